From an optimization exercise on the open Yosys and OpenROAD flow, aimed at small area; shortcuts taken in it are not production practice.
Where RTL was checked, it was by simulation tests only, not by an equivalence proof against the original.
Runs are listed by start time; runs that overlapped did not see each other's results, and the first one shown may already differ from the original design.
The series may have gaps, and a smaller design here may also do less where the tests do not look.
No functional check of the RTL was part of runs 2 to 7 and 18.
Power is estimated from default activity; no workload was simulated.

$ cat flow/run.sh
#!/bin/bash
# synth_recipe.tcl (not shown) runs the flow's synth.tcl, then flattens the netlist and writes it again
# the make line also repeats each setting of config.mk as NAME=value (left out here)
make -C /OpenROAD-flow-scripts/flow DESIGN_CONFIG=/design/flow/config.mk WORK_HOME=/design/flow/orfs CLKGATE_MAP_FILE= SYNTH_SCRIPT=/design/flow/synth_recipe.tcl finish
$ cat flow/config.mk
export PLATFORM = sky130hd
export DESIGN_NAME = pe
export DESIGN_NICKNAME = pe
export VERILOG_FILES = /design/flow/design.v
export SDC_FILE = /design/flow/constraint.sdc
export NUM_CORES = 4
export LEC_CHECK = 0
export CAP_MARGIN = 20
export CORE_MARGIN = 2
export CORE_UTILIZATION = 40
export SLEW_MARGIN = 20
$ cat flow/constraint.sdc
create_clock -name core_clock -period 7.5 [get_ports {clk}]
set_input_delay 1.5000 -clock core_clock [delete_from_list [all_inputs] [get_ports {clk}]]
set_output_delay 1.5000 -clock core_clock [all_outputs]
set_load 0.01 [all_outputs]
$ cat flow/design.v
module pe(
    input clk,
    input rst,
    input [15:0] matchpoint,
    input [15:0] gap_e,
    input [15:0] gap_o,
    input [2:0] Q,
    input [2:0] R,
    input en,
    input signed [32:0] H_up,
    input signed [32:0] D_up,
    output reg signed [32:0] curr_H,
    output reg signed [32:0] curr_I,
    output reg signed [32:0] curr_D,
    output [3:0] ptr
);
    reg signed [32:0] H_diag;
    wire signed [32:0] D_out;
    wire signed [32:0] H_out;
    wire signed [32:0] I_out;
    wire [15:0] matchin;
    assign matchin = (Q==R) ? matchpoint :16'd0;
    always @(posedge clk or posedge rst) begin
        if(rst) begin
            H_diag <= 33'd0;
        end else begin
            H_diag <= H_up;
        end
    end
    ALU pe_alu(
        .clk(clk), 
        .rst(rst), 
        .H_up(H_up),
        .D_up(D_up),
        .H_diag(H_diag),
        .H_left(curr_H),
        .I_left(curr_I),
        .gap_o(gap_o),
        .gap_e(gap_e),
        .matchpoint(matchin),
        .H_out(H_out),
        .D_out(D_out),
        .I_out(I_out),
        .ptr(ptr)
    );
    always @(posedge clk or posedge rst) begin
        if (rst) begin
            curr_H <= 33'd0;
            curr_D <= 33'd0;
            curr_I <= 33'd0;
        end else begin
            curr_H <= H_out;
            curr_D <= D_out;
            curr_I <= I_out;
        end
    end
endmodule
module ALU(
    input clk,
    input rst,
    input signed [32:0] H_up,
    input signed [32:0] D_up,
    input signed [32:0] H_diag,
    input signed [32:0] H_left,
    input signed [32:0] I_left,
    input [15:0] gap_o,
    input [15:0] gap_e,
    input [15:0] matchpoint,
    output signed [32:0] H_out,
    output signed [32:0] D_out,
    output signed [32:0] I_out,
    output reg [3:0] ptr  
);
    reg signed [32:0] H_out_reg;
    reg signed [32:0] D_out_reg;
    reg signed [32:0] I_out_reg;
    wire signed [32:0] I1;
    wire signed [32:0] I2;
    wire signed [32:0] D1;
    wire signed [32:0] D2;
    wire signed [32:0] H1;
    wire signed [32:0] H2;
    wire signed [32:0] H3;
    wire signed [32:0] H4;
    assign I1 = H_left - gap_o;
    assign I2 = I_left - gap_e;
    assign D1 = H_up - gap_o;
    assign D2 = D_up - gap_e;
    assign H1 = 33'd0;
    assign H2 = I_out_reg;
    assign H3 = D_out_reg;
    assign H4 = H_diag + matchpoint;
    assign I_out = I_out_reg; 
    assign D_out = D_out_reg;
    assign H_out = H_out_reg;
    always @(posedge clk or posedge rst) begin
        if (rst) begin
            I_out_reg <= 33'd0; 
            D_out_reg <= 33'd0; 
            H_out_reg <= 33'd0; 
            ptr <= 4'd0; 
        end else begin
            if (I1 >= I2) begin
                I_out_reg <= I1;
                ptr[3] <= 1'b0;
            end else begin
                I_out_reg <= I2;
                ptr[3] <= 1'b1;
            end
            if (D1 >= D2) begin
                D_out_reg <= D1;
                ptr[2] <= 1'b0;
            end else begin
                D_out_reg <= D2;
                ptr[2] <= 1'b1;
            end
            if (H1 >= H2 && H1 >= H3 && H1 >= H4) begin 
                H_out_reg <= H1;
                ptr[1:0] <= 2'd0;
            end else if (H2 >= H3 && H2 >= H4) begin
                H_out_reg <= H2;
                ptr[1:0] <= 2'd1;
            end else if (H3 >= H4) begin 
                H_out_reg <= H3;
                ptr[1:0] <= 2'd2;
            end else begin
                H_out_reg <= H4;
                ptr[1:0] <= 2'd3;
            end
        end
    end
endmodule
==> run summary, run 1 <==
Status: timing/DRC/antenna clean
Layout-stage area growth over the synthesis result: 25.0%
CTS buffer count: 26
Wire length after detailed routing: 58.6 mm
Internal power: 4.76 mW
Number of hold buffers added after CTS: 0
Placement Setup Slack: -29.8 ps
Antenna Violating Nets Remaining: 0
Relative slew slack: 0.371
Final count of pins violating max slew: 0
WS Path Type: primary input to flip-flop
Number of register bits inferred by synthesis: 235
Leak Pwr: 10.2 nW
Placed insts: 2722
Top FF cell, synth: sky130_fd_sc_hd__dfrtp_1
Remaining routing DRC violations: 0
Total GRT Usage: 0.258
Clock period minus worst slack: 6990 ps
CTS tree: done
Reported net switching power: 3.55 mW
Detail Placement HPWL: 48.4 mm
Final worst-path cycle share: 0.932
Proportion of synthesized chip area in sequential cells: 0.334
Vias: 15300
Maximum fanout along the worst path: 20
Worst hold slack: 347 ps
H-Tree Depth: 1
Wire length of the first global-routing pass: 88.9 mm
Total of max-cap violations: 0
Ys Warns: 2
Total cell area at the placement stage: 21100 um2
Critical path arrival: 7400 ps
Seq. cell area: 5880 um2
Site Rows: 76
Clk sinks: 235
Top achievable clock speed: 0.143 GHz
Via count of the first global-routing pass: 15600
Most common library cell in the layout ignoring fill and taps: sky130_fd_sc_hd__ha_1
Count of non-filler cells in the finished layout: 2770
Unrepaired setup endpoints after global routing: false
Synth Cell Area: 17600 um2
Setup Buffers After CTS: 0
Clock Pin Slew Worst Setup and Hold Paths: 60 ps
Critical path capture point type: flip-flop
Placer Congestion: 0.914
Overall power: 8.31 mW
Master cell of the clock root buffer: sky130_fd_sc_hd__clkbuf_16
CTS resizes: 0
DIE AREA: 45700 um2
Initial antenna violation count: 0
Count of buffers inserted at the top-level ports: 224
Initial Utilization: 0.407
Count of filler cells inserted in the layout: 4069
Required time of the critical path: 7910 ps
Clock insertion delay at the later pin of the skew report: 560 ps
Number of nets in the synthesized netlist: 2252
Combined area of the multi-input logic cells: 10900 um2
Core outline area: 43300 um2
Setup slack after layout: 511 ps
Clk_skew: 14.5 ps
Ratio of total power to cell area: 378 nW/um2
Share of power burned in registers: 0.277
Number of distinct library cells after synthesis: 82
Mapped Cells: 1880
Logic pwr share: 0.559
Number of hold violations in the final report: 0
Endpoints failing setup: 0
Iter 0 DRT Violations: 901
Die extent in x: 214 um
Max clock buf depth: 3
IR Drop Worst-Case VDD: 0.209 mV
Top cell type by total area after synthesis: sky130_fd_sc_hd__dfrtp_1
Routed vias/inst: 5.53
Largest cells by area after synthesis: sky130_fd_sc_hd__dfrtp_1 (33%), sky130_fd_sc_hd__ha_1 (17%), sky130_fd_sc_hd__xnor2_1 (4.0%)
Nature of the critical path startpoint: primary input
Proportion of layout cells with a drive suffix above 1: 0.0778
Number of synthesized flops with an enable pin: 0
Commonest non-fill, non-tap cells in the layout: sky130_fd_sc_hd__ha_1 (244), sky130_fd_sc_hd__dfrtp_1 (235), sky130_fd_sc_hd__clkdlybuf4s50_1 (224)
Final instance area: 22000 um2
Post-Syn Area per Cell: 9.37 um2
Transition time at the pin with the least slew margin: 944 ps
Portion of total power attributed to the clock network: 0.164
Type of the most critical hold path: flip-flop to flip-flop
Initial DRT Pass Iterations: 5
Synth top area share: 0.334
Average detailed-routed wire length per instance: 21.2 um
Die extent in y: 214 um
I/O Pins: 226
Pin count of the biggest net entering global routing: 150
Sw frac: 0.427
Net count of the finished layout: 2537
Total congestion overflow after global routing: 0
Async set or reset register ratio after synthesis: 1.00
## power by group through the flow
stage | Clock (mW) | Sequential (mW) | Combinational [mW]
floorplan | 0 | 2.18 | 2.90
CTS | 1.39 | 2.31 | 4.63
global route | 1.44 | 2.36 | 5.16
detailed placement | 0 | 2.33 | 4.59
finish | 1.36 | 2.31 | 4.64
global placement | 0 | 2.32 | 4.47
## cells by family (layout without fill, tap and decap cells)
group / after synthesis / count (layout) / share of synthesized area
AO/OA/AOI/OAI: 440 / 440 / 0.171
XOR/XNOR: 149 / 149 / 0.0741
adder cells (fa/ha/maj): 251 / 251 / 0.180
buffers and inverters: 202 / 506 / 0.0459
flip-flops: 235 / 235 / 0.334
multiplexers: 54 / 54 / 0.0325
other: 0 / 1 / 0
AND/OR/NAND/NOR: 549 / 549 / 0.162
## final timing paths
path,slack (ps),cells past startpoint,start,end
hold / removal,350,0,pe_alu.H_out_reg[16],curr_H[16]
max in group asynchronous,4880,3,rst,H_diag[14]
setup reg to reg,1930,26,curr_H[0],pe_alu.I_out_reg[2]
setup / recovery,510,27,Q[0],pe_alu.H_out_reg[13]
hold reg to reg,350,0,pe_alu.H_out_reg[16],curr_H[16]
min in group asynchronous,1320,2,rst,curr_I[2]
## synth_stat cells (all sizes together) (5+ instances only)
| library cell | n |
|---|---|
| a31oi | 11 |
| or2 | 8 |
| nand3 | 46 |
| nand2b | 22 |
| buf | 22 |
| mux2i | 43 |
| a311oi | 6 |
| nor2 | 115 |
| a21o | 54 |
| o21ai | 64 |
| a21oi | 132 |
| ha | 244 |
| nor3 | 57 |
| and2 | 25 |
| or4 | 7 |
| and3 | 17 |
| mux2 | 11 |
| a211oi | 22 |
| o21bai | 13 |
| o211ai | 18 |
| a221oi | 10 |
| o2111ai | 5 |
| a211o | 19 |
| o21a | 25 |
| nand4 | 39 |
| xnor2 | 81 |
| and4 | 7 |
| inv | 155 |
| xor2 | 68 |
| nor4 | 37 |
| a21boi | 5 |
| a2111oi | 8 |
| dfrtp | 235 |
| nor2b | 30 |
| or3 | 16 |
| nor3b | 6 |
| fa | 5 |
| clkbuf | 24 |
| nand2 | 104 |
| o31ai | 13 |
## worst max-delay path, stage by stage
cell and delay [ps]:
sky130_fd_sc_hd__clkdlybuf4s50_1 470, sky130_fd_sc_hd__xor2_1 150, sky130_fd_sc_hd__nor3_1 70, sky130_fd_sc_hd__buf_4 180
sky130_fd_sc_hd__and2_1 170, sky130_fd_sc_hd__ha_1 220, sky130_fd_sc_hd__fa_1 390, sky130_fd_sc_hd__a211oi_1 330
sky130_fd_sc_hd__o21bai_1 190, sky130_fd_sc_hd__a41o_1 340, sky130_fd_sc_hd__a21o_1 190, sky130_fd_sc_hd__and2_1 200
sky130_fd_sc_hd__nand4_1 140, sky130_fd_sc_hd__xor2_1 260, sky130_fd_sc_hd__ha_1 300, sky130_fd_sc_hd__a21o_1 180
sky130_fd_sc_hd__a21oi_1 150, sky130_fd_sc_hd__nor2b_1 70, sky130_fd_sc_hd__o21ai_0 150, sky130_fd_sc_hd__a21oi_1 140
sky130_fd_sc_hd__a2111oi_2 380, sky130_fd_sc_hd__o21ai_1 160, sky130_fd_sc_hd__o211ai_2 220, sky130_fd_sc_hd__nand2_1 110
sky130_fd_sc_hd__buf_12 170, sky130_fd_sc_hd__a221oi_1 450, sky130_fd_sc_hd__nor3_1 100
## layout make-up
class / instances / share of cell area
well taps: 585 / 0.0333
flip-flops and latches: 235 / 0.267
multi-input cells: 1443 / 0.497
diodes: 1 / 0.000114
clock buffers: 36 / 0.0345
inverters: 156 / 0.0268
repair buffers: 303 / 0.135
clock inverters: 11 / 0.00671
## metrics by stage
step           setup TNS, ps  utilization
2_1_floorplan              0            -
3_5_place_dp           -29.8        0.488
3_3_place_gp               0        0.488
4_1_cts                    0        0.509
5_1_grt                    0        0.509
6_report                   0        0.509
## metal layers
metal | part of all wire | routed length [um] | track usage
met2 | 0.46 | 27000 | 0.427
met5 | 0 | 0 | 0
met4 | 0.029 | 1710 | 0.0800
met1 | 0.46 | 27100 | 0.354
met3 | 0.048 | 2810 | 0.0277
==> inputs of run 2 (changes only) <==
==> flow/design.v (replaced) <==
module pe(
    input clk,
    input rst,
    input [15:0] matchpoint,
    input [15:0] gap_e,
    input [15:0] gap_o,
    input [2:0] Q,
    input [2:0] R,
    input en,
    input signed [32:0] H_up,
    input signed [32:0] D_up,
    output signed [32:0] curr_H,
    output reg signed [32:0] curr_I,
    output reg signed [32:0] curr_D,
    output [3:0] ptr
);
    reg signed [32:0] Hd, Ir, Dr;
    reg [31:0] Hr, cH;
    reg [3:0] p;
    assign curr_H = {1'b0, cH};
    assign ptr = p;
    function [32:0] sub16;
        input [32:0] a;
        input [15:0] b;
        integer i;
        reg c, bb;
        begin
            c = 1'b1;
            for (i = 0; i < 33; i = i + 1) begin
                bb = (i < 16) ? ~b[i] : 1'b1;
                sub16[i] = a[i] ^ bb ^ c;
                c = (a[i] & bb) | (c & (a[i] ^ bb));
            end
        end
    endfunction
    function [32:0] add16;
        input [32:0] a;
        input [15:0] b;
        integer i;
        reg c, bb;
        begin
            c = 1'b0;
            for (i = 0; i < 33; i = i + 1) begin
                bb = (i < 16) ? b[i] : 1'b0;
                add16[i] = a[i] ^ bb ^ c;
                c = (a[i] & bb) | (c & (a[i] ^ bb));
            end
        end
    endfunction
    function ge;
        input [32:0] x;
        input [32:0] y;
        integer i;
        reg c, xa, yb;
        begin
            c = 1'b1;
            for (i = 0; i < 33; i = i + 1) begin
                xa = (i == 32) ? ~x[i] : x[i];
                yb = (i == 32) ? y[i] : ~y[i];
                c = (xa & yb) | (c & (xa | yb));
            end
            ge = c;
        end
    endfunction
    wire [15:0] m = (Q == R) ? matchpoint : 16'd0;
    wire [32:0] I1 = sub16({1'b0, cH}, gap_o);
    wire [32:0] I2 = sub16(curr_I, gap_e);
    wire [32:0] D1 = sub16(H_up, gap_o);
    wire [32:0] D2 = sub16(D_up, gap_e);
    wire [32:0] H4 = add16(Hd, m);
    wire selI = ~ge(I1, I2);
    wire selD = ~ge(D1, D2);
    wire [32:0] In = selI ? I2 : I1;
    wire [32:0] Dn = selD ? D2 : D1;
    wire gDH = ge(Dr, H4);
    wire [32:0] b = gDH ? Dr : H4;
    wire [1:0] bi = gDH ? 2'd2 : 2'd3;
    wire gIb = ge(Ir, b);
    wire [32:0] c = gIb ? Ir : b;
    wire [1:0] ci = gIb ? 2'd1 : bi;
    wire pos = ~c[32] & (|c[31:0]);
    wire [31:0] Hn = pos ? c[31:0] : 32'd0;
    wire [1:0] hi = pos ? ci : 2'd0;
    always @(posedge clk or posedge rst) begin
        if (rst) begin
            Hd <= 33'd0;
            Ir <= 33'd0;
            Dr <= 33'd0;
            Hr <= 32'd0;
            cH <= 32'd0;
            curr_I <= 33'd0;
            curr_D <= 33'd0;
            p <= 4'd0;
        end else begin
            Hd <= H_up;
            Ir <= In;
            Dr <= Dn;
            Hr <= Hn;
            cH <= Hr;
            curr_I <= Ir;
            curr_D <= Dr;
            p <= {selI, selD, hi};
        end
    end
endmodule
--- a/flow/config.mk
+++ b/flow/config.mk
@@ -7,2 +7,3 @@
 export LEC_CHECK = 0
+export ABC_AREA = 1
 export CAP_MARGIN = 20
==> run summary, run 2 <==
Share of power burned in registers: 0.243 (was 0.277)
Placed insts: 2233 (was 2722)
Worst hold slack: 346 ps (was 347 ps)
Final worst-path cycle share: 1.91 (was 0.932)
Type of the most critical hold path: flip-flop to flip-flop (unchanged)
Top cell type by total area after synthesis: sky130_fd_sc_hd__dfrtp_1 (unchanged)
Clk sinks: 233 (was 235)
Category of cells accounting for the largest share of critical-path delay: adder cells (was compound AO/OA/AOI/OAI gates)
Leak Pwr: 9.94 nW (was 10.2 nW)
Synth top area share: 0.441 (was 0.334)
Antenna Violating Nets Remaining: 0 (unchanged)
Total congestion overflow after global routing: 0 (unchanged)
Largest cells by area after synthesis: sky130_fd_sc_hd__dfrtp_1 (44%), sky130_fd_sc_hd__fa_1 (11%), sky130_fd_sc_hd__nand2_1 (8.9%) (was sky130_fd_sc_hd__dfrtp_1 (33%), sky130_fd_sc_hd__ha_1 (17%), sky130_fd_sc_hd__xnor2_1 (4.0%))
Die extent in y: 186 um (was 214 um)
Unrepaired setup endpoints after global routing: true (was false)
Top achievable clock speed: 0.0697 GHz (was 0.143 GHz)
Total cell area at the placement stage: 18700 um2 (was 21100 um2)
Average detailed-routed wire length per instance: 17.4 um (was 21.2 um)
Relative slew slack: 0.432 (was 0.371)
Die extent in x: 186 um (was 214 um)
Top Layer Used: met5 (was met4)
Met2 WL: 20.2 mm (was 27.0 mm)
Count of buffers inserted at the top-level ports: 223 (was 224)
Nature of the critical path startpoint: primary input (unchanged)
Critical path capture point type: flip-flop (unchanged)
Violated Checks: negative setup slack
Most repeated cell in the gate-level netlist after synthesis: sky130_fd_sc_hd__nand2_1 (was sky130_fd_sc_hd__ha_1)
Number of register bits inferred by synthesis: 233 (was 235)
Max clock buf depth: 3 (unchanged)
Remaining routing DRC violations: 0 (unchanged)
Detail Placement HPWL: 27.3 mm (was 48.4 mm)
Setup slack after layout: -6840 ps (was 511 ps)
Status: finished with violations (was timing/DRC/antenna clean)
I/O Pins: 226 (unchanged)
Wire length after detailed routing: 40.6 mm (was 58.6 mm)
CTS tree: done (unchanged)
H-Tree Depth: 1 (unchanged)
Initial Utilization: 0.407 (about the same)
Pin count of the biggest net entering global routing: 77 (was 150)
Transition time at the pin with the least slew margin: 853 ps (was 944 ps)
Master cell of the clock root buffer: sky130_fd_sc_hd__clkbuf_16 (unchanged)
Critical path arrival: 14790 ps (was 7400 ps)
Site Rows: 66 (was 76)
Ratio of total power to cell area: 404 nW/um2 (was 378 nW/um2)
Clock period minus worst slack: 14340 ps (was 6990 ps)
Number of distinct library cells after synthesis: 40 (was 82)
Wire length of the first global-routing pass: 62.8 mm (was 88.9 mm)
Number of hold violations in the final report: 0 (unchanged)
Portion of total power attributed to the clock network: 0.155 (was 0.164)
Total of max-cap violations: 0 (unchanged)
Layout-stage area growth over the synthesis result: 60.8% (was 25.0%)
Reported net switching power: 3.42 mW (was 3.55 mW)
CP max stage delay: 380 ps (was 470 ps)
Endpoints failing setup: 102 (was 0)
Net count of the finished layout: 2150 (was 2537)
Ys Warns: 1 (was 2)
Number of nets in the synthesized netlist: 1675 (was 2252)
Proportion of synthesized chip area in sequential cells: 0.441 (was 0.334)
Sw frac: 0.399 (was 0.427)
Most common library cell in the layout ignoring fill and taps: sky130_fd_sc_hd__nand2_1 (was sky130_fd_sc_hd__ha_1)
Initial antenna violation count: 2 (was 0)
Wire length on met3: 1.67 mm (was 2.81 mm)
Clock Pin Slew Worst Setup and Hold Paths: 60 ps (about the same)
Detailed-route wire length on metal 1: 17.7 mm (was 27.1 mm)
Top FF cell, synth: sky130_fd_sc_hd__dfrtp_1 (unchanged)
Logic pwr share: 0.601 (was 0.559)
Final count of pins violating max slew: 0 (unchanged)
Routed vias/inst: 4.74 (was 5.53)
Via count of the first global-routing pass: 11800 (was 15600)
Clock insertion delay at the later pin of the skew report: 550 ps (was 560 ps)
Required time of the critical path: 7950 ps (was 7910 ps)
Post-synth top cells: sky130_fd_sc_hd__nand2_1 (312), sky130_fd_sc_hd__inv_1 (264), sky130_fd_sc_hd__dfrtp_1 (233) (was sky130_fd_sc_hd__ha_1 (244), sky130_fd_sc_hd__dfrtp_1 (235), sky130_fd_sc_hd__inv_1 (155))
Maximum fanout along the worst path: 6 (was 20)
Commonest non-fill, non-tap cells in the layout: sky130_fd_sc_hd__nand2_1 (243), sky130_fd_sc_hd__inv_1 (235), sky130_fd_sc_hd__dfrtp_1 (233) (was sky130_fd_sc_hd__ha_1 (244), sky130_fd_sc_hd__dfrtp_1 (235), sky130_fd_sc_hd__clkdlybuf4s50_1 (224))
Placer Congestion: 0.863 (was 0.914)
Total GRT Usage: 0.239 (was 0.258)
Mapped Cells: 1392 (was 1880)
Core outline area: 32500 um2 (was 43300 um2)
IR Drop Worst-Case VDD: 0.293 mV (was 0.209 mV)
CTS buffer count: 27 (was 26)
Count of non-filler cells in the finished layout: 2330 (was 2770)
Post-Syn Area per Cell: 9.50 um2 (was 9.37 um2)
Cell at the slowest stage of the critical path: sky130_fd_sc_hd__fa_2 (was sky130_fd_sc_hd__clkdlybuf4s50_1)
Internal power: 5.17 mW (was 4.76 mW)
CP dominant cell by count: sky130_fd_sc_hd__nand3_2
Proportion of layout cells with a drive suffix above 1: 0.404 (was 0.0778)
WS Path Type: primary input to flip-flop (unchanged)
Async set or reset register ratio after synthesis: 1.00 (unchanged)
Number of synthesized flops with an enable pin: 0 (unchanged)
Initial DRT Pass Iterations: 5 (unchanged)
Final instance area: 21300 um2 (was 22000 um2)
Clk_skew: 15.6 ps (was 14.5 ps)
Iter 0 DRT Violations: 410 (was 901)
Number of buffer and inverter stages on the critical path: 12 (was 3)
Vias: 11000 (was 15300)
Synth Cell Area: 13200 um2 (was 17600 um2)
DIE AREA: 34500 um2 (was 45700 um2)
-- run 2: cell types whose count changed in the layout (fill, tap and decap cells not counted), sizes merged, moves of 54 or more --
| cell | before | now |
|---|---|---|
| nor3 | 57 | 0 |
| ha | 244 | 85 |
| buf | 79 | 264 |
| a21oi | 132 | 10 |
| xnor2 | 81 | 5 |
| inv | 155 | 269 |
| xor2 | 68 | 1 |
| a21o | 54 | 0 |
| nand2 | 104 | 331 |
| fa | 5 | 75 |
-- run 2: final timing paths --
kind / from / slack [ps] / endpoint / cells past startpoint
max in group asynchronous: rst / 4690 / Hd[20] / 4
setup / recovery: Q[2] / -6840 / Hr[12] / 95
min in group asynchronous: rst / 1500 / cH[31] / 3
hold / removal: Hr[8] / 350 / cH[8] / 0
hold reg to reg: Hr[8] / 350 / cH[8] / 0
setup reg to reg: Hd[0] / -5860 / Hr[12] / 89
-- run 2: what timing repair did --
action,in CTS,in global routing
cloned,20,3
buffers inserted,27,9
endpoints found under the setup margin,102,102
hold buffers,0,0
pin swaps,44,31
resized for setup,237,110
-- run 2: area by class of cell --
| class | instances | area (um2) |
|---|---|---|
| antenna | 1 | 2.50 |
| clock buffer | 41 | 818 |
| clock inverter | 8 | 80.1 |
| fill | 2636 | 11300 |
| inverter | 270 | 1040 |
| multi-input combinational | 859 | 8220 |
| sequential | 233 | 5830 |
| tap | 442 | 553 |
| timing repair buffer | 476 | 4720 |
-- run 2: cells by family (layout without fill, tap and decap cells) --
group / after synthesis / count (layout) / synth area share
flops: 233 / 233 / 0.441
fa+ha+maj: 160 / 160 / 0.194
simple gates: 503 / 507 / 0.180
buf+inv: 304 / 795 / 0.0971
xor+xnor: 6 / 6 / 0.00397
compound gates: 185 / 185 / 0.0835
other cells: 1 / 2 / 0.000283
-- run 2: power groups by stage --
| stage | Sequential [mW] | Combinational (mW) | Clock (mW) |
|---|---|---|---|
| floorplan | 2.06 | 2.25 | 0 |
| global placement | 2.11 | 3.79 | 0 |
| detailed placement | 2.11 | 3.87 | 0 |
| CTS | 2.10 | 4.89 | 1.36 |
| global route | 2.15 | 5.61 | 1.41 |
| finish | 2.09 | 5.17 | 1.33 |
-- run 2: per-stage QoR --
step	total power [mW]	TNS, ps	setup slack, ps	utilization
after floorplan	4.30	-344800	-6380	-
after global placement	5.91	-459410	-7660	0.576
after detailed placement	5.98	-471440	-7870	0.576
after CTS	8.35	-369550	-6820	0.643
after global routing	9.17	-407470	-7440	0.654
final	8.59	-370520	-6840	0.654
-- run 2: per-layer routing --
| layer | track usage | up-vias |
|---|---|---|
| li1 | - | 5321 |
| met1 | 0.316 | 5401 |
| met2 | 0.404 | 253 |
| met3 | 0.0387 | 58 |
| met4 | 0.0715 | 2 |
| met5 | 0 | - |
==> inputs of run 3 (changes only) <==
--- a/flow/design.v
+++ b/flow/design.v
@@ -74,11 +74,11 @@
     wire [32:0] Dn = selD ? D2 : D1;
+    wire gID = ge(Ir, Dr);
+    wire gIH = ge(Ir, H4);
     wire gDH = ge(Dr, H4);
-    wire [32:0] b = gDH ? Dr : H4;
-    wire [1:0] bi = gDH ? 2'd2 : 2'd3;
-    wire gIb = ge(Ir, b);
-    wire [32:0] c = gIb ? Ir : b;
-    wire [1:0] ci = gIb ? 2'd1 : bi;
-    wire pos = ~c[32] & (|c[31:0]);
-    wire [31:0] Hn = pos ? c[31:0] : 32'd0;
-    wire [1:0] hi = pos ? ci : 2'd0;
+    wire wI = gID & gIH & ~Ir[32];
+    wire wD = ~gID & gDH & ~Dr[32];
+    wire wH = ~gIH & ~gDH & ~H4[32];
+    wire [31:0] Hn = ({32{wI}} & Ir[31:0]) | ({32{wD}} & Dr[31:0]) | ({32{wH}} & H4[31:0]);
+    wire nz = |Hn;
+    wire [1:0] hi = nz ? {wD | wH, wI | wH} : 2'd0;
     always @(posedge clk or posedge rst) begin
==> flow/flow/run.sh (new file) <==
#!/bin/bash
# Own layout flow: the standard ORFS flow, with two changes:
#  - synthesis maps with an area-oriented ABC script (flow/abc_area.script),
#  - ports are buffered with sky130_fd_sc_hd__buf_1 instead of the default cell.
# Every tool's output goes to a log file in this folder.
set -uo pipefail
here=$(pwd)
rm -rf "$here/scripts_copy"
cp -r "$FLOW_HOME/scripts" "$here/scripts_copy"
cp "$here/flow/abc_area.script" "$here/scripts_copy/abc_area.script"
knobs=(SCRIPTS_DIR="$here/scripts_copy" ABC_AREA=1)
[ -f "$here/flow/knobs.txt" ] && while read -r l; do [ -n "$l" ] && knobs+=("$l"); done < "$here/flow/knobs.txt"
bash standard.sh "${knobs[@]}" finish > "$here/flow_make.log" 2>&1
rc=$?
cp -r "$here/orfs/logs" "$here/orfs_logs" 2>/dev/null
exit $rc
==> flow/flow/abc_area.script (new file) <==
strash; dch -f; amap; topo; stime -c
==> flow/flow/knobs.txt (new file) <==
BUFFER_PORTS_ARGS=-buffer_cell sky130_fd_sc_hd__buf_1
ADDER_MAP_FILE=
==> flow/standard.sh (new file) <==
#!/bin/bash
# synth_recipe.tcl (not shown) runs the flow's synth.tcl, then flattens the netlist and writes it again
# the make line also repeats each setting of config.mk as NAME=value (left out here)
make -C /OpenROAD-flow-scripts/flow DESIGN_CONFIG=/design/flow/config.mk WORK_HOME=/design/flow/orfs CLKGATE_MAP_FILE= SYNTH_SCRIPT=/design/flow/synth_recipe.tcl "${@:-finish}"
--- a/flow/config.mk
+++ b/flow/config.mk
@@ -7,3 +7,2 @@
 export LEC_CHECK = 0
-export ABC_AREA = 1
 export CAP_MARGIN = 20
removed: flow/run.sh
==> run summary, run 3 <==
Final instance area: 22500 um2 (was 21300 um2)
CTS buffer count: 25 (was 27)
CTS tree: done (unchanged)
Type of the most critical hold path: flip-flop to flip-flop (unchanged)
Leak Pwr: 9.39 nW (was 9.94 nW)
Number of register bits inferred by synthesis: 233 (unchanged)
Placer Congestion: 0.875 (was 0.863)
I/O Pins: 226 (unchanged)
Die extent in y: 181 um (was 186 um)
Ys Warns: 1 (unchanged)
Top cell type by total area after synthesis: sky130_fd_sc_hd__dfrtp_1 (unchanged)
Via count of the first global-routing pass: 14400 (was 11800)
Clock Pin Slew Worst Setup and Hold Paths: 60 ps (about the same)
Clk sinks: 233 (unchanged)
Required time of the critical path: 7910 ps (was 7950 ps)
WS Path Type: primary input to flip-flop (unchanged)
CP dominant cell by count: sky130_fd_sc_hd__o21ai_1 (was sky130_fd_sc_hd__nand3_2)
Most common library cell in the layout ignoring fill and taps: sky130_fd_sc_hd__buf_4 (was sky130_fd_sc_hd__nand2_1)
Detail Placement HPWL: 28.8 mm (was 27.3 mm)
Seq. cell area: 5830 um2 (unchanged)
Initial antenna violation count: 3 (was 2)
Initial Utilization: 0.408 (was 0.407)
IR Drop Worst-Case VDD: 0.243 mV (was 0.293 mV)
Endpoints failing setup: 100 (was 102)
Clock period minus worst slack: 10510 ps (was 14340 ps)
Average detailed-routed wire length per instance: 16.9 um (was 17.4 um)
Critical path arrival: 10920 ps (was 14790 ps)
Remaining routing DRC violations: 0 (unchanged)
Initial DRT Pass Iterations: 5 (unchanged)
Commonest non-fill, non-tap cells in the layout: sky130_fd_sc_hd__buf_4 (429), sky130_fd_sc_hd__clkinv_1 (268), sky130_fd_sc_hd__dfrtp_1 (233) (was sky130_fd_sc_hd__nand2_1 (243), sky130_fd_sc_hd__inv_1 (235), sky130_fd_sc_hd__dfrtp_1 (233))
Top Layer Used: met4 (was met5)
DIE AREA: 32700 um2 (was 34500 um2)
Total of max-cap violations: 0 (unchanged)
Status: finished with violations (unchanged)
Transition time at the pin with the least slew margin: 973 ps (was 853 ps)
Count of filler cells inserted in the layout: 2182 (was 2636)
Number of synthesized flops with an enable pin: 0 (unchanged)
Placed insts: 2536 (was 2233)
Site Rows: 64 (was 66)
Proportion of synthesized chip area in sequential cells: 0.466 (was 0.441)
Fin Setup TNS: -142040 ps (was -370520 ps)
Cell at the slowest stage of the critical path: sky130_fd_sc_hd__or3_4 (was sky130_fd_sc_hd__fa_2)
Core outline area: 30700 um2 (was 32500 um2)
Vias: 14700 (was 11000)
Most repeated cell in the gate-level netlist after synthesis: sky130_fd_sc_hd__clkinv_1 (was sky130_fd_sc_hd__nand2_1)
CP max stage delay: 450 ps (was 380 ps)
Clk_skew: 14.0 ps (was 15.6 ps)
Wire length after detailed routing: 47.4 mm (was 40.6 mm)
Max clock buf depth: 3 (unchanged)
Count of non-filler cells in the finished layout: 2801 (was 2330)
Met2 WL: 24.3 mm (was 20.2 mm)
Net count of the finished layout: 2507 (was 2150)
Wire length of the first global-routing pass: 71.0 mm (was 62.8 mm)
Combined area of the multi-input logic cells: 8350 um2 (was 8220 um2)
Layout-stage area growth over the synthesis result: 80.0% (was 60.8%)
Post-synth top cells: sky130_fd_sc_hd__clkinv_1 (378), sky130_fd_sc_hd__o21ai_0 (363), sky130_fd_sc_hd__dfrtp_1 (233) (was sky130_fd_sc_hd__nand2_1 (312), sky130_fd_sc_hd__inv_1 (264), sky130_fd_sc_hd__dfrtp_1 (233))
Master cell of the clock root buffer: sky130_fd_sc_hd__clkbuf_16 (unchanged)
Nature of the critical path startpoint: primary input (unchanged)
Setup slack after layout: -3010 ps (was -6840 ps)
Detailed-route wire length on metal 1: 18.7 mm (was 17.7 mm)
Synth Cell Area: 12500 um2 (was 13200 um2)
Synth top area share: 0.466 (was 0.441)
Count of buffers inserted at the top-level ports: 223 (unchanged)
Number of hold violations in the final report: 0 (unchanged)
H-Tree Depth: 1 (unchanged)
Total congestion overflow after global routing: 0 (unchanged)
Total GRT Usage: 0.271 (was 0.239)
Number of hold buffers added after CTS: 0 (unchanged)
Relative slew slack: 0.351 (was 0.432)
Placement Setup Slack: -3560 ps (was -7870 ps)
Unrepaired setup endpoints after global routing: true (unchanged)
Overall power: 8.89 mW (was 8.59 mW)
Top achievable clock speed: 0.0951 GHz (was 0.0697 GHz)
Ratio of total power to cell area: 395 nW/um2 (was 404 nW/um2)
Final worst-path cycle share: 1.40 (was 1.91)
Async set or reset register ratio after synthesis: 1.00 (unchanged)
Critical path capture point type: flip-flop (unchanged)
Iter 0 DRT Violations: 675 (was 410)
Top FF cell, synth: sky130_fd_sc_hd__dfrtp_1 (unchanged)
Final count of pins violating max slew: 0 (unchanged)
Antenna Violating Nets Remaining: 0 (unchanged)
Violated Checks: negative setup slack (unchanged)
Routed vias/inst: 5.25 (was 4.74)
Die extent in x: 181 um (was 186 um)
Number of distinct library cells after synthesis: 23 (was 40)
Maximum fanout along the worst path: 8 (was 6)
Proportion of layout cells with a drive suffix above 1: 0.496 (was 0.404)
Mapped Cells: 1616 (was 1392)
Clock insertion delay at the later pin of the skew report: 530 ps (was 550 ps)
Pin count of the biggest net entering global routing: 136 (was 77)
Number of nets in the synthesized netlist: 1739 (was 1675)
Wire length on met3: 2.37 mm (was 1.67 mm)
Post-Syn Area per Cell: 7.73 um2 (was 9.50 um2)
Total cell area at the placement stage: 16900 um2 (was 18700 um2)
Largest cells by area after synthesis: sky130_fd_sc_hd__dfrtp_1 (47%), sky130_fd_sc_hd__o21ai_0 (15%), sky130_fd_sc_hd__clkinv_1 (11%) (was sky130_fd_sc_hd__dfrtp_1 (44%), sky130_fd_sc_hd__fa_1 (11%), sky130_fd_sc_hd__nand2_1 (8.9%))
## run 3: through the flow
| step | hold WS, ps | utilization |
|---|---|---|
| after floorplan | 331 | - |
| after global placement | 331 | 0.551 |
| after detailed placement | 335 | 0.551 |
| after CTS | 345 | 0.696 |
| after global routing | 350 | 0.734 |
| final | 335 | 0.734 |
## run 3: cell type report
| type | instances | share of cell area |
|---|---|---|
| tap | 396 | 0.0220 |
| clock buffer | 36 | 0.0314 |
| inverter | 378 | 0.0736 |
| clock inverter | 8 | 0.00512 |
| sequential | 233 | 0.259 |
| multi-input combinational | 1010 | 0.371 |
| timing repair buffer | 736 | 0.237 |
| antenna | 4 | 0.000445 |
## run 3: per-layer routing
metal	global-route usage	up-vias
met2	0.493	442
met5	0	-
met3	0.0296	138
met1	0.331	7023
li1	-	7108
met4	0.0952	0
## run 3: cells by family after synthesis
group,after synthesis,share of synthesized area
buffers and inverters,379,0.114
flip-flops,233,0.466
AO/OA/AOI/OAI,729,0.330
other,1,0.000300
AND/OR/NAND/NOR,274,0.0892
## run 3: final timing paths
kind                            start         end  slack [ps]  cells past startpoint
worst min-delay path            Hr[6]       cH[6]         330                      0
worst min register to register  Hr[6]       cH[6]         330                      0
min in group asynchronous         rst  curr_D[14]        1130                      2
worst max register to register  Hd[1]        p[1]       -1640                     79
worst max-delay path             R[2]        p[1]       -3010                     84
max in group asynchronous         rst       Hr[6]        5110                      3
## run 3: timing repair
| action | CTS | global route |
|---|---|---|
| cloned | 16 | 1 |
| pin swaps | 101 | 124 |
| endpoints found under the setup margin | 102 | 102 |
| resized for setup | 677 | 278 |
| buffers inserted | 160 | 58 |
## run 3: critical path, delay by kind of cell
family	cells	cell delay, ps
buffers and inverters	8	890
AND/OR/NAND/NOR	16	2530
AO/OA/AOI/OAI	60	5940
## run 3: where the power goes
part	total (mW)	internal [mW]	leakage (nW)	switching, mW
registers	2.09	1.64	2.86	0.446
clock network	1.27	0.754	0.407	0.511
logic	5.53	2.72	6.12	2.81
==> inputs of run 4 (changes only) <==
--- a/flow/design.v
+++ b/flow/design.v
@@ -25,9 +25,14 @@
         integer i;
-        reg c, bb;
+        reg c, bb, z;
         begin
             c = 1'b1;
-            for (i = 0; i < 33; i = i + 1) begin
-                bb = (i < 16) ? ~b[i] : 1'b1;
+            for (i = 0; i < 16; i = i + 1) begin
+                bb = ~b[i];
                 sub16[i] = a[i] ^ bb ^ c;
                 c = (a[i] & bb) | (c & (a[i] ^ bb));
+            end
+            z = 1'b1;
+            for (i = 16; i < 33; i = i + 1) begin
+                sub16[i] = a[i] ^ (~c & z);
+                z = z & ~a[i];
             end
@@ -39,9 +44,13 @@
         integer i;
-        reg c, bb;
+        reg c, p;
         begin
             c = 1'b0;
-            for (i = 0; i < 33; i = i + 1) begin
-                bb = (i < 16) ? b[i] : 1'b0;
-                add16[i] = a[i] ^ bb ^ c;
-                c = (a[i] & bb) | (c & (a[i] ^ bb));
+            for (i = 0; i < 16; i = i + 1) begin
+                add16[i] = a[i] ^ b[i] ^ c;
+                c = (a[i] & b[i]) | (c & (a[i] ^ b[i]));
+            end
+            p = 1'b1;
+            for (i = 16; i < 33; i = i + 1) begin
+                add16[i] = a[i] ^ (c & p);
+                p = p & a[i];
             end
==> flow/flow/abc_area.script (replaced) <==
strash; dch -f; map -D 6000; topo; buffer -c; upsize -D 6000; dnsize -D 6000; stime -c
==> run summary, run 4 <==
Combined area of the multi-input logic cells: 7820 um2 (was 8350 um2)
WS Path Type: primary input to flip-flop (unchanged)
Largest cells by area after synthesis: sky130_fd_sc_hd__dfrtp_1 (43%), sky130_fd_sc_hd__nand2_1 (9.3%), sky130_fd_sc_hd__inv_1 (7.1%) (was sky130_fd_sc_hd__dfrtp_1 (47%), sky130_fd_sc_hd__o21ai_0 (15%), sky130_fd_sc_hd__clkinv_1 (11%))
Number of buffer and inverter stages on the critical path: 6 (was 8)
Proportion of layout cells with a drive suffix above 1: 0.322 (was 0.496)
Antenna Violating Nets Remaining: 0 (unchanged)
Endpoints failing setup: 94 (was 100)
Layout-stage area growth over the synthesis result: 47.7% (was 80.0%)
Post-synth top cells: sky130_fd_sc_hd__nand2_1 (337), sky130_fd_sc_hd__inv_1 (257), sky130_fd_sc_hd__dfrtp_1 (233) (was sky130_fd_sc_hd__clkinv_1 (378), sky130_fd_sc_hd__o21ai_0 (363), sky130_fd_sc_hd__dfrtp_1 (233))
Most common library cell in the layout ignoring fill and taps: sky130_fd_sc_hd__buf_4 (unchanged)
Synth top area share: 0.427 (was 0.466)
Top achievable clock speed: 0.125 GHz (was 0.0951 GHz)
Ratio of total power to cell area: 406 nW/um2 (was 395 nW/um2)
DIE AREA: 35700 um2 (was 32700 um2)
Maximum fanout along the worst path: 7 (was 8)
Total of max-cap violations: 0 (unchanged)
Via count of the first global-routing pass: 13000 (was 14400)
Wire length after detailed routing: 44.0 mm (was 47.4 mm)
Number of hold violations in the final report: 0 (unchanged)
Master cell of the clock root buffer: sky130_fd_sc_hd__clkbuf_16 (unchanged)
Most repeated cell in the gate-level netlist after synthesis: sky130_fd_sc_hd__nand2_1 (was sky130_fd_sc_hd__clkinv_1)
Routing usage on met1: 0.336 (was 0.331)
Proportion of synthesized chip area in sequential cells: 0.427 (was 0.466)
Critical path arrival: 8450 ps (was 10920 ps)
CTS buffer count: 25 (unchanged)
Core outline area: 33600 um2 (was 30700 um2)
Number of hold buffers added after CTS: 0 (unchanged)
CP max stage delay: 320 ps (was 450 ps)
Net count of the finished layout: 2398 (was 2507)
Commonest non-fill, non-tap cells in the layout: sky130_fd_sc_hd__buf_4 (300), sky130_fd_sc_hd__nand2_1 (275), sky130_fd_sc_hd__inv_1 (252) (was sky130_fd_sc_hd__buf_4 (429), sky130_fd_sc_hd__clkinv_1 (268), sky130_fd_sc_hd__dfrtp_1 (233))
Initial DRT Pass Iterations: 5 (unchanged)
Total congestion overflow after global routing: 0 (unchanged)
Type of the most critical hold path: flip-flop to flip-flop (unchanged)
Number of nets in the synthesized netlist: 1829 (was 1739)
Internal power: 4.71 mW (was 5.12 mW)
Clock Pin Slew Worst Setup and Hold Paths: 60 ps (about the same)
Count of filler cells inserted in the layout: 2890 (was 2182)
Clock period minus worst slack: 7990 ps (was 10510 ps)
GRT Max-Usage Layer: met2 (unchanged)
CP dominant cell by count: sky130_fd_sc_hd__maj3_2 (was sky130_fd_sc_hd__o21ai_1)
Final worst-path cycle share: 1.07 (was 1.40)
Routed vias/inst: 4.89 (was 5.25)
Sw frac: 0.425 (was 0.424)
Top FF cell, synth: sky130_fd_sc_hd__dfrtp_1 (unchanged)
Number of distinct library cells after synthesis: 56 (was 23)
Met2 Resource Use GR: 0.387 (was 0.493)
CTS tree: done (unchanged)
Average detailed-routed wire length per instance: 16.0 um (was 16.9 um)
Vias: 13400 (was 14700)
Violated Checks: negative setup slack (unchanged)
Status: finished with violations (unchanged)
Post-Syn Area per Cell: 8.01 um2 (was 7.73 um2)
Max clock buf depth: 3 (unchanged)
Wire length of the first global-routing pass: 68.0 mm (was 71.0 mm)
Async set or reset register ratio after synthesis: 1.00 (unchanged)
Required time of the critical path: 7950 ps (was 7910 ps)
Category of cells accounting for the largest share of critical-path delay: adder cells (was compound AO/OA/AOI/OAI gates)
Leak Pwr: 9.59 nW (was 9.39 nW)
Share of power burned in registers: 0.255 (was 0.235)
Reported net switching power: 3.48 mW (was 3.77 mW)
Die extent in y: 189 um (was 181 um)
Number of register bits inferred by synthesis: 233 (unchanged)
Setup slack after layout: -493 ps (was -3010 ps)
Clock insertion delay at the later pin of the skew report: 530 ps (about the same)
Clk sinks: 233 (unchanged)
Final count of pins violating max slew: 0 (unchanged)
Seq. cell area: 5830 um2 (unchanged)
Cell at the slowest stage of the critical path: sky130_fd_sc_hd__maj3_2 (was sky130_fd_sc_hd__or3_4)
Iter 0 DRT Violations: 850 (was 675)
Nature of the critical path startpoint: primary input (unchanged)
Initial antenna violation count: 2 (was 3)
Fraction of met3 tracks used by global routing: 0.0441 (was 0.0296)
Detail Placement HPWL: 29.7 mm (was 28.8 mm)
H-Tree Depth: 1 (unchanged)
Die extent in x: 189 um (was 181 um)
Pin count of the biggest net entering global routing: 166 (was 136)
Transition time at the pin with the least slew margin: 965 ps (was 973 ps)
Mapped Cells: 1706 (was 1616)
Synth Cell Area: 13700 um2 (was 12500 um2)
Portion of total power attributed to the clock network: 0.161 (was 0.142)
Unrepaired setup endpoints after global routing: true (unchanged)
Count of non-filler cells in the finished layout: 2743 (was 2801)
Initial Utilization: 0.407 (was 0.408)
Ys Warns: 1 (unchanged)
Placement Setup Slack: -1220 ps (was -3560 ps)
I/O Pins: 226 (unchanged)
Top cell type by total area after synthesis: sky130_fd_sc_hd__dfrtp_1 (unchanged)
Remaining routing DRC violations: 0 (unchanged)
Site Rows: 67 (was 64)
Clk_skew: 15.5 ps (was 14.0 ps)
Critical path capture point type: flip-flop (unchanged)
Placed insts: 2621 (was 2536)
Placer Congestion: 0.863 (was 0.875)
Total GRT Usage: 0.242 (was 0.271)
Logic pwr share: 0.585 (was 0.623)
Count of buffers inserted at the top-level ports: 223 (unchanged)
Relative slew slack: 0.357 (was 0.351)
IR Drop Worst-Case VDD: 0.246 mV (was 0.243 mV)
Number of synthesized flops with an enable pin: 0 (unchanged)
-- run 4: metrics by stage --
stage          cell area [um2]  hold slack [ps]  total power [mW]  TNS (ps)  utilization
6_report                 20200              347              8.20    -29970        0.601
5_1_grt                  20200              353              8.69    -73460        0.601
4_1_cts                  19500              347              7.91    -25570        0.579
3_5_place_dp             17100              335              5.47    -84190        0.508
3_3_place_gp             17100              333              5.39    -71580        0.508
2_1_floorplan            13800              331              4.25     -16.1            -
-- run 4: cell families after synthesis --
| kind of cell | count (synthesis) | synth area share |
|---|---|---|
| AND/OR/NAND/NOR | 681 | 0.207 |
| AO/OA/AOI/OAI | 320 | 0.156 |
| buffers and inverters | 297 | 0.0934 |
| flip-flops | 233 | 0.427 |
| XOR/XNOR | 142 | 0.0915 |
| adder cells (fa/ha/maj) | 32 | 0.0251 |
| other | 1 | 0.000274 |
-- run 4: metal layers --
metal | part of all wire | vias to the layer above | wire length [um]
li1 | - | 6690 | -
met1 | 0.45 | 6306 | 20000
met2 | 0.45 | 356 | 19900
met3 | 0.062 | 69 | 2740
met4 | 0.030 | 0 | 1300
met5 | 0 | - | 0
-- run 4: power by group through the flow --
stage	Sequential [mW]	Combinational, mW	Clock, mW
finish	2.09	4.79	1.32
CTS	2.08	4.51	1.33
global route	2.13	5.17	1.39
floorplan	2.04	2.21	0
global placement	2.08	3.31	0
detailed placement	2.08	3.39	0
-- run 4: worst paths after layout --
kind | start | to | slack, ps | depth (start not counted)
max in group asynchronous | rst | curr_D[32] | 5070 | 3
worst max register to register | curr_I[1] | Ir[30] | 240 | 46
worst min-delay path | Hr[29] | cH[29] | 350 | 0
worst max-delay path | R[0] | p[1] | -490 | 50
min in group asynchronous | rst | curr_D[14] | 1070 | 2
worst min register to register | Hr[29] | cH[29] | 350 | 0
-- run 4: cell type report --
cell class | instances | area share
Tap cell | 448 | 0.0278
Antenna cell | 2 | 0.000248
Inverter | 269 | 0.0506
Multi-Input combinational cell | 1176 | 0.387
Timing Repair Buffer | 570 | 0.202
Clock buffer | 33 | 0.0345
Clock inverter | 12 | 0.00867
Sequential cell | 233 | 0.289
-- run 4: worst reg2reg max path, delay by kind of cell (launching register included) --
| kind | cells | cell delay, ps |
|---|---|---|
| AO/OA/AOI/OAI | 25 | 3240 |
| adder cells (fa/ha/maj) | 6 | 1980 |
| buffers and inverters | 5 | 680 |
| AND/OR/NAND/NOR | 9 | 640 |
| flip-flops | 1 | 400 |
| XOR/XNOR | 1 | 160 |
-- run 4: what timing repair did --
| item | CTS | global route |
|---|---|---|
| gates cloned | 18 | 2 |
| gates resized for setup | 192 | 162 |
| buffers inserted | 48 | 18 |
| pin swaps | 49 | 97 |
| setup endpoints to repair | 100 | 100 |
==> inputs of run 5 (changes only) <==
==> flow/flow/abc_area.script (replaced) <==
strash; dch -f; map -D 5500; topo; buffer -c; upsize -D 5500; dnsize -D 5500; stime -c
==> run summary, run 5 <==
Status: finished with violations (unchanged)
Violated Checks: negative setup slack (unchanged)
Number of nets in the synthesized netlist: 1944 (was 1829)
Remaining routing DRC violations: 0 (unchanged)
Count of filler cells inserted in the layout: 3035 (was 2890)
CP dominant cell by count: sky130_fd_sc_hd__nand2_2 (was sky130_fd_sc_hd__maj3_2)
Number of register bits inferred by synthesis: 233 (unchanged)
Logic pwr share: 0.570 (was 0.585)
Clock Pin Slew Worst Setup and Hold Paths: 60 ps (about the same)
Area fraction in and, or, nand and nor cells after synthesis: 0.250 (was 0.207)
Mapped Cells: 1821 (was 1706)
Worst-case reg-to-reg path depth: 46 (unchanged)
Top achievable clock speed: 0.132 GHz (was 0.125 GHz)
Startpoint of the worst-slack reg-to-reg timing path: curr_I[0] (was curr_I[1])
WS Path Type: primary input to flip-flop (unchanged)
Clock period minus worst slack: 7570 ps (was 7990 ps)
Commonest non-fill, non-tap cells in the layout: sky130_fd_sc_hd__nand2_1 (319), sky130_fd_sc_hd__inv_1 (273), sky130_fd_sc_hd__buf_4 (240) (was sky130_fd_sc_hd__buf_4 (300), sky130_fd_sc_hd__nand2_1 (275), sky130_fd_sc_hd__inv_1 (252))
Number of hold violations in the final report: 0 (unchanged)
Startpoint of the worst hold path: Hr[18] (was Hr[29])
Required time of the critical path: 7960 ps (was 7950 ps)
H-Tree Depth: 1 (unchanged)
Clk_skew: 20.4 ps (was 15.5 ps)
Site Rows: 67 (unchanged)
Initial antenna violation count: 2 (unchanged)
Wire length of the first global-routing pass: 63.8 mm (was 68.0 mm)
Master cell of the clock root buffer: sky130_fd_sc_hd__clkbuf_16 (unchanged)
Critical path capture point type: flip-flop (unchanged)
Relative slew slack: 0.375 (was 0.357)
Initial DRT Pass Iterations: 5 (unchanged)
Portion of total power attributed to the clock network: 0.165 (was 0.161)
Vias: 14000 (was 13400)
Leak Pwr: 9.53 nW (was 9.59 nW)
Clock insertion delay at the later pin of the skew report: 540 ps (was 530 ps)
Setup slack after layout: -65.9 ps (was -493 ps)
CP max stage delay: 380 ps (was 320 ps)
Post-synth top cells: sky130_fd_sc_hd__nand2_1 (369), sky130_fd_sc_hd__inv_1 (286), sky130_fd_sc_hd__dfrtp_1 (233) (was sky130_fd_sc_hd__nand2_1 (337), sky130_fd_sc_hd__inv_1 (257), sky130_fd_sc_hd__dfrtp_1 (233))
Reg-to-reg setup timing slack: 850 ps (was 240 ps)
Routed vias/inst: 4.99 (was 4.89)
IR Drop Worst-Case VDD: 0.232 mV (was 0.246 mV)
Post-synthesis adder-cell area fraction: 0.0102 (was 0.0251)
Core outline area: 33700 um2 (was 33600 um2)
CTS tree: done (unchanged)
Top FF cell, synth: sky130_fd_sc_hd__dfrtp_1 (unchanged)
Type of the most critical hold path: flip-flop to flip-flop (unchanged)
Die extent in x: 190 um (was 189 um)
Internal power: 4.44 mW (was 4.71 mW)
Top cell type by total area after synthesis: sky130_fd_sc_hd__dfrtp_1 (unchanged)
Transition time at the pin with the least slew margin: 937 ps (was 965 ps)
Detail Placement HPWL: 31.4 mm (was 29.7 mm)
Count of buffers inserted at the top-level ports: 223 (unchanged)
Net count of the finished layout: 2454 (was 2398)
Share of power burned in registers: 0.265 (was 0.255)
Number of synthesized flops with an enable pin: 0 (unchanged)
Final worst-path cycle share: 1.01 (was 1.07)
Via count of the first global-routing pass: 12900 (was 13000)
Area fraction in compound gates after synthesis: 0.142 (was 0.156)
Number of distinct library cells after synthesis: 49 (was 56)
Proportion of layout cells with a drive suffix above 1: 0.255 (was 0.322)
Average detailed-routed wire length per instance: 16.2 um (was 16.0 um)
Total cell area at the placement stage: 16800 um2 (was 17100 um2)
Layout-stage area growth over the synthesis result: 42.3% (was 47.7%)
Post-Syn Area per Cell: 7.57 um2 (was 8.01 um2)
Async set or reset register ratio after synthesis: 1.00 (unchanged)
Dominant combinational cell family by area after synthesis: simple AND/OR/NAND/NOR gates (unchanged)
Pin count of the biggest net entering global routing: 74 (was 166)
I/O Pins: 226 (unchanged)
Maximum fanout along the worst path: 6 (was 7)
Wire length after detailed routing: 45.3 mm (was 44.0 mm)
Unrepaired setup endpoints after global routing: true (unchanged)
Terminating pin of the worst hold path: cH[18] (was cH[29])
Synth Cell Area: 13800 um2 (was 13700 um2)
Most repeated cell in the gate-level netlist after synthesis: sky130_fd_sc_hd__nand2_1 (unchanged)
Max clock buf depth: 3 (unchanged)
Die extent in y: 190 um (was 189 um)
Initial Utilization: 0.409 (was 0.407)
Cells on Worst Hold Path: 0 (unchanged)
DIE AREA: 36000 um2 (was 35700 um2)
Cell at the slowest stage of the critical path: sky130_fd_sc_hd__a31oi_4 (was sky130_fd_sc_hd__maj3_2)
Iter 0 DRT Violations: 806 (was 850)
Placer Congestion: 0.854 (was 0.863)
CTS buffer count: 28 (was 25)
Ratio of total power to cell area: 403 nW/um2 (was 406 nW/um2)
Synth top area share: 0.423 (was 0.427)
Mux contribution to synthesized area: 0 (unchanged)
Proportion of synthesized chip area in sequential cells: 0.423 (was 0.427)
Largest cells by area after synthesis: sky130_fd_sc_hd__dfrtp_1 (42%), sky130_fd_sc_hd__nand2_1 (10%), sky130_fd_sc_hd__inv_1 (7.8%) (was sky130_fd_sc_hd__dfrtp_1 (43%), sky130_fd_sc_hd__nand2_1 (9.3%), sky130_fd_sc_hd__inv_1 (7.1%))
Final count of pins violating max slew: 0 (unchanged)
Area share of xor/xnor cells in the synthesized design: 0.0832 (was 0.0915)
Sw frac: 0.439 (was 0.425)
Total of max-cap violations: 0 (unchanged)
Antenna Violating Nets Remaining: 0 (unchanged)
Critical path arrival: 8030 ps (was 8450 ps)
Placement Setup Slack: -522 ps (was -1220 ps)
Most common library cell in the layout ignoring fill and taps: sky130_fd_sc_hd__nand2_1 (was sky130_fd_sc_hd__buf_4)
Ys Warns: 1 (unchanged)
Nature of the critical path startpoint: primary input (unchanged)
Endpoints failing setup: 6 (was 94)
Reported net switching power: 3.47 mW (was 3.48 mW)
Final instance area: 19600 um2 (was 20200 um2)
Total congestion overflow after global routing: 0 (unchanged)
Clk sinks: 233 (unchanged)
End of the worst register-to-register path: Ir[26] (was Ir[30])
Worst hold slack: 341 ps (was 347 ps)
Total GRT Usage: 0.221 (was 0.242)
run 5: worst max path at each step:
stage	from	to
6_report	R[0]	p[1]
5_1_grt	R[0]	p[1]
4_1_cts	gap_o[0]	Dr[1]
3_5_place_dp	R[1]	p[1]
3_3_place_gp	R[1]	p[1]
2_1_floorplan	R[0]	p[0]
run 5: power groups by stage:
stage,sequential (mW),combinational [mW],clock (mW)
floorplan,2.05,1.90,0
global placement,2.08,3.20,0
detailed placement,2.09,3.27,0
CTS,2.08,3.29,1.33
global route,2.15,4.87,1.38
finish,2.09,4.50,1.31
run 5: worst max-delay path, delay by kind of cell:
kind / cells / cell delay (ps)
XOR/XNOR: 1 / 180
AO/OA/AOI/OAI: 12 / 1730
AND/OR/NAND/NOR: 33 / 3620
buffers and inverters: 8 / 970
run 5: stage by stage:
step                      total power [mW]  setup TNS [ps]   util  cells
after floorplan                       3.95               0      -   1821
after global placement                5.29          -21980  0.500   2690
after detailed placement              5.37          -30240  0.500   2690
after CTS                             6.69               0  0.527   2740
after global routing                  8.39          -18330  0.582   2799
final                                 7.90            -128  0.582   2801
run 5: logic make-up after synthesis:
family,after synthesis
AO/OA/AOI/OAI,307
AND/OR/NAND/NOR,817
flip-flops,233
buffers and inverters,318
other,1
XOR/XNOR,131
adder cells (fa/ha/maj),14
run 5: area by class of cell:
type                    count  area, um2  area share
diodes                      2       5.00    0.000255
repair buffers            508       3490       0.178
multi-input cells        1271       7750       0.395
flip-flops and latches    233       5830       0.297
well taps                 448        561      0.0286
inverters                 289       1090      0.0556
clock buffers              37        786      0.0401
clock inverters            13        103     0.00523
run 5: what timing repair did:
item / 4_1_cts / 5_1_grt
setup buffers: 0 / 43
hold buffers: 0 / 0
pin swaps: 0 / 135
gates cloned: 0 / 16
gates resized for setup: 2 / 359
endpoints found under the setup margin: 2 / 100
run 5: routing by layer:
layer	vias up	part of all wire	routed length [um]	GRT usage
li1	6929	-	-	-
met5	-	0.0027	120	0
met4	2	0.023	1060	0.0531
met3	82	0.058	2640	0.0330
met2	420	0.46	20700	0.357
met1	6533	0.46	20700	0.314
==> inputs of run 6 (changes only) <==
--- a/flow/design.v
+++ b/flow/design.v
@@ -16,7 +16,6 @@
 );
-    reg signed [32:0] Hd, Ir, Dr;
-    reg [31:0] Hr, cH;
-    reg [3:0] p;
+    reg signed [32:0] Hd, Ir, Dr, H4r;
+    reg [31:0] cH;
+    reg [1:0] pID;
     assign curr_H = {1'b0, cH};
-    assign ptr = p;
     function [32:0] sub16;
@@ -83,11 +82,11 @@
     wire [32:0] Dn = selD ? D2 : D1;
-    wire gID = ge(Ir, Dr);
-    wire gIH = ge(Ir, H4);
-    wire gDH = ge(Dr, H4);
-    wire wI = gID & gIH & ~Ir[32];
-    wire wD = ~gID & gDH & ~Dr[32];
-    wire wH = ~gIH & ~gDH & ~H4[32];
-    wire [31:0] Hn = ({32{wI}} & Ir[31:0]) | ({32{wD}} & Dr[31:0]) | ({32{wH}} & H4[31:0]);
-    wire nz = |Hn;
-    wire [1:0] hi = nz ? {wD | wH, wI | wH} : 2'd0;
+    wire gID = ge(curr_I, curr_D);
+    wire gIH = ge(curr_I, H4r);
+    wire gDH = ge(curr_D, H4r);
+    wire wI = gID & gIH & ~curr_I[32];
+    wire wD = ~gID & gDH & ~curr_D[32];
+    wire wH = ~gIH & ~gDH & ~H4r[32];
+    wire [31:0] Hr = ({32{wI}} & curr_I[31:0]) | ({32{wD}} & curr_D[31:0]) | ({32{wH}} & H4r[31:0]);
+    wire nz = |Hr;
+    assign ptr = {pID, nz & (wD | wH), nz & (wI | wH)};
     always @(posedge clk or posedge rst) begin
@@ -97,3 +96,3 @@
             Dr <= 33'd0;
-            Hr <= 32'd0;
+            H4r <= 33'd0;
             cH <= 32'd0;
@@ -101,3 +100,3 @@
             curr_D <= 33'd0;
-            p <= 4'd0;
+            pID <= 2'd0;
         end else begin
@@ -106,3 +105,3 @@
             Dr <= Dn;
-            Hr <= Hn;
+            H4r <= H4;
             cH <= Hr;
@@ -110,3 +109,3 @@
             curr_D <= Dr;
-            p <= {selI, selD, hi};
+            pID <= {selI, selD};
         end
==> flow/flow/abc_area.script (replaced) <==
strash; dch -f; map -D 5000; topo; buffer -c; upsize -D 5000; dnsize -D 5000; stime -c
--- a/flow/config.mk
+++ b/flow/config.mk
@@ -10,2 +10,3 @@
 export CORE_UTILIZATION = 40
+export GPL_TIMING_DRIVEN = 0
 export SLEW_MARGIN = 20
==> run summary, run 6 <==
Die extent in x: 186 um (was 190 um)
Vias: 12400 (was 14000)
Top FF cell, synth: sky130_fd_sc_hd__dfrtp_1 (unchanged)
Layout-stage area growth over the synthesis result: 29.4% (was 42.3%)
Via count of the first global-routing pass: 11700 (was 12900)
Number of hold buffers added after CTS: 0 (unchanged)
Clock Pin Slew Worst Setup and Hold Paths: 60 ps (about the same)
Mapped Cells: 1679 (was 1821)
Total congestion overflow after global routing: 0 (unchanged)
Initial antenna violation count: 0 (was 2)
Max clock buf depth: 3 (unchanged)
Total of max-cap violations: 0 (unchanged)
Initial Utilization: 0.407 (was 0.409)
Synth Cell Area: 13200 um2 (was 13800 um2)
Most repeated cell in the gate-level netlist after synthesis: sky130_fd_sc_hd__nand2_1 (unchanged)
Antenna Violating Nets Remaining: 0 (unchanged)
Maximum fanout along the worst path: 10 (was 6)
Net count of the finished layout: 2101 (was 2454)
Master cell of the clock root buffer: sky130_fd_sc_hd__clkbuf_16 (unchanged)
Die extent in y: 186 um (was 190 um)
Ys Warns: 1 (unchanged)
Clk sinks: 232 (was 233)
Fin Setup TNS: -1200 ps (was -128 ps)
Total cell area at the placement stage: 14800 um2 (was 16800 um2)
Pin count of the biggest net entering global routing: 36 (was 74)
Total GRT Usage: 0.228 (was 0.221)
Final instance area: 17100 um2 (was 19600 um2)
I/O Pins: 226 (unchanged)
Placer Congestion: 0.926 (was 0.854)
Seq. cell area: 5810 um2 (was 5830 um2)
WS Path Type: flip-flop to primary output (was primary input to flip-flop)
Violated Checks: negative setup slack (unchanged)
Proportion of layout cells with a drive suffix above 1: 0.155 (was 0.255)
Required time of the critical path: 6000 ps (was 7960 ps)
CP max stage delay: 390 ps (was 380 ps)
Remaining routing DRC violations: 0 (unchanged)
Status: finished with violations (unchanged)
Relative slew slack: 0.501 (was 0.375)
Post-Syn Area per Cell: 7.89 um2 (was 7.57 um2)
Ratio of total power to cell area: 439 nW/um2 (was 403 nW/um2)
Top achievable clock speed: 0.124 GHz (was 0.132 GHz)
IR Drop Worst-Case VDD: 0.252 mV (was 0.232 mV)
Transition time at the pin with the least slew margin: 748 ps (was 937 ps)
Nature of the critical path startpoint: flip-flop (was primary input)
Final count of pins violating max slew: 0 (unchanged)
Type of the most critical hold path: flip-flop to flip-flop (unchanged)
Cell at the slowest stage of the critical path: sky130_fd_sc_hd__dfrtp_1 (was sky130_fd_sc_hd__a31oi_4)
Leak Pwr: 8.14 nW (was 9.53 nW)
CTS buffer count: 27 (was 28)
Count of buffers inserted at the top-level ports: 223 (unchanged)
Critical path capture point type: primary output (was flip-flop)
Synth top area share: 0.438 (was 0.423)
Wire length after detailed routing: 41.2 mm (was 45.3 mm)
Async set or reset register ratio after synthesis: 1.00 (unchanged)
Clk_skew: 40.3 ps (was 20.4 ps)
Number of register bits inferred by synthesis: 232 (was 233)
DIE AREA: 34600 um2 (was 36000 um2)
Post-synth top cells: sky130_fd_sc_hd__nand2_1 (297), sky130_fd_sc_hd__inv_1 (286), sky130_fd_sc_hd__dfrtp_1 (232) (was sky130_fd_sc_hd__nand2_1 (369), sky130_fd_sc_hd__inv_1 (286), sky130_fd_sc_hd__dfrtp_1 (233))
Top cell type by total area after synthesis: sky130_fd_sc_hd__dfrtp_1 (unchanged)
Core outline area: 32500 um2 (was 33700 um2)
H-Tree Depth: 1 (unchanged)
Number of distinct library cells after synthesis: 47 (was 49)
Critical path arrival: 6560 ps (was 8030 ps)
Routed vias/inst: 5.08 (was 4.99)
CP dominant cell by count: sky130_fd_sc_hd__o22ai_1 (was sky130_fd_sc_hd__nand2_2)
CTS tree: done (unchanged)
Clock insertion delay at the later pin of the skew report: 550 ps (was 540 ps)
Wire length of the first global-routing pass: 61.1 mm (was 63.8 mm)
Count of filler cells inserted in the layout: 3129 (was 3035)
Largest cells by area after synthesis: sky130_fd_sc_hd__dfrtp_1 (44%), sky130_fd_sc_hd__nand2_1 (8.4%), sky130_fd_sc_hd__inv_1 (8.1%) (was sky130_fd_sc_hd__dfrtp_1 (42%), sky130_fd_sc_hd__nand2_1 (10%), sky130_fd_sc_hd__inv_1 (7.8%))
Iter 0 DRT Violations: 969 (was 806)
Average detailed-routed wire length per instance: 16.9 um (was 16.2 um)
Detail Placement HPWL: 31.4 mm (about the same)
Combined area of the multi-input logic cells: 7010 um2 (was 7750 um2)
Commonest non-fill, non-tap cells in the layout: sky130_fd_sc_hd__inv_1 (283), sky130_fd_sc_hd__nand2_1 (261), sky130_fd_sc_hd__dfrtp_1 (227) (was sky130_fd_sc_hd__nand2_1 (319), sky130_fd_sc_hd__inv_1 (273), sky130_fd_sc_hd__buf_4 (240))
Number of nets in the synthesized netlist: 1802 (was 1944)
Unrepaired setup endpoints after global routing: true (unchanged)
Initial DRT Pass Iterations: 5 (unchanged)
Proportion of synthesized chip area in sequential cells: 0.438 (was 0.423)
Clock period minus worst slack: 8060 ps (was 7570 ps)
Most common library cell in the layout ignoring fill and taps: sky130_fd_sc_hd__inv_1 (was sky130_fd_sc_hd__nand2_1)
Post-Route Utilization: 0.527 (was 0.582)
Number of synthesized flops with an enable pin: 0 (unchanged)
Site Rows: 66 (was 67)
Setup slack after layout: -560 ps (was -65.9 ps)
Endpoints failing setup: 14 (was 6)
Number of hold violations in the final report: 0 (unchanged)
Final worst-path cycle share: 1.07 (was 1.01)
[run 6: cell types whose count changed after synthesis, moves of 7 or more]
cell                       delta
sky130_fd_sc_hd__a21oi_1      +9
sky130_fd_sc_hd__nand3_1    -118
sky130_fd_sc_hd__nand2_1     -72
sky130_fd_sc_hd__o21ai_2     +12
sky130_fd_sc_hd__a22oi_1     +14
sky130_fd_sc_hd__o22ai_1      +8
sky130_fd_sc_hd__o21a_1      -18
sky130_fd_sc_hd__nor4_1       +7
sky130_fd_sc_hd__o211ai_1    -10
sky130_fd_sc_hd__maj3_1      -10
sky130_fd_sc_hd__a21boi_1     -7
sky130_fd_sc_hd__o21ai_0     +24
sky130_fd_sc_hd__o221ai_1    +30
sky130_fd_sc_hd__nand2_2      +7
[run 6: through the flow]
step / hold WS [ps] / total power [mW] / worst slack [ps] / std cells
5_1_grt: 340 / 8.01 / -1050 / 2436
6_report: 331 / 7.53 / -560 / 2437
3_5_place_dp: 335 / 4.97 / -1460 / 2351
3_3_place_gp: 331 / 4.92 / -1460 / 2344
2_1_floorplan: 331 / 4.01 / 498 / 1679
4_1_cts: 328 / 6.43 / -649 / 2404
[run 6: worst paths after layout]
| path | cells past startpoint | start | slack [ps] | endpoint |
|---|---|---|---|---|
| setup / recovery | 42 | H4r[1] | -560 | ptr[0] |
| hold / removal | 0 | Dr[20] | 330 | curr_D[20] |
| setup reg to reg | 45 | cH[1] | 650 | Ir[24] |
| hold reg to reg | 0 | Dr[20] | 330 | curr_D[20] |
| max in group asynchronous | 6 | rst | 5250 | curr_D[26] |
| min in group asynchronous | 2 | rst | 970 | cH[3] |
[run 6: repair_timing]
action | 4_1_cts | 5_1_grt
pin swaps | 25 | 72
cloned | 2 | 7
endpoints found under the setup margin | 66 | 70
gates resized for setup | 90 | 190
setup buffers | 6 | 26
[run 6: critical path, delay by kind of cell, from the launching register on]
kind            cells  cell delay (ps)
compound gates     28             3670
simple gates        9             1110
buf+inv             4              520
flops               1              390
fa+ha+maj           1              300
[run 6: layer usage]
metal | part of all wire | up-vias | track usage | wire length (um)
met5 | 0 | - | 0 | 0
met4 | 0.033 | 0 | 0.0806 | 1380
met3 | 0.061 | 78 | 0.0409 | 2520
met2 | 0.46 | 348 | 0.373 | 18900
met1 | 0.45 | 5870 | 0.305 | 18400
li1 | - | 6094 | - | -
[run 6: cell type report]
cell class                      instances  share of cell area
Multi-Input combinational cell       1133               0.409
Sequential cell                       232               0.339
Timing Repair Buffer                  271              0.0863
Inverter                              289              0.0645
Clock buffer                           37              0.0439
Tap cell                              442              0.0323
Buffer                                 24              0.0190
Clock inverter                          8             0.00584
Antenna cell                            1            0.000146
[run 6: cells by family after synthesis]
family                   after synthesis  share of synthesized area
AND/OR/NAND/NOR                      616                      0.191
AO/OA/AOI/OAI                        374                      0.182
buffers and inverters                314                     0.0934
flip-flops                           232                      0.438
XOR/XNOR                             133                     0.0879
adder cells (fa/ha/maj)                9                    0.00727
other                                  1                   0.000283
[run 6: where the power goes]
group          total [mW]  switching (mW)  internal, mW
clock network        1.28           0.518         0.765
logic                4.30            2.43          1.87
registers            1.94           0.349          1.60
==> inputs of run 7 (changes only) <==
==> flow/flow/abc_area.script (replaced) <==
strash; dch -f; map -D 5500; topo; buffer -c; upsize -D 5500; dnsize -D 5500; stime -c
==> run summary, run 7 <==
Combined area of the multi-input logic cells: 7540 um2 (was 7010 um2)
Detail Placement HPWL: 30.8 mm (was 31.4 mm)
Type of the most critical hold path: flip-flop to flip-flop (unchanged)
Initial Utilization: 0.405 (was 0.407)
Critical path arrival: 7040 ps (was 6560 ps)
Fin Setup TNS: -14650 ps (was -1200 ps)
Largest cells by area after synthesis: sky130_fd_sc_hd__dfrtp_1 (44%), sky130_fd_sc_hd__nand2_1 (8.7%), sky130_fd_sc_hd__inv_1 (8.2%) (was sky130_fd_sc_hd__dfrtp_1 (44%), sky130_fd_sc_hd__nand2_1 (8.4%), sky130_fd_sc_hd__inv_1 (8.1%))
Top FF cell, synth: sky130_fd_sc_hd__dfrtp_1 (unchanged)
Number of synthesized flops with an enable pin: 0 (unchanged)
Ratio of total power to cell area: 431 nW/um2 (was 439 nW/um2)
WS Path Type: flip-flop to primary output (unchanged)
Clock period minus worst slack: 8540 ps (was 8060 ps)
Top achievable clock speed: 0.117 GHz (was 0.124 GHz)
H-Tree Depth: 1 (unchanged)
Synth Cell Area: 13100 um2 (was 13200 um2)
Cell at the slowest stage of the critical path: sky130_fd_sc_hd__dfrtp_1 (unchanged)
Average detailed-routed wire length per instance: 17.6 um (was 16.9 um)
Async set or reset register ratio after synthesis: 1.00 (unchanged)
Worst hold slack: 344 ps (was 331 ps)
Antenna Violating Nets Remaining: 0 (unchanged)
Site Rows: 66 (unchanged)
Pin count of the biggest net entering global routing: 36 (unchanged)
IR Drop Worst-Case VDD: 0.268 mV (was 0.252 mV)
Wire length of the first global-routing pass: 64.8 mm (was 61.1 mm)
Count of buffers inserted at the top-level ports: 223 (unchanged)
Clock insertion delay at the later pin of the skew report: 550 ps (about the same)
Ys Warns: 1 (unchanged)
Transition time at the pin with the least slew margin: 759 ps (was 748 ps)
Die extent in y: 185 um (was 186 um)
Endpoints failing setup: 35 (was 14)
Violated Checks: negative setup slack (unchanged)
Net count of the finished layout: 2161 (was 2101)
Required time of the critical path: 6000 ps (about the same)
Number of hold violations in the final report: 0 (unchanged)
Mapped Cells: 1657 (was 1679)
Leak Pwr: 8.72 nW (was 8.14 nW)
Routed vias/inst: 5.10 (was 5.08)
DIE AREA: 34200 um2 (was 34600 um2)
CP dominant cell by count: sky130_fd_sc_hd__a21oi_1 (was sky130_fd_sc_hd__o22ai_1)
Remaining routing DRC violations: 0 (unchanged)
Post-Route Utilization: 0.574 (was 0.527)
Core outline area: 32400 um2 (was 32500 um2)
Clock Pin Slew Worst Setup and Hold Paths: 60 ps (about the same)
Final count of pins violating max slew: 0 (unchanged)
Antenna fix cells: 0 (was 1)
Most repeated cell in the gate-level netlist after synthesis: sky130_fd_sc_hd__nand2_1 (unchanged)
CTS buffer count: 27 (unchanged)
Max clock buf depth: 3 (unchanged)
Via count of the first global-routing pass: 12400 (was 11700)
CTS tree: done (unchanged)
Wire length after detailed routing: 44.1 mm (was 41.2 mm)
Status: finished with violations (unchanged)
Total congestion overflow after global routing: 0 (unchanged)
Unrepaired setup endpoints after global routing: true (unchanged)
Number of distinct library cells after synthesis: 41 (was 47)
Seq. cell area: 5810 um2 (about the same)
Iter 0 DRT Violations: 823 (was 969)
Die extent in x: 185 um (was 186 um)
Setup slack after layout: -1040 ps (was -560 ps)
Post-Syn Area per Cell: 7.91 um2 (was 7.89 um2)
Initial antenna violation count: 0 (unchanged)
Synth top area share: 0.443 (was 0.438)
Post-synth top cells: sky130_fd_sc_hd__nand2_1 (303), sky130_fd_sc_hd__inv_1 (285), sky130_fd_sc_hd__dfrtp_1 (232) (was sky130_fd_sc_hd__nand2_1 (297), sky130_fd_sc_hd__inv_1 (286), sky130_fd_sc_hd__dfrtp_1 (232))
Vias: 12700 (was 12400)
Clk_skew: 20.6 ps (was 40.3 ps)
I/O Pins: 226 (unchanged)
Commonest non-fill, non-tap cells in the layout: sky130_fd_sc_hd__inv_1 (272), sky130_fd_sc_hd__nand2_1 (237), sky130_fd_sc_hd__dfrtp_1 (228) (was sky130_fd_sc_hd__inv_1 (283), sky130_fd_sc_hd__nand2_1 (261), sky130_fd_sc_hd__dfrtp_1 (227))
Proportion of synthesized chip area in sequential cells: 0.443 (was 0.438)
Initial DRT Pass Iterations: 5 (unchanged)
Total GRT Usage: 0.245 (was 0.228)
Number of nets in the synthesized netlist: 1780 (was 1802)
Nature of the critical path startpoint: flip-flop (unchanged)
Maximum fanout along the worst path: 4 (was 10)
Number of hold buffers added after CTS: 0 (unchanged)
Relative slew slack: 0.489 (was 0.501)
Most common library cell in the layout ignoring fill and taps: sky130_fd_sc_hd__inv_1 (unchanged)
Placer Congestion: 0.976 (was 0.926)
Proportion of layout cells with a drive suffix above 1: 0.236 (was 0.155)
Total of max-cap violations: 0 (unchanged)
Top cell type by total area after synthesis: sky130_fd_sc_hd__dfrtp_1 (unchanged)
Layout-stage area growth over the synthesis result: 41.7% (was 29.4%)
Master cell of the clock root buffer: sky130_fd_sc_hd__clkbuf_16 (unchanged)
CP max stage delay: 400 ps (was 390 ps)
Cells on Worst Hold Path: 0 (unchanged)
Number of register bits inferred by synthesis: 232 (unchanged)
Count of filler cells inserted in the layout: 2890 (was 3129)
Clk sinks: 232 (unchanged)
Worst-case reg-to-reg path depth: 48 (was 45)
Final worst-path cycle share: 1.14 (was 1.07)
Critical path capture point type: primary output (unchanged)
[run 7: cell types whose count changed after synthesis, moves of 6 or more]
cell and delta:
sky130_fd_sc_hd__a22oi_1 -23, sky130_fd_sc_hd__nand2_1 +6, sky130_fd_sc_hd__xnor2_1 -6, sky130_fd_sc_hd__xor2_1 +6, sky130_fd_sc_hd__clkbuf_1 +9, sky130_fd_sc_hd__maj3_1 +7
sky130_fd_sc_hd__o221ai_1 +12, sky130_fd_sc_hd__o21a_1 -7, sky130_fd_sc_hd__o21ai_2 -14, sky130_fd_sc_hd__o21ai_1 +27, sky130_fd_sc_hd__nor2_1 -21
[run 7: stage by stage]
step                      power, mW  setup WS [ps]  cell area [um2]  cells
after global routing           8.45          -1440            18600   2499
after CTS                      7.33          -1110            17300   2455
final                          8.01          -1040            18600   2499
after floorplan                3.82            125            13100   1657
after global placement         4.73          -1720            14500   2322
after detailed placement       4.77          -1720            14600   2329
[run 7: final timing paths]
check | slack, ps | start | to
worst max-delay path | -1040 | curr_I[1] | ptr[0]
worst min-delay path | 340 | Ir[18] | curr_I[18]
worst max register to register | 180 | cH[1] | Ir[18]
worst min register to register | 340 | Ir[18] | curr_I[18]
max in group asynchronous | 5390 | rst | curr_D[31]
min in group asynchronous | 1030 | rst | curr_I[18]
[run 7: cells by family after synthesis]
logic type                 count (synthesis)  share of synthesized area
and+or+nand+nor                          592                      0.183
buffers and inverters                    313                     0.0934
AOI/OAI and AO/OA                        366                      0.175
other                                      1                   0.000286
adders and majority gates                 20                     0.0161
DFF                                      232                      0.443
xor gates and xnor gates                 133                     0.0889
[run 7: cell type report]
type,count,area share
inverter,285,0.0583
timing repair buffer,352,0.120
clock buffer,35,0.0396
clock inverter,13,0.00829
sequential,232,0.313
tap,442,0.0298
multi-input combinational,1112,0.406
buffer,28,0.0254
[run 7: routing by layer]
metal  track usage  vias up  part of all wire
met4        0.0781        0             0.033
li1              -     6225                 -
met3        0.0372       83             0.058
met1         0.318     6071              0.42
met5             0        -                 0
met2         0.422      364              0.48
[run 7: report_power, final]
part / switching [mW] / total, mW / internal [mW] / leakage, nW
registers: 0.343 / 1.93 / 1.59 / 2.81
clock network: 0.532 / 1.32 / 0.793 / 0.439
logic: 2.64 / 4.75 / 2.11 / 5.47
[run 7: critical path: cells and delay by family, from the launching register on]
family | cells | cell delay, ps
simple gates | 5 | 450
flops | 1 | 400
compound gates | 36 | 4350
fa+ha+maj | 1 | 340
buf+inv | 7 | 970
[run 7: timing repair]
| item | 4_1_cts | 5_1_grt |
|---|---|---|
| gates cloned | 10 | 4 |
| pin swaps | 41 | 76 |
| buffers inserted | 68 | 41 |
| endpoints found under the setup margin | 68 | 74 |
| resized for setup | 270 | 226 |
==> inputs of run 8 (changes only) <==
--- a/flow/design.v
+++ b/flow/design.v
@@ -89,4 +89,6 @@
     wire [31:0] Hr = ({32{wI}} & curr_I[31:0]) | ({32{wD}} & curr_D[31:0]) | ({32{wH}} & H4r[31:0]);
-    wire nz = |Hr;
-    assign ptr = {pID, nz & (wD | wH), nz & (wI | wH)};
+    wire xI = wI & (|curr_I[31:0]);
+    wire xD = wD & (|curr_D[31:0]);
+    wire xH = wH & (|H4r[31:0]);
+    assign ptr = {pID, xD | xH, xI | xH};
     always @(posedge clk or posedge rst) begin
==> flow/flow/abc_area.script (replaced) <==
strash; dc2; dc2; dch -f; map -D 5500; topo; buffer -c; upsize -D 5500; dnsize -D 5500; stime -c
==> run summary, run 8 <==
Initial antenna violation count: 0 (unchanged)
Number of register bits inferred by synthesis: 232 (unchanged)
Share of power burned in registers: 0.310 (was 0.242)
Logic pwr share: 0.481 (was 0.593)
CP dominant cell by count: sky130_fd_sc_hd__maj3_2 (was sky130_fd_sc_hd__a21oi_1)
Post-synth top cells: sky130_fd_sc_hd__inv_1 (259), sky130_fd_sc_hd__nand2_1 (248), sky130_fd_sc_hd__dfrtp_1 (232) (was sky130_fd_sc_hd__nand2_1 (303), sky130_fd_sc_hd__inv_1 (285), sky130_fd_sc_hd__dfrtp_1 (232))
Proportion of synthesized chip area in sequential cells: 0.444 (was 0.443)
Critical path arrival: 8780 ps (was 7040 ps)
Internal power: 3.54 mW (was 4.50 mW)
Average detailed-routed wire length per instance: 17.4 um (was 17.6 um)
Total congestion overflow after global routing: 0 (unchanged)
Max clock buf depth: 3 (unchanged)
Die extent in x: 185 um (about the same)
Violated Checks: negative setup slack (unchanged)
Maximum fanout along the worst path: 7 (was 4)
Worst-case reg-to-reg path depth: 50 (was 48)
Antenna fix cells: 0 (unchanged)
Total GRT Usage: 0.235 (was 0.245)
Setup slack after layout: -876 ps (was -1040 ps)
Unrepaired setup endpoints after global routing: true (unchanged)
Clk sinks: 232 (unchanged)
Fin Setup TNS: -27090 ps (was -14650 ps)
DIE AREA: 34200 um2 (about the same)
Pin count of the biggest net entering global routing: 36 (unchanged)
CP max stage delay: 380 ps (was 400 ps)
Number of distinct library cells after synthesis: 49 (was 41)
Ys Warns: 1 (unchanged)
Commonest non-fill, non-tap cells in the layout: sky130_fd_sc_hd__inv_1 (255), sky130_fd_sc_hd__dfrtp_1 (229), sky130_fd_sc_hd__nand2_1 (224) (was sky130_fd_sc_hd__inv_1 (272), sky130_fd_sc_hd__nand2_1 (237), sky130_fd_sc_hd__dfrtp_1 (228))
Mapped Cells: 1586 (was 1657)
Wire length of the first global-routing pass: 61.8 mm (was 64.8 mm)
Critical path capture point type: flip-flop (was primary output)
Top FF cell, synth: sky130_fd_sc_hd__dfrtp_1 (unchanged)
Count of buffers inserted at the top-level ports: 223 (unchanged)
Largest cells by area after synthesis: sky130_fd_sc_hd__dfrtp_1 (44%), sky130_fd_sc_hd__inv_1 (7.4%), sky130_fd_sc_hd__nand2_1 (7.1%) (was sky130_fd_sc_hd__dfrtp_1 (44%), sky130_fd_sc_hd__nand2_1 (8.7%), sky130_fd_sc_hd__inv_1 (8.2%))
Detail Placement HPWL: 30.6 mm (was 30.8 mm)
Worst hold slack: 344 ps (about the same)
Endpoints failing setup: 34 (was 35)
Top achievable clock speed: 0.119 GHz (was 0.117 GHz)
Relative slew slack: 0.491 (was 0.489)
Required time of the critical path: 7910 ps (was 6000 ps)
Synth top area share: 0.444 (was 0.443)
Transition time at the pin with the least slew margin: 756 ps (was 759 ps)
Number of hold violations in the final report: 0 (unchanged)
Sw frac: 0.435 (was 0.439)
Top cell type by total area after synthesis: sky130_fd_sc_hd__dfrtp_1 (unchanged)
Cell at the slowest stage of the critical path: sky130_fd_sc_hd__or3_4 (was sky130_fd_sc_hd__dfrtp_1)
Placer Congestion: 0.886 (was 0.976)
Nature of the critical path startpoint: primary input (was flip-flop)
Core outline area: 32400 um2 (unchanged)
Portion of total power attributed to the clock network: 0.209 (was 0.165)
Cells on Worst Hold Path: 0 (unchanged)
Master cell of the clock root buffer: sky130_fd_sc_hd__clkbuf_16 (unchanged)
Wire length after detailed routing: 40.8 mm (was 44.1 mm)
Type of the most critical hold path: flip-flop to flip-flop (unchanged)
Leak Pwr: 7.56 nW (was 8.72 nW)
IR Drop Worst-Case VDD: 0.212 mV (was 0.268 mV)
Clk_skew: 6.79 ps (was 20.6 ps)
Number of hold buffers added after CTS: 0 (unchanged)
Reported net switching power: 2.72 mW (was 3.51 mW)
Initial Utilization: 0.404 (was 0.405)
Async set or reset register ratio after synthesis: 1.00 (unchanged)
Site Rows: 66 (unchanged)
Combined area of the multi-input logic cells: 6590 um2 (was 7540 um2)
Count of filler cells inserted in the layout: 3097 (was 2890)
Remaining routing DRC violations: 0 (unchanged)
Post-Syn Area per Cell: 8.24 um2 (was 7.91 um2)
Total of max-cap violations: 0 (unchanged)
Iter 0 DRT Violations: 844 (was 823)
Placement Setup Slack: -2180 ps (was -1720 ps)
Ratio of total power to cell area: 377 nW/um2 (was 431 nW/um2)
WS Path Type: primary input to flip-flop (was flip-flop to primary output)
Most repeated cell in the gate-level netlist after synthesis: sky130_fd_sc_hd__inv_1 (was sky130_fd_sc_hd__nand2_1)
Routed vias/inst: 5.08 (was 5.10)
Status: finished with violations (unchanged)
CTS tree: done (unchanged)
Via count of the first global-routing pass: 11300 (was 12400)
Seq. cell area: 5810 um2 (about the same)
Post-Route Utilization: 0.513 (was 0.574)
I/O Pins: 226 (unchanged)
Number of nets in the synthesized netlist: 1709 (was 1780)
Layout-stage area growth over the synthesis result: 27.0% (was 41.7%)
Proportion of layout cells with a drive suffix above 1: 0.143 (was 0.236)
Die extent in y: 185 um (about the same)
Number of synthesized flops with an enable pin: 0 (unchanged)
Vias: 11900 (was 12700)
Most common library cell in the layout ignoring fill and taps: sky130_fd_sc_hd__inv_1 (unchanged)
Antenna Violating Nets Remaining: 0 (unchanged)
Synth Cell Area: 13100 um2 (about the same)
Overall power: 6.26 mW (was 8.01 mW)
Initial DRT Pass Iterations: 6 (was 5)
H-Tree Depth: 1 (unchanged)
Clock insertion delay at the later pin of the skew report: 530 ps (was 550 ps)
Final worst-path cycle share: 1.12 (was 1.14)
Final count of pins violating max slew: 0 (unchanged)
CTS buffer count: 26 (was 27)
Net count of the finished layout: 2011 (was 2161)
Clock Pin Slew Worst Setup and Hold Paths: 60 ps (about the same)
Clock period minus worst slack: 8380 ps (was 8540 ps)
run 8: area by class of cell:
class | count | share of cell area
clock buffer | 39 | 0.0476
multi-input combinational | 1060 | 0.397
sequential | 232 | 0.350
clock inverter | 7 | 0.00527
inverter | 260 | 0.0596
timing repair buffer | 275 | 0.0893
tap | 442 | 0.0333
buffer | 33 | 0.0185
run 8: worst max-delay path, delay by kind of cell:
kind | cells | cell delay (ps)
adders and majority gates | 10 | 3290
and+or+nand+nor | 18 | 2480
AOI/OAI and AO/OA | 8 | 810
buffers and inverters | 6 | 700
run 8: repair_timing:
action | 4_1_cts | 5_1_grt
pin swaps | 13 | 11
gates cloned | 3 | 2
gates resized for setup | 123 | 85
setup buffers | 28 | 16
setup endpoints to repair | 75 | 80
hold endpoints to repair | 0 | 0
run 8: through the flow:
stage / area, um2 / cells
detailed placement: 14700 / 2258
CTS: 16300 / 2335
global route: 16600 / 2348
finish: 16600 / 2348
floorplan: 13100 / 1586
global placement: 14500 / 2251
run 8: final timing paths:
path / start / slack (ps) / to
max: gap_e[0] / -880 / Dr[28]
min: Ir[12] / 340 / curr_I[12]
max reg2reg: curr_I[1] / 560 / Ir[16]
min reg2reg: Ir[12] / 340 / curr_I[12]
max in group asynchronous: rst / 5520 / curr_D[17]
min in group asynchronous: rst / 990 / Hd[3]
run 8: per-layer routing:
| layer | global-route usage | vias up | part of all wire |
|---|---|---|---|
| li1 | - | 5836 | - |
| met1 | 0.328 | 5609 | 0.44 |
| met2 | 0.366 | 407 | 0.45 |
| met3 | 0.0411 | 86 | 0.066 |
| met4 | 0.0876 | 0 | 0.038 |
| met5 | 0 | - | 0 |
run 8: cell families (layout without fill, tap and decap cells):
kind of cell / count (synthesis) / in the layout / synth area share
AOI/OAI and AO/OA: 349 / 349 / 0.176
xor gates and xnor gates: 155 / 155 / 0.104
adders and majority gates: 20 / 20 / 0.0163
buffers and inverters: 294 / 614 / 0.0888
DFF: 232 / 232 / 0.444
other: 1 / 1 / 0.000287
and+or+nand+nor: 535 / 535 / 0.171
run 8: power by group through the flow:
stage                     clock network, mW  logic (mW)  registers [mW]
after floorplan                           0        1.78            1.94
after global placement                    0        2.66            1.94
after detailed placement                  0        2.70            1.95
after CTS                              1.33        2.93            1.94
after global routing                   1.38        3.32            1.99
final                                  1.31        3.01            1.94
==> inputs of run 9 (changes only) <==
==> flow/flow/abc_area.script (replaced) <==
strash; dc2; dc2; dch -f; map -D 5000; topo; buffer -c; upsize -D 5000; dnsize -D 5000; stime -c
--- a/flow/config.mk
+++ b/flow/config.mk
@@ -9,4 +9,8 @@
 export CORE_MARGIN = 2
-export CORE_UTILIZATION = 40
+export CORE_UTILIZATION = 60
+export CTS_BUF_LIST = sky130_fd_sc_hd__clkbuf_8
+export CTS_CLUSTER_DIAMETER = 60
+export CTS_CLUSTER_SIZE = 16
 export GPL_TIMING_DRIVEN = 0
+export SETUP_SLACK_MARGIN = 0.05
 export SLEW_MARGIN = 20
==> run summary, run 9 <==
Status: timing/DRC/antenna clean (was finished with violations)
CTS buffer count: 21 (was 26)
Proportion of synthesized chip area in sequential cells: 0.435 (was 0.444)
Number of distinct library cells after synthesis: 56 (was 49)
CP max stage delay: 390 ps (was 380 ps)
Number of synthesized flops with an enable pin: 0 (unchanged)
Post-Syn Area per Cell: 8.23 um2 (was 8.24 um2)
Startpoint of the worst hold path: Dr[11] (was Ir[12])
Antenna Violating Nets Remaining: 0 (unchanged)
Routed vias/inst: 5.82 (was 5.08)
Total congestion overflow after global routing: 0 (unchanged)
Mapped Cells: 1620 (was 1586)
Site Rows: 54 (was 66)
Type of the most critical hold path: flip-flop to flip-flop (unchanged)
Async set or reset register ratio after synthesis: 1.00 (unchanged)
Number of hold buffers added after CTS: 0 (unchanged)
CP dominant cell by count: sky130_fd_sc_hd__nand2_2 (was sky130_fd_sc_hd__maj3_2)
Number of register bits inferred by synthesis: 232 (unchanged)
Final worst-path cycle share: 0.973 (was 1.12)
Top FF cell, synth: sky130_fd_sc_hd__dfrtp_1 (unchanged)
Largest cells by area after synthesis: sky130_fd_sc_hd__dfrtp_1 (44%), sky130_fd_sc_hd__inv_1 (7.6%), sky130_fd_sc_hd__nand2_1 (6.6%) (was sky130_fd_sc_hd__dfrtp_1 (44%), sky130_fd_sc_hd__inv_1 (7.4%), sky130_fd_sc_hd__nand2_1 (7.1%))
Ys Warns: 1 (unchanged)
Max clock buf depth: 3 (unchanged)
Master cell of the clock root buffer: sky130_fd_sc_hd__clkbuf_8 (was sky130_fd_sc_hd__clkbuf_16)
Unrepaired setup endpoints after global routing: true (unchanged)
Commonest non-fill, non-tap cells in the layout: sky130_fd_sc_hd__inv_1 (267), sky130_fd_sc_hd__dfrtp_1 (225), sky130_fd_sc_hd__nand2_1 (220) (was sky130_fd_sc_hd__inv_1 (255), sky130_fd_sc_hd__dfrtp_1 (229), sky130_fd_sc_hd__nand2_1 (224))
Clk sinks: 232 (unchanged)
Leak Pwr: 7.55 nW (was 7.56 nW)
Origin of the worst setup path: gap_e[1] (was gap_e[0])
Die extent in x: 153 um (was 185 um)
Total GRT Usage: 0.330 (was 0.235)
Clock period minus worst slack: 7300 ps (was 8380 ps)
Detail Placement HPWL: 30.4 mm (was 30.6 mm)
H-Tree Depth: 1 (unchanged)
Critical path capture point type: flip-flop (unchanged)
Post-synth top cells: sky130_fd_sc_hd__inv_1 (271), sky130_fd_sc_hd__nand2_1 (234), sky130_fd_sc_hd__dfrtp_1 (232) (was sky130_fd_sc_hd__inv_1 (259), sky130_fd_sc_hd__nand2_1 (248), sky130_fd_sc_hd__dfrtp_1 (232))
Placer Congestion: 0.945 (was 0.886)
Number of hold violations in the final report: 0 (unchanged)
Top cell type by total area after synthesis: sky130_fd_sc_hd__dfrtp_1 (unchanged)
Initial DRT Pass Iterations: 5 (was 6)
Count of filler cells inserted in the layout: 1647 (was 3097)
Clock insertion delay at the later pin of the skew report: 540 ps (was 530 ps)
Clock Pin Slew Worst Setup and Hold Paths: 100 ps (was 60 ps)
Final count of pins violating max slew: 0 (unchanged)
Proportion of layout cells with a drive suffix above 1: 0.163 (was 0.143)
DIE AREA: 23400 um2 (was 34200 um2)
Layout-stage area growth over the synthesis result: 22.6% (was 27.0%)
Initial Utilization: 0.611 (was 0.404)
Startpoint of the worst-slack reg-to-reg timing path: curr_I[1] (unchanged)
Worst hold slack: 342 ps (was 344 ps)
Average detailed-routed wire length per instance: 18.5 um (was 17.4 um)
Via count of the first global-routing pass: 11900 (was 11300)
Endpoints failing setup: 0 (was 34)
Most repeated cell in the gate-level netlist after synthesis: sky130_fd_sc_hd__inv_1 (unchanged)
Wire length after detailed routing: 41.2 mm (was 40.8 mm)
Wire length of the first global-routing pass: 61.2 mm (was 61.8 mm)
Most common library cell in the layout ignoring fill and taps: sky130_fd_sc_hd__inv_1 (unchanged)
Synth top area share: 0.435 (was 0.444)
Antenna fix cells: 0 (unchanged)
Critical path arrival: 7710 ps (was 8780 ps)
Ratio of total power to cell area: 373 nW/um2 (was 377 nW/um2)
Core outline area: 21800 um2 (was 32400 um2)
Nature of the critical path startpoint: primary input (unchanged)
Count of buffers inserted at the top-level ports: 223 (unchanged)
Vias: 12900 (was 11900)
Remaining routing DRC violations: 0 (unchanged)
Top achievable clock speed: 0.137 GHz (was 0.119 GHz)
Die extent in y: 153 um (was 185 um)
Initial antenna violation count: 1 (was 0)
Pin count of the biggest net entering global routing: 37 (was 36)
WS Path Type: primary input to flip-flop (unchanged)
Total cell area at the placement stage: 14700 um2 (about the same)
I/O Pins: 226 (unchanged)
Overall power: 6.09 mW (was 6.26 mW)
Iter 0 DRT Violations: 1120 (was 844)
Required time of the critical path: 7910 ps (about the same)
IR Drop Worst-Case VDD: 0.208 mV (was 0.212 mV)
Final instance area: 16400 um2 (was 16600 um2)
Number of nets in the synthesized netlist: 1743 (was 1709)
CTS tree: done (unchanged)
Clk_skew: 24.9 ps (was 6.79 ps)
Synth Cell Area: 13300 um2 (was 13100 um2)
Maximum fanout along the worst path: 10 (was 7)
Cell at the slowest stage of the critical path: sky130_fd_sc_hd__or3_4 (unchanged)
Total of max-cap violations: 0 (unchanged)
Net count of the finished layout: 2054 (was 2011)
Relative slew slack: 0.445 (was 0.491)
Transition time at the pin with the least slew margin: 833 ps (was 756 ps)
[run 9: cell types whose count changed in the layout (fill, tap and decap cells not counted), moves of 16 or more]
cell	previous run	this run
sky130_fd_sc_hd__buf_4	34	55
sky130_fd_sc_hd__o21ai_0	54	36
sky130_fd_sc_hd__clkbuf_16	30	4
sky130_fd_sc_hd__nor2_1	177	160
sky130_fd_sc_hd__o21ai_1	30	46
sky130_fd_sc_hd__o211ai_1	1	19
[run 9: path summary, 6_finish.rpt]
kind | to | slack [ps] | depth (start not counted)
setup / recovery | Dr[4] | 200 | 44
hold / removal | curr_D[11] | 340 | 0
setup reg to reg | Ir[28] | 1020 | 45
hold reg to reg | curr_D[11] | 340 | 0
max in group asynchronous | Dr[29] | 5290 | 6
min in group asynchronous | Hd[5] | 990 | 2
[run 9: area by class of cell]
class	count	area (um2)	share of cell area
clock buffer	22	303	0.0185
timing repair buffer	288	1550	0.0948
tap	280	350	0.0214
clock inverter	12	130	0.00796
sequential	232	5810	0.356
buffer	36	284	0.0174
multi-input combinational	1079	6890	0.421
inverter	273	1030	0.0632
[run 9: cells by family (layout without fill, tap and decap cells)]
kind of cell             count (synthesis)  in the layout  synth area share
flip-flops                             232            232             0.435
other                                    1              1          0.000281
XOR/XNOR                               155            155             0.102
AO/OA/AOI/OAI                          389            389             0.195
buffers and inverters                  309            631            0.0911
AND/OR/NAND/NOR                        525            525             0.169
adder cells (fa/ha/maj)                  9              9           0.00732
[run 9: layer usage]
metal  track usage  wire (um)  up-vias
li1              -          -     6030
met1         0.465      17100     6167
met2         0.519      19000      624
met3        0.0493       3350      115
met4         0.126       1740        2
met5             0          8        -
[run 9: repair_timing]
item,CTS,global route
resized for setup,60,173
cloned,0,4
pin swaps,7,36
buffers inserted,7,47
endpoints found under the setup margin,74,81
[run 9: metrics by stage]
step / std cells / utilization / setup slack, ps / setup TNS [ps]
after global routing: 2222 / 0.749 / -111 / -1240
final: 2222 / 0.749 / 199 / 0
after floorplan: 1620 / - / 395 / 0
after global placement: 2123 / 0.666 / -1360 / -61200
after CTS: 2171 / 0.704 / 82.9 / 0
after detailed placement: 2130 / 0.673 / -1340 / -69100
[run 9: critical path: cells and delay by family]
kind | cells | cell delay, ps
AOI/OAI and AO/OA | 8 | 860
buffers and inverters | 4 | 550
and+or+nand+nor | 26 | 2810
adders and majority gates | 6 | 1990
[run 9: report_power, final]
group	switching, mW	internal (mW)	total (mW)
Sequential	0.348	1.60	1.95
Clock	0.445	0.352	0.797
Combinational	2.04	1.30	3.35
==> inputs of run 10 (changes only) <==
==> flow/flow/abc_area.script (replaced) <==
strash; dc2; dc2; dch -f; map -D 5000; topo; upsize -D 5000; dnsize -D 5000; stime -c
==> flow/flow/knobs.txt (replaced) <==
BUFFER_PORTS_ARGS=-buffer_cell sky130_fd_sc_hd__buf_1
ADDER_MAP_FILE=
CTS_ARGS=-sink_clustering_enable -repair_clock_nets -buf_list sky130_fd_sc_hd__clkbuf_4 -sink_clustering_size 8 -sink_clustering_max_diameter 40 -dont_use_dummy_load
--- a/flow/config.mk
+++ b/flow/config.mk
@@ -10,5 +10,2 @@
 export CORE_UTILIZATION = 60
-export CTS_BUF_LIST = sky130_fd_sc_hd__clkbuf_8
-export CTS_CLUSTER_DIAMETER = 60
-export CTS_CLUSTER_SIZE = 16
 export GPL_TIMING_DRIVEN = 0
==> run summary, run 10 <==
Status: finished with violations (was timing/DRC/antenna clean)
Violated Checks: negative setup slack
WS Path Type: flip-flop to primary output (was primary input to flip-flop)
Number of hold buffers added after CTS: 0 (unchanged)
Top cell type by total area after synthesis: sky130_fd_sc_hd__dfrtp_1 (unchanged)
Wire length of the first global-routing pass: 60.6 mm (was 61.2 mm)
Die extent in x: 151 um (was 153 um)
H-Tree Depth: 2 (was 1)
CP dominant cell by count: sky130_fd_sc_hd__o221ai_1 (was sky130_fd_sc_hd__nand2_2)
Core outline area: 21200 um2 (was 21800 um2)
Final worst-path cycle share: 1.03 (was 0.973)
Initial Utilization: 0.615 (was 0.611)
Layout-stage area growth over the synthesis result: 25.1% (was 22.6%)
Critical path capture point type: primary output (was flip-flop)
Die extent in y: 151 um (was 153 um)
Synth Cell Area: 13000 um2 (was 13300 um2)
Master cell of the clock root buffer: sky130_fd_sc_hd__clkbuf_4 (was sky130_fd_sc_hd__clkbuf_8)
Largest cells by area after synthesis: sky130_fd_sc_hd__dfrtp_1 (45%), sky130_fd_sc_hd__clkinv_1 (7.8%), sky130_fd_sc_hd__nand2_1 (7.1%) (was sky130_fd_sc_hd__dfrtp_1 (44%), sky130_fd_sc_hd__inv_1 (7.6%), sky130_fd_sc_hd__nand2_1 (6.6%))
Most common library cell in the layout ignoring fill and taps: sky130_fd_sc_hd__clkinv_1 (was sky130_fd_sc_hd__inv_1)
Initial antenna violation count: 1 (unchanged)
Count of non-filler cells in the finished layout: 2207 (was 2222)
CTS tree: done (unchanged)
Setup slack after layout: -249 ps (was 199 ps)
Clock Pin Slew Worst Setup and Hold Paths: 70 ps (was 100 ps)
Clk_skew: 79.9 ps (was 24.9 ps)
Clock period minus worst slack: 7750 ps (was 7300 ps)
Ys Warns: 1 (unchanged)
CTS buffer count: 41 (was 21)
Antenna Violating Nets Remaining: 0 (unchanged)
Total GRT Usage: 0.346 (was 0.330)
Final count of pins violating max slew: 0 (unchanged)
Placement Setup Slack: -1680 ps (was -1340 ps)
Net count of the finished layout: 2056 (was 2054)
Proportion of synthesized chip area in sequential cells: 0.446 (was 0.435)
Category of cells accounting for the largest share of critical-path delay: compound AO/OA/AOI/OAI gates (was simple AND/OR/NAND/NOR gates)
Max clock buf depth: 3 (unchanged)
Detail Placement HPWL: 26.4 mm (was 30.4 mm)
Vias: 13100 (was 12900)
Remaining routing DRC violations: 0 (unchanged)
Number of nets in the synthesized netlist: 1708 (was 1743)
Fin Setup TNS: -328 ps (was 0 ps)
Most repeated cell in the gate-level netlist after synthesis: sky130_fd_sc_hd__clkinv_1 (was sky130_fd_sc_hd__inv_1)
Clock insertion delay at the later pin of the skew report: 670 ps (was 540 ps)
I/O Pins: 226 (unchanged)
Nature of the critical path startpoint: flip-flop (was primary input)
IR Drop Worst-Case VDD: 0.245 mV (was 0.208 mV)
Post-Syn Area per Cell: 8.21 um2 (was 8.23 um2)
Proportion of layout cells with a drive suffix above 1: 0.175 (was 0.163)
Routed vias/inst: 5.93 (was 5.82)
Number of hold violations in the final report: 0 (unchanged)
Via count of the first global-routing pass: 11700 (was 11900)
Top FF cell, synth: sky130_fd_sc_hd__dfrtp_1 (unchanged)
Initial DRT Pass Iterations: 8 (was 5)
DIE AREA: 22900 um2 (was 23400 um2)
Placer Congestion: 0.898 (was 0.945)
Total congestion overflow after global routing: 0 (unchanged)
Site Rows: 53 (was 54)
Relative slew slack: 0.367 (was 0.445)
Required time of the critical path: 6000 ps (was 7910 ps)
Count of filler cells inserted in the layout: 1574 (was 1647)
Average detailed-routed wire length per instance: 19.0 um (was 18.5 um)
Type of the most critical hold path: flip-flop to flip-flop (unchanged)
Transition time at the pin with the least slew margin: 941 ps (was 833 ps)
Count of buffers inserted at the top-level ports: 223 (unchanged)
Clk sinks: 232 (unchanged)
Commonest non-fill, non-tap cells in the layout: sky130_fd_sc_hd__clkinv_1 (255), sky130_fd_sc_hd__dfrtp_1 (227), sky130_fd_sc_hd__buf_1 (215) (was sky130_fd_sc_hd__inv_1 (267), sky130_fd_sc_hd__dfrtp_1 (225), sky130_fd_sc_hd__nand2_1 (220))
Total of max-cap violations: 0 (unchanged)
Number of distinct library cells after synthesis: 50 (was 56)
Leak Pwr: 6.57 nW (was 7.55 nW)
Synth top area share: 0.446 (was 0.435)
Ratio of total power to cell area: 365 nW/um2 (was 373 nW/um2)
Unrepaired setup endpoints after global routing: true (unchanged)
Critical path arrival: 6250 ps (was 7710 ps)
Iter 0 DRT Violations: 1059 (was 1120)
Wire length after detailed routing: 41.9 mm (was 41.2 mm)
Async set or reset register ratio after synthesis: 1.00 (unchanged)
Cell at the slowest stage of the critical path: sky130_fd_sc_hd__dfrtp_1 (was sky130_fd_sc_hd__or3_4)
Mapped Cells: 1585 (was 1620)
Pin count of the biggest net entering global routing: 83 (was 37)
Post-synth top cells: sky130_fd_sc_hd__clkinv_1 (271), sky130_fd_sc_hd__nand2_1 (245), sky130_fd_sc_hd__dfrtp_1 (232) (was sky130_fd_sc_hd__inv_1 (271), sky130_fd_sc_hd__nand2_1 (234), sky130_fd_sc_hd__dfrtp_1 (232))
CP max stage delay: 470 ps (was 390 ps)
Maximum fanout along the worst path: 20 (was 10)
Placed insts: 2087 (was 2130)
Top achievable clock speed: 0.129 GHz (was 0.137 GHz)
Endpoints failing setup: 2 (was 0)
Number of synthesized flops with an enable pin: 0 (unchanged)
Number of buffer and inverter stages on the critical path: 3 (was 4)
Number of register bits inferred by synthesis: 232 (unchanged)
==> run 10: layer usage <==
layer	vias to the layer above	global-route usage	wire length, um	share of wire
li1	6094	-	-	-
met1	6261	0.450	16700	0.40
met2	621	0.550	19700	0.47
met3	114	0.104	4000	0.095
met4	0	0.122	1470	0.035
met5	-	0	0	0
==> run 10: path summary, 6_finish.rpt <==
check | start | cells past startpoint | end | slack, ps
worst max-delay path | curr_I[1] | 36 | ptr[0] | -250
worst min-delay path | Dr[5] | 0 | curr_D[5] | 340
worst max register to register | curr_I[1] | 45 | Ir[23] | 770
worst min register to register | Dr[5] | 0 | curr_D[5] | 340
max in group asynchronous | rst | 3 | Hd[11] | 5670
min in group asynchronous | rst | 2 | Dr[31] | 940
==> run 10: through the flow <==
stage                util  cell area (um2)  total power [mW]  hold WS (ps)
floorplan               -            13000              3.79           331
global placement    0.671            14200              4.54           331
detailed placement  0.677            14300              4.64           335
CTS                 0.726            15400              5.55           329
global route        0.770            16300              6.31           339
finish              0.770            16300              5.94           339
==> run 10: what timing repair did <==
action / CTS / global route
pin swaps: 21 / 67
cloned: 10 / 2
resized for setup: 78 / 214
buffers inserted: 32 / 34
endpoints found under the setup margin: 76 / 78
==> run 10: where the power goes <==
| group | total, mW | internal [mW] | leakage (nW) | switching, mW |
|---|---|---|---|---|
| sequential | 2.01 | 1.60 | 2.79 | 0.414 |
| combinational | 3.24 | 1.25 | 3.59 | 1.99 |
| clock | 0.689 | 0.251 | 0.189 | 0.439 |
==> run 10: logic make-up after synthesis <==
family	after synthesis	synth area share
AOI/OAI and AO/OA	389	0.195
xor gates and xnor gates	155	0.104
adders and majority gates	9	0.00750
buffers and inverters	274	0.0793
DFF	232	0.446
other	1	0.000288
and+or+nand+nor	525	0.168
==> run 10: cell type report <==
type | instances | area [um2] | area share
antenna | 1 | 2.50 | 0.000154
tap | 275 | 344 | 0.0211
multi-input combinational | 1090 | 7190 | 0.441
clock buffer | 41 | 308 | 0.0189
inverter | 273 | 1050 | 0.0648
buffer | 1 | 7.51 | 0.000461
sequential | 232 | 5810 | 0.357
timing repair buffer | 294 | 1570 | 0.0963
==> inputs of run 11 (changes only) <==
==> flow/flow/abc_area.script (replaced) <==
strash; dc2; dc2; dch -f; map -D 5000; topo; buffer -c; upsize -D 5000; dnsize -D 5000; stime -c
--- a/flow/config.mk
+++ b/flow/config.mk
@@ -7,3 +7,3 @@
 export LEC_CHECK = 0
-export CAP_MARGIN = 20
+export CAP_MARGIN = 5
 export CORE_MARGIN = 2
@@ -12,2 +12,2 @@
 export SETUP_SLACK_MARGIN = 0.05
-export SLEW_MARGIN = 20
+export SLEW_MARGIN = 5
==> run summary, run 11 <==
Status: timing/DRC/antenna clean (was finished with violations)
Clock insertion delay at the later pin of the skew report: 680 ps (was 670 ps)
Top Layer Used: met4 (unchanged)
Final worst-path cycle share: 0.975 (was 1.03)
WS Path Type: primary input to flip-flop (was flip-flop to primary output)
CTS tree: done (unchanged)
Top FF cell, synth: sky130_fd_sc_hd__dfrtp_1 (unchanged)
Master cell of the clock root buffer: sky130_fd_sc_hd__clkbuf_4 (unchanged)
Relative slew slack: 0.399 (was 0.367)
Net count of the finished layout: 2065 (was 2056)
Worst hold slack: 312 ps (was 339 ps)
Async set or reset register ratio after synthesis: 1.00 (unchanged)
Via count of the first global-routing pass: 12000 (was 11700)
Number of distinct library cells after synthesis: 56 (was 50)
Clk sinks: 232 (unchanged)
Post-Route Utilization: 0.736 (was 0.770)
Post-Syn Area per Cell: 8.23 um2 (was 8.21 um2)
Cell at the slowest stage of the critical path: sky130_fd_sc_hd__or3_4 (was sky130_fd_sc_hd__dfrtp_1)
Die extent in x: 153 um (was 151 um)
Total congestion overflow after global routing: 0 (unchanged)
Total of max-cap violations: 0 (unchanged)
Number of hold violations in the final report: 0 (unchanged)
Unrepaired setup endpoints after global routing: true (unchanged)
Initial antenna violation count: 1 (unchanged)
Leak Pwr: 7.43 nW (was 6.57 nW)
Initial Utilization: 0.611 (was 0.615)
Nature of the critical path startpoint: primary input (was flip-flop)
Total GRT Usage: 0.330 (was 0.346)
Ys Warns: 1 (unchanged)
Post-synth top cells: sky130_fd_sc_hd__inv_1 (271), sky130_fd_sc_hd__nand2_1 (234), sky130_fd_sc_hd__dfrtp_1 (232) (was sky130_fd_sc_hd__clkinv_1 (271), sky130_fd_sc_hd__nand2_1 (245), sky130_fd_sc_hd__dfrtp_1 (232))
Setup slack after layout: 185 ps (was -249 ps)
Top cell type by total area after synthesis: sky130_fd_sc_hd__dfrtp_1 (unchanged)
Iter 0 DRT Violations: 922 (was 1059)
Initial DRT Pass Iterations: 5 (was 8)
H-Tree Depth: 2 (unchanged)
CP max stage delay: 380 ps (was 470 ps)
Count of non-filler cells in the finished layout: 2222 (was 2207)
CP dominant cell by count: sky130_fd_sc_hd__nand2_2 (was sky130_fd_sc_hd__o221ai_1)
Placer Congestion: 0.945 (was 0.898)
Ratio of total power to cell area: 363 nW/um2 (was 365 nW/um2)
Placed insts: 2129 (was 2087)
Wire length after detailed routing: 40.8 mm (was 41.9 mm)
Count of buffers inserted at the top-level ports: 223 (unchanged)
Final count of pins violating max slew: 0 (unchanged)
Clock Pin Slew Worst Setup and Hold Paths: 90 ps (was 70 ps)
Antenna Violating Nets Remaining: 0 (unchanged)
Number of synthesized flops with an enable pin: 0 (unchanged)
Largest cells by area after synthesis: sky130_fd_sc_hd__dfrtp_1 (44%), sky130_fd_sc_hd__inv_1 (7.6%), sky130_fd_sc_hd__nand2_1 (6.6%) (was sky130_fd_sc_hd__dfrtp_1 (45%), sky130_fd_sc_hd__clkinv_1 (7.8%), sky130_fd_sc_hd__nand2_1 (7.1%))
Most repeated cell in the gate-level netlist after synthesis: sky130_fd_sc_hd__inv_1 (was sky130_fd_sc_hd__clkinv_1)
Wire length of the first global-routing pass: 60.8 mm (was 60.6 mm)
Pin count of the biggest net entering global routing: 43 (was 83)
Transition time at the pin with the least slew margin: 902 ps (was 941 ps)
Wire length on met3: 3.59 mm (was 4.00 mm)
Number of register bits inferred by synthesis: 232 (unchanged)
Endpoints failing setup: 0 (was 2)
Remaining routing DRC violations: 0 (unchanged)
Top achievable clock speed: 0.137 GHz (was 0.129 GHz)
Critical path arrival: 7900 ps (was 6250 ps)
Required time of the critical path: 8080 ps (was 6000 ps)
Site Rows: 54 (was 53)
Vias: 12800 (was 13100)
Commonest non-fill, non-tap cells in the layout: sky130_fd_sc_hd__inv_1 (269), sky130_fd_sc_hd__dfrtp_1 (225), sky130_fd_sc_hd__nand2_1 (223) (was sky130_fd_sc_hd__clkinv_1 (255), sky130_fd_sc_hd__dfrtp_1 (227), sky130_fd_sc_hd__buf_1 (215))
Placement Setup Slack: -1370 ps (was -1680 ps)
Die extent in y: 153 um (was 151 um)
IR Drop Worst-Case VDD: 0.160 mV (was 0.245 mV)
DIE AREA: 23400 um2 (was 22900 um2)
Critical path capture point type: flip-flop (was primary output)
Average detailed-routed wire length per instance: 18.3 um (was 19.0 um)
Maximum fanout along the worst path: 5 (was 20)
Met2 WL: 18.8 mm (was 19.7 mm)
Detailed-route wire length on metal 1: 16.7 mm (about the same)
Max clock buf depth: 3 (unchanged)
Detail Placement HPWL: 30.2 mm (was 26.4 mm)
CTS buffer count: 43 (was 41)
Proportion of layout cells with a drive suffix above 1: 0.155 (was 0.175)
Mapped Cells: 1620 (was 1585)
Clk_skew: 85.6 ps (was 79.9 ps)
Number of nets in the synthesized netlist: 1743 (was 1708)
Proportion of synthesized chip area in sequential cells: 0.435 (was 0.446)
Layout-stage area growth over the synthesis result: 20.5% (was 25.1%)
Most common library cell in the layout ignoring fill and taps: sky130_fd_sc_hd__inv_1 (was sky130_fd_sc_hd__clkinv_1)
Core outline area: 21800 um2 (was 21200 um2)
Synth Cell Area: 13300 um2 (was 13000 um2)
Synth top area share: 0.435 (was 0.446)
Routed vias/inst: 5.78 (was 5.93)
Type of the most critical hold path: flip-flop to flip-flop (unchanged)
Clock period minus worst slack: 7310 ps (was 7750 ps)
I/O Pins: 226 (unchanged)
run 11: cell count changes in the layout (fill, tap and decap cells not counted), moves of 9 or more:
cell                       before  now
sky130_fd_sc_hd__buf_4         60   47
sky130_fd_sc_hd__inv_1          0  269
sky130_fd_sc_hd__clkbuf_1       0   16
sky130_fd_sc_hd__nor2_4        24   15
sky130_fd_sc_hd__nand2_2       34   20
sky130_fd_sc_hd__clkinv_1     255    0
sky130_fd_sc_hd__nand2_1      205  223
run 11: cell families after synthesis:
group | count (synthesis) | synth area share
other | 1 | 0.000281
and+or+nand+nor | 525 | 0.169
adders and majority gates | 9 | 0.00732
buffers and inverters | 309 | 0.0911
xor gates and xnor gates | 155 | 0.102
DFF | 232 | 0.435
AOI/OAI and AO/OA | 389 | 0.195
run 11: layout make-up:
cell class / instances / area, um2
Multi-Input combinational cell: 1079 / 6860
Sequential cell: 232 / 5810
Fill cell: 1768 / 5750
Timing Repair Buffer: 278 / 1420
Inverter: 273 / 1030
Tap cell: 280 / 350
Clock buffer: 43 / 323
Buffer: 35 / 265
Antenna cell: 2 / 5.00
run 11: layer usage:
metal  global-route usage  vias up
li1                     -     6034
met1                0.456     6057
met2                0.521      627
met3               0.0584      120
met4                0.131        0
met5                    0        -
run 11: worst max-delay path, delay by kind of cell:
kind,cells,cell delay [ps]
buf+inv,6,670
simple gates,27,3000
compound gates,7,730
fa+ha+maj,6,1990
run 11: final timing paths:
path,from,cells past startpoint,slack [ps],to
worst max-delay path,gap_e[1],46,190,Dr[1]
worst min-delay path,Dr[17],0,310,curr_D[17]
worst max register to register,curr_I[0],44,960,Ir[20]
worst min register to register,Dr[17],0,310,curr_D[17]
max in group asynchronous,rst,6,5330,Dr[27]
min in group asynchronous,rst,2,830,cH[9]
run 11: report_power, final:
group / total [mW] / internal [mW] / leakage [nW] / switching (mW)
combinational: 3.20 / 1.22 / 4.45 / 1.98
clock: 0.691 / 0.262 / 0.198 / 0.429
sequential: 1.95 / 1.60 / 2.79 / 0.346
run 11: per-stage QoR:
stage | setup TNS, ps | power, mW | instance area (um2)
6_report | 0 | 5.84 | 16100
5_1_grt | -671 | 6.21 | 16100
4_1_cts | 0 | 5.53 | 15200
3_5_place_dp | -68380 | 4.71 | 14700
3_3_place_gp | -61200 | 4.64 | 14500
2_1_floorplan | 0 | 3.82 | 13300
run 11: what timing repair did:
| action | in CTS | in global routing |
|---|---|---|
| buffers inserted | 6 | 40 |
| cloned | 0 | 3 |
| gates resized for setup | 45 | 165 |
| setup endpoints to repair | 71 | 80 |
| pin swaps | 4 | 25 |
| hold buffers | 0 | 0 |
==> inputs of run 12 (changes only) <==
--- a/flow/design.v
+++ b/flow/design.v
@@ -72,2 +72,28 @@
     endfunction
+    function gef;
+        input [32:0] x;
+        input [32:0] y;
+        integer i, k;
+        reg [32:0] gt, eq;
+        reg [8:0] gg, ee;
+        reg c;
+        begin
+            for (i = 0; i < 33; i = i + 1) begin
+                gt[i] = (i == 32) ? (~x[i] & y[i]) : (x[i] & ~y[i]);
+                eq[i] = ~(x[i] ^ y[i]);
+            end
+            for (k = 0; k < 9; k = k + 1) begin
+                gg[k] = 1'b0;
+                ee[k] = 1'b1;
+                for (i = 4 * k; i < 4 * k + 4 && i < 33; i = i + 1) begin
+                    gg[k] = gt[i] | (eq[i] & gg[k]);
+                    ee[k] = ee[k] & eq[i];
+                end
+            end
+            c = 1'b1;
+            for (k = 0; k < 9; k = k + 1)
+                c = gg[k] | (ee[k] & c);
+            gef = c;
+        end
+    endfunction
     wire [15:0] m = (Q == R) ? matchpoint : 16'd0;
@@ -78,9 +104,9 @@
     wire [32:0] H4 = add16(Hd, m);
-    wire selI = ~ge(I1, I2);
-    wire selD = ~ge(D1, D2);
+    wire selI = ~gef(I1, I2);
+    wire selD = ~gef(D1, D2);
     wire [32:0] In = selI ? I2 : I1;
     wire [32:0] Dn = selD ? D2 : D1;
-    wire gID = ge(curr_I, curr_D);
-    wire gIH = ge(curr_I, H4r);
-    wire gDH = ge(curr_D, H4r);
+    wire gID = gef(curr_I, curr_D);
+    wire gIH = gef(curr_I, H4r);
+    wire gDH = gef(curr_D, H4r);
     wire wI = gID & gIH & ~curr_I[32];
==> flow/flow/abc_area.script (replaced) <==
strash; dc2; dc2; dch -f; map -D 5800; topo; buffer -c; upsize -D 5800; dnsize -D 5800; stime -c
==> run summary, run 12 <==
Sw frac: 0.474 (was 0.472)
Unrepaired setup endpoints after global routing: true (unchanged)
Layout-stage area growth over the synthesis result: 21.2% (was 20.5%)
Cells on Worst Hold Path: 0 (unchanged)
Detail Placement HPWL: 29.3 mm (was 30.2 mm)
Violated Checks: negative setup slack
Leak Pwr: 7.36 nW (was 7.43 nW)
CP max stage delay: 330 ps (was 380 ps)
Core outline area: 21200 um2 (was 21800 um2)
Endpoints failing setup: 27 (was 0)
Clock Pin Slew Worst Setup and Hold Paths: 90 ps (about the same)
Final worst-path cycle share: 1.01 (was 0.975)
Max clock buf depth: 3 (unchanged)
Top achievable clock speed: 0.132 GHz (was 0.137 GHz)
Top cell type by total area after synthesis: sky130_fd_sc_hd__dfrtp_1 (unchanged)
Total of max-cap violations: 0 (unchanged)
Number of hold buffers added after CTS: 0 (unchanged)
IR Drop Worst-Case VDD: 0.263 mV (was 0.160 mV)
Number of register bits inferred by synthesis: 232 (unchanged)
Share of power burned in registers: 0.319 (was 0.334)
CP dominant cell by count: sky130_fd_sc_hd__maj3_2 (was sky130_fd_sc_hd__nand2_2)
Terminating pin of the worst hold path: curr_D[15] (was curr_D[17])
Master cell of the clock root buffer: sky130_fd_sc_hd__clkbuf_4 (unchanged)
Overall power: 6.23 mW (was 5.84 mW)
Ys Warns: 1 (unchanged)
Routed vias/inst: 5.72 (was 5.78)
Relative slew slack: 0.457 (was 0.399)
Initial DRT Pass Iterations: 8 (was 5)
Number of synthesized flops with an enable pin: 0 (unchanged)
Required time of the critical path: 8060 ps (was 8080 ps)
Ratio of total power to cell area: 393 nW/um2 (was 363 nW/um2)
Commonest non-fill, non-tap cells in the layout: sky130_fd_sc_hd__nand2_1 (279), sky130_fd_sc_hd__inv_1 (254), sky130_fd_sc_hd__dfrtp_1 (232) (was sky130_fd_sc_hd__inv_1 (269), sky130_fd_sc_hd__dfrtp_1 (225), sky130_fd_sc_hd__nand2_1 (223))
Maximum fanout along the worst path: 10 (was 5)
Synth top area share: 0.444 (was 0.435)
Type of the most critical hold path: flip-flop to flip-flop (unchanged)
Setup slack after layout: -90.8 ps (was 185 ps)
Most common library cell in the layout ignoring fill and taps: sky130_fd_sc_hd__nand2_1 (was sky130_fd_sc_hd__inv_1)
Initial antenna violation count: 1 (unchanged)
Final count of pins violating max slew: 0 (unchanged)
Async set or reset register ratio after synthesis: 1.00 (unchanged)
Cell at the slowest stage of the critical path: sky130_fd_sc_hd__maj3_2 (was sky130_fd_sc_hd__or3_4)
Average detailed-routed wire length per instance: 17.9 um (was 18.3 um)
Proportion of layout cells with a drive suffix above 1: 0.137 (was 0.155)
Logic pwr share: 0.576 (was 0.548)
CTS buffer count: 37 (was 43)
Post-Syn Area per Cell: 7.89 um2 (was 8.23 um2)
Placer Congestion: 0.912 (was 0.945)
Largest cells by area after synthesis: sky130_fd_sc_hd__dfrtp_1 (44%), sky130_fd_sc_hd__nand2_1 (8.3%), sky130_fd_sc_hd__inv_1 (7.4%) (was sky130_fd_sc_hd__dfrtp_1 (44%), sky130_fd_sc_hd__inv_1 (7.6%), sky130_fd_sc_hd__nand2_1 (6.6%))
Initial Utilization: 0.616 (was 0.611)
Synth Cell Area: 13100 um2 (was 13300 um2)
H-Tree Depth: 2 (unchanged)
Antenna Violating Nets Remaining: 0 (unchanged)
Total GRT Usage: 0.342 (was 0.330)
Critical path capture point type: flip-flop (unchanged)
I/O Pins: 226 (unchanged)
Wire length of the first global-routing pass: 60.5 mm (was 60.8 mm)
Category of cells accounting for the largest share of critical-path delay: compound AO/OA/AOI/OAI gates (was simple AND/OR/NAND/NOR gates)
Critical path arrival: 8150 ps (was 7900 ps)
Die extent in y: 152 um (was 153 um)
Clk_skew: 86.5 ps (was 85.6 ps)
WS Path Type: primary input to flip-flop (unchanged)
Number of hold violations in the final report: 0 (unchanged)
Transition time at the pin with the least slew margin: 814 ps (was 902 ps)
Site Rows: 53 (was 54)
Startpoint of the worst hold path: Dr[15] (was Dr[17])
Wire length after detailed routing: 40.3 mm (was 40.8 mm)
Vias: 12900 (was 12800)
Status: finished with violations (was timing/DRC/antenna clean)
Startpoint of the worst-slack reg-to-reg timing path: cH[1] (was curr_I[0])
Reported net switching power: 2.95 mW (was 2.76 mW)
Worst-case reg-to-reg path depth: 41 (was 44)
Internal power: 3.27 mW (was 3.08 mW)
Nature of the critical path startpoint: primary input (unchanged)
Reg-to-reg setup timing slack: 350 ps (was 960 ps)
Proportion of synthesized chip area in sequential cells: 0.444 (was 0.435)
Pin count of the biggest net entering global routing: 43 (unchanged)
Clock period minus worst slack: 7590 ps (was 7310 ps)
Clock insertion delay at the later pin of the skew report: 660 ps (was 680 ps)
Number of nets in the synthesized netlist: 1780 (was 1743)
Via count of the first global-routing pass: 11900 (was 12000)
Portion of total power attributed to the clock network: 0.105 (was 0.118)
Remaining routing DRC violations: 0 (unchanged)
Total congestion overflow after global routing: 0 (unchanged)
Number of distinct library cells after synthesis: 50 (was 56)
Iter 0 DRT Violations: 974 (was 922)
Mapped Cells: 1657 (was 1620)
CTS tree: done (unchanged)
Clk sinks: 232 (unchanged)
Number of buffer and inverter stages on the critical path: 5 (was 6)
Post-synth top cells: sky130_fd_sc_hd__nand2_1 (289), sky130_fd_sc_hd__inv_1 (259), sky130_fd_sc_hd__nor2_1 (236) (was sky130_fd_sc_hd__inv_1 (271), sky130_fd_sc_hd__nand2_1 (234), sky130_fd_sc_hd__dfrtp_1 (232))
Top FF cell, synth: sky130_fd_sc_hd__dfrtp_1 (unchanged)
DIE AREA: 23000 um2 (was 23400 um2)
End of the worst register-to-register path: Ir[19] (was Ir[20])
Count of non-filler cells in the finished layout: 2251 (was 2222)
Most repeated cell in the gate-level netlist after synthesis: sky130_fd_sc_hd__nand2_1 (was sky130_fd_sc_hd__inv_1)
Placed insts: 2161 (was 2129)
Count of buffers inserted at the top-level ports: 223 (unchanged)
Die extent in x: 152 um (was 153 um)
Net count of the finished layout: 2100 (was 2065)
-- run 12: cell types whose count changed after synthesis, sizes merged, moves of 4 or more --
cell,before,now
a211oi,0,4
a21oi,55,79
a22oi,32,22
and3,6,10
clkbuf,27,16
inv,272,264
nand2,247,289
nand3,19,14
nor2,201,236
o211ai,19,10
o221ai,67,39
o22ai,52,61
o31ai,14,1
-- run 12: power by group through the flow --
stage	clock network, mW	registers (mW)	logic [mW]
floorplan	0	1.97	1.86
global placement	0	1.98	2.66
detailed placement	0	1.99	2.73
CTS	0.664	1.97	3.27
global route	0.714	2.03	3.90
finish	0.656	1.98	3.58
-- run 12: worst max path at each step --
stage               startpoint  endpoint  cells after the start
floorplan             gap_o[0]     Ir[3]                     37
global placement       H_up[0]    Dr[30]                     61
detailed placement    gap_e[0]    Dr[30]                     58
CTS                   gap_o[0]    Ir[13]                     40
global route          gap_e[0]    Ir[21]                     56
finish                gap_o[0]    Ir[19]                     41
-- run 12: logic make-up (layout without fill, tap and decap cells) --
family	count (synthesis)	count (layout)	share of synthesized area
fa+ha+maj	9	9	0.00737
compound gates	373	373	0.177
buf+inv	291	609	0.0853
simple gates	600	600	0.184
flops	232	232	0.444
other cells	1	2	0.000287
xor+xnor	151	151	0.101
-- run 12: layout make-up --
cell class,instances,area (um2)
Fill cell,1653,5380
Clock buffer,37,278
Timing Repair Buffer,282,1430
Antenna cell,1,2.50
Sequential cell,232,5810
Inverter,265,998
Multi-Input combinational cell,1134,6730
Tap cell,275,344
Buffer,25,256
-- run 12: through the flow --
step	hold slack (ps)	area, um2	setup TNS (ps)	util	setup WS (ps)
detailed placement	335	14400	-83880	0.677	-1390
finish	314	15800	-1020	0.747	-90.8
CTS	281	15300	-5.41	0.722	-5.41
global route	324	15800	-32540	0.747	-589
floorplan	331	13100	0	-	242
global placement	331	14300	-65050	0.672	-1140
-- run 12: what timing repair did --
action / 4_1_cts / 5_1_grt
pin swaps: 19 / 35
buffers inserted: 24 / 26
endpoints found under the setup margin: 68 / 73
gates cloned: 3 / 1
gates resized for setup: 129 / 104
-- run 12: routing by layer --
metal | vias to the layer above | part of all wire | routed length (um) | global-route usage
met2 | 645 | 0.47 | 18800 | 0.551
met1 | 6023 | 0.41 | 16400 | 0.459
met3 | 113 | 0.093 | 3740 | 0.0749
li1 | 6103 | - | - | -
met5 | - | 0 | 0 | 0
met4 | 0 | 0.033 | 1340 | 0.121
==> inputs of run 13 (changes only) <==
==> flow/flow/abc_area.script (replaced) <==
strash; dc2; dc2; dch -f; map -D 5300; topo; buffer -c; upsize -D 5300; dnsize -D 5300; stime -c
==> run summary, run 13 <==
Average detailed-routed wire length per instance: 17.8 um (was 17.9 um)
Clock period minus worst slack: 7290 ps (was 7590 ps)
Total cell area at the placement stage: 14600 um2 (was 14400 um2)
Core outline area: 21800 um2 (was 21200 um2)
Detail Placement HPWL: 28.3 mm (was 29.3 mm)
Top cell type by total area after synthesis: sky130_fd_sc_hd__dfrtp_1 (unchanged)
Worst hold slack: 326 ps (was 314 ps)
Total of max-cap violations: 0 (unchanged)
Critical path capture point type: flip-flop (unchanged)
Leak Pwr: 7.42 nW (was 7.36 nW)
Wire length after detailed routing: 39.8 mm (was 40.3 mm)
Number of synthesized flops with an enable pin: 0 (unchanged)
IR Drop Worst-Case VDD: 0.210 mV (was 0.263 mV)
Routed vias/inst: 5.69 (was 5.72)
Initial antenna violation count: 1 (unchanged)
Async set or reset register ratio after synthesis: 1.00 (unchanged)
Number of register bits inferred by synthesis: 232 (unchanged)
Final instance area: 16100 um2 (was 15800 um2)
Portion of total power attributed to the clock network: 0.107 (was 0.105)
Clk_skew: 83.7 ps (was 86.5 ps)
Setup slack after layout: 211 ps (was -90.8 ps)
Internal power: 3.32 mW (was 3.27 mW)
Die extent in x: 153 um (was 152 um)
Sw frac: 0.470 (was 0.474)
Maximum fanout along the worst path: 6 (was 10)
Synth top area share: 0.437 (was 0.444)
Commonest non-fill, non-tap cells in the layout: sky130_fd_sc_hd__nand2_1 (255), sky130_fd_sc_hd__inv_1 (249), sky130_fd_sc_hd__dfrtp_1 (232) (was sky130_fd_sc_hd__nand2_1 (279), sky130_fd_sc_hd__inv_1 (254), sky130_fd_sc_hd__dfrtp_1 (232))
Total GRT Usage: 0.316 (was 0.342)
Status: timing/DRC/antenna clean (was finished with violations)
Placer Congestion: 0.929 (was 0.912)
Max clock buf depth: 3 (unchanged)
Count of buffers inserted at the top-level ports: 223 (unchanged)
Most common library cell in the layout ignoring fill and taps: sky130_fd_sc_hd__nand2_1 (unchanged)
Top achievable clock speed: 0.137 GHz (was 0.132 GHz)
Critical path arrival: 7810 ps (was 8150 ps)
Share of power burned in registers: 0.315 (was 0.319)
Count of filler cells inserted in the layout: 1725 (was 1653)
Reg-to-reg setup timing slack: 700 ps (was 350 ps)
Number of hold violations in the final report: 0 (unchanged)
Post-Syn Area per Cell: 8.07 um2 (was 7.89 um2)
Clock insertion delay at the later pin of the skew report: 660 ps (about the same)
CP max stage delay: 340 ps (was 330 ps)
Reported net switching power: 2.95 mW (about the same)
Initial Utilization: 0.611 (was 0.616)
Largest cells by area after synthesis: sky130_fd_sc_hd__dfrtp_1 (44%), sky130_fd_sc_hd__nand2_1 (7.5%), sky130_fd_sc_hd__inv_1 (7.2%) (was sky130_fd_sc_hd__dfrtp_1 (44%), sky130_fd_sc_hd__nand2_1 (8.3%), sky130_fd_sc_hd__inv_1 (7.4%))
Clock Pin Slew Worst Setup and Hold Paths: 90 ps (about the same)
I/O Pins: 226 (unchanged)
CTS buffer count: 39 (was 37)
Proportion of layout cells with a drive suffix above 1: 0.156 (was 0.137)
Ratio of total power to cell area: 389 nW/um2 (was 393 nW/um2)
Iter 0 DRT Violations: 1033 (was 974)
Layout-stage area growth over the synthesis result: 21.4% (was 21.2%)
Remaining routing DRC violations: 0 (unchanged)
Initial DRT Pass Iterations: 8 (unchanged)
Type of the most critical hold path: flip-flop to flip-flop (unchanged)
Die extent in y: 153 um (was 152 um)
Most repeated cell in the gate-level netlist after synthesis: sky130_fd_sc_hd__nand2_1 (unchanged)
Synth Cell Area: 13300 um2 (was 13100 um2)
Clk sinks: 232 (unchanged)
Required time of the critical path: 8020 ps (was 8060 ps)
Antenna Violating Nets Remaining: 0 (unchanged)
Net count of the finished layout: 2079 (was 2100)
Top FF cell, synth: sky130_fd_sc_hd__dfrtp_1 (unchanged)
Ys Warns: 1 (unchanged)
Via count of the first global-routing pass: 11600 (was 11900)
CTS tree: done (unchanged)
Site Rows: 54 (was 53)
Total congestion overflow after global routing: 0 (unchanged)
Final count of pins violating max slew: 0 (unchanged)
Wire length of the first global-routing pass: 59.2 mm (was 60.5 mm)
Placement Setup Slack: -1210 ps (was -1390 ps)
Transition time at the pin with the least slew margin: 713 ps (was 814 ps)
Post-synth top cells: sky130_fd_sc_hd__nand2_1 (265), sky130_fd_sc_hd__inv_1 (255), sky130_fd_sc_hd__dfrtp_1 (232) (was sky130_fd_sc_hd__nand2_1 (289), sky130_fd_sc_hd__inv_1 (259), sky130_fd_sc_hd__nor2_1 (236))
Number of nets in the synthesized netlist: 1770 (was 1780)
H-Tree Depth: 2 (unchanged)
Vias: 12700 (was 12900)
WS Path Type: primary input to flip-flop (unchanged)
Number of distinct library cells after synthesis: 59 (was 50)
CP dominant cell by count: sky130_fd_sc_hd__maj3_2 (unchanged)
Fin Setup TNS: 0 ps (was -1020 ps)
Mapped Cells: 1647 (was 1657)
Endpoints failing setup: 0 (was 27)
Nature of the critical path startpoint: primary input (unchanged)
Proportion of synthesized chip area in sequential cells: 0.437 (was 0.444)
Final worst-path cycle share: 0.972 (was 1.01)
DIE AREA: 23400 um2 (was 23000 um2)
Cell at the slowest stage of the critical path: sky130_fd_sc_hd__maj3_2 (unchanged)
Master cell of the clock root buffer: sky130_fd_sc_hd__clkbuf_4 (unchanged)
Overall power: 6.28 mW (was 6.23 mW)
Relative slew slack: 0.523 (was 0.457)
Unrepaired setup endpoints after global routing: true (unchanged)
Logic pwr share: 0.578 (was 0.576)
Pin count of the biggest net entering global routing: 42 (was 43)
run 13: cell count changes after synthesis, sizes merged, moves of 3 or more:
cell    change
buf         +5
xor2        +6
nor2        -8
clkbuf      -5
o22ai       -3
nand3       +3
inv         -5
nand2       -7
run 13: worst paths after layout:
check,to,cells after the start,startpoint
worst max-delay path,Ir[29],41,gap_e[1]
worst min-delay path,curr_D[9],0,Dr[9]
worst max register to register,Ir[29],40,curr_I[1]
worst min register to register,curr_D[9],0,Dr[9]
max in group asynchronous,H4r[21],4,rst
min in group asynchronous,curr_D[3],2,rst
run 13: cells by family (layout without fill, tap and decap cells):
logic type / Yosys count / count (layout) / synth area share
and+or+nand+nor: 589 / 589 / 0.185
adders and majority gates: 9 / 9 / 0.00725
AOI/OAI and AO/OA: 372 / 372 / 0.177
other: 1 / 2 / 0.000282
DFF: 232 / 232 / 0.437
xor gates and xnor gates: 158 / 158 / 0.106
buffers and inverters: 286 / 593 / 0.0881
run 13: per-stage QoR:
stage                util  cells
floorplan               -   1647
global placement    0.666   2150
detailed placement  0.671   2156
CTS                 0.693   2200
global route        0.742   2235
finish              0.742   2235
run 13: power by group through the flow:
stage          clock [mW]  sequential (mW)  combinational [mW]
2_1_floorplan           0             1.97                2.02
3_3_place_gp            0             1.97                2.82
3_5_place_dp            0             1.98                2.88
4_1_cts             0.686             1.96                2.93
5_1_grt             0.737             2.02                3.91
6_report            0.672             1.98                3.62
run 13: layer usage:
metal  up-vias  GRT usage  share of wire
met5         -          0              0
met4         0      0.108          0.030
met3        84     0.0547          0.076
met2       598      0.513           0.48
met1      5990      0.433           0.41
li1       6040          -              -
run 13: critical path, delay by kind of cell:
family / cells / cell delay (ps)
and+or+nand+nor: 10 / 870
AOI/OAI and AO/OA: 19 / 2510
adders and majority gates: 7 / 2200
xor gates and xnor gates: 1 / 180
buffers and inverters: 4 / 540
run 13: cell type report:
| cell class | instances | area (um2) | area share |
|---|---|---|---|
| Multi-Input combinational cell | 1129 | 7020 | 0.435 |
| Sequential cell | 232 | 5810 | 0.360 |
| Timing Repair Buffer | 268 | 1400 | 0.0868 |
| Inverter | 260 | 982 | 0.0608 |
| Tap cell | 280 | 350 | 0.0217 |
| Buffer | 26 | 294 | 0.0182 |
| Clock buffer | 39 | 293 | 0.0181 |
| Antenna cell | 1 | 2.50 | 0.000155 |
run 13: timing repair:
action | in CTS | in global routing
resized for setup | 35 | 197
endpoints found under the hold margin | 0 | 0
setup endpoints to repair | 67 | 74
pin swaps | 4 | 51
cloned | 1 | 6
buffers inserted | 4 | 29
hold buffers | 0 | 0
==> inputs of run 14 (changes only) <==
==> flow/flow/abc_area.script (replaced) <==
strash; dc2; dc2; dch -f; map -D 5000; topo; buffer -c; upsize -D 5000; dnsize -D 5000; stime -c
==> run summary, run 14 <==
Status: timing/DRC/antenna clean (unchanged)
Final count of pins violating max slew: 0 (unchanged)
Terminating pin of the worst hold path: curr_I[10] (was curr_D[9])
CTS buffer count: 40 (was 39)
DIE AREA: 23000 um2 (was 23400 um2)
Layout-stage area growth over the synthesis result: 21.1% (was 21.4%)
WS Path Type: primary input to flip-flop (unchanged)
Initial Utilization: 0.615 (was 0.611)
Nature of the critical path startpoint: primary input (unchanged)
Total of max-cap violations: 0 (unchanged)
H-Tree Depth: 2 (unchanged)
Overall power: 5.92 mW (was 6.28 mW)
Ratio of total power to cell area: 374 nW/um2 (was 389 nW/um2)
Critical path capture point type: flip-flop (unchanged)
Routing usage on met1: 0.451 (was 0.433)
Number of hold violations in the final report: 0 (unchanged)
Average detailed-routed wire length per instance: 17.7 um (was 17.8 um)
Largest cells by area after synthesis: sky130_fd_sc_hd__dfrtp_1 (44%), sky130_fd_sc_hd__nand2_1 (8.4%), sky130_fd_sc_hd__inv_1 (7.3%) (was sky130_fd_sc_hd__dfrtp_1 (44%), sky130_fd_sc_hd__nand2_1 (7.5%), sky130_fd_sc_hd__inv_1 (7.2%))
I/O Pins: 226 (unchanged)
Initial antenna violation count: 1 (unchanged)
Max clock buf depth: 3 (unchanged)
Top cell type by total area after synthesis: sky130_fd_sc_hd__dfrtp_1 (unchanged)
Core outline area: 21200 um2 (was 21800 um2)
Met2 Resource Use GR: 0.548 (was 0.513)
Clock Pin Slew Worst Setup and Hold Paths: 90 ps (about the same)
Relative slew slack: 0.401 (was 0.523)
GRT Max-Usage Layer: met2 (unchanged)
Proportion of layout cells with a drive suffix above 1: 0.136 (was 0.156)
Post-Route Utilization: 0.745 (was 0.742)
Seq. cell area: 5810 um2 (unchanged)
Reg-to-reg setup timing slack: 710 ps (was 700 ps)
Wire length after detailed routing: 39.4 mm (was 39.8 mm)
Pin count of the biggest net entering global routing: 43 (was 42)
Fraction of met3 tracks used by global routing: 0.0569 (was 0.0547)
Count of filler cells inserted in the layout: 1689 (was 1725)
Detail Placement HPWL: 28.4 mm (was 28.3 mm)
Number of register bits inferred by synthesis: 232 (unchanged)
Startpoint of the worst hold path: Ir[10] (was Dr[9])
Proportion of synthesized chip area in sequential cells: 0.445 (was 0.437)
Number of distinct library cells after synthesis: 52 (was 59)
Routed vias/inst: 5.75 (was 5.69)
Total congestion overflow after global routing: 0 (unchanged)
Clk sinks: 232 (unchanged)
Total GRT Usage: 0.332 (was 0.316)
Unrepaired setup endpoints after global routing: true (unchanged)
Site Rows: 53 (was 54)
Die extent in y: 152 um (was 153 um)
Cell at the slowest stage of the critical path: sky130_fd_sc_hd__maj3_2 (unchanged)
End of the worst register-to-register path: Ir[30] (was Ir[29])
Critical path arrival: 7880 ps (was 7810 ps)
Synth top area share: 0.445 (was 0.437)
Most repeated cell in the gate-level netlist after synthesis: sky130_fd_sc_hd__nand2_1 (unchanged)
Post-Syn Area per Cell: 7.95 um2 (was 8.07 um2)
Placer Congestion: 0.916 (was 0.929)
Synth Cell Area: 13100 um2 (was 13300 um2)
Vias: 12800 (was 12700)
Number of hold buffers added after CTS: 0 (unchanged)
Iter 0 DRT Violations: 1116 (was 1033)
Number of synthesized flops with an enable pin: 0 (unchanged)
Remaining routing DRC violations: 0 (unchanged)
Count of buffers inserted at the top-level ports: 223 (unchanged)
Clock insertion delay at the later pin of the skew report: 650 ps (was 660 ps)
IR Drop Worst-Case VDD: 0.197 mV (was 0.210 mV)
Required time of the critical path: 8050 ps (was 8020 ps)
Mapped Cells: 1643 (was 1647)
Leak Pwr: 7.37 nW (was 7.42 nW)
Transition time at the pin with the least slew margin: 897 ps (was 713 ps)
Number of nets in the synthesized netlist: 1766 (was 1770)
CP dominant cell by count: sky130_fd_sc_hd__maj3_2 (unchanged)
Clock period minus worst slack: 7330 ps (was 7290 ps)
Post-synth top cells: sky130_fd_sc_hd__nand2_1 (291), sky130_fd_sc_hd__inv_1 (255), sky130_fd_sc_hd__dfrtp_1 (232) (was sky130_fd_sc_hd__nand2_1 (265), sky130_fd_sc_hd__inv_1 (255), sky130_fd_sc_hd__dfrtp_1 (232))
Top achievable clock speed: 0.136 GHz (was 0.137 GHz)
Net count of the finished layout: 2072 (was 2079)
Combined area of the multi-input logic cells: 6870 um2 (was 7020 um2)
Antenna Violating Nets Remaining: 0 (unchanged)
Initial DRT Pass Iterations: 6 (was 8)
Cells on Worst Hold Path: 0 (unchanged)
Wire length of the first global-routing pass: 59.1 mm (was 59.2 mm)
Ys Warns: 1 (unchanged)
Commonest non-fill, non-tap cells in the layout: sky130_fd_sc_hd__nand2_1 (268), sky130_fd_sc_hd__inv_1 (250), sky130_fd_sc_hd__dfrtp_1 (232) (was sky130_fd_sc_hd__nand2_1 (255), sky130_fd_sc_hd__inv_1 (249), sky130_fd_sc_hd__dfrtp_1 (232))
Die extent in x: 152 um (was 153 um)
CP max stage delay: 340 ps (about the same)
Final worst-path cycle share: 0.977 (was 0.972)
Startpoint of the worst-slack reg-to-reg timing path: cH[0] (was curr_I[1])
Via count of the first global-routing pass: 11700 (was 11600)
Type of the most critical hold path: flip-flop to flip-flop (unchanged)
Worst-case reg-to-reg path depth: 33 (was 40)
CTS tree: done (unchanged)
Async set or reset register ratio after synthesis: 1.00 (unchanged)
Most common library cell in the layout ignoring fill and taps: sky130_fd_sc_hd__nand2_1 (unchanged)
Maximum fanout along the worst path: 7 (was 6)
Clk_skew: 61.9 ps (was 83.7 ps)
Master cell of the clock root buffer: sky130_fd_sc_hd__clkbuf_4 (unchanged)
Top FF cell, synth: sky130_fd_sc_hd__dfrtp_1 (unchanged)
Endpoints failing setup: 0 (unchanged)
==> run 14: cell types whose count changed after synthesis, sizes merged, moves of 3 or more <==
cell   previous run  this run
inv             259       256
nor2            228       216
nand3            17        22
o21ai           125       122
a22oi            23        26
nand2           282       291
xnor2            76        80
o22ai            58        61
xor2             82        72
==> run 14: how the worst max path moves through the flow <==
| stage | from | cells after the start | end | slack (ps) |
|---|---|---|---|---|
| 2_1_floorplan | gap_o[0] | 34 | Ir[28] | 440 |
| 3_3_place_gp | gap_o[0] | 55 | Dr[10] | -950 |
| 3_5_place_dp | gap_o[0] | 55 | Dr[10] | -1270 |
| 4_1_cts | gap_o[0] | 57 | Dr[29] | 50 |
| 5_1_grt | gap_o[0] | 56 | Ir[30] | -90 |
| 6_report | gap_o[0] | 35 | Ir[30] | 170 |
==> run 14: timing repair <==
item,4_1_cts,5_1_grt
resized for setup,57,178
setup buffers,10,20
pin swaps,6,58
endpoints found under the setup margin,70,75
cloned,4,2
==> run 14: critical path: cells and delay by family <==
family	cells	cell delay (ps)
AND/OR/NAND/NOR	5	520
AO/OA/AOI/OAI	19	3050
XOR/XNOR	1	190
buffers and inverters	3	320
adder cells (fa/ha/maj)	7	2260
==> run 14: logic make-up after synthesis <==
logic type / count (synthesis) / synth area share
buffers and inverters: 282 / 0.0840
adder cells (fa/ha/maj): 9 / 0.00738
other: 1 / 0.000287
AO/OA/AOI/OAI: 375 / 0.178
flip-flops: 232 / 0.445
AND/OR/NAND/NOR: 592 / 0.184
XOR/XNOR: 152 / 0.102
==> run 14: layout make-up <==
class	count	area share
tap	275	0.0218
sequential	232	0.367
multi-input combinational	1130	0.435
timing repair buffer	263	0.0822
inverter	256	0.0615
buffer	26	0.0137
clock buffer	40	0.0190
antenna	1	0.000158
==> run 14: power by group <==
part	switching, mW	internal [mW]	total, mW
combinational	1.99	1.27	3.26
sequential	0.370	1.61	1.98
clock	0.430	0.245	0.675
==> run 14: stage by stage <==
step	area, um2	setup slack (ps)	instances	setup TNS (ps)	hold WS (ps)
after detailed placement	14300	-1270	2146	-69430	335
after global placement	14200	-949	2141	-55030	331
after floorplan	13100	445	1643	0	331
final	15800	172	2223	0	325
after global routing	15800	-92.3	2223	-2470	333
after CTS	15000	50.2	2200	0	334
==> run 14: layer usage <==
metal | wire length, um | part of all wire
met4 | 1310 | 0.033
met2 | 18500 | 0.47
met3 | 3270 | 0.083
met1 | 16400 | 0.41
met5 | 0 | 0
==> inputs of run 15 (changes only) <==
==> flow/flow/knobs.txt (replaced) <==
BUFFER_PORTS_ARGS=-buffer_cell sky130_fd_sc_hd__buf_1
ADDER_MAP_FILE=
CTS_ARGS=-sink_clustering_enable -repair_clock_nets -buf_list sky130_fd_sc_hd__clkbuf_8 -sink_clustering_size 20 -sink_clustering_max_diameter 60 -dont_use_dummy_load
==> run summary, run 15 <==
CP dominant cell by count: sky130_fd_sc_hd__maj3_2 (unchanged)
Post-synth top cells: sky130_fd_sc_hd__nand2_1 (291), sky130_fd_sc_hd__inv_1 (255), sky130_fd_sc_hd__dfrtp_1 (232) (unchanged)
Proportion of synthesized chip area in sequential cells: 0.445 (unchanged)
WS Path Type: primary input to flip-flop (unchanged)
Overall power: 6.03 mW (was 5.92 mW)
Critical path destination: Ir[30] (unchanged)
IR Drop Worst-Case VDD: 0.227 mV (was 0.197 mV)
Number of distinct library cells after synthesis: 52 (unchanged)
Iter 0 DRT Violations: 1082 (was 1116)
Die extent in y: 152 um (unchanged)
Fin Setup TNS: -59.1 ps (was 0 ps)
Vias: 12700 (was 12800)
Detail Placement HPWL: 28.4 mm (unchanged)
Clk_skew: 75.2 ps (was 61.9 ps)
Clock Pin Slew Worst Setup and Hold Paths: 110 ps (was 90 ps)
Unrepaired setup endpoints after global routing: true (unchanged)
Area share of xor/xnor cells in the synthesized design: 0.102 (unchanged)
Number of hold violations in the final report: 0 (unchanged)
Master cell of the clock root buffer: sky130_fd_sc_hd__clkbuf_8 (was sky130_fd_sc_hd__clkbuf_4)
Endpoints failing setup: 1 (was 0)
Portion of total power attributed to the clock network: 0.107 (was 0.114)
CTS tree: done (unchanged)
Placed insts: 2146 (unchanged)
Transition time at the pin with the least slew margin: 890 ps (was 897 ps)
Post-Route Utilization: 0.751 (was 0.745)
Startpoint of the worst hold path: Dr[13] (was Ir[10])
Wire length of the first global-routing pass: 58.5 mm (was 59.1 mm)
Clock period minus worst slack: 7560 ps (was 7330 ps)
Placement Setup Slack: -1270 ps (unchanged)
Routed vias/inst: 5.74 (was 5.75)
Seq. cell area: 5810 um2 (unchanged)
Total of max-cap violations: 0 (unchanged)
Net count of the finished layout: 2060 (was 2072)
Maximum fanout along the worst path: 6 (was 7)
DIE AREA: 23000 um2 (unchanged)
Die extent in x: 152 um (unchanged)
Nature of the critical path startpoint: primary input (unchanged)
Number of nets in the synthesized netlist: 1766 (unchanged)
Number of register bits inferred by synthesis: 232 (unchanged)
Number of synthesized flops with an enable pin: 0 (unchanged)
Startpoint of the worst-slack reg-to-reg timing path: cH[0] (unchanged)
Pin count of the biggest net entering global routing: 43 (unchanged)
Async set or reset register ratio after synthesis: 1.00 (unchanged)
Leak Pwr: 7.38 nW (was 7.37 nW)
Violated Checks: negative setup slack
Status: finished with violations (was timing/DRC/antenna clean)
CP max stage delay: 340 ps (about the same)
Setup slack after layout: -59.1 ps (was 172 ps)
Post-Syn Area per Cell: 7.95 um2 (unchanged)
Top achievable clock speed: 0.132 GHz (was 0.136 GHz)
Mapped Cells: 1643 (unchanged)
Internal power: 3.20 mW (was 3.12 mW)
Remaining routing DRC violations: 0 (unchanged)
Count of non-filler cells in the finished layout: 2210 (was 2223)
I/O Pins: 226 (unchanged)
Total GRT Usage: 0.329 (was 0.332)
Average detailed-routed wire length per instance: 17.9 um (was 17.7 um)
Reg-to-reg setup timing slack: 590 ps (was 710 ps)
Count of buffers inserted at the top-level ports: 223 (unchanged)
Post-synthesis adder-cell area fraction: 0.00738 (unchanged)
Synth Cell Area: 13100 um2 (unchanged)
Final worst-path cycle share: 1.01 (was 0.977)
Final count of pins violating max slew: 0 (unchanged)
Ratio of total power to cell area: 378 nW/um2 (was 374 nW/um2)
Antenna fix cells: 0 (was 1)
Ys Warns: 1 (unchanged)
CTS buffer count: 20 (was 40)
Commonest non-fill, non-tap cells in the layout: sky130_fd_sc_hd__nand2_1 (267), sky130_fd_sc_hd__inv_1 (251), sky130_fd_sc_hd__dfrtp_1 (232) (was sky130_fd_sc_hd__nand2_1 (268), sky130_fd_sc_hd__inv_1 (250), sky130_fd_sc_hd__dfrtp_1 (232))
Core outline area: 21200 um2 (unchanged)
Initial DRT Pass Iterations: 5 (was 6)
Max clock buf depth: 3 (unchanged)
Worst-case reg-to-reg path depth: 33 (unchanged)
Proportion of layout cells with a drive suffix above 1: 0.136 (about the same)
Site Rows: 53 (unchanged)
Top FF cell, synth: sky130_fd_sc_hd__dfrtp_1 (unchanged)
H-Tree Depth: 1 (was 2)
Sw frac: 0.470 (was 0.472)
Via count of the first global-routing pass: 11500 (was 11700)
Reported net switching power: 2.83 mW (was 2.79 mW)
Clk sinks: 232 (unchanged)
Share of power burned in registers: 0.328 (was 0.334)
Dominant combinational cell family by area after synthesis: simple AND/OR/NAND/NOR gates (unchanged)
Layout-stage area growth over the synthesis result: 22.0% (was 21.1%)
Placer Congestion: 0.916 (unchanged)
Logic pwr share: 0.565 (was 0.552)
Initial Utilization: 0.615 (unchanged)
Cell at the slowest stage of the critical path: sky130_fd_sc_hd__maj3_2 (unchanged)
Critical path capture point type: flip-flop (unchanged)
End of the worst register-to-register path: Ir[30] (unchanged)
Clock insertion delay at the later pin of the skew report: 580 ps (was 650 ps)
Type of the most critical hold path: flip-flop to flip-flop (unchanged)
Area fraction in and, or, nand and nor cells after synthesis: 0.184 (unchanged)
Origin of the worst setup path: gap_o[0] (unchanged)
Wire length after detailed routing: 39.5 mm (was 39.4 mm)
Mux contribution to synthesized area: 0 (unchanged)
Count of filler cells inserted in the layout: 1639 (was 1689)
Combined area of the multi-input logic cells: 6880 um2 (was 6870 um2)
Critical path arrival: 8000 ps (was 7880 ps)
Initial antenna violation count: 0 (was 1)
Number of hold buffers added after CTS: 0 (unchanged)
Relative slew slack: 0.406 (was 0.401)
Largest cells by area after synthesis: sky130_fd_sc_hd__dfrtp_1 (44%), sky130_fd_sc_hd__nand2_1 (8.4%), sky130_fd_sc_hd__inv_1 (7.3%) (unchanged)
Total congestion overflow after global routing: 0 (unchanged)
Most common library cell in the layout ignoring fill and taps: sky130_fd_sc_hd__nand2_1 (unchanged)
Synth top area share: 0.445 (unchanged)
Top cell type by total area after synthesis: sky130_fd_sc_hd__dfrtp_1 (unchanged)
Area fraction in compound gates after synthesis: 0.178 (unchanged)
Most repeated cell in the gate-level netlist after synthesis: sky130_fd_sc_hd__nand2_1 (unchanged)
Required time of the critical path: 7940 ps (was 8050 ps)
Antenna Violating Nets Remaining: 0 (unchanged)
run 15: how the worst min path moves through the flow:
stage,end,slack [ps],depth (start not counted)
2_1_floorplan,curr_D[0],330,0
3_3_place_gp,curr_I[25],330,0
3_5_place_dp,curr_D[21],330,0
4_1_cts,curr_D[13],320,0
5_1_grt,curr_D[19],330,0
6_report,curr_D[13],320,0
run 15: area by class of cell:
type	count	share of cell area
multi-input cells	1130	0.432
inverters	256	0.0609
flip-flops and latches	232	0.364
plain buffers	26	0.0156
clock buffers	20	0.0173
repair buffers	271	0.0883
well taps	275	0.0216
run 15: metrics by stage:
| stage | hold WS, ps | area (um2) |
|---|---|---|
| final | 318 | 15900 |
| after global routing | 326 | 15900 |
| after CTS | 318 | 15100 |
| after detailed placement | 335 | 14300 |
| after global placement | 331 | 14200 |
| after floorplan | 331 | 13100 |
run 15: power by group through the flow:
stage | registers, mW | clock network, mW | logic, mW
2_1_floorplan | 1.96 | 0 | 1.83
3_3_place_gp | 1.97 | 0 | 2.63
3_5_place_dp | 1.98 | 0 | 2.68
4_1_cts | 1.96 | 0.654 | 2.89
5_1_grt | 2.01 | 0.693 | 3.70
6_report | 1.98 | 0.643 | 3.41
run 15: cell families (layout without fill, tap and decap cells):
family / Yosys count / after routing
buffers and inverters: 282 / 573
flip-flops: 232 / 232
XOR/XNOR: 152 / 152
other: 1 / 1
adder cells (fa/ha/maj): 9 / 9
AO/OA/AOI/OAI: 375 / 376
AND/OR/NAND/NOR: 592 / 592
run 15: worst max-delay path: cells and delay by family:
kind                       cells  cell delay, ps
xor gates and xnor gates       1             210
and+or+nand+nor                5             580
AOI/OAI and AO/OA             19            3060
buffers and inverters          3             320
adders and majority gates      7            2300
run 15: repair_timing:
item,CTS,global route
gates cloned,5,3
hold endpoints to repair,0,0
resized for setup,76,182
endpoints found under the setup margin,71,75
pin swaps,13,64
buffers inserted,13,23
run 15: layer usage:
metal	track usage	wire length, um	vias to the layer above	part of all wire
met5	0	0	-	0
met1	0.454	16300	5991	0.41
li1	-	-	6014	-
met2	0.535	18500	578	0.47
met4	0.119	1660	0	0.042
met3	0.0464	3060	97	0.078
==> inputs of run 16 (changes only) <==
==> flow/flow/knobs.txt (replaced) <==
BUFFER_PORTS_ARGS=-buffer_cell sky130_fd_sc_hd__buf_1
ADDER_MAP_FILE=
CTS_ARGS=-sink_clustering_enable -repair_clock_nets -buf_list sky130_fd_sc_hd__clkbuf_4 -sink_clustering_size 8 -sink_clustering_max_diameter 40 -dont_use_dummy_load
--- a/flow/config.mk
+++ b/flow/config.mk
@@ -9,3 +9,3 @@
 export CORE_MARGIN = 2
-export CORE_UTILIZATION = 60
+export CORE_UTILIZATION = 65
 export GPL_TIMING_DRIVEN = 0
==> run summary, run 16 <==
IR Drop Worst-Case VDD: 0.217 mV (was 0.227 mV)
Synth top area share: 0.445 (unchanged)
Worst hold slack: 329 ps (was 318 ps)
Relative slew slack: 0.491 (was 0.406)
Iter 0 DRT Violations: 1140 (was 1082)
Critical path capture point type: flip-flop (unchanged)
Number of hold buffers added after CTS: 0 (unchanged)
Via count of the first global-routing pass: 12100 (was 11500)
Number of buffer and inverter stages on the critical path: 4 (was 3)
CTS tree: done (unchanged)
Leak Pwr: 7.31 nW (was 7.38 nW)
Antenna Violating Nets Remaining: 0 (unchanged)
Routed vias/inst: 5.89 (was 5.74)
Top cell type by total area after synthesis: sky130_fd_sc_hd__dfrtp_1 (unchanged)
Remaining routing DRC violations: 0 (unchanged)
Initial DRT Pass Iterations: 6 (was 5)
Site Rows: 51 (was 53)
Max clock buf depth: 3 (unchanged)
Pin count of the biggest net entering global routing: 43 (unchanged)
Required time of the critical path: 8050 ps (was 7940 ps)
Count of buffers inserted at the top-level ports: 223 (unchanged)
CP dominant cell by count: sky130_fd_sc_hd__maj3_2 (unchanged)
Total of max-cap violations: 0 (unchanged)
Count of filler cells inserted in the layout: 1311 (was 1639)
Seq. cell area: 5810 um2 (unchanged)
Count of non-filler cells in the finished layout: 2206 (was 2210)
Proportion of layout cells with a drive suffix above 1: 0.127 (was 0.136)
Initial antenna violation count: 1 (was 0)
WS Path Type: primary input to flip-flop (unchanged)
Detail Placement HPWL: 28.3 mm (was 28.4 mm)
Wire length after detailed routing: 40.4 mm (was 39.5 mm)
Placer Congestion: 0.918 (was 0.916)
Placed insts: 2137 (was 2146)
Most common library cell in the layout ignoring fill and taps: sky130_fd_sc_hd__nand2_1 (unchanged)
Commonest non-fill, non-tap cells in the layout: sky130_fd_sc_hd__nand2_1 (272), sky130_fd_sc_hd__inv_1 (250), sky130_fd_sc_hd__dfrtp_1 (232) (was sky130_fd_sc_hd__nand2_1 (267), sky130_fd_sc_hd__inv_1 (251), sky130_fd_sc_hd__dfrtp_1 (232))
I/O Pins: 226 (unchanged)
Final count of pins violating max slew: 0 (unchanged)
Ys Warns: 1 (unchanged)
Async set or reset register ratio after synthesis: 1.00 (unchanged)
Combined area of the multi-input logic cells: 6800 um2 (was 6880 um2)
Ratio of total power to cell area: 374 nW/um2 (was 378 nW/um2)
Status: timing/DRC/antenna clean (was finished with violations)
Maximum fanout along the worst path: 8 (was 6)
Worst path depth: 38 (was 35)
Initial Utilization: 0.667 (was 0.615)
Clk_skew: 52.5 ps (was 75.2 ps)
Clock Pin Slew Worst Setup and Hold Paths: 90 ps (was 110 ps)
Type of the most critical hold path: flip-flop to flip-flop (unchanged)
Average detailed-routed wire length per instance: 18.3 um (was 17.9 um)
Mapped Cells: 1643 (unchanged)
CP max stage delay: 330 ps (was 340 ps)
Largest cells by area after synthesis: sky130_fd_sc_hd__dfrtp_1 (44%), sky130_fd_sc_hd__nand2_1 (8.4%), sky130_fd_sc_hd__inv_1 (7.3%) (unchanged)
H-Tree Depth: 2 (was 1)
Vias: 13000 (was 12700)
Number of synthesized flops with an enable pin: 0 (unchanged)
Endpoints failing setup: 0 (was 1)
Net count of the finished layout: 2065 (was 2060)
Total GRT Usage: 0.356 (was 0.329)
Clock period minus worst slack: 7320 ps (was 7560 ps)
Cell at the slowest stage of the critical path: sky130_fd_sc_hd__maj3_2 (unchanged)
Transition time at the pin with the least slew margin: 761 ps (was 890 ps)
Layout-stage area growth over the synthesis result: 20.4% (was 22.0%)
Wire length of the first global-routing pass: 60.3 mm (was 58.5 mm)
Final worst-path cycle share: 0.976 (was 1.01)
Number of distinct library cells after synthesis: 52 (unchanged)
Post-synth top cells: sky130_fd_sc_hd__nand2_1 (291), sky130_fd_sc_hd__inv_1 (255), sky130_fd_sc_hd__dfrtp_1 (232) (unchanged)
Master cell of the clock root buffer: sky130_fd_sc_hd__clkbuf_4 (was sky130_fd_sc_hd__clkbuf_8)
Worst-case reg-to-reg path depth: 36 (was 33)
Synth Cell Area: 13100 um2 (unchanged)
Proportion of synthesized chip area in sequential cells: 0.445 (unchanged)
Cells on Worst Hold Path: 0 (unchanged)
Number of hold violations in the final report: 0 (unchanged)
Die extent in y: 146 um (was 152 um)
CTS buffer count: 38 (was 20)
Total congestion overflow after global routing: 0 (unchanged)
Category of cells accounting for the largest share of critical-path delay: compound AO/OA/AOI/OAI gates (unchanged)
Core outline area: 19600 um2 (was 21200 um2)
Number of nets in the synthesized netlist: 1766 (unchanged)
Top achievable clock speed: 0.137 GHz (was 0.132 GHz)
Die extent in x: 146 um (was 152 um)
Most repeated cell in the gate-level netlist after synthesis: sky130_fd_sc_hd__nand2_1 (unchanged)
Clock insertion delay at the later pin of the skew report: 660 ps (was 580 ps)
Overall power: 5.88 mW (was 6.03 mW)
Unrepaired setup endpoints after global routing: true (unchanged)
Top FF cell, synth: sky130_fd_sc_hd__dfrtp_1 (unchanged)
DIE AREA: 21200 um2 (was 23000 um2)
Clk sinks: 232 (unchanged)
Number of register bits inferred by synthesis: 232 (unchanged)
Nature of the critical path startpoint: primary input (unchanged)
Post-Syn Area per Cell: 7.95 um2 (unchanged)
Critical path arrival: 7870 ps (was 8000 ps)
-- run 16: cell types whose count changed in the layout (fill, tap and decap cells not counted), moves of 3 or more --
| cell | before | now |
|---|---|---|
| sky130_fd_sc_hd__a21oi_2 | 12 | 6 |
| sky130_fd_sc_hd__a21oi_1 | 66 | 72 |
| sky130_fd_sc_hd__xor2_2 | 1 | 4 |
| sky130_fd_sc_hd__clkbuf_4 | 2 | 39 |
| sky130_fd_sc_hd__nor2_1 | 175 | 183 |
| sky130_fd_sc_hd__clkbuf_8 | 20 | 0 |
| sky130_fd_sc_hd__nand2_2 | 20 | 14 |
| sky130_fd_sc_hd__nor2_4 | 21 | 15 |
| sky130_fd_sc_hd__buf_8 | 5 | 1 |
| sky130_fd_sc_hd__nand2_1 | 267 | 272 |
| sky130_fd_sc_hd__xor2_1 | 71 | 68 |
| sky130_fd_sc_hd__buf_4 | 31 | 23 |
-- run 16: final cells by class --
| class | instances | area share |
|---|---|---|
| antenna | 1 | 0.000159 |
| buffer | 26 | 0.0162 |
| clock buffer | 38 | 0.0181 |
| inverter | 256 | 0.0615 |
| multi-input combinational | 1130 | 0.433 |
| sequential | 232 | 0.369 |
| tap | 265 | 0.0211 |
| timing repair buffer | 258 | 0.0810 |
-- run 16: kinds of logic after synthesis --
group                    count (synthesis)  share of synthesized area
AO/OA/AOI/OAI                          375                      0.178
XOR/XNOR                               152                      0.102
adder cells (fa/ha/maj)                  9                    0.00738
buffers and inverters                  282                     0.0840
flip-flops                             232                      0.445
other                                    1                   0.000287
AND/OR/NAND/NOR                        592                      0.184
-- run 16: path summary, 6_finish.rpt --
| kind | from | to | slack (ps) |
|---|---|---|---|
| max in group asynchronous | rst | curr_D[20] | 5840 |
| min in group asynchronous | rst | Dr[2] | 810 |
| worst min register to register | Ir[21] | curr_I[21] | 330 |
| worst min-delay path | Ir[21] | curr_I[21] | 330 |
| worst max-delay path | gap_o[0] | Ir[19] | 180 |
| worst max register to register | cH[0] | Ir[19] | 680 |
-- run 16: power by group --
| group | switching [mW] | internal [mW] | total [mW] |
|---|---|---|---|
| clock | 0.431 | 0.234 | 0.665 |
| combinational | 2.00 | 1.23 | 3.23 |
| sequential | 0.379 | 1.61 | 1.99 |
-- run 16: metal layers --
metal,track usage,wire [um],part of all wire,vias to the layer above
met5,0,0,0,-
li1,-,-,-,6036
met3,0.0665,3690,0.091,155
met4,0.172,1970,0.049,0
met2,0.567,19100,0.47,701
met1,0.473,15600,0.39,6096
-- run 16: worst register-to-register path, delay by kind of cell, from the launching register on --
kind	cells	cell delay (ps)
DFF	1	440
AOI/OAI and AO/OA	19	2790
buffers and inverters	2	370
adders and majority gates	7	2200
and+or+nand+nor	7	740
xor gates and xnor gates	1	180
-- run 16: what timing repair did --
item                       4_1_cts  5_1_grt
cloned                           4        4
setup endpoints to repair       70       74
pin swaps                       11       38
buffers inserted                 4       18
gates resized for setup         69      159
-- run 16: stage by stage --
| step | setup WS, ps | utilization | TNS (ps) | area, um2 |
|---|---|---|---|---|
| after floorplan | 445 | - | 0 | 13100 |
| after global placement | -888 | 0.726 | -49830 | 14200 |
| after detailed placement | -1220 | 0.733 | -70250 | 14400 |
| after CTS | 51.7 | 0.764 | 0 | 15000 |
| after global routing | -161 | 0.803 | -4620 | 15700 |
| final | 183 | 0.803 | 0 | 15700 |
==> inputs of run 17 (changes only) <==
--- a/flow/config.mk
+++ b/flow/config.mk
@@ -11,3 +11,3 @@
 export GPL_TIMING_DRIVEN = 0
-export SETUP_SLACK_MARGIN = 0.05
+export SETUP_SLACK_MARGIN = 0.03
 export SLEW_MARGIN = 5
==> run summary, run 17 <==
Status: timing/DRC/antenna clean (unchanged)
Reg-to-reg setup timing slack: 630 ps (was 680 ps)
Wire length after detailed routing: 41.3 mm (was 40.4 mm)
Commonest non-fill, non-tap cells in the layout: sky130_fd_sc_hd__nand2_1 (272), sky130_fd_sc_hd__inv_1 (251), sky130_fd_sc_hd__dfrtp_1 (232) (was sky130_fd_sc_hd__nand2_1 (272), sky130_fd_sc_hd__inv_1 (250), sky130_fd_sc_hd__dfrtp_1 (232))
Worst-case reg-to-reg path depth: 36 (unchanged)
Endpoints failing setup: 0 (unchanged)
Type of the most critical hold path: flip-flop to flip-flop (unchanged)
Core outline area: 19600 um2 (unchanged)
Post-synth top cells: sky130_fd_sc_hd__nand2_1 (291), sky130_fd_sc_hd__inv_1 (255), sky130_fd_sc_hd__dfrtp_1 (232) (unchanged)
Top achievable clock speed: 0.136 GHz (was 0.137 GHz)
Total congestion overflow after global routing: 0 (unchanged)
Pin count of the biggest net entering global routing: 43 (unchanged)
Final count of pins violating max slew: 0 (unchanged)
Number of nets in the synthesized netlist: 1766 (unchanged)
Most common library cell in the layout ignoring fill and taps: sky130_fd_sc_hd__nand2_1 (unchanged)
Iter 0 DRT Violations: 1301 (was 1140)
Relative slew slack: 0.283 (was 0.491)
Proportion of synthesized chip area in sequential cells: 0.445 (unchanged)
Total of max-cap violations: 0 (unchanged)
Site Rows: 51 (unchanged)
Ratio of total power to cell area: 383 nW/um2 (was 374 nW/um2)
End of the worst register-to-register path: Ir[13] (was Ir[19])
Mapped Cells: 1643 (unchanged)
Synth top area share: 0.445 (unchanged)
Cells on Worst Hold Path: 0 (unchanged)
Maximum fanout along the worst path: 5 (was 8)
CTS tree: done (unchanged)
Count of filler cells inserted in the layout: 1264 (was 1311)
DIE AREA: 21200 um2 (unchanged)
Clock insertion delay at the later pin of the skew report: 660 ps (about the same)
Critical path arrival: 7900 ps (was 7870 ps)
Top cell type by total area after synthesis: sky130_fd_sc_hd__dfrtp_1 (unchanged)
Synth Cell Area: 13100 um2 (unchanged)
Async set or reset register ratio after synthesis: 1.00 (unchanged)
Clock period minus worst slack: 7340 ps (was 7320 ps)
Nature of the critical path startpoint: primary input (unchanged)
Vias: 13100 (was 13000)
IR Drop Worst-Case VDD: 0.227 mV (was 0.217 mV)
Top FF cell, synth: sky130_fd_sc_hd__dfrtp_1 (unchanged)
Placer Congestion: 0.918 (unchanged)
Initial DRT Pass Iterations: 6 (unchanged)
I/O Pins: 226 (unchanged)
Largest cells by area after synthesis: sky130_fd_sc_hd__dfrtp_1 (44%), sky130_fd_sc_hd__nand2_1 (8.4%), sky130_fd_sc_hd__inv_1 (7.3%) (unchanged)
Startpoint of the worst hold path: Dr[21] (was Ir[21])
Terminating pin of the worst hold path: curr_D[21] (was curr_I[21])
CTS buffer count: 38 (unchanged)
Number of distinct library cells after synthesis: 52 (unchanged)
Antenna Violating Nets Remaining: 0 (unchanged)
Total GRT Usage: 0.353 (was 0.356)
Transition time at the pin with the least slew margin: 1070 ps (was 761 ps)
Startpoint of the worst-slack reg-to-reg timing path: cH[0] (unchanged)
Layout-stage area growth over the synthesis result: 21.8% (was 20.4%)
Max clock buf depth: 3 (unchanged)
Leak Pwr: 7.37 nW (was 7.31 nW)
Remaining routing DRC violations: 0 (unchanged)
Ys Warns: 1 (unchanged)
Average detailed-routed wire length per instance: 18.6 um (was 18.3 um)
CP dominant cell by count: sky130_fd_sc_hd__maj3_2 (unchanged)
Total cell area at the placement stage: 14400 um2 (unchanged)
Initial Utilization: 0.667 (unchanged)
Clk_skew: 51.2 ps (was 52.5 ps)
Most repeated cell in the gate-level netlist after synthesis: sky130_fd_sc_hd__nand2_1 (unchanged)
Master cell of the clock root buffer: sky130_fd_sc_hd__clkbuf_4 (unchanged)
Number of hold violations in the final report: 0 (unchanged)
Required time of the critical path: 8060 ps (was 8050 ps)
Detail Placement HPWL: 28.3 mm (unchanged)
Clock Pin Slew Worst Setup and Hold Paths: 90 ps (about the same)
Die extent in x: 146 um (unchanged)
Wire length of the first global-routing pass: 60.0 mm (was 60.3 mm)
Count of buffers inserted at the top-level ports: 223 (unchanged)
Die extent in y: 146 um (unchanged)
Number of register bits inferred by synthesis: 232 (unchanged)
Post-Syn Area per Cell: 7.95 um2 (unchanged)
Routed vias/inst: 5.93 (was 5.89)
Proportion of layout cells with a drive suffix above 1: 0.135 (was 0.127)
Unrepaired setup endpoints after global routing: true (unchanged)
Final worst-path cycle share: 0.979 (was 0.976)
Via count of the first global-routing pass: 12000 (was 12100)
H-Tree Depth: 2 (unchanged)
Clk sinks: 232 (unchanged)
Cell at the slowest stage of the critical path: sky130_fd_sc_hd__maj3_2 (unchanged)
WS Path Type: primary input to flip-flop (unchanged)
Critical path capture point type: flip-flop (unchanged)
Net count of the finished layout: 2075 (was 2065)
Number of synthesized flops with an enable pin: 0 (unchanged)
Initial antenna violation count: 1 (unchanged)
Final instance area: 15900 um2 (was 15700 um2)
CP max stage delay: 330 ps (about the same)
Worst hold slack: 330 ps (was 329 ps)
Number of hold buffers added after CTS: 0 (unchanged)
-- run 17: changes by cell type in the layout (fill, tap and decap cells not counted), sizes merged --
| cell | previous run | this run |
|---|---|---|
| o21ai | 123 | 124 |
| buf | 266 | 274 |
| clkbuf | 56 | 57 |
-- run 17: worst max-delay path by stage --
stage | startpoint | end | slack (ps)
detailed placement | gap_o[0] | Dr[14] | -1220
finish | gap_o[0] | Ir[13] | 160
floorplan | gap_o[0] | Ir[28] | 440
global placement | gap_o[0] | Dr[10] | -890
global route | gap_o[0] | Ir[13] | -210
CTS | gap_e[0] | Dr[8] | 30
-- run 17: repair_timing --
| item | CTS | global route |
|---|---|---|
| setup endpoints to repair | 70 | 75 |
| pin swaps | 5 | 40 |
| gates cloned | 1 | 9 |
| buffers inserted | 3 | 27 |
| gates resized for setup | 54 | 196 |
-- run 17: cell families (layout without fill, tap and decap cells) --
group | after synthesis | in the layout | synth area share
compound gates | 375 | 377 | 0.178
xor+xnor | 152 | 152 | 0.102
fa+ha+maj | 9 | 9 | 0.00738
buf+inv | 282 | 587 | 0.0840
flops | 232 | 232 | 0.445
other cells | 1 | 2 | 0.000287
simple gates | 592 | 592 | 0.184
-- run 17: final cells by class --
type / count / area (um2) / area share
inverter: 256 / 970 / 0.0610
timing repair buffer: 267 / 1350 / 0.0849
antenna: 1 / 2.50 / 0.000157
tap: 265 / 332 / 0.0208
buffer: 26 / 254 / 0.0160
multi-input combinational: 1131 / 6910 / 0.434
clock buffer: 38 / 285 / 0.0179
sequential: 232 / 5810 / 0.365
-- run 17: per-layer routing --
| metal | share of wire | vias to the layer above | track usage |
|---|---|---|---|
| met5 | 0 | - | 0 |
| met4 | 0.049 | 0 | 0.165 |
| met3 | 0.098 | 163 | 0.0643 |
| met2 | 0.47 | 800 | 0.567 |
| met1 | 0.38 | 6133 | 0.470 |
| li1 | - | 6052 | - |
-- run 17: critical path, delay by kind of cell --
| kind | cells | cell delay, ps |
|---|---|---|
| and+or+nand+nor | 7 | 690 |
| AOI/OAI and AO/OA | 19 | 2870 |
| adders and majority gates | 7 | 2200 |
| buffers and inverters | 4 | 470 |
| xor gates and xnor gates | 1 | 180 |
-- run 17: report_power, final --
| part | total (mW) | switching, mW | internal (mW) |
|---|---|---|---|
| combinational | 3.43 | 2.11 | 1.33 |
| clock | 0.666 | 0.433 | 0.234 |
| sequential | 1.99 | 0.382 | 1.61 |
-- run 17: stage by stage --
step | TNS, ps | std cells | utilization | setup slack (ps) | power (mW)
4_1_cts | 0 | 2179 | 0.759 | 32.3 | 5.38
2_1_floorplan | 0 | 1643 | - | 445 | 3.79
6_report | 0 | 2216 | 0.812 | 156 | 6.09
3_3_place_gp | -49830 | 2131 | 0.726 | -888 | 4.58
3_5_place_dp | -70250 | 2137 | 0.733 | -1220 | 4.66
5_1_grt | -6350 | 2216 | 0.812 | -211 | 6.41
==> inputs of run 18 (changes only) <==
--- a/flow/design.v
+++ b/flow/design.v
@@ -16,6 +16,7 @@
 );
-    reg signed [32:0] Hd, Ir, Dr, H4r;
-    reg [31:0] cH;
-    reg [1:0] pID;
+    reg signed [32:0] Hd, Ir, Dr;
+    reg [31:0] Hr, cH;
+    reg [3:0] p;
     assign curr_H = {1'b0, cH};
+    assign ptr = p;
     function [32:0] sub16;
@@ -108,13 +109,12 @@
     wire [32:0] Dn = selD ? D2 : D1;
-    wire gID = gef(curr_I, curr_D);
-    wire gIH = gef(curr_I, H4r);
-    wire gDH = gef(curr_D, H4r);
-    wire wI = gID & gIH & ~curr_I[32];
-    wire wD = ~gID & gDH & ~curr_D[32];
-    wire wH = ~gIH & ~gDH & ~H4r[32];
-    wire [31:0] Hr = ({32{wI}} & curr_I[31:0]) | ({32{wD}} & curr_D[31:0]) | ({32{wH}} & H4r[31:0]);
-    wire xI = wI & (|curr_I[31:0]);
-    wire xD = wD & (|curr_D[31:0]);
-    wire xH = wH & (|H4r[31:0]);
-    assign ptr = {pID, xD | xH, xI | xH};
+    wire gID = gef(Ir, Dr);
+    wire gIH = gef(Ir, H4);
+    wire gDH = gef(Dr, H4);
+    wire wI = gID & gIH & ~Ir[32];
+    wire wD = ~gID & gDH & ~Dr[32];
+    wire wH = ~gIH & ~gDH & ~H4[32];
+    wire [31:0] Hn = ({32{wI}} & Ir[31:0]) | ({32{wD}} & Dr[31:0]) | ({32{wH}} & H4[31:0]);
+    wire xI = wI & (|Ir[31:0]);
+    wire xD = wD & (|Dr[31:0]);
+    wire xH = wH & (|H4[31:0]);
     always @(posedge clk or posedge rst) begin
@@ -124,3 +124,3 @@
             Dr <= 33'd0;
-            H4r <= 33'd0;
+            Hr <= 32'd0;
             cH <= 32'd0;
@@ -128,3 +128,3 @@
             curr_D <= 33'd0;
-            pID <= 2'd0;
+            p <= 4'd0;
         end else begin
@@ -133,3 +133,3 @@
             Dr <= Dn;
-            H4r <= H4;
+            Hr <= Hn;
             cH <= Hr;
@@ -137,3 +137,3 @@
             curr_D <= Dr;
-            pID <= {selI, selD};
+            p <= {selI, selD, xD | xH, xI | xH};
         end
==> flow/flow/abc_area.script (replaced) <==
strash; dc2; dc2; dch -f; map -D 5800; topo; buffer -c; upsize -D 5800; dnsize -D 5800; stime -c
--- a/flow/config.mk
+++ b/flow/config.mk
@@ -11,3 +11,3 @@
 export GPL_TIMING_DRIVEN = 0
-export SETUP_SLACK_MARGIN = 0.03
+export SETUP_SLACK_MARGIN = 0.05
 export SLEW_MARGIN = 5
==> run summary, run 18 <==
Most repeated cell in the gate-level netlist after synthesis: sky130_fd_sc_hd__nand2_1 (unchanged)
Final worst-path cycle share: 1.07 (was 0.979)
Pin count of the biggest net entering global routing: 43 (unchanged)
Worst-case reg-to-reg path depth: 53 (was 36)
Die extent in x: 146 um (about the same)
End of the worst register-to-register path: Hr[2] (was Ir[13])
Leak Pwr: 8.12 nW (was 7.37 nW)
Placed insts: 2133 (was 2137)
Via count of the first global-routing pass: 12500 (was 12000)
Nature of the critical path startpoint: primary input (unchanged)
H-Tree Depth: 2 (unchanged)
Initial DRT Pass Iterations: 12 (was 6)
Net count of the finished layout: 2136 (was 2075)
Endpoints failing setup: 34 (was 0)
Final count of pins violating max slew: 0 (unchanged)
Detail Placement HPWL: 28.3 mm (about the same)
Count of non-filler cells in the finished layout: 2286 (was 2216)
Terminating pin of the worst hold path: cH[29] (was curr_D[21])
Reg-to-reg setup timing slack: 450 ps (was 630 ps)
Synth Cell Area: 13100 um2 (about the same)
Critical path arrival: 8560 ps (was 7900 ps)
Mapped Cells: 1634 (was 1643)
Synth top area share: 0.444 (was 0.445)
Number of register bits inferred by synthesis: 233 (was 232)
Final instance area: 17500 um2 (was 15900 um2)
Initial antenna violation count: 3 (was 1)
Relative slew slack: 0.431 (was 0.283)
Average detailed-routed wire length per instance: 20.1 um (was 18.6 um)
Total congestion overflow after global routing: 0 (unchanged)
Type of the most critical hold path: flip-flop to flip-flop (unchanged)
Number of hold buffers added after CTS: 0 (unchanged)
Layout-stage area growth over the synthesis result: 33.5% (was 21.8%)
Number of synthesized flops with an enable pin: 0 (unchanged)
Async set or reset register ratio after synthesis: 1.00 (unchanged)
Clock period minus worst slack: 8000 ps (was 7340 ps)
Max clock buf depth: 3 (unchanged)
Count of buffers inserted at the top-level ports: 223 (unchanged)
Number of nets in the synthesized netlist: 1757 (was 1766)
Commonest non-fill, non-tap cells in the layout: sky130_fd_sc_hd__inv_1 (250), sky130_fd_sc_hd__dfrtp_1 (233), sky130_fd_sc_hd__buf_1 (219) (was sky130_fd_sc_hd__nand2_1 (272), sky130_fd_sc_hd__inv_1 (251), sky130_fd_sc_hd__dfrtp_1 (232))
Largest cells by area after synthesis: sky130_fd_sc_hd__dfrtp_1 (44%), sky130_fd_sc_hd__nand2_1 (7.8%), sky130_fd_sc_hd__inv_1 (7.8%) (was sky130_fd_sc_hd__dfrtp_1 (44%), sky130_fd_sc_hd__nand2_1 (8.4%), sky130_fd_sc_hd__inv_1 (7.3%))
Most common library cell in the layout ignoring fill and taps: sky130_fd_sc_hd__inv_1 (was sky130_fd_sc_hd__nand2_1)
Clock Pin Slew Worst Setup and Hold Paths: 80 ps (was 90 ps)
Fin Setup TNS: -13570 ps (was 0 ps)
Placement Setup Slack: -1520 ps (was -1220 ps)
Total cell area at the placement stage: 14400 um2 (about the same)
Wire length of the first global-routing pass: 63.5 mm (was 60.0 mm)
Top cell type by total area after synthesis: sky130_fd_sc_hd__dfrtp_1 (unchanged)
Number of distinct library cells after synthesis: 50 (was 52)
Placer Congestion: 0.940 (was 0.918)
Total GRT Usage: 0.377 (was 0.353)
Top achievable clock speed: 0.125 GHz (was 0.136 GHz)
Clock insertion delay at the later pin of the skew report: 670 ps (was 660 ps)
Cell at the slowest stage of the critical path: sky130_fd_sc_hd__o211a_1 (was sky130_fd_sc_hd__maj3_2)
Number of hold violations in the final report: 0 (unchanged)
Ys Warns: 1 (unchanged)
Transition time at the pin with the least slew margin: 853 ps (was 1070 ps)
Ratio of total power to cell area: 374 nW/um2 (was 383 nW/um2)
DIE AREA: 21400 um2 (was 21200 um2)
Proportion of synthesized chip area in sequential cells: 0.444 (was 0.445)
Status: finished with violations (was timing/DRC/antenna clean)
IR Drop Worst-Case VDD: 0.292 mV (was 0.227 mV)
Routed vias/inst: 6.08 (was 5.93)
I/O Pins: 226 (unchanged)
Iter 0 DRT Violations: 1509 (was 1301)
WS Path Type: primary input to flip-flop (unchanged)
Setup slack after layout: -505 ps (was 156 ps)
Proportion of layout cells with a drive suffix above 1: 0.249 (was 0.135)
Cells on Worst Hold Path: 0 (unchanged)
Startpoint of the worst-slack reg-to-reg timing path: Hd[1] (was cH[0])
Antenna Violating Nets Remaining: 0 (unchanged)
Startpoint of the worst hold path: Hr[29] (was Dr[21])
Core outline area: 20000 um2 (was 19600 um2)
Post-Route Utilization: 0.876 (was 0.812)
Wire length after detailed routing: 46.0 mm (was 41.3 mm)
Top FF cell, synth: sky130_fd_sc_hd__dfrtp_1 (unchanged)
Remaining routing DRC violations: 0 (unchanged)
Vias: 13900 (was 13100)
Violated Checks: negative setup slack
Post-synth top cells: sky130_fd_sc_hd__nand2_1 (274), sky130_fd_sc_hd__inv_1 (273), sky130_fd_sc_hd__dfrtp_1 (233) (was sky130_fd_sc_hd__nand2_1 (291), sky130_fd_sc_hd__inv_1 (255), sky130_fd_sc_hd__dfrtp_1 (232))
CTS buffer count: 39 (was 38)
Unrepaired setup endpoints after global routing: true (unchanged)
Die extent in y: 146 um (about the same)
Total of max-cap violations: 0 (unchanged)
Post-Syn Area per Cell: 8.04 um2 (was 7.95 um2)
Master cell of the clock root buffer: sky130_fd_sc_hd__clkbuf_4 (unchanged)
Site Rows: 52 (was 51)
Critical path capture point type: flip-flop (unchanged)
Initial Utilization: 0.656 (was 0.667)
CTS tree: done (unchanged)
Required time of the critical path: 8050 ps (was 8060 ps)
Maximum fanout along the worst path: 7 (was 5)
CP max stage delay: 240 ps (was 330 ps)
Clk sinks: 233 (was 232)
Clk_skew: 73.5 ps (was 51.2 ps)
run 18: changes by cell type after synthesis, sizes merged, moves of 10 or more:
cell,previous run,this run
inv,256,273
o221ai,40,57
nand2,291,276
o22ai,61,47
o21ai,122,110
a21oi,78,68
run 18: layout make-up:
class,instances,area (um2)
clock buffers,39,293
plain buffers,25,379
diodes,5,12.5
well taps,270,338
repair buffers,337,1980
multi-input cells,1104,7690
fillers,1046,2490
inverters,273,1030
flip-flops and latches,233,5830
run 18: kinds of logic (layout without fill, tap and decap cells):
logic type,Yosys count,in the layout,share of synthesized area
DFF,233,233,0.444
other,1,6,0.000285
and+or+nand+nor,574,575,0.177
xor gates and xnor gates,168,168,0.112
adders and majority gates,6,6,0.00457
AOI/OAI and AO/OA,354,354,0.172
buffers and inverters,298,674,0.0906
run 18: stage by stage:
stage | power, mW | hold slack [ps]
after detailed placement | 4.80 | 335
final | 6.55 | 303
after CTS | 5.88 | 299
after floorplan | 3.91 | 331
after global routing | 6.90 | 294
after global placement | 4.72 | 332
run 18: layer usage:
layer,vias up,part of all wire,track usage
li1,6132,-,-
met5,-,0,0
met3,292,0.11,0.0744
met1,6490,0.37,0.513
met2,994,0.45,0.600
met4,0,0.066,0.157
run 18: what timing repair did:
action / 4_1_cts / 5_1_grt
pin swaps: 49 / 105
setup endpoints to repair: 100 / 102
cloned: 10 / 4
setup buffers: 55 / 49
gates resized for setup: 267 / 252
run 18: where the power goes:
group          internal [mW]  switching, mW  total (mW)
Clock                  0.239          0.441       0.680
Combinational           1.50           2.22        3.72
Sequential              1.68          0.475        2.16
Total                   3.42           3.13        6.55
run 18: worst max-delay path: cells and delay by family:
| family | cells | cell delay (ps) |
|---|---|---|
| xor gates and xnor gates | 1 | 160 |
| AOI/OAI and AO/OA | 17 | 2650 |
| buffers and inverters | 8 | 930 |
| and+or+nand+nor | 31 | 3260 |
run 18: how the worst max path moves through the flow:
stage,slack (ps),start,endpoint,cells after the start
6_report,-500,R[1],Hr[2],57
5_1_grt,-850,Q[0],Hr[2],57
4_1_cts,-210,R[2],Hr[9],59
3_5_place_dp,-1520,R[1],Hr[5],52
3_3_place_gp,-1310,gap_e[1],Dr[19],58
2_1_floorplan,220,R[2],Hr[14],50
==> inputs of run 19 (changes only) <==
--- a/flow/design.v
+++ b/flow/design.v
@@ -16,7 +16,6 @@
 );
-    reg signed [32:0] Hd, Ir, Dr;
-    reg [31:0] Hr, cH;
-    reg [3:0] p;
+    reg signed [32:0] Hd, Ir, Dr, H4r;
+    reg [31:0] cH;
+    reg [1:0] pID;
     assign curr_H = {1'b0, cH};
-    assign ptr = p;
     function [32:0] sub16;
@@ -109,12 +108,13 @@
     wire [32:0] Dn = selD ? D2 : D1;
-    wire gID = gef(Ir, Dr);
-    wire gIH = gef(Ir, H4);
-    wire gDH = gef(Dr, H4);
-    wire wI = gID & gIH & ~Ir[32];
-    wire wD = ~gID & gDH & ~Dr[32];
-    wire wH = ~gIH & ~gDH & ~H4[32];
-    wire [31:0] Hn = ({32{wI}} & Ir[31:0]) | ({32{wD}} & Dr[31:0]) | ({32{wH}} & H4[31:0]);
-    wire xI = wI & (|Ir[31:0]);
-    wire xD = wD & (|Dr[31:0]);
-    wire xH = wH & (|H4[31:0]);
+    wire gID = gef(curr_I, curr_D);
+    wire gIH = gef(curr_I, H4r);
+    wire gDH = gef(curr_D, H4r);
+    wire wI = gID & gIH & ~curr_I[32];
+    wire wD = ~gID & gDH & ~curr_D[32];
+    wire wH = ~gIH & ~gDH & ~H4r[32];
+    wire [31:0] Hr = ({32{wI}} & curr_I[31:0]) | ({32{wD}} & curr_D[31:0]) | ({32{wH}} & H4r[31:0]);
+    wire xI = wI & (|curr_I[31:0]);
+    wire xD = wD & (|curr_D[31:0]);
+    wire xH = wH & (|H4r[31:0]);
+    assign ptr = {pID, xD | xH, xI | xH};
     always @(posedge clk or posedge rst) begin
@@ -124,3 +124,3 @@
             Dr <= 33'd0;
-            Hr <= 32'd0;
+            H4r <= 33'd0;
             cH <= 32'd0;
@@ -128,3 +128,3 @@
             curr_D <= 33'd0;
-            p <= 4'd0;
+            pID <= 2'd0;
         end else begin
@@ -133,3 +133,3 @@
             Dr <= Dn;
-            Hr <= Hn;
+            H4r <= H4;
             cH <= Hr;
@@ -137,3 +137,3 @@
             curr_D <= Dr;
-            p <= {selI, selD, xD | xH, xI | xH};
+            pID <= {selI, selD};
         end
==> flow/flow/abc_area.script (replaced) <==
strash; dc2; dc2; dch -f; map -D 5000; topo; buffer -c; upsize -D 5000; dnsize -D 5000; stime -c
==> flow/flow/knobs.txt (replaced) <==
BUFFER_PORTS_ARGS=-buffer_cell sky130_fd_sc_hd__buf_1
ADDER_MAP_FILE=
CTS_ARGS=-sink_clustering_enable -repair_clock_nets -buf_list sky130_fd_sc_hd__clkbuf_4 -sink_clustering_size 9 -sink_clustering_max_diameter 45 -dont_use_dummy_load
==> run summary, run 19 <==
Endpoints failing setup: 0 (was 34)
DIE AREA: 21200 um2 (was 21400 um2)
Master cell of the clock root buffer: sky130_fd_sc_hd__clkbuf_4 (unchanged)
Via count of the first global-routing pass: 11900 (was 12500)
Required time of the critical path: 8090 ps (was 8050 ps)
I/O Pins: 226 (unchanged)
Ys Warns: 1 (unchanged)
Total of max-cap violations: 0 (unchanged)
Layout-stage area growth over the synthesis result: 20.2% (was 33.5%)
Clock Pin Slew Worst Setup and Hold Paths: 100 ps (was 80 ps)
IR Drop Worst-Case VDD: 0.229 mV (was 0.292 mV)
CTS tree: done (unchanged)
Count of buffers inserted at the top-level ports: 223 (unchanged)
Post-synth top cells: sky130_fd_sc_hd__nand2_1 (291), sky130_fd_sc_hd__inv_1 (255), sky130_fd_sc_hd__dfrtp_1 (232) (was sky130_fd_sc_hd__nand2_1 (274), sky130_fd_sc_hd__inv_1 (273), sky130_fd_sc_hd__dfrtp_1 (233))
Placement Setup Slack: -1220 ps (was -1520 ps)
Critical path capture point type: flip-flop (unchanged)
Relative slew slack: 0.443 (was 0.431)
Die extent in x: 146 um (about the same)
Critical path arrival: 7880 ps (was 8560 ps)
Most common library cell in the layout ignoring fill and taps: sky130_fd_sc_hd__nand2_1 (was sky130_fd_sc_hd__inv_1)
Detail Placement HPWL: 28.3 mm (about the same)
Worst hold slack: 342 ps (was 303 ps)
Most repeated cell in the gate-level netlist after synthesis: sky130_fd_sc_hd__nand2_1 (unchanged)
Clock insertion delay at the later pin of the skew report: 730 ps (was 670 ps)
Synth top area share: 0.445 (was 0.444)
Async set or reset register ratio after synthesis: 1.00 (unchanged)
Count of filler cells inserted in the layout: 1320 (was 1046)
Synth Cell Area: 13100 um2 (about the same)
Mapped Cells: 1643 (was 1634)
Number of hold violations in the final report: 0 (unchanged)
Die extent in y: 146 um (about the same)
Post-Syn Area per Cell: 7.95 um2 (was 8.04 um2)
Commonest non-fill, non-tap cells in the layout: sky130_fd_sc_hd__nand2_1 (272), sky130_fd_sc_hd__inv_1 (252), sky130_fd_sc_hd__dfrtp_1 (232) (was sky130_fd_sc_hd__inv_1 (250), sky130_fd_sc_hd__dfrtp_1 (233), sky130_fd_sc_hd__buf_1 (219))
Total GRT Usage: 0.346 (was 0.377)
Proportion of synthesized chip area in sequential cells: 0.445 (was 0.444)
Vias: 13100 (was 13900)
WS Path Type: primary input to flip-flop (unchanged)
Initial antenna violation count: 1 (was 3)
Ratio of total power to cell area: 371 nW/um2 (was 374 nW/um2)
Routed vias/inst: 5.97 (was 6.08)
Maximum fanout along the worst path: 10 (was 7)
Net count of the finished layout: 2058 (was 2136)
Clock period minus worst slack: 7290 ps (was 8000 ps)
Max clock buf depth: 3 (unchanged)
Iter 0 DRT Violations: 1340 (was 1509)
Transition time at the pin with the least slew margin: 832 ps (was 853 ps)
Antenna Violating Nets Remaining: 0 (unchanged)
H-Tree Depth: 1 (was 2)
Final count of pins violating max slew: 0 (unchanged)
Type of the most critical hold path: flip-flop to flip-flop (unchanged)
Placed insts: 2137 (was 2133)
Number of register bits inferred by synthesis: 232 (was 233)
Top cell type by total area after synthesis: sky130_fd_sc_hd__dfrtp_1 (unchanged)
Status: timing/DRC/antenna clean (was finished with violations)
Initial DRT Pass Iterations: 10 (was 12)
Placer Congestion: 0.918 (was 0.940)
Largest cells by area after synthesis: sky130_fd_sc_hd__dfrtp_1 (44%), sky130_fd_sc_hd__nand2_1 (8.4%), sky130_fd_sc_hd__inv_1 (7.3%) (was sky130_fd_sc_hd__dfrtp_1 (44%), sky130_fd_sc_hd__nand2_1 (7.8%), sky130_fd_sc_hd__inv_1 (7.8%))
Number of nets in the synthesized netlist: 1766 (was 1757)
Core outline area: 19600 um2 (was 20000 um2)
Remaining routing DRC violations: 0 (unchanged)
CTS buffer count: 31 (was 39)
Average detailed-routed wire length per instance: 18.6 um (was 20.1 um)
Wire length after detailed routing: 40.9 mm (was 46.0 mm)
Site Rows: 51 (was 52)
Final worst-path cycle share: 0.972 (was 1.07)
Clk sinks: 232 (was 233)
Number of hold buffers added after CTS: 0 (unchanged)
Top FF cell, synth: sky130_fd_sc_hd__dfrtp_1 (unchanged)
Leak Pwr: 7.30 nW (was 8.12 nW)
Wire length of the first global-routing pass: 59.2 mm (was 63.5 mm)
CP dominant cell by count: sky130_fd_sc_hd__maj3_2
CP max stage delay: 370 ps (was 240 ps)
Total congestion overflow after global routing: 0 (unchanged)
Number of synthesized flops with an enable pin: 0 (unchanged)
Pin count of the biggest net entering global routing: 43 (unchanged)
Clk_skew: 33.8 ps (was 73.5 ps)
Top achievable clock speed: 0.137 GHz (was 0.125 GHz)
Initial Utilization: 0.667 (was 0.656)
Unrepaired setup endpoints after global routing: true (unchanged)
Proportion of layout cells with a drive suffix above 1: 0.121 (was 0.249)
Cell at the slowest stage of the critical path: sky130_fd_sc_hd__a221oi_2 (was sky130_fd_sc_hd__o211a_1)
Nature of the critical path startpoint: primary input (unchanged)
Setup slack after layout: 207 ps (was -505 ps)
Count of non-filler cells in the finished layout: 2199 (was 2286)
Number of distinct library cells after synthesis: 52 (was 50)
[run 19: layout make-up]
| type | instances | area (um2) | share of cell area |
|---|---|---|---|
| Antenna cell | 1 | 2.50 | 0.000159 |
| Buffer | 26 | 246 | 0.0157 |
| Clock buffer | 31 | 233 | 0.0148 |
| Inverter | 256 | 967 | 0.0616 |
| Multi-Input combinational cell | 1130 | 6800 | 0.433 |
| Sequential cell | 232 | 5810 | 0.370 |
| Tap cell | 265 | 332 | 0.0211 |
| Timing Repair Buffer | 258 | 1310 | 0.0835 |
[run 19: critical path: cells and delay by family]
kind	cells	cell delay (ps)
AND/OR/NAND/NOR	5	560
AO/OA/AOI/OAI	19	2870
adder cells (fa/ha/maj)	7	2200
buffers and inverters	4	500
XOR/XNOR	1	220
[run 19: cell families after synthesis]
kind of cell,after synthesis,share of synthesized area
XOR/XNOR,152,0.102
flip-flops,232,0.445
buffers and inverters,282,0.0840
adder cells (fa/ha/maj),9,0.00738
AND/OR/NAND/NOR,592,0.184
AO/OA/AOI/OAI,375,0.178
other,1,0.000287
[run 19: path summary, 6_finish.rpt]
path                       slack (ps)    endpoint  startpoint  cells after the start
max                               210      Ir[22]    gap_o[0]                     36
min                               340  curr_I[11]      Ir[11]                      0
max reg2reg                       640      Ir[22]       cH[0]                     34
min reg2reg                       340  curr_I[11]      Ir[11]                      0
max in group asynchronous        5930      Dr[30]         rst                      4
min in group asynchronous         730       Hd[1]         rst                      2
[run 19: metal layers]
| layer | wire [um] | vias up | track usage |
|---|---|---|---|
| met5 | 0 | - | 0 |
| met4 | 2090 | 0 | 0.147 |
| met2 | 19200 | 802 | 0.554 |
| met3 | 3810 | 179 | 0.0558 |
| met1 | 15900 | 6119 | 0.471 |
| li1 | - | 6024 | - |
[run 19: power breakdown]
part / internal, mW / switching [mW]
sequential: 1.61 / 0.376
combinational: 1.22 / 2.01
clock: 0.188 / 0.418
total: 3.02 / 2.81
[run 19: what timing repair did]
item / CTS / global route
setup endpoints to repair: 69 / 74
buffers inserted: 4 / 17
resized for setup: 38 / 180
gates cloned: 0 / 9
pin swaps: 2 / 43
[run 19: through the flow]
stage                     TNS, ps  power [mW]  area, um2  utilization
after floorplan                 0        3.79      13100            -
after global placement     -49830        4.58      14200        0.726
after detailed placement   -70250        4.66      14400        0.733
after CTS                       0        5.30      14700        0.753
after global routing        -4820        6.15      15700        0.801
final                           0        5.83      15700        0.801

[what the ideal ports hide]
In the flow no input, the clock included, has a driving cell. The finished layouts below were timed again as built, in two steps. Step 1: set_driving_cell puts a clkbuf_16 on clk and a buf_2 on each other input, an assumption about the parent block. Step 2 moves the port delays by t, midway between the first and last clock arrival at a register: inputs arrive t later, outputs are due t later. That takes back most of the time a late clock gives input paths. Slacks: ideal / step 1 / step 2; pairs: ideal / step 1.
| run | shift t [ns] | setup WS [ns] | worst slew at a driven data input, ns |
|---|---|---|---|
| run 1 | 0.606 | 0.511 / 0.544 / -0.062 | 0.05 |
| run 2 | 0.597 | -6.843 / -6.831 / -7.428 | 0.06 |
| run 3 | 0.567 | -3.011 / -3.002 / -3.569 | 0.09 |
| run 4 | 0.577 | -0.493 / -0.486 / -1.063 | 0.08 |
| run 5 | 0.583 | -0.066 / -0.059 / -0.643 | 0.06 |
| run 6 | 0.581 | -0.560 / -0.609 / -0.584 | 0.06 |
| run 7 | 0.595 | -1.043 / -1.095 / -1.021 | 0.06 |
| run 8 | 0.585 | -0.876 / -0.889 / -1.475 | 0.06 |
| run 9 | 0.575 | 0.199 / 0.209 / -0.366 | 0.06 |
| run 10 | 0.676 | -0.249 / -0.296 / -0.600 | 0.06 |
| run 11 | 0.675 | 0.185 / 0.201 / -0.474 | 0.07 |
| run 12 | 0.663 | -0.091 / -0.069 / -0.732 | 0.08 |
| run 13 | 0.667 | 0.211 / 0.213 / -0.454 | 0.04 |
| run 14 | 0.665 | 0.172 / 0.165 / -0.500 | 0.05 |
| run 15 | 0.586 | -0.059 / -0.065 / -0.651 | 0.05 |
| run 16 | 0.671 | 0.183 / 0.173 / -0.499 | 0.05 |
| run 17 | 0.676 | 0.156 / 0.132 / -0.544 | 0.06 |
| run 18 | 0.680 | -0.505 / -0.480 / -1.160 | 0.08 |
| run 19 | 0.760 | 0.207 / 0.203 / -0.557 | 0.05 |
With both steps, setup timing fails in 8 of these runs, where it was met with ideal ports. For run 19, which loses most, drivers alone change the setup slack by -0.004 ns; drivers and shift together by -0.764 ns.
